Context: an optimization exercise on an open-source flow, tuned for small area, a short achievable clock period and few clock cycles per item. The choices shown serve that exercise and are no tape-out recipe.
RTL that was checked went through simulation tests only; none was proved equivalent to the original.
Runs are listed by start time; runs that overlapped did not see each other's results, and the first one shown may already differ from the original design.
The series may have gaps, and a smaller design here may also do less where the tests do not look.
For run 3, only the layout was checked, not whether the RTL still works.
Power and IR drop assume default switching activity.

--- flow/config.mk ---
export PLATFORM = sky130hd
export DESIGN_NAME = Multi_float
export DESIGN_NICKNAME = Multi_float
export VERILOG_FILES = /design/flow/design.v
export SDC_FILE = /design/flow/constraint.sdc
export NUM_CORES = 4
export LEC_CHECK = 0
export CAP_MARGIN = 20
export CORE_MARGIN = 2
export CORE_UTILIZATION = 40
export SLEW_MARGIN = 20
--- flow/constraint.sdc ---
create_clock -name core_clock -period 4.5 [get_ports {CLK}]
set_input_delay 0.9000 -clock core_clock [delete_from_list [all_inputs] [get_ports {CLK}]]
set_output_delay 0.9000 -clock core_clock [all_outputs]
set_load 0.01 [all_outputs]
--- flow/design.v ---
module ALU (In1, In2, Out, Over);
input [7:0] In1, In2;
output [7:0] Out;
output Over;
wire [8:0] OutT;
assign OutT = In1 + In2 - 9'd127;
assign Over = (OutT < 9'd1) || (OutT > 9'd254);
assign Out  = OutT[7:0];
endmodule
module Comparator0(In1, In2, Equal);
input [31:0] In1, In2;
output Equal;
assign Equal = (In1 == 32'd0) || (In2 == 32'd0);
endmodule
module Multi(   input wire          CLK,
                input wire          Start,
                input wire          Reset,
                input wire [23:0]   Multiplier,
                input wire [23:0]   Multiplicand,
                output wire [47:0]  Out_M,
                output reg          DoneO);
    reg  [4:0]      round_reg;
    reg             round_add;
    reg  [23:0]     plicand_r;
    reg  [47:0]     product_r;
    wire [24:0]     upper_sum;
    wire [48:0]     temp2;
    assign upper_sum = {1'b0, product_r[47:24]} + {1'b0, plicand_r};
    assign temp2     = product_r[0] ? {upper_sum, product_r[23:0]} : {1'b0, product_r};
    assign Out_M     = product_r;
    always @(posedge CLK) begin
        if (Reset) begin
            round_reg <= 5'd0;
            round_add <= 1'b0;
            DoneO     <= 1'b0;
        end else if (Start) begin
            round_reg <= 5'd0;
            round_add <= 1'b1;
            DoneO     <= 1'b0;
        end else if (round_add) begin
            round_reg <= round_reg + 5'd1;
            if (round_reg == 5'd23) begin
                round_add <= 1'b0;
                DoneO     <= 1'b1;
            end else begin
                DoneO     <= 1'b0;
            end
        end else begin
            DoneO <= 1'b0;
        end
    end
    always @(posedge CLK) begin
        if (Start) begin
            plicand_r <= Multiplicand;
            product_r <= {24'b0, Multiplier};
        end else if (round_add) begin
            product_r <= temp2[48:1];
        end
    end
endmodule
module Rounding (Ex, M, ExO, MO, Over2);
input  [7:0]  Ex;
input  [47:0] M;
output [7:0]  ExO;
output [22:0] MO;
output Over2;
wire [47:0] Mt;
wire [8:0]  Ext;
wire [24:0] MOt;
wire [8:0]  ExF;
assign Mt  = M[47] ? (M >> 1) : M;
assign Ext = {1'b0, Ex} + {8'd0, M[47]};
assign MOt = Mt[47:23] + {24'd0, Mt[22]};
assign MO  = MOt[24] ? MOt[23:1] : MOt[22:0];
assign ExF = Ext + {8'd0, MOt[24]};
assign ExO = ExF[7:0];
assign Over2 = (ExF > 9'd254);
endmodule
module Controller (CLK, Reset, Start, Special, DoneO, Accept, StartM, StartR, DONE);
input CLK, Reset, Start, Special, DoneO;
output Accept, StartM, StartR, DONE;
reg [1:0] Q;
localparam s0 = 2'd0, s1 = 2'd1, s2 = 2'd2, s3 = 2'd3;
wire acc = Start && (Q == s0 || Q == s3);
assign Accept = acc;
assign StartM = acc && !Special;
assign StartR = (Q == s2);
assign DONE   = (Q == s3);
always @(posedge CLK) begin
    if (Reset)
        Q <= s0;
    else if (acc)
        Q <= Special ? s3 : s1;
    else case (Q)
        s1: if (DoneO) Q <= s2;
        s2: Q <= s3;
        default: Q <= Q;
    endcase
end
endmodule
module Multi_float (Multiplier, Multiplicand, CLK, Start, Reset, Out, DONE, Over2, Over1, Equal);
input [31:0] Multiplier, Multiplicand;
input CLK, Reset, Start;
output [31:0] Out;
output DONE, Over2, Over1, Equal;
wire        eq_w, ov1_w, ov2_w;
wire [7:0]  sum_w, exo_w;
wire [22:0] mo_w;
wire [47:0] prod_w;
wire        Accept, StartM, StartR, DoneO;
reg         sign_r, eq_r, ov1_r, ov2_r;
reg [7:0]   sum_r;
reg [31:0]  out_r;
Comparator0 C0(.In1(Multiplier), .In2(Multiplicand), .Equal(eq_w));
ALU AD(.In1(Multiplier[30:23]), .In2(Multiplicand[30:23]), .Out(sum_w), .Over(ov1_w));
Controller CT(.CLK(CLK), .Reset(Reset), .Start(Start), .Special(eq_w | ov1_w),
              .DoneO(DoneO), .Accept(Accept), .StartM(StartM), .StartR(StartR), .DONE(DONE));
Multi Mu(.CLK(CLK), .Start(StartM), .Reset(Reset),
         .Multiplier({1'b1, Multiplier[22:0]}), .Multiplicand({1'b1, Multiplicand[22:0]}),
         .Out_M(prod_w), .DoneO(DoneO));
Rounding R(.Ex(sum_r), .M(prod_w), .ExO(exo_w), .MO(mo_w), .Over2(ov2_w));
always @(posedge CLK) begin
    if (Accept) begin
        sign_r <= Multiplier[31] ^ Multiplicand[31];
        eq_r   <= eq_w;
        ov1_r  <= ov1_w;
        sum_r  <= sum_w;
        out_r  <= 32'd0;
        ov2_r  <= 1'b0;
    end else if (StartR) begin
        out_r  <= ov2_w ? 32'd0 : {sign_r, exo_w, mo_w};
        ov2_r  <= ov2_w;
    end
end
assign Out   = out_r;
assign Over2 = ov2_r;
assign Over1 = ov1_r;
assign Equal = eq_r;
endmodule
--- flow/run.sh ---
#!/bin/bash
# synth_recipe.tcl (not shown) runs the flow's synth.tcl, then flattens the netlist and writes it again
# the make line also repeats each setting of config.mk as NAME=value (left out here)
make -C /OpenROAD-flow-scripts/flow DESIGN_CONFIG=/design/flow/config.mk WORK_HOME=/design/flow/orfs CLKGATE_MAP_FILE= SYNTH_SCRIPT=/design/flow/synth_recipe.tcl finish
==> key figures, run 1 <==
Placement
  – Placed Cells: approximately 1100
  – Instance area at placement: approximately 9000 um2
  – Placer Congestion: 0.827
  – Detail Placement HPWL: between 10000 and 15000 um
  – PortBufs: around 100

Synthesis
  – Sequential fraction of the synthesis area: 0.398
  – Number of distinct library cell variants in the gate-level netlist after synthesis: 74
  – Yosys warning count: 3
  – EDFF count, synth: 57
  – Synthesis-stage register bit count: about 120
  – Count of mapped cells out of synthesis: a little under 800
  – Synthesized area: about 7700 um2
  – Post-synth ARST share: 0
  – Synthesized net count: ~900
  – Avg Synthesized Cell Area: just under 10 um2
  – Most instantiated flip-flop cell in the synthesis netlist: sky130_fd_sc_hd__dfxtp_1

Flow run
  – Number of violations of the max-capacitance limit: 0

Power
  – Internal cell power: 3950 uW
  – Switching Share: 0.395
  – Leakage Power: approximately 0.0036 uW
  – Pwr dens: ~680 nW/um2
  – Worst-case vdd ir drop: 0.000340 V
  – Gate power share: 0.490
  – Power share of the sequential group: 0.312
  – Power dissipated by switching net loads: around 2600 uW
  – Clock network fraction of design power: 0.198

Die
  – Top Ports: 103
  – Floorplan die area: approximately 20000 um2
  – Total core area: ~19000 um2
  – Number of rows created at floorplan: 50
  – Initial standard-cell utilization of the core: 0.409
  – Die extent in y: approximately 140 um
  – Die Wd: between 100 and 150 um

Cells and area
  – Share of cells above drive strength 1: 0.151
  – Final Instance Area: 9630 um2
  – Final-stage net count: 999
  – Number of fill cells in the layout: approximately 1700
  – Number of diodes added for antenna fixing: 0
  – Post-synthesis to final-layout area growth: 25.4%
  – Largest register by flop count: Mu.product_r
  – Most common library cell in the layout ignoring fill and taps: sky130_fd_sc_hd__clkdlybuf4s50_1
  – Final Instance Count excl. Fillers: 1130
  – Largest register FFs: 48
  – Most frequent cells in the layout: sky130_fd_sc_hd__clkdlybuf4s50_1 (102), sky130_fd_sc_hd__dfxtp_1 (66), sky130_fd_sc_hd__nor2_1 (60), sky130_fd_sc_hd__edfxtp_1 (57), sky130_fd_sc_hd__nand2_1 (52)

Clock tree
  – Buffers inserted during post-CTS setup optimization: 0
  – Post-CTS Hold Buffers: 0
  – Number of gates resized after CTS: 0
  – Clock transition time at the flip-flop clock pins of the worst setup and hold paths: 50 ps
  – Worst-case clock buffer depth: 2
  – Clock tree from TritonCTS: built
  – Max H-tree Level: 4
  – TritonCTS Buffers: 17
  – Clock sinks: ~120
  – CTS root buffer: sky130_fd_sc_hd__clkbuf_16
  – Clock insertion delay at the later pin of the skew report: around 430 ps

Setup path
  – Maximum fanout along the worst path: 39
  – Critical path arrival: between 4000 and 5000 ps
  – Most frequent cell on the critical path: sky130_fd_sc_hd__ha_1
  – CP Class: input pin to register
  – Kind of end point of the critical path: register
  – Stage delay of the slowest cell on the critical path: about 450 ps
  – Slowest stage cell, crit path: sky130_fd_sc_hd__clkdlybuf4s50_1
  – Crit path cell chain: clkdlybuf4s50_1 > ha_1 > ha_1 > fa_1 > a21o_1 > a21oi_1 > or4b_1 > o2111ai_1 > nand4_1 > nor4bb_4 > buf_12 > mux2_2
  – Type of element launching the critical path: input pin
  – Required time reported for the critical path endpoint: 4670 ps

STA
  – Transition time of the tightest slew-check pin: 738 ps
  – Post-layout min period: 4120 ps
  – Number of slew-limit violations in the final report: 0
  – Tightest slew margin relative to the limit: 0.495
  – Endpoints failing hold: 0
  – Highest clock rate: 243 MHz
  – Skew final: about 10 ps
  – Final cycle utilization of the critical path: 0.916
  – RSZ-0062 raised after global routing: false
  – Final setup viols: 0

GRT
  – Number of antenna violations at the first check in global routing: 0
  – Via count of the first global-routing pass: 5915
  – Largest net degree at the start of global routing: between 50 and 60
  – Global-route usage over all layers: 0.198
  – First-pass GRT wire length: 31100 um
  – Total congestion overflow after global routing: 0

Route
  – Met1 wire length: 9080 um
  – Met2 WL: 9380 um
  – Starting DRT DRC Count: approximately 350
  – Final wirelength: about 19000 um
  – Overall via count from detail_route: 6274
  – First-pass iteration count of the detailed router: 5
  – Detail-routed via count per cell: roughly 5.6
  – Number of nets with antenna violations after routing: 0
  – Avg WL per Cell: between 15 and 20 um
  – Routed wl met3: 588 um
  – DRC violation count after routing: 0
  – Top sig layer: met4

Hold path
  – Hold WC Path Type: register to register

Status
  – Status: complete, no violations
[metal layers]
metal  global-route usage  vias to the layer above
li1                     -                     3132
met1                0.256                     3009
met2                0.331                      113
met3               0.0407                       20
met4               0.0646                        0
met5                    0                        -
[synth_stat cells, types with 6 or more instances]
master / n / share of area
sky130_fd_sc_hd__dfxtp_1: 67 / 0.17
sky130_fd_sc_hd__a21oi_1: 42 / 0.027
sky130_fd_sc_hd__nor2_2: 9 / 0.0073
sky130_fd_sc_hd__nor4_1: 18 / 0.015
sky130_fd_sc_hd__nand3_1: 15 / 0.0098
sky130_fd_sc_hd__nor3_1: 14 / 0.0091
sky130_fd_sc_hd__a211oi_1: 27 / 0.026
sky130_fd_sc_hd__nand2b_1: 6 / 0.0049
sky130_fd_sc_hd__nor2b_1: 12 / 0.0098
sky130_fd_sc_hd__nand4_1: 19 / 0.015
sky130_fd_sc_hd__o21ai_0: 32 / 0.021
sky130_fd_sc_hd__clkbuf_1: 30 / 0.015
sky130_fd_sc_hd__or2_2: 6 / 0.0049
sky130_fd_sc_hd__a32o_1: 9 / 0.012
sky130_fd_sc_hd__a21o_1: 11 / 0.011
sky130_fd_sc_hd__edfxtp_1: 57 / 0.22
sky130_fd_sc_hd__nand2_1: 52 / 0.025
sky130_fd_sc_hd__o21ai_2: 11 / 0.013
sky130_fd_sc_hd__inv_1: 30 / 0.015
sky130_fd_sc_hd__xor2_1: 21 / 0.024
sky130_fd_sc_hd__mux2i_1: 32 / 0.042
sky130_fd_sc_hd__nor2_1: 61 / 0.030
sky130_fd_sc_hd__ha_1: 47 / 0.077
sky130_fd_sc_hd__a31oi_1: 10 / 0.0081
sky130_fd_sc_hd__mux2_2: 32 / 0.047
sky130_fd_sc_hd__xnor2_1: 22 / 0.025
[power by group through the flow]
stage          Clock [uW]  Sequential (uW)  Combinational [uW]
3_3_place_gp            0             2060                3180
2_1_floorplan           0             2000                2240
6_report             1290             2040                3210
5_1_grt              1370             2090                3560
3_5_place_dp            0             2060                3210
4_1_cts              1310             2040                3220
[through the flow]
| step | setup TNS, ps | hold WS, ps | setup slack (ps) | utilization | power [uW] |
|---|---|---|---|---|---|
| CTS | 0 | 455 | 374 | 0.513 | 6580 |
| global placement | 0 | 437 | 69.6 | 0.484 | 5240 |
| floorplan | -320 | 462 | -130 | - | 4240 |
| finish | 0 | 450 | 377 | 0.513 | 6540 |
| global route | 0 | 465 | 87.2 | 0.513 | 7030 |
| detailed placement | -968 | 443 | -42.7 | 0.484 | 5270 |
[cells by family (layout without fill, tap and decap cells)]
kind of cell    Yosys count  after routing  synth area share
simple gates            241            241             0.169
compound gates          187            187             0.172
flops                   124            124             0.398
buf+inv                  71            187            0.0403
mux                      64             64            0.0887
fa+ha+maj                49             49            0.0818
xor+xnor                 44             44            0.0512
[final cells by class]
class | count | area (um2) | area share
Clock buffer | 17 | 425 | 0.0442
Multi-Input combinational cell | 585 | 4370 | 0.454
Timing Repair Buffer | 125 | 1240 | 0.129
Tap cell | 234 | 293 | 0.0304
Clock inverter | 15 | 125 | 0.0130
Sequential cell | 124 | 3050 | 0.317
Inverter | 30 | 113 | 0.0117
[final timing paths]
path,from,endpoint,slack (ps),depth (start not counted)
worst max-delay path,Multiplier[24],Mu.product_r[20],380,12
worst min-delay path,out_r[8],out_r[8],450,2
worst max register to register,Mu.product_r[47],out_r[19],390,17
worst min register to register,out_r[8],out_r[8],450,2
[critical path, delay by kind of cell]
family | cells | cell delay [ps]
AOI/OAI and AO/OA | 3 | 640
and+or+nand+nor | 3 | 710
muxes | 1 | 370
buffers and inverters | 2 | 710
adders and majority gates | 3 | 950
Testbench counts, summed over its fixed seeds: cycles 83,964, items 3,200.
==> run 2: changes to the inputs <==
==> flow/design.v (replaced) <==
module ALU (In1, In2, Out, Over);
input [7:0] In1, In2;
output [7:0] Out;
output Over;
wire [8:0] OutT;
assign OutT = In1 + In2 - 9'd127;
assign Over = (OutT < 9'd1) || (OutT > 9'd254);
assign Out  = OutT[7:0];
endmodule
module Comparator0(In1, In2, Equal);
input [31:0] In1, In2;
output Equal;
assign Equal = (In1 == 32'd0) || (In2 == 32'd0);
endmodule
module Multi (Multiplier, Multiplicand, Sum, Car, Cin);
input  [22:0] Multiplier, Multiplicand;
output [33:0] Sum, Car;
output        Cin;
wire [22:0] a = Multiplicand;
wire [22:0] b = Multiplier;
wire one0 = b[0] ^ 1'b0;
wire two0 = (b[1] & ~b[0] & ~1'b0) | (~b[1] & b[0] & 1'b0);
wire neg0 = b[1];
wire pp0_0 = ((a[0] & one0) | (1'b0 & two0)) ^ neg0;
wire pp0_1 = ((a[1] & one0) | (a[0] & two0)) ^ neg0;
wire pp0_2 = ((a[2] & one0) | (a[1] & two0)) ^ neg0;
wire pp0_3 = ((a[3] & one0) | (a[2] & two0)) ^ neg0;
wire pp0_4 = ((a[4] & one0) | (a[3] & two0)) ^ neg0;
wire pp0_5 = ((a[5] & one0) | (a[4] & two0)) ^ neg0;
wire pp0_6 = ((a[6] & one0) | (a[5] & two0)) ^ neg0;
wire pp0_7 = ((a[7] & one0) | (a[6] & two0)) ^ neg0;
wire pp0_8 = ((a[8] & one0) | (a[7] & two0)) ^ neg0;
wire pp0_9 = ((a[9] & one0) | (a[8] & two0)) ^ neg0;
wire pp0_10 = ((a[10] & one0) | (a[9] & two0)) ^ neg0;
wire pp0_11 = ((a[11] & one0) | (a[10] & two0)) ^ neg0;
wire pp0_12 = ((a[12] & one0) | (a[11] & two0)) ^ neg0;
wire pp0_13 = ((a[13] & one0) | (a[12] & two0)) ^ neg0;
wire pp0_14 = ((a[14] & one0) | (a[13] & two0)) ^ neg0;
wire pp0_15 = ((a[15] & one0) | (a[14] & two0)) ^ neg0;
wire pp0_16 = ((a[16] & one0) | (a[15] & two0)) ^ neg0;
wire pp0_17 = ((a[17] & one0) | (a[16] & two0)) ^ neg0;
wire pp0_18 = ((a[18] & one0) | (a[17] & two0)) ^ neg0;
wire pp0_19 = ((a[19] & one0) | (a[18] & two0)) ^ neg0;
wire pp0_20 = ((a[20] & one0) | (a[19] & two0)) ^ neg0;
wire pp0_21 = ((a[21] & one0) | (a[20] & two0)) ^ neg0;
wire pp0_22 = ((a[22] & one0) | (a[21] & two0)) ^ neg0;
wire pp0_23 = ((1'b1 & one0) | (a[22] & two0)) ^ neg0;
wire pp0_24 = ((1'b0 & one0) | (1'b1 & two0)) ^ neg0;
wire ns0 = ~neg0;
wire one1 = b[2] ^ b[1];
wire two1 = (b[3] & ~b[2] & ~b[1]) | (~b[3] & b[2] & b[1]);
wire neg1 = b[3];
wire pp1_0 = ((a[0] & one1) | (1'b0 & two1)) ^ neg1;
wire pp1_1 = ((a[1] & one1) | (a[0] & two1)) ^ neg1;
wire pp1_2 = ((a[2] & one1) | (a[1] & two1)) ^ neg1;
wire pp1_3 = ((a[3] & one1) | (a[2] & two1)) ^ neg1;
wire pp1_4 = ((a[4] & one1) | (a[3] & two1)) ^ neg1;
wire pp1_5 = ((a[5] & one1) | (a[4] & two1)) ^ neg1;
wire pp1_6 = ((a[6] & one1) | (a[5] & two1)) ^ neg1;
wire pp1_7 = ((a[7] & one1) | (a[6] & two1)) ^ neg1;
wire pp1_8 = ((a[8] & one1) | (a[7] & two1)) ^ neg1;
wire pp1_9 = ((a[9] & one1) | (a[8] & two1)) ^ neg1;
wire pp1_10 = ((a[10] & one1) | (a[9] & two1)) ^ neg1;
wire pp1_11 = ((a[11] & one1) | (a[10] & two1)) ^ neg1;
wire pp1_12 = ((a[12] & one1) | (a[11] & two1)) ^ neg1;
wire pp1_13 = ((a[13] & one1) | (a[12] & two1)) ^ neg1;
wire pp1_14 = ((a[14] & one1) | (a[13] & two1)) ^ neg1;
wire pp1_15 = ((a[15] & one1) | (a[14] & two1)) ^ neg1;
wire pp1_16 = ((a[16] & one1) | (a[15] & two1)) ^ neg1;
wire pp1_17 = ((a[17] & one1) | (a[16] & two1)) ^ neg1;
wire pp1_18 = ((a[18] & one1) | (a[17] & two1)) ^ neg1;
wire pp1_19 = ((a[19] & one1) | (a[18] & two1)) ^ neg1;
wire pp1_20 = ((a[20] & one1) | (a[19] & two1)) ^ neg1;
wire pp1_21 = ((a[21] & one1) | (a[20] & two1)) ^ neg1;
wire pp1_22 = ((a[22] & one1) | (a[21] & two1)) ^ neg1;
wire pp1_23 = ((1'b1 & one1) | (a[22] & two1)) ^ neg1;
wire pp1_24 = ((1'b0 & one1) | (1'b1 & two1)) ^ neg1;
wire ns1 = ~neg1;
wire one2 = b[4] ^ b[3];
wire two2 = (b[5] & ~b[4] & ~b[3]) | (~b[5] & b[4] & b[3]);
wire neg2 = b[5];
wire pp2_0 = ((a[0] & one2) | (1'b0 & two2)) ^ neg2;
wire pp2_1 = ((a[1] & one2) | (a[0] & two2)) ^ neg2;
wire pp2_2 = ((a[2] & one2) | (a[1] & two2)) ^ neg2;
wire pp2_3 = ((a[3] & one2) | (a[2] & two2)) ^ neg2;
wire pp2_4 = ((a[4] & one2) | (a[3] & two2)) ^ neg2;
wire pp2_5 = ((a[5] & one2) | (a[4] & two2)) ^ neg2;
wire pp2_6 = ((a[6] & one2) | (a[5] & two2)) ^ neg2;
wire pp2_7 = ((a[7] & one2) | (a[6] & two2)) ^ neg2;
wire pp2_8 = ((a[8] & one2) | (a[7] & two2)) ^ neg2;
wire pp2_9 = ((a[9] & one2) | (a[8] & two2)) ^ neg2;
wire pp2_10 = ((a[10] & one2) | (a[9] & two2)) ^ neg2;
wire pp2_11 = ((a[11] & one2) | (a[10] & two2)) ^ neg2;
wire pp2_12 = ((a[12] & one2) | (a[11] & two2)) ^ neg2;
wire pp2_13 = ((a[13] & one2) | (a[12] & two2)) ^ neg2;
wire pp2_14 = ((a[14] & one2) | (a[13] & two2)) ^ neg2;
wire pp2_15 = ((a[15] & one2) | (a[14] & two2)) ^ neg2;
wire pp2_16 = ((a[16] & one2) | (a[15] & two2)) ^ neg2;
wire pp2_17 = ((a[17] & one2) | (a[16] & two2)) ^ neg2;
wire pp2_18 = ((a[18] & one2) | (a[17] & two2)) ^ neg2;
wire pp2_19 = ((a[19] & one2) | (a[18] & two2)) ^ neg2;
wire pp2_20 = ((a[20] & one2) | (a[19] & two2)) ^ neg2;
wire pp2_21 = ((a[21] & one2) | (a[20] & two2)) ^ neg2;
wire pp2_22 = ((a[22] & one2) | (a[21] & two2)) ^ neg2;
wire pp2_23 = ((1'b1 & one2) | (a[22] & two2)) ^ neg2;
wire pp2_24 = ((1'b0 & one2) | (1'b1 & two2)) ^ neg2;
wire ns2 = ~neg2;
wire one3 = b[6] ^ b[5];
wire two3 = (b[7] & ~b[6] & ~b[5]) | (~b[7] & b[6] & b[5]);
wire neg3 = b[7];
wire pp3_0 = ((a[0] & one3) | (1'b0 & two3)) ^ neg3;
wire pp3_1 = ((a[1] & one3) | (a[0] & two3)) ^ neg3;
wire pp3_2 = ((a[2] & one3) | (a[1] & two3)) ^ neg3;
wire pp3_3 = ((a[3] & one3) | (a[2] & two3)) ^ neg3;
wire pp3_4 = ((a[4] & one3) | (a[3] & two3)) ^ neg3;
wire pp3_5 = ((a[5] & one3) | (a[4] & two3)) ^ neg3;
wire pp3_6 = ((a[6] & one3) | (a[5] & two3)) ^ neg3;
wire pp3_7 = ((a[7] & one3) | (a[6] & two3)) ^ neg3;
wire pp3_8 = ((a[8] & one3) | (a[7] & two3)) ^ neg3;
wire pp3_9 = ((a[9] & one3) | (a[8] & two3)) ^ neg3;
wire pp3_10 = ((a[10] & one3) | (a[9] & two3)) ^ neg3;
wire pp3_11 = ((a[11] & one3) | (a[10] & two3)) ^ neg3;
wire pp3_12 = ((a[12] & one3) | (a[11] & two3)) ^ neg3;
wire pp3_13 = ((a[13] & one3) | (a[12] & two3)) ^ neg3;
wire pp3_14 = ((a[14] & one3) | (a[13] & two3)) ^ neg3;
wire pp3_15 = ((a[15] & one3) | (a[14] & two3)) ^ neg3;
wire pp3_16 = ((a[16] & one3) | (a[15] & two3)) ^ neg3;
wire pp3_17 = ((a[17] & one3) | (a[16] & two3)) ^ neg3;
wire pp3_18 = ((a[18] & one3) | (a[17] & two3)) ^ neg3;
wire pp3_19 = ((a[19] & one3) | (a[18] & two3)) ^ neg3;
wire pp3_20 = ((a[20] & one3) | (a[19] & two3)) ^ neg3;
wire pp3_21 = ((a[21] & one3) | (a[20] & two3)) ^ neg3;
wire pp3_22 = ((a[22] & one3) | (a[21] & two3)) ^ neg3;
wire pp3_23 = ((1'b1 & one3) | (a[22] & two3)) ^ neg3;
wire pp3_24 = ((1'b0 & one3) | (1'b1 & two3)) ^ neg3;
wire ns3 = ~neg3;
wire one4 = b[8] ^ b[7];
wire two4 = (b[9] & ~b[8] & ~b[7]) | (~b[9] & b[8] & b[7]);
wire neg4 = b[9];
wire pp4_0 = ((a[0] & one4) | (1'b0 & two4)) ^ neg4;
wire pp4_1 = ((a[1] & one4) | (a[0] & two4)) ^ neg4;
wire pp4_2 = ((a[2] & one4) | (a[1] & two4)) ^ neg4;
wire pp4_3 = ((a[3] & one4) | (a[2] & two4)) ^ neg4;
wire pp4_4 = ((a[4] & one4) | (a[3] & two4)) ^ neg4;
wire pp4_5 = ((a[5] & one4) | (a[4] & two4)) ^ neg4;
wire pp4_6 = ((a[6] & one4) | (a[5] & two4)) ^ neg4;
wire pp4_7 = ((a[7] & one4) | (a[6] & two4)) ^ neg4;
wire pp4_8 = ((a[8] & one4) | (a[7] & two4)) ^ neg4;
wire pp4_9 = ((a[9] & one4) | (a[8] & two4)) ^ neg4;
wire pp4_10 = ((a[10] & one4) | (a[9] & two4)) ^ neg4;
wire pp4_11 = ((a[11] & one4) | (a[10] & two4)) ^ neg4;
wire pp4_12 = ((a[12] & one4) | (a[11] & two4)) ^ neg4;
wire pp4_13 = ((a[13] & one4) | (a[12] & two4)) ^ neg4;
wire pp4_14 = ((a[14] & one4) | (a[13] & two4)) ^ neg4;
wire pp4_15 = ((a[15] & one4) | (a[14] & two4)) ^ neg4;
wire pp4_16 = ((a[16] & one4) | (a[15] & two4)) ^ neg4;
wire pp4_17 = ((a[17] & one4) | (a[16] & two4)) ^ neg4;
wire pp4_18 = ((a[18] & one4) | (a[17] & two4)) ^ neg4;
wire pp4_19 = ((a[19] & one4) | (a[18] & two4)) ^ neg4;
wire pp4_20 = ((a[20] & one4) | (a[19] & two4)) ^ neg4;
wire pp4_21 = ((a[21] & one4) | (a[20] & two4)) ^ neg4;
wire pp4_22 = ((a[22] & one4) | (a[21] & two4)) ^ neg4;
wire pp4_23 = ((1'b1 & one4) | (a[22] & two4)) ^ neg4;
wire pp4_24 = ((1'b0 & one4) | (1'b1 & two4)) ^ neg4;
wire ns4 = ~neg4;
wire one5 = b[10] ^ b[9];
wire two5 = (b[11] & ~b[10] & ~b[9]) | (~b[11] & b[10] & b[9]);
wire neg5 = b[11];
wire pp5_0 = ((a[0] & one5) | (1'b0 & two5)) ^ neg5;
wire pp5_1 = ((a[1] & one5) | (a[0] & two5)) ^ neg5;
wire pp5_2 = ((a[2] & one5) | (a[1] & two5)) ^ neg5;
wire pp5_3 = ((a[3] & one5) | (a[2] & two5)) ^ neg5;
wire pp5_4 = ((a[4] & one5) | (a[3] & two5)) ^ neg5;
wire pp5_5 = ((a[5] & one5) | (a[4] & two5)) ^ neg5;
wire pp5_6 = ((a[6] & one5) | (a[5] & two5)) ^ neg5;
wire pp5_7 = ((a[7] & one5) | (a[6] & two5)) ^ neg5;
wire pp5_8 = ((a[8] & one5) | (a[7] & two5)) ^ neg5;
wire pp5_9 = ((a[9] & one5) | (a[8] & two5)) ^ neg5;
wire pp5_10 = ((a[10] & one5) | (a[9] & two5)) ^ neg5;
wire pp5_11 = ((a[11] & one5) | (a[10] & two5)) ^ neg5;
wire pp5_12 = ((a[12] & one5) | (a[11] & two5)) ^ neg5;
wire pp5_13 = ((a[13] & one5) | (a[12] & two5)) ^ neg5;
wire pp5_14 = ((a[14] & one5) | (a[13] & two5)) ^ neg5;
wire pp5_15 = ((a[15] & one5) | (a[14] & two5)) ^ neg5;
wire pp5_16 = ((a[16] & one5) | (a[15] & two5)) ^ neg5;
wire pp5_17 = ((a[17] & one5) | (a[16] & two5)) ^ neg5;
wire pp5_18 = ((a[18] & one5) | (a[17] & two5)) ^ neg5;
wire pp5_19 = ((a[19] & one5) | (a[18] & two5)) ^ neg5;
wire pp5_20 = ((a[20] & one5) | (a[19] & two5)) ^ neg5;
wire pp5_21 = ((a[21] & one5) | (a[20] & two5)) ^ neg5;
wire pp5_22 = ((a[22] & one5) | (a[21] & two5)) ^ neg5;
wire pp5_23 = ((1'b1 & one5) | (a[22] & two5)) ^ neg5;
wire pp5_24 = ((1'b0 & one5) | (1'b1 & two5)) ^ neg5;
wire ns5 = ~neg5;
wire one6 = b[12] ^ b[11];
wire two6 = (b[13] & ~b[12] & ~b[11]) | (~b[13] & b[12] & b[11]);
wire neg6 = b[13];
wire pp6_0 = ((a[0] & one6) | (1'b0 & two6)) ^ neg6;
wire pp6_1 = ((a[1] & one6) | (a[0] & two6)) ^ neg6;
wire pp6_2 = ((a[2] & one6) | (a[1] & two6)) ^ neg6;
wire pp6_3 = ((a[3] & one6) | (a[2] & two6)) ^ neg6;
wire pp6_4 = ((a[4] & one6) | (a[3] & two6)) ^ neg6;
wire pp6_5 = ((a[5] & one6) | (a[4] & two6)) ^ neg6;
wire pp6_6 = ((a[6] & one6) | (a[5] & two6)) ^ neg6;
wire pp6_7 = ((a[7] & one6) | (a[6] & two6)) ^ neg6;
wire pp6_8 = ((a[8] & one6) | (a[7] & two6)) ^ neg6;
wire pp6_9 = ((a[9] & one6) | (a[8] & two6)) ^ neg6;
wire pp6_10 = ((a[10] & one6) | (a[9] & two6)) ^ neg6;
wire pp6_11 = ((a[11] & one6) | (a[10] & two6)) ^ neg6;
wire pp6_12 = ((a[12] & one6) | (a[11] & two6)) ^ neg6;
wire pp6_13 = ((a[13] & one6) | (a[12] & two6)) ^ neg6;
wire pp6_14 = ((a[14] & one6) | (a[13] & two6)) ^ neg6;
wire pp6_15 = ((a[15] & one6) | (a[14] & two6)) ^ neg6;
wire pp6_16 = ((a[16] & one6) | (a[15] & two6)) ^ neg6;
wire pp6_17 = ((a[17] & one6) | (a[16] & two6)) ^ neg6;
wire pp6_18 = ((a[18] & one6) | (a[17] & two6)) ^ neg6;
wire pp6_19 = ((a[19] & one6) | (a[18] & two6)) ^ neg6;
wire pp6_20 = ((a[20] & one6) | (a[19] & two6)) ^ neg6;
wire pp6_21 = ((a[21] & one6) | (a[20] & two6)) ^ neg6;
wire pp6_22 = ((a[22] & one6) | (a[21] & two6)) ^ neg6;
wire pp6_23 = ((1'b1 & one6) | (a[22] & two6)) ^ neg6;
wire pp6_24 = ((1'b0 & one6) | (1'b1 & two6)) ^ neg6;
wire ns6 = ~neg6;
wire one7 = b[14] ^ b[13];
wire two7 = (b[15] & ~b[14] & ~b[13]) | (~b[15] & b[14] & b[13]);
wire neg7 = b[15];
wire pp7_0 = ((a[0] & one7) | (1'b0 & two7)) ^ neg7;
wire pp7_1 = ((a[1] & one7) | (a[0] & two7)) ^ neg7;
wire pp7_2 = ((a[2] & one7) | (a[1] & two7)) ^ neg7;
wire pp7_3 = ((a[3] & one7) | (a[2] & two7)) ^ neg7;
wire pp7_4 = ((a[4] & one7) | (a[3] & two7)) ^ neg7;
wire pp7_5 = ((a[5] & one7) | (a[4] & two7)) ^ neg7;
wire pp7_6 = ((a[6] & one7) | (a[5] & two7)) ^ neg7;
wire pp7_7 = ((a[7] & one7) | (a[6] & two7)) ^ neg7;
wire pp7_8 = ((a[8] & one7) | (a[7] & two7)) ^ neg7;
wire pp7_9 = ((a[9] & one7) | (a[8] & two7)) ^ neg7;
wire pp7_10 = ((a[10] & one7) | (a[9] & two7)) ^ neg7;
wire pp7_11 = ((a[11] & one7) | (a[10] & two7)) ^ neg7;
wire pp7_12 = ((a[12] & one7) | (a[11] & two7)) ^ neg7;
wire pp7_13 = ((a[13] & one7) | (a[12] & two7)) ^ neg7;
wire pp7_14 = ((a[14] & one7) | (a[13] & two7)) ^ neg7;
wire pp7_15 = ((a[15] & one7) | (a[14] & two7)) ^ neg7;
wire pp7_16 = ((a[16] & one7) | (a[15] & two7)) ^ neg7;
wire pp7_17 = ((a[17] & one7) | (a[16] & two7)) ^ neg7;
wire pp7_18 = ((a[18] & one7) | (a[17] & two7)) ^ neg7;
wire pp7_19 = ((a[19] & one7) | (a[18] & two7)) ^ neg7;
wire pp7_20 = ((a[20] & one7) | (a[19] & two7)) ^ neg7;
wire pp7_21 = ((a[21] & one7) | (a[20] & two7)) ^ neg7;
wire pp7_22 = ((a[22] & one7) | (a[21] & two7)) ^ neg7;
wire pp7_23 = ((1'b1 & one7) | (a[22] & two7)) ^ neg7;
wire pp7_24 = ((1'b0 & one7) | (1'b1 & two7)) ^ neg7;
wire ns7 = ~neg7;
wire one8 = b[16] ^ b[15];
wire two8 = (b[17] & ~b[16] & ~b[15]) | (~b[17] & b[16] & b[15]);
wire neg8 = b[17];
wire pp8_0 = ((a[0] & one8) | (1'b0 & two8)) ^ neg8;
wire pp8_1 = ((a[1] & one8) | (a[0] & two8)) ^ neg8;
wire pp8_2 = ((a[2] & one8) | (a[1] & two8)) ^ neg8;
wire pp8_3 = ((a[3] & one8) | (a[2] & two8)) ^ neg8;
wire pp8_4 = ((a[4] & one8) | (a[3] & two8)) ^ neg8;
wire pp8_5 = ((a[5] & one8) | (a[4] & two8)) ^ neg8;
wire pp8_6 = ((a[6] & one8) | (a[5] & two8)) ^ neg8;
wire pp8_7 = ((a[7] & one8) | (a[6] & two8)) ^ neg8;
wire pp8_8 = ((a[8] & one8) | (a[7] & two8)) ^ neg8;
wire pp8_9 = ((a[9] & one8) | (a[8] & two8)) ^ neg8;
wire pp8_10 = ((a[10] & one8) | (a[9] & two8)) ^ neg8;
wire pp8_11 = ((a[11] & one8) | (a[10] & two8)) ^ neg8;
wire pp8_12 = ((a[12] & one8) | (a[11] & two8)) ^ neg8;
wire pp8_13 = ((a[13] & one8) | (a[12] & two8)) ^ neg8;
wire pp8_14 = ((a[14] & one8) | (a[13] & two8)) ^ neg8;
wire pp8_15 = ((a[15] & one8) | (a[14] & two8)) ^ neg8;
wire pp8_16 = ((a[16] & one8) | (a[15] & two8)) ^ neg8;
wire pp8_17 = ((a[17] & one8) | (a[16] & two8)) ^ neg8;
wire pp8_18 = ((a[18] & one8) | (a[17] & two8)) ^ neg8;
wire pp8_19 = ((a[19] & one8) | (a[18] & two8)) ^ neg8;
wire pp8_20 = ((a[20] & one8) | (a[19] & two8)) ^ neg8;
wire pp8_21 = ((a[21] & one8) | (a[20] & two8)) ^ neg8;
wire pp8_22 = ((a[22] & one8) | (a[21] & two8)) ^ neg8;
wire pp8_23 = ((1'b1 & one8) | (a[22] & two8)) ^ neg8;
wire pp8_24 = ((1'b0 & one8) | (1'b1 & two8)) ^ neg8;
wire ns8 = ~neg8;
wire one9 = b[18] ^ b[17];
wire two9 = (b[19] & ~b[18] & ~b[17]) | (~b[19] & b[18] & b[17]);
wire neg9 = b[19];
wire pp9_0 = ((a[0] & one9) | (1'b0 & two9)) ^ neg9;
wire pp9_1 = ((a[1] & one9) | (a[0] & two9)) ^ neg9;
wire pp9_2 = ((a[2] & one9) | (a[1] & two9)) ^ neg9;
wire pp9_3 = ((a[3] & one9) | (a[2] & two9)) ^ neg9;
wire pp9_4 = ((a[4] & one9) | (a[3] & two9)) ^ neg9;
wire pp9_5 = ((a[5] & one9) | (a[4] & two9)) ^ neg9;
wire pp9_6 = ((a[6] & one9) | (a[5] & two9)) ^ neg9;
wire pp9_7 = ((a[7] & one9) | (a[6] & two9)) ^ neg9;
wire pp9_8 = ((a[8] & one9) | (a[7] & two9)) ^ neg9;
wire pp9_9 = ((a[9] & one9) | (a[8] & two9)) ^ neg9;
wire pp9_10 = ((a[10] & one9) | (a[9] & two9)) ^ neg9;
wire pp9_11 = ((a[11] & one9) | (a[10] & two9)) ^ neg9;
wire pp9_12 = ((a[12] & one9) | (a[11] & two9)) ^ neg9;
wire pp9_13 = ((a[13] & one9) | (a[12] & two9)) ^ neg9;
wire pp9_14 = ((a[14] & one9) | (a[13] & two9)) ^ neg9;
wire pp9_15 = ((a[15] & one9) | (a[14] & two9)) ^ neg9;
wire pp9_16 = ((a[16] & one9) | (a[15] & two9)) ^ neg9;
wire pp9_17 = ((a[17] & one9) | (a[16] & two9)) ^ neg9;
wire pp9_18 = ((a[18] & one9) | (a[17] & two9)) ^ neg9;
wire pp9_19 = ((a[19] & one9) | (a[18] & two9)) ^ neg9;
wire pp9_20 = ((a[20] & one9) | (a[19] & two9)) ^ neg9;
wire pp9_21 = ((a[21] & one9) | (a[20] & two9)) ^ neg9;
wire pp9_22 = ((a[22] & one9) | (a[21] & two9)) ^ neg9;
wire pp9_23 = ((1'b1 & one9) | (a[22] & two9)) ^ neg9;
wire pp9_24 = ((1'b0 & one9) | (1'b1 & two9)) ^ neg9;
wire ns9 = ~neg9;
wire one10 = b[20] ^ b[19];
wire two10 = (b[21] & ~b[20] & ~b[19]) | (~b[21] & b[20] & b[19]);
wire neg10 = b[21];
wire pp10_0 = ((a[0] & one10) | (1'b0 & two10)) ^ neg10;
wire pp10_1 = ((a[1] & one10) | (a[0] & two10)) ^ neg10;
wire pp10_2 = ((a[2] & one10) | (a[1] & two10)) ^ neg10;
wire pp10_3 = ((a[3] & one10) | (a[2] & two10)) ^ neg10;
wire pp10_4 = ((a[4] & one10) | (a[3] & two10)) ^ neg10;
wire pp10_5 = ((a[5] & one10) | (a[4] & two10)) ^ neg10;
wire pp10_6 = ((a[6] & one10) | (a[5] & two10)) ^ neg10;
wire pp10_7 = ((a[7] & one10) | (a[6] & two10)) ^ neg10;
wire pp10_8 = ((a[8] & one10) | (a[7] & two10)) ^ neg10;
wire pp10_9 = ((a[9] & one10) | (a[8] & two10)) ^ neg10;
wire pp10_10 = ((a[10] & one10) | (a[9] & two10)) ^ neg10;
wire pp10_11 = ((a[11] & one10) | (a[10] & two10)) ^ neg10;
wire pp10_12 = ((a[12] & one10) | (a[11] & two10)) ^ neg10;
wire pp10_13 = ((a[13] & one10) | (a[12] & two10)) ^ neg10;
wire pp10_14 = ((a[14] & one10) | (a[13] & two10)) ^ neg10;
wire pp10_15 = ((a[15] & one10) | (a[14] & two10)) ^ neg10;
wire pp10_16 = ((a[16] & one10) | (a[15] & two10)) ^ neg10;
wire pp10_17 = ((a[17] & one10) | (a[16] & two10)) ^ neg10;
wire pp10_18 = ((a[18] & one10) | (a[17] & two10)) ^ neg10;
wire pp10_19 = ((a[19] & one10) | (a[18] & two10)) ^ neg10;
wire pp10_20 = ((a[20] & one10) | (a[19] & two10)) ^ neg10;
wire pp10_21 = ((a[21] & one10) | (a[20] & two10)) ^ neg10;
wire pp10_22 = ((a[22] & one10) | (a[21] & two10)) ^ neg10;
wire pp10_23 = ((1'b1 & one10) | (a[22] & two10)) ^ neg10;
wire pp10_24 = ((1'b0 & one10) | (1'b1 & two10)) ^ neg10;
wire ns10 = ~neg10;
wire one11 = b[22] ^ b[21];
wire two11 = (1'b0 & ~b[22] & ~b[21]) | (~1'b0 & b[22] & b[21]);
wire pp11_0 = (a[0] & one11) | (1'b0 & two11);
wire pp11_1 = (a[1] & one11) | (a[0] & two11);
wire pp11_2 = (a[2] & one11) | (a[1] & two11);
wire pp11_3 = (a[3] & one11) | (a[2] & two11);
wire pp11_4 = (a[4] & one11) | (a[3] & two11);
wire pp11_5 = (a[5] & one11) | (a[4] & two11);
wire pp11_6 = (a[6] & one11) | (a[5] & two11);
wire pp11_7 = (a[7] & one11) | (a[6] & two11);
wire pp11_8 = (a[8] & one11) | (a[7] & two11);
wire pp11_9 = (a[9] & one11) | (a[8] & two11);
wire pp11_10 = (a[10] & one11) | (a[9] & two11);
wire pp11_11 = (a[11] & one11) | (a[10] & two11);
wire pp11_12 = (a[12] & one11) | (a[11] & two11);
wire pp11_13 = (a[13] & one11) | (a[12] & two11);
wire pp11_14 = (a[14] & one11) | (a[13] & two11);
wire pp11_15 = (a[15] & one11) | (a[14] & two11);
wire pp11_16 = (a[16] & one11) | (a[15] & two11);
wire pp11_17 = (a[17] & one11) | (a[16] & two11);
wire pp11_18 = (a[18] & one11) | (a[17] & two11);
wire pp11_19 = (a[19] & one11) | (a[18] & two11);
wire pp11_20 = (a[20] & one11) | (a[19] & two11);
wire pp11_21 = (a[21] & one11) | (a[20] & two11);
wire pp11_22 = (a[22] & one11) | (a[21] & two11);
wire pp11_23 = (1'b1 & one11) | (a[22] & two11);
wire pp11_24 = (1'b0 & one11) | (1'b1 & two11);
wire s1, c2;
HA hs1 (.A(neg1), .B(pp0_2), .S(s1), .Co(c2));
wire s3, c4;
HA hs3 (.A(pp0_3), .B(pp1_1), .S(s3), .Co(c4));
wire s5, c6;
FA fs5 (.A(neg2), .B(pp0_4), .C(pp1_2), .S(s5), .Co(c6));
wire s7, c8;
HA hs7 (.A(pp2_0), .B(c4), .S(s7), .Co(c8));
wire s9, c10;
FA fs9 (.A(pp0_5), .B(pp1_3), .C(pp2_1), .S(s9), .Co(c10));
wire s11, c12;
HA hs11 (.A(c6), .B(c8), .S(s11), .Co(c12));
wire s13, c14;
FA fs13 (.A(neg3), .B(pp0_6), .C(pp1_4), .S(s13), .Co(c14));
wire s15, c16;
FA fs15 (.A(pp2_2), .B(pp3_0), .C(c10), .S(s15), .Co(c16));
wire s17, c18;
HA hs17 (.A(s13), .B(c12), .S(s17), .Co(c18));
wire s19, c20;
FA fs19 (.A(pp0_7), .B(pp1_5), .C(pp2_3), .S(s19), .Co(c20));
wire s21, c22;
FA fs21 (.A(pp3_1), .B(c14), .C(s19), .S(s21), .Co(c22));
wire s23, c24;
HA hs23 (.A(c16), .B(c18), .S(s23), .Co(c24));
wire s25, c26;
FA fs25 (.A(neg4), .B(pp0_8), .C(pp1_6), .S(s25), .Co(c26));
wire s27, c28;
FA fs27 (.A(pp2_4), .B(pp3_2), .C(pp4_0), .S(s27), .Co(c28));
wire s29, c30;
FA fs29 (.A(c20), .B(s25), .C(s27), .S(s29), .Co(c30));
wire s31, c32;
HA hs31 (.A(c22), .B(s29), .S(s31), .Co(c32));
wire s33, c34;
FA fs33 (.A(pp0_9), .B(pp1_7), .C(pp2_5), .S(s33), .Co(c34));
wire s35, c36;
FA fs35 (.A(pp3_3), .B(pp4_1), .C(c26), .S(s35), .Co(c36));
wire s37, c38;
FA fs37 (.A(c28), .B(s33), .C(c30), .S(s37), .Co(c38));
wire s39, c40;
HA hs39 (.A(s35), .B(c32), .S(s39), .Co(c40));
wire s41, c42;
FA fs41 (.A(neg5), .B(pp0_10), .C(pp1_8), .S(s41), .Co(c42));
wire s43, c44;
FA fs43 (.A(pp2_6), .B(pp3_4), .C(pp4_2), .S(s43), .Co(c44));
wire s45, c46;
FA fs45 (.A(pp5_0), .B(c34), .C(s41), .S(s45), .Co(c46));
wire s47, c48;
FA fs47 (.A(s43), .B(c36), .C(s45), .S(s47), .Co(c48));
wire s49, c50;
HA hs49 (.A(c38), .B(c40), .S(s49), .Co(c50));
wire s51, c52;
FA fs51 (.A(pp0_11), .B(pp1_9), .C(pp2_7), .S(s51), .Co(c52));
wire s53, c54;
FA fs53 (.A(pp3_5), .B(pp4_3), .C(pp5_1), .S(s53), .Co(c54));
wire s55, c56;
FA fs55 (.A(c42), .B(c44), .C(s51), .S(s55), .Co(c56));
wire s57, c58;
FA fs57 (.A(s53), .B(c46), .C(s55), .S(s57), .Co(c58));
wire s59, c60;
HA hs59 (.A(c48), .B(s57), .S(s59), .Co(c60));
wire s61, c62;
FA fs61 (.A(neg6), .B(pp0_12), .C(pp1_10), .S(s61), .Co(c62));
wire s63, c64;
FA fs63 (.A(pp2_8), .B(pp3_6), .C(pp4_4), .S(s63), .Co(c64));
wire s65, c66;
FA fs65 (.A(pp5_2), .B(pp6_0), .C(c52), .S(s65), .Co(c66));
wire s67, c68;
FA fs67 (.A(c54), .B(s61), .C(s63), .S(s67), .Co(c68));
wire s69, c70;
FA fs69 (.A(c56), .B(s65), .C(s67), .S(s69), .Co(c70));
wire s71, c72;
HA hs71 (.A(c58), .B(s69), .S(s71), .Co(c72));
wire s73, c74;
FA fs73 (.A(pp0_13), .B(pp1_11), .C(pp2_9), .S(s73), .Co(c74));
wire s75, c76;
FA fs75 (.A(pp3_7), .B(pp4_5), .C(pp5_3), .S(s75), .Co(c76));
wire s77, c78;
FA fs77 (.A(pp6_1), .B(c62), .C(c64), .S(s77), .Co(c78));
wire s79, c80;
FA fs79 (.A(s73), .B(s75), .C(c66), .S(s79), .Co(c80));
wire s81, c82;
FA fs81 (.A(c68), .B(s77), .C(s79), .S(s81), .Co(c82));
wire s83, c84;
HA hs83 (.A(c70), .B(c72), .S(s83), .Co(c84));
wire s85, c86;
FA fs85 (.A(neg7), .B(pp0_14), .C(pp1_12), .S(s85), .Co(c86));
wire s87, c88;
FA fs87 (.A(pp2_10), .B(pp3_8), .C(pp4_6), .S(s87), .Co(c88));
wire s89, c90;
FA fs89 (.A(pp5_4), .B(pp6_2), .C(pp7_0), .S(s89), .Co(c90));
wire s91, c92;
FA fs91 (.A(c74), .B(c76), .C(s85), .S(s91), .Co(c92));
wire s93, c94;
FA fs93 (.A(s87), .B(s89), .C(c78), .S(s93), .Co(c94));
wire s95, c96;
FA fs95 (.A(s91), .B(c80), .C(s93), .S(s95), .Co(c96));
wire s97, c98;
HA hs97 (.A(c82), .B(s95), .S(s97), .Co(c98));
wire s99, c100;
FA fs99 (.A(pp0_15), .B(pp1_13), .C(pp2_11), .S(s99), .Co(c100));
wire s101, c102;
FA fs101 (.A(pp3_9), .B(pp4_7), .C(pp5_5), .S(s101), .Co(c102));
wire s103, c104;
FA fs103 (.A(pp6_3), .B(pp7_1), .C(c86), .S(s103), .Co(c104));
wire s105, c106;
FA fs105 (.A(c88), .B(c90), .C(s101), .S(s105), .Co(c106));
wire s107, c108;
FA fs107 (.A(s99), .B(c92), .C(s103), .S(s107), .Co(c108));
wire s109, c110;
FA fs109 (.A(s105), .B(c94), .C(s107), .S(s109), .Co(c110));
wire s111, c112;
HA hs111 (.A(c96), .B(s109), .S(s111), .Co(c112));
wire s113, c114;
FA fs113 (.A(neg8), .B(pp0_16), .C(pp1_14), .S(s113), .Co(c114));
wire s115, c116;
FA fs115 (.A(pp2_12), .B(pp3_10), .C(pp4_8), .S(s115), .Co(c116));
wire s117, c118;
FA fs117 (.A(pp5_6), .B(pp6_4), .C(pp7_2), .S(s117), .Co(c118));
wire s119, c120;
FA fs119 (.A(pp8_0), .B(c100), .C(c102), .S(s119), .Co(c120));
wire s121, c122;
FA fs121 (.A(s113), .B(s115), .C(s117), .S(s121), .Co(c122));
wire s123, c124;
FA fs123 (.A(c104), .B(c106), .C(s119), .S(s123), .Co(c124));
wire s125, c126;
FA fs125 (.A(s121), .B(c108), .C(s123), .S(s125), .Co(c126));
wire s127, c128;
HA hs127 (.A(c110), .B(s125), .S(s127), .Co(c128));
wire s129, c130;
FA fs129 (.A(pp0_17), .B(pp1_15), .C(pp2_13), .S(s129), .Co(c130));
wire s131, c132;
FA fs131 (.A(pp3_11), .B(pp4_9), .C(pp5_7), .S(s131), .Co(c132));
wire s133, c134;
FA fs133 (.A(pp6_5), .B(pp7_3), .C(pp8_1), .S(s133), .Co(c134));
wire s135, c136;
FA fs135 (.A(c114), .B(c116), .C(c118), .S(s135), .Co(c136));
wire s137, c138;
FA fs137 (.A(s129), .B(s131), .C(s133), .S(s137), .Co(c138));
wire s139, c140;
FA fs139 (.A(c120), .B(c122), .C(s135), .S(s139), .Co(c140));
wire s141, c142;
FA fs141 (.A(s137), .B(c124), .C(s139), .S(s141), .Co(c142));
wire s143, c144;
HA hs143 (.A(c126), .B(s141), .S(s143), .Co(c144));
wire s145, c146;
FA fs145 (.A(neg9), .B(pp0_18), .C(pp1_16), .S(s145), .Co(c146));
wire s147, c148;
FA fs147 (.A(pp2_14), .B(pp3_12), .C(pp4_10), .S(s147), .Co(c148));
wire s149, c150;
FA fs149 (.A(pp5_8), .B(pp6_6), .C(pp7_4), .S(s149), .Co(c150));
wire s151, c152;
FA fs151 (.A(pp8_2), .B(pp9_0), .C(c130), .S(s151), .Co(c152));
wire s153, c154;
FA fs153 (.A(c132), .B(c134), .C(s145), .S(s153), .Co(c154));
wire s155, c156;
FA fs155 (.A(s147), .B(s149), .C(c136), .S(s155), .Co(c156));
wire s157, c158;
FA fs157 (.A(c138), .B(s151), .C(s153), .S(s157), .Co(c158));
wire s159, c160;
FA fs159 (.A(c140), .B(s155), .C(s157), .S(s159), .Co(c160));
wire s161, c162;
HA hs161 (.A(c142), .B(s159), .S(s161), .Co(c162));
wire s163, c164;
FA fs163 (.A(pp0_19), .B(pp1_17), .C(pp2_15), .S(s163), .Co(c164));
wire s165, c166;
FA fs165 (.A(pp3_13), .B(pp4_11), .C(pp5_9), .S(s165), .Co(c166));
wire s167, c168;
FA fs167 (.A(pp6_7), .B(pp7_5), .C(pp8_3), .S(s167), .Co(c168));
wire s169, c170;
FA fs169 (.A(pp9_1), .B(c146), .C(c148), .S(s169), .Co(c170));
wire s171, c172;
FA fs171 (.A(c150), .B(s163), .C(s165), .S(s171), .Co(c172));
wire s173, c174;
FA fs173 (.A(s167), .B(c152), .C(c154), .S(s173), .Co(c174));
wire s175, c176;
FA fs175 (.A(s169), .B(s171), .C(c156), .S(s175), .Co(c176));
wire s177, c178;
FA fs177 (.A(c158), .B(s173), .C(s175), .S(s177), .Co(c178));
wire s179, c180;
HA hs179 (.A(c160), .B(c162), .S(s179), .Co(c180));
wire s181, c182;
FA fs181 (.A(neg10), .B(pp0_20), .C(pp10_0), .S(s181), .Co(c182));
wire s183, c184;
FA fs183 (.A(pp1_18), .B(pp2_16), .C(pp3_14), .S(s183), .Co(c184));
wire s185, c186;
FA fs185 (.A(pp4_12), .B(pp5_10), .C(pp6_8), .S(s185), .Co(c186));
wire s187, c188;
FA fs187 (.A(pp7_6), .B(pp8_4), .C(pp9_2), .S(s187), .Co(c188));
wire s189, c190;
FA fs189 (.A(c164), .B(c166), .C(c168), .S(s189), .Co(c190));
wire s191, c192;
FA fs191 (.A(s181), .B(s183), .C(s185), .S(s191), .Co(c192));
wire s193, c194;
FA fs193 (.A(s187), .B(c170), .C(c172), .S(s193), .Co(c194));
wire s195, c196;
FA fs195 (.A(s189), .B(s191), .C(c174), .S(s195), .Co(c196));
wire s197, c198;
FA fs197 (.A(s193), .B(c176), .C(s195), .S(s197), .Co(c198));
wire s199, c200;
HA hs199 (.A(c178), .B(s197), .S(s199), .Co(c200));
wire s201, c202;
FA fs201 (.A(pp0_21), .B(pp10_1), .C(pp1_19), .S(s201), .Co(c202));
wire s203, c204;
FA fs203 (.A(pp2_17), .B(pp3_15), .C(pp4_13), .S(s203), .Co(c204));
wire s205, c206;
FA fs205 (.A(pp5_11), .B(pp6_9), .C(pp7_7), .S(s205), .Co(c206));
wire s207, c208;
FA fs207 (.A(pp8_5), .B(pp9_3), .C(c182), .S(s207), .Co(c208));
wire s209, c210;
FA fs209 (.A(c184), .B(c186), .C(c188), .S(s209), .Co(c210));
wire s211, c212;
FA fs211 (.A(s201), .B(s203), .C(s205), .S(s211), .Co(c212));
wire s213, c214;
FA fs213 (.A(c190), .B(c192), .C(s207), .S(s213), .Co(c214));
wire s215, c216;
FA fs215 (.A(s209), .B(s211), .C(c194), .S(s215), .Co(c216));
wire s217, c218;
FA fs217 (.A(s213), .B(c196), .C(s215), .S(s217), .Co(c218));
wire s219, c220;
HA hs219 (.A(c198), .B(s217), .S(s219), .Co(c220));
wire s221, c222;
assign s221 = ~(pp0_22 ^ pp10_2);
assign c222 = pp0_22 | pp10_2;
wire s223, c224;
FA fs223 (.A(pp11_0), .B(pp1_20), .C(pp2_18), .S(s223), .Co(c224));
wire s225, c226;
FA fs225 (.A(pp3_16), .B(pp4_14), .C(pp5_12), .S(s225), .Co(c226));
wire s227, c228;
FA fs227 (.A(pp6_10), .B(pp7_8), .C(pp8_6), .S(s227), .Co(c228));
wire s229, c230;
FA fs229 (.A(pp9_4), .B(c202), .C(c204), .S(s229), .Co(c230));
wire s231, c232;
FA fs231 (.A(c206), .B(s221), .C(s223), .S(s231), .Co(c232));
wire s233, c234;
FA fs233 (.A(s225), .B(s227), .C(c208), .S(s233), .Co(c234));
wire s235, c236;
FA fs235 (.A(c210), .B(c212), .C(s229), .S(s235), .Co(c236));
wire s237, c238;
FA fs237 (.A(s231), .B(c214), .C(s233), .S(s237), .Co(c238));
wire s239, c240;
FA fs239 (.A(s235), .B(c216), .C(s237), .S(s239), .Co(c240));
wire s241, c242;
HA hs241 (.A(c218), .B(s239), .S(s241), .Co(c242));
wire s243, c244;
FA fs243 (.A(a[0]), .B(pp0_23), .C(pp10_3), .S(s243), .Co(c244));
wire s245, c246;
FA fs245 (.A(pp11_1), .B(pp1_21), .C(pp2_19), .S(s245), .Co(c246));
wire s247, c248;
FA fs247 (.A(pp3_17), .B(pp4_15), .C(pp5_13), .S(s247), .Co(c248));
wire s249, c250;
FA fs249 (.A(pp6_11), .B(pp7_9), .C(pp8_7), .S(s249), .Co(c250));
wire s251, c252;
FA fs251 (.A(pp9_5), .B(c222), .C(c224), .S(s251), .Co(c252));
wire s253, c254;
FA fs253 (.A(c226), .B(c228), .C(s243), .S(s253), .Co(c254));
wire s255, c256;
FA fs255 (.A(s245), .B(s247), .C(s249), .S(s255), .Co(c256));
wire s257, c258;
FA fs257 (.A(c230), .B(c232), .C(s251), .S(s257), .Co(c258));
wire s259, c260;
FA fs259 (.A(s253), .B(s255), .C(c234), .S(s259), .Co(c260));
wire s261, c262;
FA fs261 (.A(c236), .B(s257), .C(c238), .S(s261), .Co(c262));
wire s263, c264;
FA fs263 (.A(s259), .B(c240), .C(s261), .S(s263), .Co(c264));
wire s265, c266;
FA fs265 (.A(a[1]), .B(pp0_24), .C(pp10_4), .S(s265), .Co(c266));
wire s267, c268;
FA fs267 (.A(pp11_2), .B(pp1_22), .C(pp2_20), .S(s267), .Co(c268));
wire s269, c270;
FA fs269 (.A(pp3_18), .B(pp4_16), .C(pp5_14), .S(s269), .Co(c270));
wire s271, c272;
FA fs271 (.A(pp6_12), .B(pp7_10), .C(pp8_8), .S(s271), .Co(c272));
wire s273, c274;
FA fs273 (.A(pp9_6), .B(c244), .C(c246), .S(s273), .Co(c274));
wire s275, c276;
FA fs275 (.A(c248), .B(c250), .C(s265), .S(s275), .Co(c276));
wire s277, c278;
FA fs277 (.A(s267), .B(s269), .C(s271), .S(s277), .Co(c278));
wire s279, c280;
FA fs279 (.A(c252), .B(c254), .C(c256), .S(s279), .Co(c280));
wire s281, c282;
FA fs281 (.A(s273), .B(s275), .C(s277), .S(s281), .Co(c282));
wire s283, c284;
FA fs283 (.A(c258), .B(s279), .C(s281), .S(s283), .Co(c284));
wire s285, c286;
FA fs285 (.A(c260), .B(s283), .C(c262), .S(s285), .Co(c286));
wire s287, c288;
assign s287 = ~(a[2] ^ ns0);
assign c288 = a[2] | ns0;
wire s289, c290;
FA fs289 (.A(pp10_5), .B(pp11_3), .C(pp1_23), .S(s289), .Co(c290));
wire s291, c292;
FA fs291 (.A(pp2_21), .B(pp3_19), .C(pp4_17), .S(s291), .Co(c292));
wire s293, c294;
FA fs293 (.A(pp5_15), .B(pp6_13), .C(pp7_11), .S(s293), .Co(c294));
wire s295, c296;
FA fs295 (.A(pp8_9), .B(pp9_7), .C(s287), .S(s295), .Co(c296));
wire s297, c298;
FA fs297 (.A(c266), .B(c268), .C(c270), .S(s297), .Co(c298));
wire s299, c300;
FA fs299 (.A(c272), .B(s289), .C(s291), .S(s299), .Co(c300));
wire s301, c302;
FA fs301 (.A(s293), .B(s295), .C(c274), .S(s301), .Co(c302));
wire s303, c304;
FA fs303 (.A(c276), .B(c278), .C(s297), .S(s303), .Co(c304));
wire s305, c306;
FA fs305 (.A(s299), .B(c280), .C(s301), .S(s305), .Co(c306));
wire s307, c308;
FA fs307 (.A(c282), .B(s303), .C(s305), .S(s307), .Co(c308));
wire s309, c310;
HA hs309 (.A(c284), .B(s307), .S(s309), .Co(c310));
wire s311, c312;
assign s311 = ~(a[3] ^ pp10_6);
assign c312 = a[3] | pp10_6;
wire s313, c314;
FA fs313 (.A(pp11_4), .B(pp1_24), .C(pp2_22), .S(s313), .Co(c314));
wire s315, c316;
FA fs315 (.A(pp3_20), .B(pp4_18), .C(pp5_16), .S(s315), .Co(c316));
wire s317, c318;
FA fs317 (.A(pp6_14), .B(pp7_12), .C(pp8_10), .S(s317), .Co(c318));
wire s319, c320;
FA fs319 (.A(pp9_8), .B(c288), .C(c290), .S(s319), .Co(c320));
wire s321, c322;
FA fs321 (.A(c292), .B(c294), .C(s311), .S(s321), .Co(c322));
wire s323, c324;
FA fs323 (.A(s313), .B(s315), .C(s317), .S(s323), .Co(c324));
wire s325, c326;
FA fs325 (.A(c296), .B(c298), .C(c300), .S(s325), .Co(c326));
wire s327, c328;
FA fs327 (.A(s319), .B(s321), .C(s323), .S(s327), .Co(c328));
wire s329, c330;
FA fs329 (.A(c302), .B(c304), .C(s325), .S(s329), .Co(c330));
wire s331, c332;
FA fs331 (.A(s327), .B(c306), .C(s329), .S(s331), .Co(c332));
wire s333, c334;
HA hs333 (.A(c308), .B(s331), .S(s333), .Co(c334));
wire s335, c336;
FA fs335 (.A(a[4]), .B(ns1), .C(pp10_7), .S(s335), .Co(c336));
wire s337, c338;
FA fs337 (.A(pp11_5), .B(pp2_23), .C(pp3_21), .S(s337), .Co(c338));
wire s339, c340;
FA fs339 (.A(pp4_19), .B(pp5_17), .C(pp6_15), .S(s339), .Co(c340));
wire s341, c342;
FA fs341 (.A(pp7_13), .B(pp8_11), .C(pp9_9), .S(s341), .Co(c342));
wire s343, c344;
FA fs343 (.A(c312), .B(c314), .C(c316), .S(s343), .Co(c344));
wire s345, c346;
FA fs345 (.A(c318), .B(s335), .C(s337), .S(s345), .Co(c346));
wire s347, c348;
FA fs347 (.A(s339), .B(s341), .C(c320), .S(s347), .Co(c348));
wire s349, c350;
FA fs349 (.A(c322), .B(c324), .C(s343), .S(s349), .Co(c350));
wire s351, c352;
FA fs351 (.A(s345), .B(c326), .C(s347), .S(s351), .Co(c352));
wire s353, c354;
FA fs353 (.A(c328), .B(s349), .C(c330), .S(s353), .Co(c354));
wire s355, c356;
FA fs355 (.A(s351), .B(c332), .C(s353), .S(s355), .Co(c356));
wire s357, c358;
assign s357 = ~(a[5] ^ pp10_8);
assign c358 = a[5] | pp10_8;
wire s359, c360;
FA fs359 (.A(pp11_6), .B(pp2_24), .C(pp3_22), .S(s359), .Co(c360));
wire s361, c362;
FA fs361 (.A(pp4_20), .B(pp5_18), .C(pp6_16), .S(s361), .Co(c362));
wire s363, c364;
FA fs363 (.A(pp7_14), .B(pp8_12), .C(pp9_10), .S(s363), .Co(c364));
wire s365, c366;
FA fs365 (.A(c336), .B(c338), .C(c340), .S(s365), .Co(c366));
wire s367, c368;
FA fs367 (.A(c342), .B(s357), .C(s359), .S(s367), .Co(c368));
wire s369, c370;
FA fs369 (.A(s361), .B(s363), .C(c344), .S(s369), .Co(c370));
wire s371, c372;
FA fs371 (.A(c346), .B(s365), .C(s367), .S(s371), .Co(c372));
wire s373, c374;
FA fs373 (.A(c348), .B(c350), .C(s369), .S(s373), .Co(c374));
wire s375, c376;
FA fs375 (.A(s371), .B(c352), .C(s373), .S(s375), .Co(c376));
wire s377, c378;
HA hs377 (.A(c354), .B(s375), .S(s377), .Co(c378));
wire s379, c380;
FA fs379 (.A(a[6]), .B(ns2), .C(pp10_9), .S(s379), .Co(c380));
wire s381, c382;
FA fs381 (.A(pp11_7), .B(pp3_23), .C(pp4_21), .S(s381), .Co(c382));
wire s383, c384;
FA fs383 (.A(pp5_19), .B(pp6_17), .C(pp7_15), .S(s383), .Co(c384));
wire s385, c386;
FA fs385 (.A(pp8_13), .B(pp9_11), .C(c358), .S(s385), .Co(c386));
wire s387, c388;
FA fs387 (.A(c360), .B(c362), .C(c364), .S(s387), .Co(c388));
wire s389, c390;
FA fs389 (.A(s379), .B(s381), .C(s383), .S(s389), .Co(c390));
wire s391, c392;
FA fs391 (.A(c366), .B(c368), .C(s385), .S(s391), .Co(c392));
wire s393, c394;
FA fs393 (.A(s387), .B(s389), .C(c370), .S(s393), .Co(c394));
wire s395, c396;
FA fs395 (.A(c372), .B(s391), .C(c374), .S(s395), .Co(c396));
wire s397, c398;
FA fs397 (.A(s393), .B(c376), .C(s395), .S(s397), .Co(c398));
wire s399, c400;
assign s399 = ~(a[7] ^ pp10_10);
assign c400 = a[7] | pp10_10;
wire s401, c402;
FA fs401 (.A(pp11_8), .B(pp3_24), .C(pp4_22), .S(s401), .Co(c402));
wire s403, c404;
FA fs403 (.A(pp5_20), .B(pp6_18), .C(pp7_16), .S(s403), .Co(c404));
wire s405, c406;
FA fs405 (.A(pp8_14), .B(pp9_12), .C(c380), .S(s405), .Co(c406));
wire s407, c408;
FA fs407 (.A(c382), .B(c384), .C(s399), .S(s407), .Co(c408));
wire s409, c410;
FA fs409 (.A(s401), .B(s403), .C(c386), .S(s409), .Co(c410));
wire s411, c412;
FA fs411 (.A(c388), .B(c390), .C(s405), .S(s411), .Co(c412));
wire s413, c414;
FA fs413 (.A(s407), .B(c392), .C(s409), .S(s413), .Co(c414));
wire s415, c416;
FA fs415 (.A(s411), .B(c394), .C(s413), .S(s415), .Co(c416));
wire s417, c418;
HA hs417 (.A(c396), .B(s415), .S(s417), .Co(c418));
wire s419, c420;
FA fs419 (.A(a[8]), .B(ns3), .C(pp10_11), .S(s419), .Co(c420));
wire s421, c422;
FA fs421 (.A(pp11_9), .B(pp4_23), .C(pp5_21), .S(s421), .Co(c422));
wire s423, c424;
FA fs423 (.A(pp6_19), .B(pp7_17), .C(pp8_15), .S(s423), .Co(c424));
wire s425, c426;
FA fs425 (.A(pp9_13), .B(c400), .C(c402), .S(s425), .Co(c426));
wire s427, c428;
FA fs427 (.A(c404), .B(s419), .C(s421), .S(s427), .Co(c428));
wire s429, c430;
FA fs429 (.A(s423), .B(c406), .C(c408), .S(s429), .Co(c430));
wire s431, c432;
FA fs431 (.A(s425), .B(s427), .C(c410), .S(s431), .Co(c432));
wire s433, c434;
FA fs433 (.A(c412), .B(s429), .C(c414), .S(s433), .Co(c434));
wire s435, c436;
FA fs435 (.A(s431), .B(c416), .C(s433), .S(s435), .Co(c436));
wire s437, c438;
assign s437 = ~(a[9] ^ pp10_12);
assign c438 = a[9] | pp10_12;
wire s439, c440;
FA fs439 (.A(pp11_10), .B(pp4_24), .C(pp5_22), .S(s439), .Co(c440));
wire s441, c442;
FA fs441 (.A(pp6_20), .B(pp7_18), .C(pp8_16), .S(s441), .Co(c442));
wire s443, c444;
FA fs443 (.A(pp9_14), .B(c420), .C(c422), .S(s443), .Co(c444));
wire s445, c446;
FA fs445 (.A(c424), .B(s437), .C(s439), .S(s445), .Co(c446));
wire s447, c448;
FA fs447 (.A(s441), .B(c426), .C(c428), .S(s447), .Co(c448));
wire s449, c450;
FA fs449 (.A(s443), .B(s445), .C(c430), .S(s449), .Co(c450));
wire s451, c452;
FA fs451 (.A(s447), .B(c432), .C(s449), .S(s451), .Co(c452));
wire s453, c454;
HA hs453 (.A(c434), .B(s451), .S(s453), .Co(c454));
wire s455, c456;
FA fs455 (.A(a[10]), .B(ns4), .C(pp10_13), .S(s455), .Co(c456));
wire s457, c458;
FA fs457 (.A(pp11_11), .B(pp5_23), .C(pp6_21), .S(s457), .Co(c458));
wire s459, c460;
FA fs459 (.A(pp7_19), .B(pp8_17), .C(pp9_15), .S(s459), .Co(c460));
wire s461, c462;
FA fs461 (.A(c438), .B(c440), .C(c442), .S(s461), .Co(c462));
wire s463, c464;
FA fs463 (.A(s455), .B(s457), .C(s459), .S(s463), .Co(c464));
wire s465, c466;
FA fs465 (.A(c444), .B(c446), .C(s461), .S(s465), .Co(c466));
wire s467, c468;
FA fs467 (.A(s463), .B(c448), .C(s465), .S(s467), .Co(c468));
wire s469, c470;
FA fs469 (.A(c450), .B(s467), .C(c452), .S(s469), .Co(c470));
wire s471, c472;
assign s471 = ~(a[11] ^ pp10_14);
assign c472 = a[11] | pp10_14;
wire s473, c474;
FA fs473 (.A(pp11_12), .B(pp5_24), .C(pp6_22), .S(s473), .Co(c474));
wire s475, c476;
FA fs475 (.A(pp7_20), .B(pp8_18), .C(pp9_16), .S(s475), .Co(c476));
wire s477, c478;
FA fs477 (.A(c456), .B(c458), .C(c460), .S(s477), .Co(c478));
wire s479, c480;
FA fs479 (.A(s471), .B(s473), .C(s475), .S(s479), .Co(c480));
wire s481, c482;
FA fs481 (.A(c462), .B(c464), .C(s477), .S(s481), .Co(c482));
wire s483, c484;
FA fs483 (.A(s479), .B(c466), .C(s481), .S(s483), .Co(c484));
wire s485, c486;
HA hs485 (.A(c468), .B(s483), .S(s485), .Co(c486));
wire s487, c488;
FA fs487 (.A(a[12]), .B(ns5), .C(pp10_15), .S(s487), .Co(c488));
wire s489, c490;
FA fs489 (.A(pp11_13), .B(pp6_23), .C(pp7_21), .S(s489), .Co(c490));
wire s491, c492;
FA fs491 (.A(pp8_19), .B(pp9_17), .C(c472), .S(s491), .Co(c492));
wire s493, c494;
FA fs493 (.A(c474), .B(c476), .C(s487), .S(s493), .Co(c494));
wire s495, c496;
FA fs495 (.A(s489), .B(c478), .C(c480), .S(s495), .Co(c496));
wire s497, c498;
FA fs497 (.A(s491), .B(s493), .C(c482), .S(s497), .Co(c498));
wire s499, c500;
FA fs499 (.A(s495), .B(c484), .C(s497), .S(s499), .Co(c500));
wire s501, c502;
assign s501 = ~(a[13] ^ pp10_16);
assign c502 = a[13] | pp10_16;
wire s503, c504;
FA fs503 (.A(pp11_14), .B(pp6_24), .C(pp7_22), .S(s503), .Co(c504));
wire s505, c506;
FA fs505 (.A(pp8_20), .B(pp9_18), .C(c488), .S(s505), .Co(c506));
wire s507, c508;
FA fs507 (.A(c490), .B(s501), .C(s503), .S(s507), .Co(c508));
wire s509, c510;
FA fs509 (.A(c492), .B(c494), .C(s505), .S(s509), .Co(c510));
wire s511, c512;
FA fs511 (.A(s507), .B(c496), .C(s509), .S(s511), .Co(c512));
wire s513, c514;
HA hs513 (.A(c498), .B(s511), .S(s513), .Co(c514));
wire s515, c516;
FA fs515 (.A(a[14]), .B(ns6), .C(pp10_17), .S(s515), .Co(c516));
wire s517, c518;
FA fs517 (.A(pp11_15), .B(pp7_23), .C(pp8_21), .S(s517), .Co(c518));
wire s519, c520;
FA fs519 (.A(pp9_19), .B(c502), .C(c504), .S(s519), .Co(c520));
wire s521, c522;
FA fs521 (.A(s515), .B(s517), .C(c506), .S(s521), .Co(c522));
wire s523, c524;
FA fs523 (.A(c508), .B(s519), .C(c510), .S(s523), .Co(c524));
wire s525, c526;
FA fs525 (.A(s521), .B(c512), .C(s523), .S(s525), .Co(c526));
wire s527, c528;
assign s527 = ~(a[15] ^ pp10_18);
assign c528 = a[15] | pp10_18;
wire s529, c530;
FA fs529 (.A(pp11_16), .B(pp7_24), .C(pp8_22), .S(s529), .Co(c530));
wire s531, c532;
FA fs531 (.A(pp9_20), .B(c516), .C(c518), .S(s531), .Co(c532));
wire s533, c534;
FA fs533 (.A(s527), .B(s529), .C(c520), .S(s533), .Co(c534));
wire s535, c536;
FA fs535 (.A(s531), .B(c522), .C(s533), .S(s535), .Co(c536));
wire s537, c538;
HA hs537 (.A(c524), .B(s535), .S(s537), .Co(c538));
wire s539, c540;
FA fs539 (.A(a[16]), .B(ns7), .C(pp10_19), .S(s539), .Co(c540));
wire s541, c542;
FA fs541 (.A(pp11_17), .B(pp8_23), .C(pp9_21), .S(s541), .Co(c542));
wire s543, c544;
FA fs543 (.A(c528), .B(c530), .C(s539), .S(s543), .Co(c544));
wire s545, c546;
FA fs545 (.A(s541), .B(c532), .C(s543), .S(s545), .Co(c546));
wire s547, c548;
FA fs547 (.A(c534), .B(s545), .C(c536), .S(s547), .Co(c548));
wire s549, c550;
assign s549 = ~(a[17] ^ pp10_20);
assign c550 = a[17] | pp10_20;
wire s551, c552;
FA fs551 (.A(pp11_18), .B(pp8_24), .C(pp9_22), .S(s551), .Co(c552));
wire s553, c554;
FA fs553 (.A(c540), .B(c542), .C(s549), .S(s553), .Co(c554));
wire s555, c556;
FA fs555 (.A(s551), .B(c544), .C(s553), .S(s555), .Co(c556));
wire s557, c558;
HA hs557 (.A(c546), .B(s555), .S(s557), .Co(c558));
wire s559, c560;
FA fs559 (.A(a[18]), .B(ns8), .C(pp10_21), .S(s559), .Co(c560));
wire s561, c562;
FA fs561 (.A(pp11_19), .B(pp9_23), .C(c550), .S(s561), .Co(c562));
wire s563, c564;
FA fs563 (.A(c552), .B(s559), .C(c554), .S(s563), .Co(c564));
wire s565, c566;
FA fs565 (.A(s561), .B(c556), .C(s563), .S(s565), .Co(c566));
wire s567, c568;
assign s567 = ~(a[19] ^ pp10_22);
assign c568 = a[19] | pp10_22;
wire s569, c570;
FA fs569 (.A(pp11_20), .B(pp9_24), .C(c560), .S(s569), .Co(c570));
wire s571, c572;
FA fs571 (.A(s567), .B(c562), .C(s569), .S(s571), .Co(c572));
wire s573, c574;
HA hs573 (.A(c564), .B(s571), .S(s573), .Co(c574));
wire s575, c576;
FA fs575 (.A(a[20]), .B(ns9), .C(pp10_23), .S(s575), .Co(c576));
wire s577, c578;
FA fs577 (.A(pp11_21), .B(c568), .C(s575), .S(s577), .Co(c578));
wire s579, c580;
FA fs579 (.A(c570), .B(s577), .C(c572), .S(s579), .Co(c580));
wire s581, c582;
assign s581 = ~(a[21] ^ pp10_24);
assign c582 = a[21] | pp10_24;
wire s583, c584;
FA fs583 (.A(pp11_22), .B(c576), .C(s581), .S(s583), .Co(c584));
wire s585, c586;
HA hs585 (.A(c578), .B(s583), .S(s585), .Co(c586));
wire s587, c588;
FA fs587 (.A(a[22]), .B(ns10), .C(pp11_23), .S(s587), .Co(c588));
wire s589, c590;
FA fs589 (.A(c582), .B(s587), .C(c584), .S(s589), .Co(c590));
wire s591, c592;
HA hs591 (.A(pp11_24), .B(c588), .S(s591), .Co(c592));
wire [47:0] r0 = {c592, c590, c586, c580, c574, c566, c558, c548, c538, c526, c514, c500, c486, c470, c454, c436, c418, c398, c378, c356, c334, c310, c286, c264, c242, c220, c200, c180, s177, c144, c128, c112, c98, c84, s81, c60, c50, s47, s37, c24, s21, s15, s9, s5, c2, pp1_0, pp0_1, pp0_0};
wire [47:0] r1 = {1'b0, s591, s589, s585, s579, s573, s565, s557, s547, s537, s525, s513, s499, s485, s469, s453, s435, s417, s397, s377, s355, s333, s309, s285, s263, s241, s219, s199, s179, s161, s143, s127, s111, s97, s83, s71, s59, s49, s39, s31, s23, s17, s11, s7, s3, s1, 1'b0, neg0};
wire [14:0] lo = {1'b0, r0[13:0]} + {1'b0, r1[13:0]};
assign Sum = r0[47:14];
assign Car = r1[47:14];
assign Cin = lo[14];
endmodule
module FA (A, B, C, S, Co);
input A, B, C;
output S, Co;
assign S  = A ^ B ^ C;
assign Co = (A & B) | (A & C) | (B & C);
endmodule
module HA (A, B, S, Co);
input A, B;
output S, Co;
assign S  = A ^ B;
assign Co = A & B;
endmodule
module Rounding (Sign, Special, Ex, S, C, Cin, Out, Over2);
parameter LO = 22;
input              Sign, Special, Cin;
input  [7:0]       Ex;
input  [47-LO:0]   S, C;
output [31:0]      Out;
output             Over2;
wire [47-LO:0] Q1 = S + C + {{(47-LO){1'b0}}, Cin};
wire [47-LO:0] Q2 = S + C + {{(47-LO){1'b0}}, Cin} + (48'd1 << (22 - LO));
wire        sel  = Q1[47-LO];
wire [22:0] frac = sel ? Q2[46-LO:24-LO] : Q1[45-LO:23-LO];
wire [7:0]  ExF  = Ex + {7'd0, sel};
wire        ov   = sel && (Ex == 8'd254);
assign Over2 = !Special && ov;
assign Out   = (Special || ov) ? 32'd0 : {Sign, ExF, frac};
endmodule
module Controller (CLK, Reset, Start, DONE);
input CLK, Reset, Start;
output reg DONE;
always @(posedge CLK) begin
    if (Reset)
        DONE <= 1'b0;
    else if (Start)
        DONE <= 1'b1;
end
endmodule
module Multi_float (Multiplier, Multiplicand, CLK, Start, Reset, Out, DONE, Over2, Over1, Equal);
input [31:0] Multiplier, Multiplicand;
input CLK, Reset, Start;
output [31:0] Out;
output DONE, Over2, Over1, Equal;
localparam LO = 14;              
wire            eq_w, ov1_w, cin_w;
wire [7:0]      ex_w;
wire [47-LO:0]  sum_w, car_w;
reg             sign_r, eq_r, ov1_r, cin_r;
reg [7:0]       ex_r;
reg [47-LO:0]   sum_r, car_r;
Comparator0 C0(.In1(Multiplier), .In2(Multiplicand), .Equal(eq_w));
ALU AD(.In1(Multiplier[30:23]), .In2(Multiplicand[30:23]), .Out(ex_w), .Over(ov1_w));
Multi Mu(.Multiplier(Multiplier[22:0]), .Multiplicand(Multiplicand[22:0]),
         .Sum(sum_w), .Car(car_w), .Cin(cin_w));
Controller CT(.CLK(CLK), .Reset(Reset), .Start(Start), .DONE(DONE));
always @(posedge CLK) begin
    if (Start) begin
        sign_r <= Multiplier[31] ^ Multiplicand[31];
        eq_r   <= eq_w;
        ov1_r  <= ov1_w;
        ex_r   <= ex_w;
        sum_r  <= sum_w;
        car_r  <= car_w;
        cin_r  <= cin_w;
    end
end
Rounding #(.LO(LO)) R(.Sign(sign_r), .Special(eq_r | ov1_r), .Ex(ex_r), .S(sum_r), .C(car_r),
           .Cin(cin_r), .Out(Out), .Over2(Over2));
assign Over1 = ov1_r;
assign Equal = eq_r;
endmodule
--- a/flow/config.mk
+++ b/flow/config.mk
@@ -7,2 +7,3 @@
 export LEC_CHECK = 0
+export ABC_AREA = 1
 export CAP_MARGIN = 20
==> key figures, run 2 <==
STA
  – Skew final: 0 ps
  – Smallest hold slack: between 400 and 500 ps
  – Post-layout min period: between 4000 and 5000 ps
  – RSZ-0062 raised after global routing: true
  – Endpoints failing hold: 0
  – Transition time of the tightest slew-check pin: 909 ps
  – Final worst slack: -43.1 ps
  – Final setup viols: 2
  – Sum of negative setup slack: -63.7 ps
  – Final cycle utilization of the critical path: 1.01
  – Highest clock rate: 220 MHz
  – Number of slew-limit violations in the final report: 0
  – Tightest slew margin relative to the limit: 0.386

Die
  – Floorplan die area: around 52000 um2
  – Die Wd: roughly 230 um
  – Die extent in y: 228 um
  – Top Ports: between 100 and 150
  – Number of rows created at floorplan: 82
  – Total core area: 49900 um2
  – Initial standard-cell utilization of the core: 0.404

Route
  – Avg WL per Cell: 21.7 um
  – Number of nets with antenna violations after routing: 0
  – Final wirelength: between 70000 and 80000 um
  – Overall via count from detail_route: approximately 20000
  – First-pass iteration count of the detailed router: 6
  – DRC violation count after routing: 0
  – Starting DRT DRC Count: about 1600
  – Detail-routed via count per cell: 5.52

Setup path
  – Type of element launching the critical path: input pin
  – Cell family contributing the most delay on the critical path: adder cells
  – Register-to-register setup slack: ~4000 ps
  – Stage delay of the slowest cell on the critical path: between 500 and 600 ps
  – CP bufs+invs: 6
  – Critical path arrival: 4630 ps
  – Required time reported for the critical path endpoint: 4590 ps
  – Crit path cell chain: clkdlybuf4s15_2 > clkinvlp_4 > o22ai_2 > xor2_2 > fa_1 > inv_2 > fa_2 > inv_2 > fa_1 > inv_2 > fa_2 > inv_2 > fa_2 > fa_2
  – Slowest stage cell, crit path: sky130_fd_sc_hd__fa_2
  – Maximum fanout along the worst path: 6
  – CP Class: input pin to register
  – Path depth of the worst reg2reg path: 2
  – Critical Path Stages: 14
  – Kind of end point of the critical path: register

Cells and area
  – Final core utilization: 0.556
  – Final Instance Area: between 20000 and 30000 um2
  – Most frequent cells in the layout: sky130_fd_sc_hd__inv_1 (407), sky130_fd_sc_hd__nand2_1 (347), sky130_fd_sc_hd__buf_4 (344), sky130_fd_sc_hd__xor2_1 (231), sky130_fd_sc_hd__fa_1 (205)
  – Largest register by flop count: sum_r
  – Share of cells above drive strength 1: 0.304
  – Largest register FFs: 34
  – Most common library cell in the layout ignoring fill and taps: sky130_fd_sc_hd__inv_1
  – Final-stage net count: between 3000 and 4000
  – Post-synthesis to final-layout area growth: 37.8%
  – Number of fill cells in the layout: around 4400
  – Number of diodes added for antenna fixing: 0

GRT
  – Via count of the first global-routing pass: around 20000
  – Largest net degree at the start of global routing: between 50 and 60
  – Global-route usage over all layers: 0.285
  – Total congestion overflow after global routing: 0
  – Number of antenna violations at the first check in global routing: 0
  – First-pass GRT wire length: approximately 110000 um

Synthesis
  – Synthesized net count: approximately 3000
  – Number of distinct library cell variants in the gate-level netlist after synthesis: 48
  – Multiplexer share of the synthesized area: 0
  – Post-synth ARST share: 0
  – EDFF count, synth: around 80
  – Dominant cells by area after synthesis: sky130_fd_sc_hd__fa_1 (28%), sky130_fd_sc_hd__xor2_1 (12%), sky130_fd_sc_hd__edfxtp_1 (12%), sky130_fd_sc_hd__ha_1 (8.8%), sky130_fd_sc_hd__inv_1 (8.7%)
  – Most instantiated flip-flop cell in the synthesis netlist: sky130_fd_sc_hd__edfxtp_1
  – Fraction of post-synthesis cell area in the top cell type by area: 0.278
  – Arithmetic-cell share of the synthesized area counting full adders, half adders and majority gates: 0.366
  – Most frequently used cell type in the post-synthesis netlist: sky130_fd_sc_hd__inv_1
  – Yosys warning count: 2
  – Compound-cell area share of the yosys netlist: 0.131
  – Count of mapped cells out of synthesis: ~2500
  – Main combinational cell family by area after synthesis: adder cells
  – Sequential fraction of the synthesis area: 0.119
  – Top cell type by total area after synthesis: sky130_fd_sc_hd__fa_1
  – Post-synthesis share of cell area spent on and, or, nand and nor gates: 0.142
  – XOR/XNOR share of the synthesized area: 0.125
  – Synthesized area: slightly above 20000 um2
  – Avg Synthesized Cell Area: 8.05 um2
  – Synthesis-stage register bit count: 80
  – Commonest cells in the synthesized netlist: sky130_fd_sc_hd__inv_1 (466), sky130_fd_sc_hd__nand2_1 (379), sky130_fd_sc_hd__fa_1 (279), sky130_fd_sc_hd__xor2_1 (277), sky130_fd_sc_hd__o22ai_1 (251)

Placement
  – Instance area at placement: about 24000 um2
  – Pre-CTS setup slack: -920 ps
  – PortBufs: 102
  – Placer Congestion: about 0.95
  – Detail Placement HPWL: between 60000 and 70000 um

Status
  – Status: failed layout checks
  – Causes of the layout check failure: setup timing

Clock tree
  – Clock sinks: 80
  – Worst-case clock buffer depth: 2
  – TritonCTS Buffers: 9
  – Clock tree from TritonCTS: built
  – CTS root buffer: sky130_fd_sc_hd__clkbuf_16
  – Post-CTS Hold Buffers: 0
  – Clock transition time at the flip-flop clock pins of the worst setup and hold paths: approximately 60 ps
  – Max H-tree Level: 3
  – Clock insertion delay at the later pin of the skew report: between 300 and 400 ps

Hold path
  – Hold WC Path Type: register to register
  – Hold Path Cell Cnt: 2

Power
  – Worst-case vdd ir drop: approximately 0.00044 V
  – Pwr dens: approximately 690 nW/um2
  – Leakage Power: 0.0130 uW

Flow run
  – Number of violations of the max-capacitance limit: 0
## run 2: cell count changes in the layout (fill, tap and decap cells not counted), sizes merged, moves of 54 or more
| cell | change |
|---|---|
| buf | +417 |
| clkdlybuf4s50 | -57 |
| dfxtp | -66 |
| fa | +277 |
| ha | +95 |
| inv | +446 |
| nand2 | +336 |
| nand3 | +54 |
| nor2 | +63 |
| o22ai | +247 |
| xor2 | +256 |
## run 2: path summary, 6_finish.rpt
path,start,endpoint
worst max-delay path,Multiplicand[20],car_r[13]
worst min-delay path,CT.DONE,CT.DONE
worst max register to register,CT.DONE,CT.DONE
worst min register to register,CT.DONE,CT.DONE
## run 2: timing repair
action	4_1_cts	5_1_grt
buffers inserted	83	41
resized for setup	300	292
endpoints found under the setup margin	84	67
pin swaps	86	142
gates cloned	5	2
## run 2: area by class of cell
class | instances | area, um2 | share of cell area
multi-input combinational | 1812 | 17400 | 0.627
inverter | 483 | 1900 | 0.0685
clock inverter | 6 | 50.0 | 0.00180
tap | 672 | 841 | 0.0303
timing repair buffer | 530 | 4920 | 0.177
clock buffer | 10 | 239 | 0.00862
sequential | 80 | 2390 | 0.0863
## run 2: per-stage QoR
step	std cells	total power, uW
2_1_floorplan	2501	12500
3_3_place_gp	3454	16700
3_5_place_dp	3454	17200
4_1_cts	3558	18300
5_1_grt	3593	21400
6_report	3593	19300
## run 2: metal layers
metal | share of wire | global-route usage | up-vias
met5 | 0 | 0 | -
met4 | 0.057 | 0.138 | 0
met3 | 0.078 | 0.0483 | 263
met2 | 0.47 | 0.469 | 992
met1 | 0.40 | 0.364 | 9707
li1 | - | - | 8860
## run 2: kinds of logic (layout without fill, tap and decap cells)
group	after synthesis	count (layout)
AOI/OAI and AO/OA	436	436
xor gates and xnor gates	288	288
adders and majority gates	421	421
buffers and inverters	612	1029
DFF	80	80
and+or+nand+nor	664	667
## run 2: where the power goes
part	switching, uW	leakage, uW	internal, uW	total, uW
sequential	313	0.000778	1870	2190
combinational	9760	0.0120	6590	16300
clock	330	0.000136	395	726
total	10400	0.0130	8860	19300
## run 2: worst register-to-register path, delay by kind of cell (launching register included)
| kind | cells | cell delay [ps] |
|---|---|---|
| simple gates | 2 | 140 |
| flops | 1 | 320 |
Testbench counts for the RTL of run 2, summed over its fixed seeds: cycles 3,208, items 3,200.
==> run 3: changes to the inputs <==
--- a/flow/design.v
+++ b/flow/design.v
@@ -14,5 +14,5 @@
 endmodule
-module Multi (Multiplier, Multiplicand, Sum, Car, Cin);
+module Multi (Multiplier, Multiplicand, Sum, Car, Ext, Cin);
 input  [22:0] Multiplier, Multiplicand;
-output [33:0] Sum, Car;
+output [39:0] Sum, Car, Ext;
 output        Cin;
@@ -477,501 +477,552 @@
 wire s111, c112;
-HA hs111 (.A(c96), .B(s109), .S(s111), .Co(c112));
+FA fs111 (.A(neg8), .B(pp0_16), .C(pp1_14), .S(s111), .Co(c112));
 wire s113, c114;
-FA fs113 (.A(neg8), .B(pp0_16), .C(pp1_14), .S(s113), .Co(c114));
+FA fs113 (.A(pp2_12), .B(pp3_10), .C(pp4_8), .S(s113), .Co(c114));
 wire s115, c116;
-FA fs115 (.A(pp2_12), .B(pp3_10), .C(pp4_8), .S(s115), .Co(c116));
+FA fs115 (.A(pp5_6), .B(pp6_4), .C(pp7_2), .S(s115), .Co(c116));
 wire s117, c118;
-FA fs117 (.A(pp5_6), .B(pp6_4), .C(pp7_2), .S(s117), .Co(c118));
+FA fs117 (.A(pp8_0), .B(c100), .C(c102), .S(s117), .Co(c118));
 wire s119, c120;
-FA fs119 (.A(pp8_0), .B(c100), .C(c102), .S(s119), .Co(c120));
+FA fs119 (.A(s111), .B(s113), .C(s115), .S(s119), .Co(c120));
 wire s121, c122;
-FA fs121 (.A(s113), .B(s115), .C(s117), .S(s121), .Co(c122));
+FA fs121 (.A(c104), .B(c106), .C(s117), .S(s121), .Co(c122));
 wire s123, c124;
-FA fs123 (.A(c104), .B(c106), .C(s119), .S(s123), .Co(c124));
+FA fs123 (.A(s119), .B(c108), .C(s121), .S(s123), .Co(c124));
 wire s125, c126;
-FA fs125 (.A(s121), .B(c108), .C(s123), .S(s125), .Co(c126));
+FA fs125 (.A(pp0_17), .B(pp1_15), .C(pp2_13), .S(s125), .Co(c126));
 wire s127, c128;
-HA hs127 (.A(c110), .B(s125), .S(s127), .Co(c128));
+FA fs127 (.A(pp3_11), .B(pp4_9), .C(pp5_7), .S(s127), .Co(c128));
 wire s129, c130;
-FA fs129 (.A(pp0_17), .B(pp1_15), .C(pp2_13), .S(s129), .Co(c130));
+FA fs129 (.A(pp6_5), .B(pp7_3), .C(pp8_1), .S(s129), .Co(c130));
 wire s131, c132;
-FA fs131 (.A(pp3_11), .B(pp4_9), .C(pp5_7), .S(s131), .Co(c132));
+FA fs131 (.A(c112), .B(c114), .C(c116), .S(s131), .Co(c132));
 wire s133, c134;
-FA fs133 (.A(pp6_5), .B(pp7_3), .C(pp8_1), .S(s133), .Co(c134));
+FA fs133 (.A(s125), .B(s127), .C(s129), .S(s133), .Co(c134));
 wire s135, c136;
-FA fs135 (.A(c114), .B(c116), .C(c118), .S(s135), .Co(c136));
+FA fs135 (.A(c118), .B(c120), .C(s131), .S(s135), .Co(c136));
 wire s137, c138;
-FA fs137 (.A(s129), .B(s131), .C(s133), .S(s137), .Co(c138));
+FA fs137 (.A(s133), .B(c122), .C(s135), .S(s137), .Co(c138));
 wire s139, c140;
-FA fs139 (.A(c120), .B(c122), .C(s135), .S(s139), .Co(c140));
+FA fs139 (.A(neg9), .B(pp0_18), .C(pp1_16), .S(s139), .Co(c140));
 wire s141, c142;
-FA fs141 (.A(s137), .B(c124), .C(s139), .S(s141), .Co(c142));
+FA fs141 (.A(pp2_14), .B(pp3_12), .C(pp4_10), .S(s141), .Co(c142));
 wire s143, c144;
-HA hs143 (.A(c126), .B(s141), .S(s143), .Co(c144));
+FA fs143 (.A(pp5_8), .B(pp6_6), .C(pp7_4), .S(s143), .Co(c144));
 wire s145, c146;
-FA fs145 (.A(neg9), .B(pp0_18), .C(pp1_16), .S(s145), .Co(c146));
+FA fs145 (.A(pp8_2), .B(pp9_0), .C(c126), .S(s145), .Co(c146));
 wire s147, c148;
-FA fs147 (.A(pp2_14), .B(pp3_12), .C(pp4_10), .S(s147), .Co(c148));
+FA fs147 (.A(c128), .B(c130), .C(s139), .S(s147), .Co(c148));
 wire s149, c150;
-FA fs149 (.A(pp5_8), .B(pp6_6), .C(pp7_4), .S(s149), .Co(c150));
+FA fs149 (.A(s141), .B(s143), .C(c132), .S(s149), .Co(c150));
 wire s151, c152;
-FA fs151 (.A(pp8_2), .B(pp9_0), .C(c130), .S(s151), .Co(c152));
+FA fs151 (.A(c134), .B(s145), .C(s147), .S(s151), .Co(c152));
 wire s153, c154;
-FA fs153 (.A(c132), .B(c134), .C(s145), .S(s153), .Co(c154));
+FA fs153 (.A(c136), .B(s149), .C(s151), .S(s153), .Co(c154));
 wire s155, c156;
-FA fs155 (.A(s147), .B(s149), .C(c136), .S(s155), .Co(c156));
+FA fs155 (.A(pp0_19), .B(pp1_17), .C(pp2_15), .S(s155), .Co(c156));
 wire s157, c158;
-FA fs157 (.A(c138), .B(s151), .C(s153), .S(s157), .Co(c158));
+FA fs157 (.A(pp3_13), .B(pp4_11), .C(pp5_9), .S(s157), .Co(c158));
 wire s159, c160;
-FA fs159 (.A(c140), .B(s155), .C(s157), .S(s159), .Co(c160));
+FA fs159 (.A(pp6_7), .B(pp7_5), .C(pp8_3), .S(s159), .Co(c160));
 wire s161, c162;
-HA hs161 (.A(c142), .B(s159), .S(s161), .Co(c162));
+FA fs161 (.A(pp9_1), .B(c140), .C(c142), .S(s161), .Co(c162));
 wire s163, c164;
-FA fs163 (.A(pp0_19), .B(pp1_17), .C(pp2_15), .S(s163), .Co(c164));
+FA fs163 (.A(c144), .B(s155), .C(s157), .S(s163), .Co(c164));
 wire s165, c166;
-FA fs165 (.A(pp3_13), .B(pp4_11), .C(pp5_9), .S(s165), .Co(c166));
+FA fs165 (.A(s159), .B(c146), .C(c148), .S(s165), .Co(c166));
 wire s167, c168;
-FA fs167 (.A(pp6_7), .B(pp7_5), .C(pp8_3), .S(s167), .Co(c168));
+FA fs167 (.A(s161), .B(s163), .C(c150), .S(s167), .Co(c168));
 wire s169, c170;
-FA fs169 (.A(pp9_1), .B(c146), .C(c148), .S(s169), .Co(c170));
+FA fs169 (.A(c152), .B(s165), .C(s167), .S(s169), .Co(c170));
 wire s171, c172;
-FA fs171 (.A(c150), .B(s163), .C(s165), .S(s171), .Co(c172));
+FA fs171 (.A(neg10), .B(pp0_20), .C(pp10_0), .S(s171), .Co(c172));
 wire s173, c174;
-FA fs173 (.A(s167), .B(c152), .C(c154), .S(s173), .Co(c174));
+FA fs173 (.A(pp1_18), .B(pp2_16), .C(pp3_14), .S(s173), .Co(c174));
 wire s175, c176;
-FA fs175 (.A(s169), .B(s171), .C(c156), .S(s175), .Co(c176));
+FA fs175 (.A(pp4_12), .B(pp5_10), .C(pp6_8), .S(s175), .Co(c176));
 wire s177, c178;
-FA fs177 (.A(c158), .B(s173), .C(s175), .S(s177), .Co(c178));
+FA fs177 (.A(pp7_6), .B(pp8_4), .C(pp9_2), .S(s177), .Co(c178));
 wire s179, c180;
-HA hs179 (.A(c160), .B(c162), .S(s179), .Co(c180));
+FA fs179 (.A(c156), .B(c158), .C(c160), .S(s179), .Co(c180));
 wire s181, c182;
-FA fs181 (.A(neg10), .B(pp0_20), .C(pp10_0), .S(s181), .Co(c182));
+FA fs181 (.A(s171), .B(s173), .C(s175), .S(s181), .Co(c182));
 wire s183, c184;
-FA fs183 (.A(pp1_18), .B(pp2_16), .C(pp3_14), .S(s183), .Co(c184));
+FA fs183 (.A(s177), .B(c162), .C(c164), .S(s183), .Co(c184));
 wire s185, c186;
-FA fs185 (.A(pp4_12), .B(pp5_10), .C(pp6_8), .S(s185), .Co(c186));
+FA fs185 (.A(s179), .B(s181), .C(c166), .S(s185), .Co(c186));
 wire s187, c188;
-FA fs187 (.A(pp7_6), .B(pp8_4), .C(pp9_2), .S(s187), .Co(c188));
+FA fs187 (.A(s183), .B(c168), .C(s185), .S(s187), .Co(c188));
 wire s189, c190;
-FA fs189 (.A(c164), .B(c166), .C(c168), .S(s189), .Co(c190));
+FA fs189 (.A(pp0_21), .B(pp10_1), .C(pp1_19), .S(s189), .Co(c190));
 wire s191, c192;
-FA fs191 (.A(s181), .B(s183), .C(s185), .S(s191), .Co(c192));
+FA fs191 (.A(pp2_17), .B(pp3_15), .C(pp4_13), .S(s191), .Co(c192));
 wire s193, c194;
-FA fs193 (.A(s187), .B(c170), .C(c172), .S(s193), .Co(c194));
+FA fs193 (.A(pp5_11), .B(pp6_9), .C(pp7_7), .S(s193), .Co(c194));
 wire s195, c196;
-FA fs195 (.A(s189), .B(s191), .C(c174), .S(s195), .Co(c196));
+FA fs195 (.A(pp8_5), .B(pp9_3), .C(c172), .S(s195), .Co(c196));
 wire s197, c198;
-FA fs197 (.A(s193), .B(c176), .C(s195), .S(s197), .Co(c198));
+FA fs197 (.A(c174), .B(c176), .C(c178), .S(s197), .Co(c198));
 wire s199, c200;
-HA hs199 (.A(c178), .B(s197), .S(s199), .Co(c200));
+FA fs199 (.A(s189), .B(s191), .C(s193), .S(s199), .Co(c200));
 wire s201, c202;
-FA fs201 (.A(pp0_21), .B(pp10_1), .C(pp1_19), .S(s201), .Co(c202));
+FA fs201 (.A(c180), .B(c182), .C(s195), .S(s201), .Co(c202));
 wire s203, c204;
-FA fs203 (.A(pp2_17), .B(pp3_15), .C(pp4_13), .S(s203), .Co(c204));
+FA fs203 (.A(s197), .B(s199), .C(c184), .S(s203), .Co(c204));
 wire s205, c206;
-FA fs205 (.A(pp5_11), .B(pp6_9), .C(pp7_7), .S(s205), .Co(c206));
+FA fs205 (.A(s201), .B(c186), .C(s203), .S(s205), .Co(c206));
 wire s207, c208;
-FA fs207 (.A(pp8_5), .B(pp9_3), .C(c182), .S(s207), .Co(c208));
+assign s207 = ~(pp0_22 ^ pp10_2);
+assign c208 = pp0_22 | pp10_2;
 wire s209, c210;
-FA fs209 (.A(c184), .B(c186), .C(c188), .S(s209), .Co(c210));
+FA fs209 (.A(pp11_0), .B(pp1_20), .C(pp2_18), .S(s209), .Co(c210));
 wire s211, c212;
-FA fs211 (.A(s201), .B(s203), .C(s205), .S(s211), .Co(c212));
+FA fs211 (.A(pp3_16), .B(pp4_14), .C(pp5_12), .S(s211), .Co(c212));
 wire s213, c214;
-FA fs213 (.A(c190), .B(c192), .C(s207), .S(s213), .Co(c214));
+FA fs213 (.A(pp6_10), .B(pp7_8), .C(pp8_6), .S(s213), .Co(c214));
 wire s215, c216;
-FA fs215 (.A(s209), .B(s211), .C(c194), .S(s215), .Co(c216));
+FA fs215 (.A(pp9_4), .B(c190), .C(c192), .S(s215), .Co(c216));
 wire s217, c218;
-FA fs217 (.A(s213), .B(c196), .C(s215), .S(s217), .Co(c218));
+FA fs217 (.A(c194), .B(s207), .C(s209), .S(s217), .Co(c218));
 wire s219, c220;
-HA hs219 (.A(c198), .B(s217), .S(s219), .Co(c220));
+FA fs219 (.A(s211), .B(s213), .C(c196), .S(s219), .Co(c220));
 wire s221, c222;
-assign s221 = ~(pp0_22 ^ pp10_2);
-assign c222 = pp0_22 | pp10_2;
+FA fs221 (.A(c198), .B(c200), .C(s215), .S(s221), .Co(c222));
 wire s223, c224;
-FA fs223 (.A(pp11_0), .B(pp1_20), .C(pp2_18), .S(s223), .Co(c224));
+FA fs223 (.A(s217), .B(c202), .C(s219), .S(s223), .Co(c224));
 wire s225, c226;
-FA fs225 (.A(pp3_16), .B(pp4_14), .C(pp5_12), .S(s225), .Co(c226));
+FA fs225 (.A(s221), .B(c204), .C(s223), .S(s225), .Co(c226));
 wire s227, c228;
-FA fs227 (.A(pp6_10), .B(pp7_8), .C(pp8_6), .S(s227), .Co(c228));
+FA fs227 (.A(a[0]), .B(pp0_23), .C(pp10_3), .S(s227), .Co(c228));
 wire s229, c230;
-FA fs229 (.A(pp9_4), .B(c202), .C(c204), .S(s229), .Co(c230));
+FA fs229 (.A(pp11_1), .B(pp1_21), .C(pp2_19), .S(s229), .Co(c230));
 wire s231, c232;
-FA fs231 (.A(c206), .B(s221), .C(s223), .S(s231), .Co(c232));
+FA fs231 (.A(pp3_17), .B(pp4_15), .C(pp5_13), .S(s231), .Co(c232));
 wire s233, c234;
-FA fs233 (.A(s225), .B(s227), .C(c208), .S(s233), .Co(c234));
+FA fs233 (.A(pp6_11), .B(pp7_9), .C(pp8_7), .S(s233), .Co(c234));
 wire s235, c236;
-FA fs235 (.A(c210), .B(c212), .C(s229), .S(s235), .Co(c236));
+FA fs235 (.A(pp9_5), .B(c208), .C(c210), .S(s235), .Co(c236));
 wire s237, c238;
-FA fs237 (.A(s231), .B(c214), .C(s233), .S(s237), .Co(c238));
+FA fs237 (.A(c212), .B(c214), .C(s227), .S(s237), .Co(c238));
 wire s239, c240;
-FA fs239 (.A(s235), .B(c216), .C(s237), .S(s239), .Co(c240));
+FA fs239 (.A(s229), .B(s231), .C(s233), .S(s239), .Co(c240));
 wire s241, c242;
-HA hs241 (.A(c218), .B(s239), .S(s241), .Co(c242));
+FA fs241 (.A(c216), .B(c218), .C(s235), .S(s241), .Co(c242));
 wire s243, c244;
-FA fs243 (.A(a[0]), .B(pp0_23), .C(pp10_3), .S(s243), .Co(c244));
+FA fs243 (.A(s237), .B(s239), .C(c220), .S(s243), .Co(c244));
 wire s245, c246;
-FA fs245 (.A(pp11_1), .B(pp1_21), .C(pp2_19), .S(s245), .Co(c246));
+FA fs245 (.A(c222), .B(s241), .C(c224), .S(s245), .Co(c246));
 wire s247, c248;
-FA fs247 (.A(pp3_17), .B(pp4_15), .C(pp5_13), .S(s247), .Co(c248));
+FA fs247 (.A(a[1]), .B(pp0_24), .C(pp10_4), .S(s247), .Co(c248));
 wire s249, c250;
-FA fs249 (.A(pp6_11), .B(pp7_9), .C(pp8_7), .S(s249), .Co(c250));
+FA fs249 (.A(pp11_2), .B(pp1_22), .C(pp2_20), .S(s249), .Co(c250));
 wire s251, c252;
-FA fs251 (.A(pp9_5), .B(c222), .C(c224), .S(s251), .Co(c252));
+FA fs251 (.A(pp3_18), .B(pp4_16), .C(pp5_14), .S(s251), .Co(c252));
 wire s253, c254;
-FA fs253 (.A(c226), .B(c228), .C(s243), .S(s253), .Co(c254));
+FA fs253 (.A(pp6_12), .B(pp7_10), .C(pp8_8), .S(s253), .Co(c254));
 wire s255, c256;
-FA fs255 (.A(s245), .B(s247), .C(s249), .S(s255), .Co(c256));
+FA fs255 (.A(pp9_6), .B(c228), .C(c230), .S(s255), .Co(c256));
 wire s257, c258;
-FA fs257 (.A(c230), .B(c232), .C(s251), .S(s257), .Co(c258));
+FA fs257 (.A(c232), .B(c234), .C(s247), .S(s257), .Co(c258));
 wire s259, c260;
-FA fs259 (.A(s253), .B(s255), .C(c234), .S(s259), .Co(c260));
+FA fs259 (.A(s249), .B(s251), .C(s253), .S(s259), .Co(c260));
 wire s261, c262;
-FA fs261 (.A(c236), .B(s257), .C(c238), .S(s261), .Co(c262));
+FA fs261 (.A(c236), .B(c238), .C(c240), .S(s261), .Co(c262));
 wire s263, c264;
-FA fs263 (.A(s259), .B(c240), .C(s261), .S(s263), .Co(c264));
+FA fs263 (.A(s255), .B(s257), .C(s259), .S(s263), .Co(c264));
 wire s265, c266;
-FA fs265 (.A(a[1]), .B(pp0_24), .C(pp10_4), .S(s265), .Co(c266));
+FA fs265 (.A(c242), .B(s261), .C(s263), .S(s265), .Co(c266));
 wire s267, c268;
-FA fs267 (.A(pp11_2), .B(pp1_22), .C(pp2_20), .S(s267), .Co(c268));
+assign s267 = ~(a[2] ^ ns0);
+assign c268 = a[2] | ns0;
 wire s269, c270;
-FA fs269 (.A(pp3_18), .B(pp4_16), .C(pp5_14), .S(s269), .Co(c270));
+FA fs269 (.A(pp10_5), .B(pp11_3), .C(pp1_23), .S(s269), .Co(c270));
 wire s271, c272;
-FA fs271 (.A(pp6_12), .B(pp7_10), .C(pp8_8), .S(s271), .Co(c272));
+FA fs271 (.A(pp2_21), .B(pp3_19), .C(pp4_17), .S(s271), .Co(c272));
 wire s273, c274;
-FA fs273 (.A(pp9_6), .B(c244), .C(c246), .S(s273), .Co(c274));
+FA fs273 (.A(pp5_15), .B(pp6_13), .C(pp7_11), .S(s273), .Co(c274));
 wire s275, c276;
-FA fs275 (.A(c248), .B(c250), .C(s265), .S(s275), .Co(c276));
+FA fs275 (.A(pp8_9), .B(pp9_7), .C(s267), .S(s275), .Co(c276));
 wire s277, c278;
-FA fs277 (.A(s267), .B(s269), .C(s271), .S(s277), .Co(c278));
+FA fs277 (.A(c248), .B(c250), .C(c252), .S(s277), .Co(c278));
 wire s279, c280;
-FA fs279 (.A(c252), .B(c254), .C(c256), .S(s279), .Co(c280));
+FA fs279 (.A(c254), .B(s269), .C(s271), .S(s279), .Co(c280));
 wire s281, c282;
-FA fs281 (.A(s273), .B(s275), .C(s277), .S(s281), .Co(c282));
+FA fs281 (.A(s273), .B(s275), .C(c256), .S(s281), .Co(c282));
 wire s283, c284;
-FA fs283 (.A(c258), .B(s279), .C(s281), .S(s283), .Co(c284));
+FA fs283 (.A(c258), .B(c260), .C(s277), .S(s283), .Co(c284));
 wire s285, c286;
-FA fs285 (.A(c260), .B(s283), .C(c262), .S(s285), .Co(c286));
+FA fs285 (.A(s279), .B(c262), .C(s281), .S(s285), .Co(c286));
 wire s287, c288;
-assign s287 = ~(a[2] ^ ns0);
-assign c288 = a[2] | ns0;
+FA fs287 (.A(c264), .B(s283), .C(s285), .S(s287), .Co(c288));
 wire s289, c290;
-FA fs289 (.A(pp10_5), .B(pp11_3), .C(pp1_23), .S(s289), .Co(c290));
+assign s289 = ~(a[3] ^ pp10_6);
+assign c290 = a[3] | pp10_6;
 wire s291, c292;
-FA fs291 (.A(pp2_21), .B(pp3_19), .C(pp4_17), .S(s291), .Co(c292));
+FA fs291 (.A(pp11_4), .B(pp1_24), .C(pp2_22), .S(s291), .Co(c292));
 wire s293, c294;
-FA fs293 (.A(pp5_15), .B(pp6_13), .C(pp7_11), .S(s293), .Co(c294));
+FA fs293 (.A(pp3_20), .B(pp4_18), .C(pp5_16), .S(s293), .Co(c294));
 wire s295, c296;
-FA fs295 (.A(pp8_9), .B(pp9_7), .C(s287), .S(s295), .Co(c296));
+FA fs295 (.A(pp6_14), .B(pp7_12), .C(pp8_10), .S(s295), .Co(c296));
 wire s297, c298;
-FA fs297 (.A(c266), .B(c268), .C(c270), .S(s297), .Co(c298));
+FA fs297 (.A(pp9_8), .B(c268), .C(c270), .S(s297), .Co(c298));
 wire s299, c300;
-FA fs299 (.A(c272), .B(s289), .C(s291), .S(s299), .Co(c300));
+FA fs299 (.A(c272), .B(c274), .C(s289), .S(s299), .Co(c300));
 wire s301, c302;
-FA fs301 (.A(s293), .B(s295), .C(c274), .S(s301), .Co(c302));
+FA fs301 (.A(s291), .B(s293), .C(s295), .S(s301), .Co(c302));
 wire s303, c304;
-FA fs303 (.A(c276), .B(c278), .C(s297), .S(s303), .Co(c304));
+FA fs303 (.A(c276), .B(c278), .C(c280), .S(s303), .Co(c304));
 wire s305, c306;
-FA fs305 (.A(s299), .B(c280), .C(s301), .S(s305), .Co(c306));
+FA fs305 (.A(s297), .B(s299), .C(s301), .S(s305), .Co(c306));
 wire s307, c308;
-FA fs307 (.A(c282), .B(s303), .C(s305), .S(s307), .Co(c308));
+FA fs307 (.A(c282), .B(c284), .C(s303), .S(s307), .Co(c308));
 wire s309, c310;
-HA hs309 (.A(c284), .B(s307), .S(s309), .Co(c310));
+FA fs309 (.A(s305), .B(c286), .C(s307), .S(s309), .Co(c310));
 wire s311, c312;
-assign s311 = ~(a[3] ^ pp10_6);
-assign c312 = a[3] | pp10_6;
+FA fs311 (.A(a[4]), .B(ns1), .C(pp10_7), .S(s311), .Co(c312));
 wire s313, c314;
-FA fs313 (.A(pp11_4), .B(pp1_24), .C(pp2_22), .S(s313), .Co(c314));
+FA fs313 (.A(pp11_5), .B(pp2_23), .C(pp3_21), .S(s313), .Co(c314));
 wire s315, c316;
-FA fs315 (.A(pp3_20), .B(pp4_18), .C(pp5_16), .S(s315), .Co(c316));
+FA fs315 (.A(pp4_19), .B(pp5_17), .C(pp6_15), .S(s315), .Co(c316));
 wire s317, c318;
-FA fs317 (.A(pp6_14), .B(pp7_12), .C(pp8_10), .S(s317), .Co(c318));
+FA fs317 (.A(pp7_13), .B(pp8_11), .C(pp9_9), .S(s317), .Co(c318));
 wire s319, c320;
-FA fs319 (.A(pp9_8), .B(c288), .C(c290), .S(s319), .Co(c320));
+FA fs319 (.A(c290), .B(c292), .C(c294), .S(s319), .Co(c320));
 wire s321, c322;
-FA fs321 (.A(c292), .B(c294), .C(s311), .S(s321), .Co(c322));
+FA fs321 (.A(c296), .B(s311), .C(s313), .S(s321), .Co(c322));
 wire s323, c324;
-FA fs323 (.A(s313), .B(s315), .C(s317), .S(s323), .Co(c324));
+FA fs323 (.A(s315), .B(s317), .C(c298), .S(s323), .Co(c324));
 wire s325, c326;
-FA fs325 (.A(c296), .B(c298), .C(c300), .S(s325), .Co(c326));
+FA fs325 (.A(c300), .B(c302), .C(s319), .S(s325), .Co(c326));
 wire s327, c328;
-FA fs327 (.A(s319), .B(s321), .C(s323), .S(s327), .Co(c328));
+FA fs327 (.A(s321), .B(c304), .C(s323), .S(s327), .Co(c328));
 wire s329, c330;
-FA fs329 (.A(c302), .B(c304), .C(s325), .S(s329), .Co(c330));
+FA fs329 (.A(c306), .B(s325), .C(s327), .S(s329), .Co(c330));
 wire s331, c332;
-FA fs331 (.A(s327), .B(c306), .C(s329), .S(s331), .Co(c332));
+assign s331 = ~(a[5] ^ pp10_8);
+assign c332 = a[5] | pp10_8;
 wire s333, c334;
-HA hs333 (.A(c308), .B(s331), .S(s333), .Co(c334));
+FA fs333 (.A(pp11_6), .B(pp2_24), .C(pp3_22), .S(s333), .Co(c334));
 wire s335, c336;
-FA fs335 (.A(a[4]), .B(ns1), .C(pp10_7), .S(s335), .Co(c336));
+FA fs335 (.A(pp4_20), .B(pp5_18), .C(pp6_16), .S(s335), .Co(c336));
 wire s337, c338;
-FA fs337 (.A(pp11_5), .B(pp2_23), .C(pp3_21), .S(s337), .Co(c338));
+FA fs337 (.A(pp7_14), .B(pp8_12), .C(pp9_10), .S(s337), .Co(c338));
 wire s339, c340;
-FA fs339 (.A(pp4_19), .B(pp5_17), .C(pp6_15), .S(s339), .Co(c340));
+FA fs339 (.A(c312), .B(c314), .C(c316), .S(s339), .Co(c340));
 wire s341, c342;
-FA fs341 (.A(pp7_13), .B(pp8_11), .C(pp9_9), .S(s341), .Co(c342));
+FA fs341 (.A(c318), .B(s331), .C(s333), .S(s341), .Co(c342));
 wire s343, c344;
-FA fs343 (.A(c312), .B(c314), .C(c316), .S(s343), .Co(c344));
+FA fs343 (.A(s335), .B(s337), .C(c320), .S(s343), .Co(c344));
 wire s345, c346;
-FA fs345 (.A(c318), .B(s335), .C(s337), .S(s345), .Co(c346));
+FA fs345 (.A(c322), .B(s339), .C(s341), .S(s345), .Co(c346));
 wire s347, c348;
-FA fs347 (.A(s339), .B(s341), .C(c320), .S(s347), .Co(c348));
+FA fs347 (.A(c324), .B(c326), .C(s343), .S(s347), .Co(c348));
 wire s349, c350;
-FA fs349 (.A(c322), .B(c324), .C(s343), .S(s349), .Co(c350));
+FA fs349 (.A(s345), .B(c328), .C(s347), .S(s349), .Co(c350));
 wire s351, c352;
-FA fs351 (.A(s345), .B(c326), .C(s347), .S(s351), .Co(c352));
+FA fs351 (.A(a[6]), .B(ns2), .C(pp10_9), .S(s351), .Co(c352));
 wire s353, c354;
-FA fs353 (.A(c328), .B(s349), .C(c330), .S(s353), .Co(c354));
+FA fs353 (.A(pp11_7), .B(pp3_23), .C(pp4_21), .S(s353), .Co(c354));
 wire s355, c356;
-FA fs355 (.A(s351), .B(c332), .C(s353), .S(s355), .Co(c356));
+FA fs355 (.A(pp5_19), .B(pp6_17), .C(pp7_15), .S(s355), .Co(c356));
 wire s357, c358;
-assign s357 = ~(a[5] ^ pp10_8);
-assign c358 = a[5] | pp10_8;
+FA fs357 (.A(pp8_13), .B(pp9_11), .C(c332), .S(s357), .Co(c358));
 wire s359, c360;
-FA fs359 (.A(pp11_6), .B(pp2_24), .C(pp3_22), .S(s359), .Co(c360));
+FA fs359 (.A(c334), .B(c336), .C(c338), .S(s359), .Co(c360));
 wire s361, c362;
-FA fs361 (.A(pp4_20), .B(pp5_18), .C(pp6_16), .S(s361), .Co(c362));
+FA fs361 (.A(s351), .B(s353), .C(s355), .S(s361), .Co(c362));
 wire s363, c364;
-FA fs363 (.A(pp7_14), .B(pp8_12), .C(pp9_10), .S(s363), .Co(c364));
+FA fs363 (.A(c340), .B(c342), .C(s357), .S(s363), .Co(c364));
 wire s365, c366;
-FA fs365 (.A(c336), .B(c338), .C(c340), .S(s365), .Co(c366));
+FA fs365 (.A(s359), .B(s361), .C(c344), .S(s365), .Co(c366));
 wire s367, c368;
-FA fs367 (.A(c342), .B(s357), .C(s359), .S(s367), .Co(c368));
+FA fs367 (.A(c346), .B(s363), .C(c348), .S(s367), .Co(c368));
 wire s369, c370;
-FA fs369 (.A(s361), .B(s363), .C(c344), .S(s369), .Co(c370));
+assign s369 = ~(a[7] ^ pp10_10);
+assign c370 = a[7] | pp10_10;
 wire s371, c372;
-FA fs371 (.A(c346), .B(s365), .C(s367), .S(s371), .Co(c372));
+FA fs371 (.A(pp11_8), .B(pp3_24), .C(pp4_22), .S(s371), .Co(c372));
 wire s373, c374;
-FA fs373 (.A(c348), .B(c350), .C(s369), .S(s373), .Co(c374));
+FA fs373 (.A(pp5_20), .B(pp6_18), .C(pp7_16), .S(s373), .Co(c374));
 wire s375, c376;
-FA fs375 (.A(s371), .B(c352), .C(s373), .S(s375), .Co(c376));
+FA fs375 (.A(pp8_14), .B(pp9_12), .C(c352), .S(s375), .Co(c376));
 wire s377, c378;
-HA hs377 (.A(c354), .B(s375), .S(s377), .Co(c378));
+FA fs377 (.A(c354), .B(c356), .C(s369), .S(s377), .Co(c378));
 wire s379, c380;
-FA fs379 (.A(a[6]), .B(ns2), .C(pp10_9), .S(s379), .Co(c380));
+FA fs379 (.A(s371), .B(s373), .C(c358), .S(s379), .Co(c380));
 wire s381, c382;
-FA fs381 (.A(pp11_7), .B(pp3_23), .C(pp4_21), .S(s381), .Co(c382));
+FA fs381 (.A(c360), .B(c362), .C(s375), .S(s381), .Co(c382));
 wire s383, c384;
-FA fs383 (.A(pp5_19), .B(pp6_17), .C(pp7_15), .S(s383), .Co(c384));
+FA fs383 (.A(s377), .B(c364), .C(s379), .S(s383), .Co(c384));
 wire s385, c386;
-FA fs385 (.A(pp8_13), .B(pp9_11), .C(c358), .S(s385), .Co(c386));
+FA fs385 (.A(s381), .B(c366), .C(s383), .S(s385), .Co(c386));
 wire s387, c388;
-FA fs387 (.A(c360), .B(c362), .C(c364), .S(s387), .Co(c388));
+FA fs387 (.A(a[8]), .B(ns3), .C(pp10_11), .S(s387), .Co(c388));
 wire s389, c390;
-FA fs389 (.A(s379), .B(s381), .C(s383), .S(s389), .Co(c390));
+FA fs389 (.A(pp11_9), .B(pp4_23), .C(pp5_21), .S(s389), .Co(c390));
 wire s391, c392;
-FA fs391 (.A(c366), .B(c368), .C(s385), .S(s391), .Co(c392));
+FA fs391 (.A(pp6_19), .B(pp7_17), .C(pp8_15), .S(s391), .Co(c392));
 wire s393, c394;
-FA fs393 (.A(s387), .B(s389), .C(c370), .S(s393), .Co(c394));
+FA fs393 (.A(pp9_13), .B(c370), .C(c372), .S(s393), .Co(c394));
 wire s395, c396;
-FA fs395 (.A(c372), .B(s391), .C(c374), .S(s395), .Co(c396));
+FA fs395 (.A(c374), .B(s387), .C(s389), .S(s395), .Co(c396));
 wire s397, c398;
-FA fs397 (.A(s393), .B(c376), .C(s395), .S(s397), .Co(c398));
+FA fs397 (.A(s391), .B(c376), .C(c378), .S(s397), .Co(c398));
 wire s399, c400;
-assign s399 = ~(a[7] ^ pp10_10);
-assign c400 = a[7] | pp10_10;
+FA fs399 (.A(s393), .B(s395), .C(c380), .S(s399), .Co(c400));
 wire s401, c402;
-FA fs401 (.A(pp11_8), .B(pp3_24), .C(pp4_22), .S(s401), .Co(c402));
+FA fs401 (.A(c382), .B(s397), .C(c384), .S(s401), .Co(c402));
 wire s403, c404;
-FA fs403 (.A(pp5_20), .B(pp6_18), .C(pp7_16), .S(s403), .Co(c404));
+assign s403 = ~(a[9] ^ pp10_12);
+assign c404 = a[9] | pp10_12;
 wire s405, c406;
-FA fs405 (.A(pp8_14), .B(pp9_12), .C(c380), .S(s405), .Co(c406));
+FA fs405 (.A(pp11_10), .B(pp4_24), .C(pp5_22), .S(s405), .Co(c406));
 wire s407, c408;
-FA fs407 (.A(c382), .B(c384), .C(s399), .S(s407), .Co(c408));
+FA fs407 (.A(pp6_20), .B(pp7_18), .C(pp8_16), .S(s407), .Co(c408));
 wire s409, c410;
-FA fs409 (.A(s401), .B(s403), .C(c386), .S(s409), .Co(c410));
+FA fs409 (.A(pp9_14), .B(c388), .C(c390), .S(s409), .Co(c410));
 wire s411, c412;
-FA fs411 (.A(c388), .B(c390), .C(s405), .S(s411), .Co(c412));
+FA fs411 (.A(c392), .B(s403), .C(s405), .S(s411), .Co(c412));
 wire s413, c414;
-FA fs413 (.A(s407), .B(c392), .C(s409), .S(s413), .Co(c414));
+FA fs413 (.A(s407), .B(c394), .C(c396), .S(s413), .Co(c414));
 wire s415, c416;
-FA fs415 (.A(s411), .B(c394), .C(s413), .S(s415), .Co(c416));
+FA fs415 (.A(s409), .B(s411), .C(c398), .S(s415), .Co(c416));
 wire s417, c418;
-HA hs417 (.A(c396), .B(s415), .S(s417), .Co(c418));
+FA fs417 (.A(s413), .B(c400), .C(s415), .S(s417), .Co(c418));
 wire s419, c420;
-FA fs419 (.A(a[8]), .B(ns3), .C(pp10_11), .S(s419), .Co(c420));
+FA fs419 (.A(a[10]), .B(ns4), .C(pp10_13), .S(s419), .Co(c420));
 wire s421, c422;
-FA fs421 (.A(pp11_9), .B(pp4_23), .C(pp5_21), .S(s421), .Co(c422));
+FA fs421 (.A(pp11_11), .B(pp5_23), .C(pp6_21), .S(s421), .Co(c422));
 wire s423, c424;
-FA fs423 (.A(pp6_19), .B(pp7_17), .C(pp8_15), .S(s423), .Co(c424));
+FA fs423 (.A(pp7_19), .B(pp8_17), .C(pp9_15), .S(s423), .Co(c424));
 wire s425, c426;
-FA fs425 (.A(pp9_13), .B(c400), .C(c402), .S(s425), .Co(c426));
+FA fs425 (.A(c404), .B(c406), .C(c408), .S(s425), .Co(c426));
 wire s427, c428;
-FA fs427 (.A(c404), .B(s419), .C(s421), .S(s427), .Co(c428));
+FA fs427 (.A(s419), .B(s421), .C(s423), .S(s427), .Co(c428));
 wire s429, c430;
-FA fs429 (.A(s423), .B(c406), .C(c408), .S(s429), .Co(c430));
+FA fs429 (.A(c410), .B(c412), .C(s425), .S(s429), .Co(c430));
 wire s431, c432;
-FA fs431 (.A(s425), .B(s427), .C(c410), .S(s431), .Co(c432));
+FA fs431 (.A(s427), .B(c414), .C(s429), .S(s431), .Co(c432));
 wire s433, c434;
-FA fs433 (.A(c412), .B(s429), .C(c414), .S(s433), .Co(c434));
+assign s433 = ~(a[11] ^ pp10_14);
+assign c434 = a[11] | pp10_14;
 wire s435, c436;
-FA fs435 (.A(s431), .B(c416), .C(s433), .S(s435), .Co(c436));
+FA fs435 (.A(pp11_12), .B(pp5_24), .C(pp6_22), .S(s435), .Co(c436));
 wire s437, c438;
-assign s437 = ~(a[9] ^ pp10_12);
-assign c438 = a[9] | pp10_12;
+FA fs437 (.A(pp7_20), .B(pp8_18), .C(pp9_16), .S(s437), .Co(c438));
 wire s439, c440;
-FA fs439 (.A(pp11_10), .B(pp4_24), .C(pp5_22), .S(s439), .Co(c440));
+FA fs439 (.A(c420), .B(c422), .C(c424), .S(s439), .Co(c440));
 wire s441, c442;
-FA fs441 (.A(pp6_20), .B(pp7_18), .C(pp8_16), .S(s441), .Co(c442));
+FA fs441 (.A(s433), .B(s435), .C(s437), .S(s441), .Co(c442));
 wire s443, c444;
-FA fs443 (.A(pp9_14), .B(c420), .C(c422), .S(s443), .Co(c444));
+FA fs443 (.A(c426), .B(c428), .C(s439), .S(s443), .Co(c444));
 wire s445, c446;
-FA fs445 (.A(c424), .B(s437), .C(s439), .S(s445), .Co(c446));
+FA fs445 (.A(s441), .B(c430), .C(s443), .S(s445), .Co(c446));
 wire s447, c448;
-FA fs447 (.A(s441), .B(c426), .C(c428), .S(s447), .Co(c448));
+FA fs447 (.A(a[12]), .B(ns5), .C(pp10_15), .S(s447), .Co(c448));
 wire s449, c450;
-FA fs449 (.A(s443), .B(s445), .C(c430), .S(s449), .Co(c450));
+FA fs449 (.A(pp11_13), .B(pp6_23), .C(pp7_21), .S(s449), .Co(c450));
 wire s451, c452;
-FA fs451 (.A(s447), .B(c432), .C(s449), .S(s451), .Co(c452));
+FA fs451 (.A(pp8_19), .B(pp9_17), .C(c434), .S(s451), .Co(c452));
 wire s453, c454;
-HA hs453 (.A(c434), .B(s451), .S(s453), .Co(c454));
+FA fs453 (.A(c436), .B(c438), .C(s447), .S(s453), .Co(c454));
 wire s455, c456;
-FA fs455 (.A(a[10]), .B(ns4), .C(pp10_13), .S(s455), .Co(c456));
+FA fs455 (.A(s449), .B(c440), .C(c442), .S(s455), .Co(c456));
 wire s457, c458;
-FA fs457 (.A(pp11_11), .B(pp5_23), .C(pp6_21), .S(s457), .Co(c458));
+FA fs457 (.A(s451), .B(s453), .C(c444), .S(s457), .Co(c458));
 wire s459, c460;
-FA fs459 (.A(pp7_19), .B(pp8_17), .C(pp9_15), .S(s459), .Co(c460));
+HA hs459 (.A(s455), .B(s457), .S(s459), .Co(c460));
 wire s461, c462;
-FA fs461 (.A(c438), .B(c440), .C(c442), .S(s461), .Co(c462));
+assign s461 = ~(a[13] ^ pp10_16);
+assign c462 = a[13] | pp10_16;
 wire s463, c464;
-FA fs463 (.A(s455), .B(s457), .C(s459), .S(s463), .Co(c464));
+FA fs463 (.A(pp11_14), .B(pp6_24), .C(pp7_22), .S(s463), .Co(c464));
 wire s465, c466;
-FA fs465 (.A(c444), .B(c446), .C(s461), .S(s465), .Co(c466));
+FA fs465 (.A(pp8_20), .B(pp9_18), .C(c448), .S(s465), .Co(c466));
 wire s467, c468;
-FA fs467 (.A(s463), .B(c448), .C(s465), .S(s467), .Co(c468));
+FA fs467 (.A(c450), .B(s461), .C(s463), .S(s467), .Co(c468));
 wire s469, c470;
-FA fs469 (.A(c450), .B(s467), .C(c452), .S(s469), .Co(c470));
+FA fs469 (.A(c452), .B(c454), .C(s465), .S(s469), .Co(c470));
 wire s471, c472;
-assign s471 = ~(a[11] ^ pp10_14);
-assign c472 = a[11] | pp10_14;
+FA fs471 (.A(s467), .B(c456), .C(s469), .S(s471), .Co(c472));
 wire s473, c474;
-FA fs473 (.A(pp11_12), .B(pp5_24), .C(pp6_22), .S(s473), .Co(c474));
+FA fs473 (.A(a[14]), .B(ns6), .C(pp10_17), .S(s473), .Co(c474));
 wire s475, c476;
-FA fs475 (.A(pp7_20), .B(pp8_18), .C(pp9_16), .S(s475), .Co(c476));
+FA fs475 (.A(pp11_15), .B(pp7_23), .C(pp8_21), .S(s475), .Co(c476));
 wire s477, c478;
-FA fs477 (.A(c456), .B(c458), .C(c460), .S(s477), .Co(c478));
+FA fs477 (.A(pp9_19), .B(c462), .C(c464), .S(s477), .Co(c478));
 wire s479, c480;
-FA fs479 (.A(s471), .B(s473), .C(s475), .S(s479), .Co(c480));
+FA fs479 (.A(s473), .B(s475), .C(c466), .S(s479), .Co(c480));
 wire s481, c482;
-FA fs481 (.A(c462), .B(c464), .C(s477), .S(s481), .Co(c482));
+FA fs481 (.A(c468), .B(s477), .C(c470), .S(s481), .Co(c482));
 wire s483, c484;
-FA fs483 (.A(s479), .B(c466), .C(s481), .S(s483), .Co(c484));
+HA hs483 (.A(s479), .B(s481), .S(s483), .Co(c484));
 wire s485, c486;
-HA hs485 (.A(c468), .B(s483), .S(s485), .Co(c486));
+assign s485 = ~(a[15] ^ pp10_18);
+assign c486 = a[15] | pp10_18;
 wire s487, c488;
-FA fs487 (.A(a[12]), .B(ns5), .C(pp10_15), .S(s487), .Co(c488));
+FA fs487 (.A(pp11_16), .B(pp7_24), .C(pp8_22), .S(s487), .Co(c488));
 wire s489, c490;
-FA fs489 (.A(pp11_13), .B(pp6_23), .C(pp7_21), .S(s489), .Co(c490));
+FA fs489 (.A(pp9_20), .B(c474), .C(c476), .S(s489), .Co(c490));
 wire s491, c492;
-FA fs491 (.A(pp8_19), .B(pp9_17), .C(c472), .S(s491), .Co(c492));
+FA fs491 (.A(s485), .B(s487), .C(c478), .S(s491), .Co(c492));
 wire s493, c494;
-FA fs493 (.A(c474), .B(c476), .C(s487), .S(s493), .Co(c494));
+FA fs493 (.A(s489), .B(c480), .C(s491), .S(s493), .Co(c494));
 wire s495, c496;
-FA fs495 (.A(s489), .B(c478), .C(c480), .S(s495), .Co(c496));
+FA fs495 (.A(a[16]), .B(ns7), .C(pp10_19), .S(s495), .Co(c496));
 wire s497, c498;
-FA fs497 (.A(s491), .B(s493), .C(c482), .S(s497), .Co(c498));
+FA fs497 (.A(pp11_17), .B(pp8_23), .C(pp9_21), .S(s497), .Co(c498));
 wire s499, c500;
-FA fs499 (.A(s495), .B(c484), .C(s497), .S(s499), .Co(c500));
+FA fs499 (.A(c486), .B(c488), .C(s495), .S(s499), .Co(c500));
 wire s501, c502;
-assign s501 = ~(a[13] ^ pp10_16);
-assign c502 = a[13] | pp10_16;
+FA fs501 (.A(s497), .B(c490), .C(s499), .S(s501), .Co(c502));
 wire s503, c504;
-FA fs503 (.A(pp11_14), .B(pp6_24), .C(pp7_22), .S(s503), .Co(c504));
+HA hs503 (.A(c492), .B(s501), .S(s503), .Co(c504));
 wire s505, c506;
-FA fs505 (.A(pp8_20), .B(pp9_18), .C(c488), .S(s505), .Co(c506));
+assign s505 = ~(a[17] ^ pp10_20);
+assign c506 = a[17] | pp10_20;
 wire s507, c508;
-FA fs507 (.A(c490), .B(s501), .C(s503), .S(s507), .Co(c508));
+FA fs507 (.A(pp11_18), .B(pp8_24), .C(pp9_22), .S(s507), .Co(c508));
 wire s509, c510;
-FA fs509 (.A(c492), .B(c494), .C(s505), .S(s509), .Co(c510));
+FA fs509 (.A(c496), .B(c498), .C(s505), .S(s509), .Co(c510));
 wire s511, c512;
-FA fs511 (.A(s507), .B(c496), .C(s509), .S(s511), .Co(c512));
+FA fs511 (.A(s507), .B(c500), .C(s509), .S(s511), .Co(c512));
 wire s513, c514;
-HA hs513 (.A(c498), .B(s511), .S(s513), .Co(c514));
+HA hs513 (.A(c502), .B(s511), .S(s513), .Co(c514));
 wire s515, c516;
-FA fs515 (.A(a[14]), .B(ns6), .C(pp10_17), .S(s515), .Co(c516));
+FA fs515 (.A(a[18]), .B(ns8), .C(pp10_21), .S(s515), .Co(c516));
 wire s517, c518;
-FA fs517 (.A(pp11_15), .B(pp7_23), .C(pp8_21), .S(s517), .Co(c518));
+FA fs517 (.A(pp11_19), .B(pp9_23), .C(c506), .S(s517), .Co(c518));
 wire s519, c520;
-FA fs519 (.A(pp9_19), .B(c502), .C(c504), .S(s519), .Co(c520));
+FA fs519 (.A(c508), .B(s515), .C(c510), .S(s519), .Co(c520));
 wire s521, c522;
-FA fs521 (.A(s515), .B(s517), .C(c506), .S(s521), .Co(c522));
+FA fs521 (.A(s517), .B(c512), .C(s519), .S(s521), .Co(c522));
 wire s523, c524;
-FA fs523 (.A(c508), .B(s519), .C(c510), .S(s523), .Co(c524));
+assign s523 = ~(a[19] ^ pp10_22);
+assign c524 = a[19] | pp10_22;
 wire s525, c526;
-FA fs525 (.A(s521), .B(c512), .C(s523), .S(s525), .Co(c526));
+FA fs525 (.A(pp11_20), .B(pp9_24), .C(c516), .S(s525), .Co(c526));
 wire s527, c528;
-assign s527 = ~(a[15] ^ pp10_18);
-assign c528 = a[15] | pp10_18;
+FA fs527 (.A(s523), .B(c518), .C(s525), .S(s527), .Co(c528));
 wire s529, c530;
-FA fs529 (.A(pp11_16), .B(pp7_24), .C(pp8_22), .S(s529), .Co(c530));
+HA hs529 (.A(c520), .B(s527), .S(s529), .Co(c530));
 wire s531, c532;
-FA fs531 (.A(pp9_20), .B(c516), .C(c518), .S(s531), .Co(c532));
+FA fs531 (.A(a[20]), .B(ns9), .C(pp10_23), .S(s531), .Co(c532));
 wire s533, c534;
-FA fs533 (.A(s527), .B(s529), .C(c520), .S(s533), .Co(c534));
+FA fs533 (.A(pp11_21), .B(c524), .C(s531), .S(s533), .Co(c534));
 wire s535, c536;
-FA fs535 (.A(s531), .B(c522), .C(s533), .S(s535), .Co(c536));
+FA fs535 (.A(c526), .B(s533), .C(c528), .S(s535), .Co(c536));
 wire s537, c538;
-HA hs537 (.A(c524), .B(s535), .S(s537), .Co(c538));
+assign s537 = ~(a[21] ^ pp10_24);
+assign c538 = a[21] | pp10_24;
 wire s539, c540;
-FA fs539 (.A(a[16]), .B(ns7), .C(pp10_19), .S(s539), .Co(c540));
+FA fs539 (.A(pp11_22), .B(c532), .C(s537), .S(s539), .Co(c540));
 wire s541, c542;
-FA fs541 (.A(pp11_17), .B(pp8_23), .C(pp9_21), .S(s541), .Co(c542));
+HA hs541 (.A(c534), .B(s539), .S(s541), .Co(c542));
 wire s543, c544;
-FA fs543 (.A(c528), .B(c530), .C(s539), .S(s543), .Co(c544));
+FA fs543 (.A(a[22]), .B(ns10), .C(pp11_23), .S(s543), .Co(c544));
 wire s545, c546;
-FA fs545 (.A(s541), .B(c532), .C(s543), .S(s545), .Co(c546));
+FA fs545 (.A(c538), .B(s543), .C(c540), .S(s545), .Co(c546));
 wire s547, c548;
-FA fs547 (.A(c534), .B(s545), .C(c536), .S(s547), .Co(c548));
-wire s549, c550;
-assign s549 = ~(a[17] ^ pp10_20);
-assign c550 = a[17] | pp10_20;
-wire s551, c552;
-FA fs551 (.A(pp11_18), .B(pp8_24), .C(pp9_22), .S(s551), .Co(c552));
-wire s553, c554;
-FA fs553 (.A(c540), .B(c542), .C(s549), .S(s553), .Co(c554));
-wire s555, c556;
-FA fs555 (.A(s551), .B(c544), .C(s553), .S(s555), .Co(c556));
-wire s557, c558;
-HA hs557 (.A(c546), .B(s555), .S(s557), .Co(c558));
-wire s559, c560;
-FA fs559 (.A(a[18]), .B(ns8), .C(pp10_21), .S(s559), .Co(c560));
-wire s561, c562;
-FA fs561 (.A(pp11_19), .B(pp9_23), .C(c550), .S(s561), .Co(c562));
-wire s563, c564;
-FA fs563 (.A(c552), .B(s559), .C(c554), .S(s563), .Co(c564));
-wire s565, c566;
-FA fs565 (.A(s561), .B(c556), .C(s563), .S(s565), .Co(c566));
-wire s567, c568;
-assign s567 = ~(a[19] ^ pp10_22);
-assign c568 = a[19] | pp10_22;
-wire s569, c570;
-FA fs569 (.A(pp11_20), .B(pp9_24), .C(c560), .S(s569), .Co(c570));
-wire s571, c572;
-FA fs571 (.A(s567), .B(c562), .C(s569), .S(s571), .Co(c572));
-wire s573, c574;
-HA hs573 (.A(c564), .B(s571), .S(s573), .Co(c574));
-wire s575, c576;
-FA fs575 (.A(a[20]), .B(ns9), .C(pp10_23), .S(s575), .Co(c576));
-wire s577, c578;
-FA fs577 (.A(pp11_21), .B(c568), .C(s575), .S(s577), .Co(c578));
-wire s579, c580;
-FA fs579 (.A(c570), .B(s577), .C(c572), .S(s579), .Co(c580));
-wire s581, c582;
-assign s581 = ~(a[21] ^ pp10_24);
-assign c582 = a[21] | pp10_24;
-wire s583, c584;
-FA fs583 (.A(pp11_22), .B(c576), .C(s581), .S(s583), .Co(c584));
-wire s585, c586;
-HA hs585 (.A(c578), .B(s583), .S(s585), .Co(c586));
-wire s587, c588;
-FA fs587 (.A(a[22]), .B(ns10), .C(pp11_23), .S(s587), .Co(c588));
-wire s589, c590;
-FA fs589 (.A(c582), .B(s587), .C(c584), .S(s589), .Co(c590));
-wire s591, c592;
-HA hs591 (.A(pp11_24), .B(c588), .S(s591), .Co(c592));
-wire [47:0] r0 = {c592, c590, c586, c580, c574, c566, c558, c548, c538, c526, c514, c500, c486, c470, c454, c436, c418, c398, c378, c356, c334, c310, c286, c264, c242, c220, c200, c180, s177, c144, c128, c112, c98, c84, s81, c60, c50, s47, s37, c24, s21, s15, s9, s5, c2, pp1_0, pp0_1, pp0_0};
-wire [47:0] r1 = {1'b0, s591, s589, s585, s579, s573, s565, s557, s547, s537, s525, s513, s499, s485, s469, s453, s435, s417, s397, s377, s355, s333, s309, s285, s263, s241, s219, s199, s179, s161, s143, s127, s111, s97, s83, s71, s59, s49, s39, s31, s23, s17, s11, s7, s3, s1, 1'b0, neg0};
-wire [14:0] lo = {1'b0, r0[13:0]} + {1'b0, r1[13:0]};
-assign Sum = r0[47:14];
-assign Car = r1[47:14];
-assign Cin = lo[14];
+HA hs547 (.A(pp11_24), .B(c544), .S(s547), .Co(c548));
+wire [47:0] r0 = {c548, c546, c542, c536, c530, c522, c514, c504, c494, c482, c472, c458, c446, c432, c416, c402, s399, c368, s365, c330, c308, c288, c266, c244, s243, c206, c188, c170, c154, c138, c124, c110, c96, c84, s81, c60, c50, s47, s37, c24, s21, s15, s9, s5, c2, pp1_0, pp0_1, pp0_0};
+wire [47:0] r1 = {1'b0, s547, s545, s541, s535, s529, s521, s513, s503, s493, s483, s471, s459, s445, s431, s417, c386, s385, c350, s349, s329, s309, s287, s265, c226, s225, s205, s187, s169, s153, s137, s123, s109, s97, s83, s71, s59, s49, s39, s31, s23, s17, s11, s7, s3, s1, 1'b0, neg0};
+wire [47:0] r2 = {1'b0, 1'b0, 1'b0, 1'b0, 1'b0, 1'b0, 1'b0, 1'b0, 1'b0, c484, 1'b0, c460, 1'b0, 1'b0, c418, 1'b0, s401, 1'b0, s367, 1'b0, c310, 1'b0, 1'b0, c246, s245, 1'b0, 1'b0, 1'b0, 1'b0, 1'b0, 1'b0, 1'b0, c98, 1'b0, 1'b0, 1'b0, 1'b0, 1'b0, 1'b0, 1'b0, 1'b0, 1'b0, 1'b0, 1'b0, 1'b0, 1'b0, 1'b0, 1'b0};
+wire [8:0] lo = {1'b0, r0[7:0]} + {1'b0, r1[7:0]};
+assign Sum = r0[47:8];
+assign Car = r1[47:8];
+assign Ext = r2[47:8];
+assign Cin = lo[8];
+endmodule
+module Merge (Sum, Car, Ext, S, C);
+input  [39:0] Sum, Car, Ext;
+output [39:0] S, C;
+wire [40:0] co;
+assign co[0] = 1'b0;
+assign S[0] = Sum[0];
+assign C[0] = Car[0];
+assign co[1] = 1'b0;
+assign S[1] = Sum[1];
+assign C[1] = Car[1];
+assign co[2] = 1'b0;
+assign S[2] = Sum[2];
+assign C[2] = Car[2];
+assign co[3] = 1'b0;
+assign S[3] = Sum[3];
+assign C[3] = Car[3];
+assign co[4] = 1'b0;
+assign S[4] = Sum[4];
+assign C[4] = Car[4];
+assign co[5] = 1'b0;
+assign S[5] = Sum[5];
+assign C[5] = Car[5];
+assign co[6] = 1'b0;
+assign S[6] = Sum[6];
+assign C[6] = Car[6];
+assign co[7] = 1'b0;
+FA m7 (.A(Sum[7]), .B(Car[7]), .C(Ext[7]), .S(S[7]), .Co(co[8]));
+assign C[7] = co[7];
+HA m8 (.A(Sum[8]), .B(Car[8]), .S(S[8]), .Co(co[9]));
+assign C[8] = co[8];
+HA m9 (.A(Sum[9]), .B(Car[9]), .S(S[9]), .Co(co[10]));
+assign C[9] = co[9];
+HA m10 (.A(Sum[10]), .B(Car[10]), .S(S[10]), .Co(co[11]));
+assign C[10] = co[10];
+HA m11 (.A(Sum[11]), .B(Car[11]), .S(S[11]), .Co(co[12]));
+assign C[11] = co[11];
+HA m12 (.A(Sum[12]), .B(Car[12]), .S(S[12]), .Co(co[13]));
+assign C[12] = co[12];
+HA m13 (.A(Sum[13]), .B(Car[13]), .S(S[13]), .Co(co[14]));
+assign C[13] = co[13];
+HA m14 (.A(Sum[14]), .B(Car[14]), .S(S[14]), .Co(co[15]));
+assign C[14] = co[14];
+FA m15 (.A(Sum[15]), .B(Car[15]), .C(Ext[15]), .S(S[15]), .Co(co[16]));
+assign C[15] = co[15];
+FA m16 (.A(Sum[16]), .B(Car[16]), .C(Ext[16]), .S(S[16]), .Co(co[17]));
+assign C[16] = co[16];
+HA m17 (.A(Sum[17]), .B(Car[17]), .S(S[17]), .Co(co[18]));
+assign C[17] = co[17];
+HA m18 (.A(Sum[18]), .B(Car[18]), .S(S[18]), .Co(co[19]));
+assign C[18] = co[18];
+FA m19 (.A(Sum[19]), .B(Car[19]), .C(Ext[19]), .S(S[19]), .Co(co[20]));
+assign C[19] = co[19];
+HA m20 (.A(Sum[20]), .B(Car[20]), .S(S[20]), .Co(co[21]));
+assign C[20] = co[20];
+FA m21 (.A(Sum[21]), .B(Car[21]), .C(Ext[21]), .S(S[21]), .Co(co[22]));
+assign C[21] = co[21];
+HA m22 (.A(Sum[22]), .B(Car[22]), .S(S[22]), .Co(co[23]));
+assign C[22] = co[22];
+FA m23 (.A(Sum[23]), .B(Car[23]), .C(Ext[23]), .S(S[23]), .Co(co[24]));
+assign C[23] = co[23];
+HA m24 (.A(Sum[24]), .B(Car[24]), .S(S[24]), .Co(co[25]));
+assign C[24] = co[24];
+FA m25 (.A(Sum[25]), .B(Car[25]), .C(Ext[25]), .S(S[25]), .Co(co[26]));
+assign C[25] = co[25];
+HA m26 (.A(Sum[26]), .B(Car[26]), .S(S[26]), .Co(co[27]));
+assign C[26] = co[26];
+HA m27 (.A(Sum[27]), .B(Car[27]), .S(S[27]), .Co(co[28]));
+assign C[27] = co[27];
+FA m28 (.A(Sum[28]), .B(Car[28]), .C(Ext[28]), .S(S[28]), .Co(co[29]));
+assign C[28] = co[28];
+HA m29 (.A(Sum[29]), .B(Car[29]), .S(S[29]), .Co(co[30]));
+assign C[29] = co[29];
+FA m30 (.A(Sum[30]), .B(Car[30]), .C(Ext[30]), .S(S[30]), .Co(co[31]));
+assign C[30] = co[30];
+HA m31 (.A(Sum[31]), .B(Car[31]), .S(S[31]), .Co(co[32]));
+assign C[31] = co[31];
+HA m32 (.A(Sum[32]), .B(Car[32]), .S(S[32]), .Co(co[33]));
+assign C[32] = co[32];
+HA m33 (.A(Sum[33]), .B(Car[33]), .S(S[33]), .Co(co[34]));
+assign C[33] = co[33];
+HA m34 (.A(Sum[34]), .B(Car[34]), .S(S[34]), .Co(co[35]));
+assign C[34] = co[34];
+HA m35 (.A(Sum[35]), .B(Car[35]), .S(S[35]), .Co(co[36]));
+assign C[35] = co[35];
+HA m36 (.A(Sum[36]), .B(Car[36]), .S(S[36]), .Co(co[37]));
+assign C[36] = co[36];
+HA m37 (.A(Sum[37]), .B(Car[37]), .S(S[37]), .Co(co[38]));
+assign C[37] = co[37];
+HA m38 (.A(Sum[38]), .B(Car[38]), .S(S[38]), .Co(co[39]));
+assign C[38] = co[38];
+assign S[39] = Sum[39] ^ Car[39];
+assign C[39] = co[39];
 endmodule
@@ -1020,9 +1071,9 @@
 output DONE, Over2, Over1, Equal;
-localparam LO = 14;              
+localparam LO = 8;              
 wire            eq_w, ov1_w, cin_w;
 wire [7:0]      ex_w;
-wire [47-LO:0]  sum_w, car_w;
+wire [47-LO:0]  sum_w, car_w, ext_w, s2_w, c2_w;
 reg             sign_r, eq_r, ov1_r, cin_r;
 reg [7:0]       ex_r;
-reg [47-LO:0]   sum_r, car_r;
+reg [47-LO:0]   sum_r, car_r, ext_r;
 Comparator0 C0(.In1(Multiplier), .In2(Multiplicand), .Equal(eq_w));
@@ -1030,3 +1081,3 @@
 Multi Mu(.Multiplier(Multiplier[22:0]), .Multiplicand(Multiplicand[22:0]),
-         .Sum(sum_w), .Car(car_w), .Cin(cin_w));
+         .Sum(sum_w), .Car(car_w), .Ext(ext_w), .Cin(cin_w));
 Controller CT(.CLK(CLK), .Reset(Reset), .Start(Start), .DONE(DONE));
@@ -1040,2 +1091,3 @@
         car_r  <= car_w;
+        ext_r  <= ext_w;
         cin_r  <= cin_w;
@@ -1043,3 +1095,4 @@
 end
-Rounding #(.LO(LO)) R(.Sign(sign_r), .Special(eq_r | ov1_r), .Ex(ex_r), .S(sum_r), .C(car_r),
+Merge MG(.Sum(sum_r), .Car(car_r), .Ext(ext_r), .S(s2_w), .C(c2_w));
+Rounding #(.LO(LO)) R(.Sign(sign_r), .Special(eq_r | ov1_r), .Ex(ex_r), .S(s2_w), .C(c2_w),
            .Cin(cin_r), .Out(Out), .Over2(Over2));
==> key figures, run 3 <==
Status
  – Status: failed layout checks
  – Causes of the layout check failure: setup timing

Synthesis
  – Multiplexer share of the synthesized area: 0
  – EDFF count, synth: 100
  – Most instantiated flip-flop cell in the synthesis netlist: sky130_fd_sc_hd__edfxtp_1
  – Sequential fraction of the synthesis area: 0.140
  – Arithmetic-cell share of the synthesized area counting full adders, half adders and majority gates: 0.353
  – Synthesized net count: around 3200
  – Yosys warning count: 2
  – Number of distinct library cell variants in the gate-level netlist after synthesis: 48
  – Avg Synthesized Cell Area: around 8.1 um2
  – Compound-cell area share of the yosys netlist: 0.134
  – Post-synth ARST share: 0
  – Synthesized area: 21600 um2
  – Post-synthesis share of cell area spent on and, or, nand and nor gates: 0.144
  – Dominant cells by area after synthesis: sky130_fd_sc_hd__fa_1 (26%), sky130_fd_sc_hd__edfxtp_1 (14%), sky130_fd_sc_hd__xor2_1 (11%), sky130_fd_sc_hd__ha_1 (9.0%), sky130_fd_sc_hd__inv_1 (8.3%)
  – Most frequently used cell type in the post-synthesis netlist: sky130_fd_sc_hd__inv_1
  – Count of mapped cells out of synthesis: between 2000 and 3000
  – XOR/XNOR share of the synthesized area: 0.117
  – Top cell type by total area after synthesis: sky130_fd_sc_hd__fa_1
  – Commonest cells in the synthesized netlist: sky130_fd_sc_hd__inv_1 (478), sky130_fd_sc_hd__nand2_1 (371), sky130_fd_sc_hd__fa_1 (283), sky130_fd_sc_hd__xor2_1 (275), sky130_fd_sc_hd__o22ai_1 (250)
  – Main combinational cell family by area after synthesis: adder cells
  – Synthesis-stage register bit count: roughly 100
  – Fraction of post-synthesis cell area in the top cell type by area: 0.263

Cells and area
  – Final Instance Area: roughly 28000 um2
  – Share of cells above drive strength 1: 0.281
  – Number of fill cells in the layout: just over 5000
  – Largest register by flop count: sum_r
  – Most frequent cells in the layout: sky130_fd_sc_hd__buf_4 (444), sky130_fd_sc_hd__inv_1 (442), sky130_fd_sc_hd__nand2_1 (333), sky130_fd_sc_hd__xor2_1 (265), sky130_fd_sc_hd__fa_1 (233)
  – Final Instance Count excl. Fillers: 3841
  – Largest register FFs: 40
  – Most common library cell in the layout ignoring fill and taps: sky130_fd_sc_hd__buf_4
  – Number of diodes added for antenna fixing: 0
  – Final-stage net count: 3646
  – Post-synthesis to final-layout area growth: 31.7%

Clock tree
  – Clock transition time at the flip-flop clock pins of the worst setup and hold paths: 70 ps
  – Clock tree from TritonCTS: built
  – Clock insertion delay at the later pin of the skew report: between 300 and 400 ps
  – TritonCTS Buffers: 9
  – Clock sinks: between 100 and 150
  – Worst-case clock buffer depth: 2
  – CTS root buffer: sky130_fd_sc_hd__clkbuf_16
  – Max H-tree Level: 3

STA
  – Skew final: 0 ps
  – RSZ-0062 raised after global routing: true
  – Tightest slew margin relative to the limit: 0.505
  – Sum of negative setup slack: -574 ps
  – Post-layout min period: between 4000 and 5000 ps
  – Highest clock rate: 217 MHz
  – Final setup viols: 12
  – Number of slew-limit violations in the final report: 0
  – Smallest hold slack: roughly 480 ps
  – Final cycle utilization of the critical path: 1.03
  – Final worst slack: -117 ps
  – Transition time of the tightest slew-check pin: about 730 ps
  – Endpoints failing hold: 0

Setup path
  – Maximum fanout along the worst path: 3
  – CP endpoint: Out[30]
  – Kind of end point of the critical path: primary output
  – Type of element launching the critical path: register
  – Critical Path Stages: 19
  – Slowest stage cell, crit path: sky130_fd_sc_hd__fa_1
  – Crit. Startpoint: sum_r[23]
  – Register-to-register setup slack: a little under 4000 ps
  – Crit path cell chain: fa_1 > ha_2 > inv_2 > fa_2 > o21ai_4 > nand2_2 > a21oi_4 > nor2_4 > nand3_2 > nand2_2 > nand2_4 > ha_4 > nand3_4 > nor2_4 > and3_4 > nand2_4 > xor2_2 > nor2_2 > buf_2
  – CP bufs+invs: 2
  – Path depth of the worst reg2reg path: 2
  – Source of the worst register-to-register timing path: CT.DONE
  – Stage delay of the slowest cell on the critical path: around 600 ps
  – Critical path arrival: 3720 ps
  – Cell family contributing the most delay on the critical path: adder cells
  – Required time reported for the critical path endpoint: roughly 3600 ps
  – Crit Reg-Reg Endpoint: CT.DONE
  – CP Class: register to primary output

Die
  – Die extent in y: about 240 um
  – Die Wd: around 240 um
  – Number of rows created at floorplan: 85
  – Total core area: about 54000 um2
  – Initial standard-cell utilization of the core: 0.402
  – Floorplan die area: roughly 56000 um2
  – Top Ports: roughly 100

GRT
  – Total congestion overflow after global routing: 0
  – Via count of the first global-routing pass: 21100
  – First-pass GRT wire length: around 130000 um
  – Number of antenna violations at the first check in global routing: 0
  – Largest net degree at the start of global routing: 43
  – Global-route usage over all layers: 0.297

Flow run
  – Number of violations of the max-capacitance limit: 0

Placement
  – PortBufs: a little over 100
  – Placed Cells: between 3000 and 4000
  – Detail Placement HPWL: just over 70000 um
  – Placer Congestion: 1.05
  – Instance area at placement: ~26000 um2

Route
  – Starting DRT DRC Count: between 1000 and 1500
  – Number of nets with antenna violations after routing: 0
  – Final wirelength: ~84000 um
  – First-pass iteration count of the detailed router: 5
  – Overall via count from detail_route: between 20000 and 25000
  – Detail-routed via count per cell: 5.37
  – DRC violation count after routing: 0
  – Avg WL per Cell: between 20 and 25 um

Hold path
  – Hold WC Path Type: register to register
-- run 3: worst register-to-register path: cells and delay by family, from the launching register on --
kind	cells	cell delay, ps
and+or+nand+nor	2	140
DFF	1	310
-- run 3: cell families after synthesis --
family | after synthesis
buffers and inverters | 627
xor gates and xnor gates | 287
DFF | 101
adders and majority gates | 439
and+or+nand+nor | 723
AOI/OAI and AO/OA | 488
-- run 3: cell type report --
class,count,area [um2],area share
clock buffers,11,243,0.00854
clock inverters,5,82.6,0.00291
inverters,497,1880,0.0662
multi-input cells,1937,17400,0.612
flip-flops and latches,101,3020,0.106
well taps,696,871,0.0307
repair buffers,593,4920,0.173
repair inverters,1,7.51,0.000264
-- run 3: worst min path at each step --
| stage | start | to | slack [ps] | cells after the start |
|---|---|---|---|---|
| 2_1_floorplan | CT.DONE | CT.DONE | 500 | 2 |
| 3_3_place_gp | CT.DONE | CT.DONE | 450 | 2 |
| 3_5_place_dp | CT.DONE | CT.DONE | 470 | 2 |
| 4_1_cts | CT.DONE | CT.DONE | 480 | 2 |
| 5_1_grt | CT.DONE | CT.DONE | 520 | 2 |
| 6_report | CT.DONE | CT.DONE | 480 | 2 |
-- run 3: what timing repair did --
item | 4_1_cts | 5_1_grt
endpoints found under the setup margin | 62 | 67
pin swaps | 48 | 95
hold buffers | 0 | 0
buffers inserted | 21 | 30
gates resized for setup | 259 | 271
cloned | 1 | 2
-- run 3: layer usage --
layer	vias to the layer above	global-route usage	share of wire
li1	9549	-	-
met1	9990	0.389	0.42
met2	894	0.489	0.46
met3	204	0.0380	0.068
met4	0	0.141	0.052
met5	-	0	0
-- run 3: per-stage QoR --
step,util,setup slack (ps)
after floorplan,-,-13.1
after global placement,0.492,-643
after detailed placement,0.492,-676
after CTS,0.511,-87.4
after global routing,0.530,-239
final,0.530,-117
Power of run 3 is not shown: the default activity estimate is doubtful for this run.

## re-timing with driven ports
How much do the figures lean on ideal ports? The routed layouts below were timed once more, with nothing changed but the port constraints.
Step 1 assumes that a clkbuf_16 drives the clock port and a buf_2 every other input.
Step 2 adds t to the input delays and takes it off the output delays; t is the mean of the earliest and latest rising clock arrival at the registers after step 1. Input paths then give back, and output paths get back, about the clock's delay inside the block.
a / b / c = ideal ports / drivers / drivers and shift; a / b = the first two.
run | t (ns) | slack for setup (ns) | latest minus earliest clock arrival (ns) | cell pins on the clock port's net
run 1 | 0.466 | 0.377 / 0.392 / -0.068 | 0.010 / 0.010 | 1
run 2 | 0.404 | -0.043 / -0.024 / -0.428 | 0.018 / 0.018 | 1
run 3 | 0.408 | -0.117 / -0.172 / -0.361 | 0.010 / 0.009 | 1
With both steps, setup timing fails in run 1, where it was met with ideal ports. For run 1, which loses most, drivers alone change the setup slack by +0.015 ns; drivers and shift together by -0.445 ns.
